Source: an optimization exercise on an open RTL-to-GDS flow (aim: small area, a short achievable clock period and few clock cycles). Production flows keep margins and buffers that such runs may drop.
At most, simulation tests tie the RTL to the original design; equivalence was not proved.
The runs stand in the order in which they began. Some may have run side by side, so a run need not build on the results above it, and the first need not be the original design.
The series may have gaps, and a smaller design here may also do less where the tests do not look.
For run 2, only the layout was checked, not whether the RTL still works.
Power figures rest on the tool's default switching activity, not on a simulated workload.

File: design/flow/run.sh
#!/bin/bash
# synth_recipe.tcl (not shown) runs the flow's synth.tcl, then flattens the netlist and writes it again
# the make line also repeats each setting of config.mk as NAME=value (left out here)
make -C /OpenROAD-flow-scripts/flow DESIGN_CONFIG=/design/flow/config.mk WORK_HOME=/design/flow/orfs CLKGATE_MAP_FILE= SYNTH_SCRIPT=/design/flow/synth_recipe.tcl finish
File: design/flow/constraint.sdc
create_clock -name core_clock -period 10.0 [get_ports {i_CLK}]
set_input_delay 2.0000 -clock core_clock [delete_from_list [all_inputs] [get_ports {i_CLK}]]
set_output_delay 2.0000 -clock core_clock [all_outputs]
set_load 0.01 [all_outputs]
File: design/flow/config.mk
export PLATFORM = sky130hd
export DESIGN_NAME = SM_TOP
export DESIGN_NICKNAME = SM_TOP
export VERILOG_FILES = /design/flow/design.v
export SDC_FILE = /design/flow/constraint.sdc
export NUM_CORES = 4
export LEC_CHECK = 0
export CAP_MARGIN = 20
export CORE_MARGIN = 2
export CORE_UTILIZATION = 40
export SLEW_MARGIN = 20
File: design/flow/design.v
module SM_CODE_RAM (i_RSTn, i_CLK, i_WE, i_WADDR, i_WDATA, i_RADDR, o_RDATA, o_WORD0);
  parameter DATA_WIDTH = 20;
  input                   i_RSTn, i_CLK, i_WE;
  input  [5:0]            i_WADDR, i_RADDR;
  input  [DATA_WIDTH-1:0] i_WDATA;
  output [DATA_WIDTH-1:0] o_RDATA;
  output [DATA_WIDTH-1:0] o_WORD0;
  reg [DATA_WIDTH-1:0] ram [0:62];
  reg [62:0]           vld;
  always @(posedge i_CLK)
    if (i_WE && i_WADDR != 6'd63)
      ram[i_WADDR] <= i_WDATA;
  always @(posedge i_CLK, negedge i_RSTn)
    if (!i_RSTn)
      vld <= 63'd0;
    else if (i_WE && i_WADDR != 6'd63)
      vld[i_WADDR] <= 1'b1;
  assign o_RDATA = (i_RADDR != 6'd63 && vld[i_RADDR]) ? ram[i_RADDR] : {DATA_WIDTH{1'b0}};
  assign o_WORD0 = vld[0] ? ram[0] : {DATA_WIDTH{1'b0}};
endmodule
module SM_DATA_RAM (i_RSTn, i_CLK, i_WE, i_WADDR, i_WDATA, i_RADDR0, o_RDATA0, i_RADDR1, o_RDATA1);
  input         i_RSTn, i_CLK, i_WE;
  input  [5:0]  i_WADDR, i_RADDR0, i_RADDR1;
  input  [15:0] i_WDATA;
  output [15:0] o_RDATA0, o_RDATA1;
  reg [15:0] ram [1:63];
  reg [63:1] vld;
  always @(posedge i_CLK)
    if (i_WE && i_WADDR != 6'd0)
      ram[i_WADDR] <= i_WDATA;
  always @(posedge i_CLK, negedge i_RSTn)
    if (!i_RSTn)
      vld <= 63'd0;
    else if (i_WE && i_WADDR != 6'd0)
      vld[i_WADDR] <= 1'b1;
  assign o_RDATA0 = (i_RADDR0 != 6'd0 && vld[i_RADDR0]) ? ram[i_RADDR0] : 16'd0;
  assign o_RDATA1 = (i_RADDR1 != 6'd0 && vld[i_RADDR1]) ? ram[i_RADDR1] : 16'd0;
endmodule
module SM_ALU (
    input  signed [15:0] i_X,
    input  signed [15:0] i_Y,
    input                i_ADD, i_SUB,
    output        [15:0] o_RES,
    output               o_OVF
);
  wire signed [16:0] sum  = i_X + i_Y;
  wire signed [16:0] diff = i_X - i_Y;
  wire signed [31:0] prod = i_X * i_Y;
  assign o_RES = i_ADD ? sum[15:0] : i_SUB ? diff[15:0] : prod[15:0];
  assign o_OVF = (sum[16] != sum[15]) | (diff[16] != diff[15]) |
                 ~((&prod[31:15]) | ~(|prod[31:15]));
endmodule
module SM_CORE (
    input             i_RSTn, i_CLK, i_WE,
    input      [6:0]  i_ADDRESS,
    input      [20:0] i_DATA,
    output            o_RDY, o_ERROR,
    output     [15:0] o_RESULT,
    output            o_CODE_WE,
    output     [5:0]  o_CODE_WADDR,
    output     [19:0] o_CODE_WDATA,
    output     [5:0]  o_CODE_RADDR,
    input      [19:0] i_CODE_RDATA,
    input      [19:0] i_CODE_WORD0,
    output            o_DATA_WE,
    output     [5:0]  o_DATA_WADDR,
    output     [15:0] o_DATA_WDATA,
    output     [5:0]  o_DATA_RADDR0,
    output     [5:0]  o_DATA_RADDR1,
    input      [15:0] i_DATA_RDATA0,
    input      [15:0] i_DATA_RDATA1
);
  wire [2:0]  iop  = i_DATA[20:18];
  wire [1:0]  icls = (iop == 3'd1) ? 2'b01 : (iop == 3'd2) ? 2'b10 :
                     (iop == 3'd3) ? 2'b11 : 2'b00;
  wire [19:0] enc  = {icls, (icls == 2'b00) ? {5'd0, iop == 3'd7} : i_DATA[17:12], i_DATA[11:0]};
  assign o_CODE_WE    = i_WE & ~i_ADDRESS[6];
  assign o_CODE_WADDR = i_ADDRESS[5:0];
  assign o_CODE_WDATA = enc;
  reg         run_r;           
  reg  [5:0]  pc;
  reg  [19:0] ir;
  reg         rdy;
  reg  [15:0] acc;
  reg         ovf;
  reg         xv, xadd, xsub, xacc_a, xacc_b, xwen;
  reg  [15:0] xa, xb;
  reg  [5:0]  xc;
  reg         wv;
  reg  [5:0]  wc;
  wire        r_act = run_r & ~i_WE;
  wire [1:0]  rcls  = ir[19:18];
  wire [5:0]  ra    = ir[17:12];
  wire [5:0]  rb    = ir[11:6];
  wire [5:0]  rc    = ir[5:0];
  wire        r_end = (rcls == 2'b00) & ra[0];
  wire        r_go  = r_act & ~r_end;
  assign o_CODE_RADDR  = pc;
  assign o_DATA_RADDR0 = ra;
  assign o_DATA_RADDR1 = rb;
  wire [15:0] op_a = (wv && wc == ra) ? acc : i_DATA_RDATA0;
  wire [15:0] op_b = (wv && wc == rb) ? acc : i_DATA_RDATA1;
  wire [19:0] fetched = {i_CODE_RDATA[19:13], i_CODE_RDATA[12] | (pc == 6'd63), i_CODE_RDATA[11:0]};
  always @(posedge i_CLK) begin
    if (i_WE) begin
      pc <= 6'd1;
      ir <= (o_CODE_WE && i_ADDRESS[5:0] == 6'd0) ? enc : i_CODE_WORD0;
    end else if (r_go) begin
      pc <= pc + 6'd1;
      ir <= fetched;
    end
  end
  always @(posedge i_CLK, negedge i_RSTn) begin
    if (!i_RSTn) begin
      run_r <= 1'b0;
      rdy   <= 1'b0;
      xv    <= 1'b0;
      xwen  <= 1'b0;
    end else begin
      if (i_WE)
        run_r <= 1'b1;
      else if (r_act && r_end)
        run_r <= 1'b0;
      rdy  <= r_act & r_end;
      xv   <= r_go & (rcls != 2'b00);
      xwen <= r_go & (rc != 6'd0);
    end
  end
  always @(posedge i_CLK) begin
    if (r_go) begin
      xadd   <= rcls == 2'b01;
      xsub   <= rcls == 2'b10;
      xacc_a <= ra == 6'd0;
      xacc_b <= rb == 6'd0;
      xa     <= op_a;
      xb     <= op_b;
      xc     <= rc;
    end
  end
  wire [15:0] x = xacc_a ? acc : xa;
  wire [15:0] y = xacc_b ? acc : xb;
  wire [15:0] res;
  wire        ovf_now;
  SM_ALU ALU (.i_X(x), .i_Y(y), .i_ADD(xadd), .i_SUB(xsub), .o_RES(res), .o_OVF(ovf_now));
  always @(posedge i_CLK, negedge i_RSTn) begin
    if (!i_RSTn) begin
      acc <= 16'd0;
      ovf <= 1'b0;
    end else begin
      if (xv)
        acc <= res;
      if (i_WE)
        ovf <= 1'b0;
      else if (xv)
        ovf <= ovf | ovf_now;
    end
  end
  wire ldw = i_WE & i_ADDRESS[6];
  assign o_DATA_WE    = ldw | wv;
  assign o_DATA_WADDR = ldw ? i_ADDRESS[5:0] : wc;
  assign o_DATA_WDATA = ldw ? i_DATA[15:0] : acc;
  always @(posedge i_CLK, negedge i_RSTn) begin
    if (!i_RSTn)
      wv <= 1'b0;
    else if (xwen)
      wv <= 1'b1;
    else if (!(ldw && i_ADDRESS[5:0] != wc))
      wv <= 1'b0;
  end
  always @(posedge i_CLK)
    if (xwen)
      wc <= xc;
  assign o_RDY    = rdy;
  assign o_ERROR  = ovf;
  assign o_RESULT = acc;
endmodule
module SM_TOP (
    input         i_CLK,
    input         i_RSTn,
    input         i_WE,
    input  [6:0]  i_ADDRESS,
    input  [20:0] i_DATA,
    output        o_RDY,
    output        o_ERROR,
    output [15:0] o_RESULT
);
  wire        code_we;
  wire [5:0]  code_waddr, code_raddr;
  wire [19:0] code_wdata, code_rdata, code_word0;
  wire        data_we;
  wire [5:0]  data_waddr, data_raddr0, data_raddr1;
  wire [15:0] data_wdata, data_rdata0, data_rdata1;
  SM_CORE CORE (
    .i_RSTn(i_RSTn), .i_CLK(i_CLK), .i_WE(i_WE), .i_ADDRESS(i_ADDRESS), .i_DATA(i_DATA),
    .o_RDY(o_RDY), .o_ERROR(o_ERROR), .o_RESULT(o_RESULT),
    .o_CODE_WE(code_we), .o_CODE_WADDR(code_waddr), .o_CODE_WDATA(code_wdata),
    .o_CODE_RADDR(code_raddr), .i_CODE_RDATA(code_rdata), .i_CODE_WORD0(code_word0),
    .o_DATA_WE(data_we), .o_DATA_WADDR(data_waddr), .o_DATA_WDATA(data_wdata),
    .o_DATA_RADDR0(data_raddr0), .o_DATA_RADDR1(data_raddr1),
    .i_DATA_RDATA0(data_rdata0), .i_DATA_RDATA1(data_rdata1)
  );
  SM_CODE_RAM CODE_RAM (
    .i_RSTn(i_RSTn), .i_CLK(i_CLK), .i_WE(code_we), .i_WADDR(code_waddr), .i_WDATA(code_wdata),
    .i_RADDR(code_raddr), .o_RDATA(code_rdata), .o_WORD0(code_word0)
  );
  SM_DATA_RAM DATA_RAM (
    .i_RSTn(i_RSTn), .i_CLK(i_CLK), .i_WE(data_we), .i_WADDR(data_waddr), .i_WDATA(data_wdata),
    .i_RADDR0(data_raddr0), .o_RDATA0(data_rdata0), .i_RADDR1(data_raddr1), .o_RDATA1(data_rdata1)
  );
endmodule
==> results.cfg, run 1 <==
[logic_synthesis]
synth_ff_type = edfxtp_1
synth_top_area_share_pct = 59.4
yosysTopAreaCell = edfxtp_1
synthTopCellsByCount = 2336 x edfxtp_1, 1086 x mux4_2, 423 x nor2_1
async_reset_ff_share_pct = 5.90
synth_most_common_cell = edfxtp_1
synth_cell_types = 79
synth_edf_count = 2336
synth_area_sq_mm = 0.118
synth_warnings = 3
ys_ff_latch = 2508
avgSynthCellArea_sq_um = 18.5
syn-instance-count = 6379
yosys-top-cells-area = edfxtp_1 59%, mux4_2 21%, fa_1 4.5%, dfrtp_1 3.1%, ha_1 1.4%
ys_seq_area_share_pct = 63.0

[drt]
vias = 63300
routed_wl_um = 332000
routed_via_density = 5.92
drt_iter0_drc = 7298
wl_per_cell_um = 31.1
drc = 0
firstDrtPassIters = 16
ant_nets = 0

[layout]
drive_above_1_share_pct = 28.6
nets = 6993
area_growth_pct = 13.1
fillCellCount = 24900
final_util_pct = 45.4

[worst_setup_path]
r2r_cells = 22
cp-start-kind = register
reg2reg_slack_ns = 1.57
cp.required_ns = 10.75
crit_type = reg2reg
worstPathMaxFanout = 9
cp-end-kind = register
arrival_ns = 9.18

[die]
die_h_um = 547
coreArea_sq_mm = 0.294
die_w_um = 547
start_util_pct = 40.2
io_pins = 49
die_area_sq_mm = 0.299
rows = 199

[timing]
fin_skew_ns = 0.0945
max_clock_freq_mhz = 119
hold-worst-slack_ns = 0.417
hold_viol = 0
drv_slew = 0
tns_ns = 0
rsz0062_at_grt = no
fin_crit_sh_pct = 84.3
worst_slew_pin_slew_ns = 1.19
slew-limit-headroom_pct = 20.3
finalCriticalPeriod_ns = 8.43
setup_viol = 0
layout_setup_ws_ns = 1.57

[clocking]
cts_resized = 0
cts_tree = done
cts.clk_slew.worst_paths_ns = 0.07
hold_buffers = 0
ctsRootBufferMaster = clkbuf_16
clock_latency_ns = 0.93
cts_setup_buffers = 0
htree_num_levels = 5
cts.sinks = 2508
clk_path_buf_depth = 4
cts_inserted_buffers = 277

[grt]
grt_pass1_vias = 65600
grt_first_pass_wirelength_um = 477000
grt_util_all_layers_pct = 22.1
grt_overflow = 0
grt_max_degree = 142
antenna_found_initial = 18

[placed_design]
dp_slack_ns = 1.73
dp_hpwl_um = 207000
port_buffers = 48
gp_congestion = 0.895

[worst_hold_path]
whs_path_depth = 0
worstHoldPathType = reg2reg

[flow_run]
drv_cap = 0

[outcome]
status = finished clean
[worst max-delay path: stages, from the launching register on]
cell       delay, ns
dfrtp_1         0.40
mux2i_1         0.81
clkinv_1        0.56
ha_1            0.44
fa_1            0.52
fa_1            0.46
fa_1            0.51
fa_1            0.55
inv_1           0.05
fa_1            0.47
inv_1           0.05
fa_1            0.43
ha_1            0.34
a21oi_1         0.28
o211ai_1        0.29
o21ai_0         0.48
a2111oi_0       0.20
a311oi_1        0.45
nand4b_1        0.16
nor4b_1         0.29
and4_1          0.25
o2111a_1        0.20
nor3_1          0.05
[layer usage]
metal	global-route usage, %	wire length [um]	vias to the layer above
met1	30.0	132000	34100
met2	36.7	165000	2639
met5	0	26	-
li1	-	-	25900
met4	7.09	11600	4
met3	3.43	24500	559
[path summary, 6_finish.rpt]
check,start,endpoint
hold reg to reg,CORE.xc[2]$_DFFE_PP_,CORE.wc[2]$_DFFE_PP_
hold / removal,CORE.xc[2]$_DFFE_PP_,CORE.wc[2]$_DFFE_PP_
max in group asynchronous,i_RSTn,DATA_RAM.vld[62]$_DFFE_PN0P_
min in group asynchronous,i_RSTn,CORE.ovf$_DFFE_PN0P_
setup reg to reg,CORE.acc[6]$_DFFE_PN0P_,CORE.ovf$_DFFE_PN0P_
setup / recovery,CORE.acc[6]$_DFFE_PN0P_,CORE.ovf$_DFFE_PN0P_
[sequential cells by signal, summed over array words and instances, names as in the netlist, 6 cells and up, named ones only]
| name | flops |
|---|---|
| CORE.xc | 6 |
| CORE.xa | 16 |
| CODE_RAM.ram | 1260 |
| CORE.acc | 16 |
| CORE.ir | 20 |
| CORE.wc | 6 |
| DATA_RAM.ram | 1008 |
| CODE_RAM.vld | 63 |
| CORE.pc | 6 |
| DATA_RAM.vld | 63 |
| CORE.xb | 16 |
[cell type report]
| class | instances | area (sq um) | share of cell area, % |
|---|---|---|---|
| antenna | 5 | 12.5 | 0.00937 |
| clock buffer | 336 | 7280 | 5.45 |
| clock inverter | 145 | 1690 | 1.26 |
| inverter | 392 | 1470 | 1.10 |
| multi-input combinational | 3108 | 41500 | 31.1 |
| sequential | 2508 | 74400 | 55.7 |
| tap | 3919 | 4900 | 3.67 |
| timing repair buffer | 277 | 2250 | 1.69 |
[logic make-up (layout without fill, tap and decap cells)]
| group | after synthesis | count (layout) | synth area share, % |
|---|---|---|---|
| AOI/OAI and AO/OA | 508 | 508 | 2.77 |
| xor gates and xnor gates | 94 | 94 | 0.704 |
| DFF | 2508 | 2508 | 63.0 |
| other | 0 | 5 | 0 |
| and+or+nand+nor | 894 | 894 | 3.34 |
| adders and majority gates | 398 | 398 | 5.90 |
| buffers and inverters | 763 | 1150 | 2.46 |
| muxes | 1214 | 1214 | 21.8 |
[cell usage in the layout, fill, tap and decap left out, drive strengths merged, types with 9 or more instances in the layout]
master,n
o21bai,78
bufinv,25
and3,16
dfxtp,24
a31oi,10
nor3,27
nand2b,15
a221oi,10
ha,134
or2,12
or3,13
o211ai,9
nand4,47
a21o,59
o21a,9
nand3,49
inv,396
nor2b,14
a21oi,115
clkinv,110
mux2i,110
a211oi,18
nor2,425
buf,242
o21ai,139
xor2,33
xnor2,61
a31o,9
fa,264
mux4,1086
nor4,13
clkdlybuf4s50,35
edfxtp,2336
mux2,18
and2,17
clkbuf,336
dfrtp,148
nand2,222
[stage by stage]
step	cell area, sq um	std cells
2_1_floorplan	118000	6379
3_3_place_gp	124000	10200
3_5_place_dp	124000	10200
4_1_cts	133000	10700
5_1_grt	133000	10700
6_report	133000	10700
Testbench counts, summed over its fixed seeds: cycles 24,872.
Power of run 1 is not shown: the default activity estimate is doubtful for this run.
==> run 2: changes to the inputs <==
--- a/design/flow/design.v
+++ b/design/flow/design.v
@@ -38,2 +38,265 @@
 endmodule
+module SM_MUL (input [15:0] i_X, input [15:0] i_Y, output [31:0] o_P0, output [31:0] o_P1);
+  wire [16:0] yy = {i_Y, 1'b0};
+  wire [16:0] x1 = {i_X[15], i_X};
+  wire [16:0] x2 = {i_X, 1'b0};
+  wire b2_0 = yy[2], b1_0 = yy[1], b0_0 = yy[0];
+  wire one_0 = b1_0 ^ b0_0;
+  wire two_0 = (b2_0 & ~b1_0 & ~b0_0) | (~b2_0 & b1_0 & b0_0);
+  wire [16:0] r_0 = (({17{one_0}} & x1) | ({17{two_0}} & x2)) ^ {17{b2_0}};
+  wire b2_1 = yy[4], b1_1 = yy[3], b0_1 = yy[2];
+  wire one_1 = b1_1 ^ b0_1;
+  wire two_1 = (b2_1 & ~b1_1 & ~b0_1) | (~b2_1 & b1_1 & b0_1);
+  wire [16:0] r_1 = (({17{one_1}} & x1) | ({17{two_1}} & x2)) ^ {17{b2_1}};
+  wire b2_2 = yy[6], b1_2 = yy[5], b0_2 = yy[4];
+  wire one_2 = b1_2 ^ b0_2;
+  wire two_2 = (b2_2 & ~b1_2 & ~b0_2) | (~b2_2 & b1_2 & b0_2);
+  wire [16:0] r_2 = (({17{one_2}} & x1) | ({17{two_2}} & x2)) ^ {17{b2_2}};
+  wire b2_3 = yy[8], b1_3 = yy[7], b0_3 = yy[6];
+  wire one_3 = b1_3 ^ b0_3;
+  wire two_3 = (b2_3 & ~b1_3 & ~b0_3) | (~b2_3 & b1_3 & b0_3);
+  wire [16:0] r_3 = (({17{one_3}} & x1) | ({17{two_3}} & x2)) ^ {17{b2_3}};
+  wire b2_4 = yy[10], b1_4 = yy[9], b0_4 = yy[8];
+  wire one_4 = b1_4 ^ b0_4;
+  wire two_4 = (b2_4 & ~b1_4 & ~b0_4) | (~b2_4 & b1_4 & b0_4);
+  wire [16:0] r_4 = (({17{one_4}} & x1) | ({17{two_4}} & x2)) ^ {17{b2_4}};
+  wire b2_5 = yy[12], b1_5 = yy[11], b0_5 = yy[10];
+  wire one_5 = b1_5 ^ b0_5;
+  wire two_5 = (b2_5 & ~b1_5 & ~b0_5) | (~b2_5 & b1_5 & b0_5);
+  wire [16:0] r_5 = (({17{one_5}} & x1) | ({17{two_5}} & x2)) ^ {17{b2_5}};
+  wire b2_6 = yy[14], b1_6 = yy[13], b0_6 = yy[12];
+  wire one_6 = b1_6 ^ b0_6;
+  wire two_6 = (b2_6 & ~b1_6 & ~b0_6) | (~b2_6 & b1_6 & b0_6);
+  wire [16:0] r_6 = (({17{one_6}} & x1) | ({17{two_6}} & x2)) ^ {17{b2_6}};
+  wire b2_7 = yy[16], b1_7 = yy[15], b0_7 = yy[14];
+  wire one_7 = b1_7 ^ b0_7;
+  wire two_7 = (b2_7 & ~b1_7 & ~b0_7) | (~b2_7 & b1_7 & b0_7);
+  wire [16:0] r_7 = (({17{one_7}} & x1) | ({17{two_7}} & x2)) ^ {17{b2_7}};
+  wire t1 = r_0[10] ^ r_1[8];
+  wire t2 = r_0[10] & r_1[8];
+  wire t3 = r_0[11] ^ r_1[9];
+  wire t4 = r_0[11] & r_1[9];
+  wire t5 = r_0[12] ^ r_1[10] ^ r_2[8];
+  wire t6 = (r_0[12] & r_1[10]) | (r_0[12] & r_2[8]) | (r_1[10] & r_2[8]);
+  wire t7 = r_3[6] ^ r_4[4];
+  wire t8 = r_3[6] & r_4[4];
+  wire t9 = r_0[13] ^ r_1[11] ^ r_2[9];
+  wire t10 = (r_0[13] & r_1[11]) | (r_0[13] & r_2[9]) | (r_1[11] & r_2[9]);
+  wire t11 = r_3[7] ^ r_4[5];
+  wire t12 = r_3[7] & r_4[5];
+  wire t13 = r_0[14] ^ r_1[12] ^ r_2[10];
+  wire t14 = (r_0[14] & r_1[12]) | (r_0[14] & r_2[10]) | (r_1[12] & r_2[10]);
+  wire t15 = r_3[8] ^ r_4[6] ^ r_5[4];
+  wire t16 = (r_3[8] & r_4[6]) | (r_3[8] & r_5[4]) | (r_4[6] & r_5[4]);
+  wire t17 = r_6[2] ^ r_7[0];
+  wire t18 = r_6[2] & r_7[0];
+  wire t19 = r_0[15] ^ r_1[13] ^ r_2[11];
+  wire t20 = (r_0[15] & r_1[13]) | (r_0[15] & r_2[11]) | (r_1[13] & r_2[11]);
+  wire t21 = r_3[9] ^ r_4[7] ^ r_5[5];
+  wire t22 = (r_3[9] & r_4[7]) | (r_3[9] & r_5[5]) | (r_4[7] & r_5[5]);
+  wire t23 = r_6[3] ^ r_7[1];
+  wire t24 = r_6[3] & r_7[1];
+  wire t25 = ~r_0[16] ^ r_1[14] ^ r_2[12];
+  wire t26 = (~r_0[16] & r_1[14]) | (~r_0[16] & r_2[12]) | (r_1[14] & r_2[12]);
+  wire t27 = r_3[10] ^ r_4[8] ^ r_5[6];
+  wire t28 = (r_3[10] & r_4[8]) | (r_3[10] & r_5[6]) | (r_4[8] & r_5[6]);
+  wire t29 = r_6[4] ^ r_7[2] ^ 1'b1;
+  wire t30 = (r_6[4] & r_7[2]) | (r_6[4] & 1'b1) | (r_7[2] & 1'b1);
+  wire t31 = r_1[15] ^ r_2[13] ^ r_3[11];
+  wire t32 = (r_1[15] & r_2[13]) | (r_1[15] & r_3[11]) | (r_2[13] & r_3[11]);
+  wire t33 = r_4[9] ^ r_5[7] ^ r_6[5];
+  wire t34 = (r_4[9] & r_5[7]) | (r_4[9] & r_6[5]) | (r_5[7] & r_6[5]);
+  wire t35 = r_7[3] ^ 1'b1;
+  wire t36 = r_7[3] & 1'b1;
+  wire t37 = ~r_1[16] ^ r_2[14] ^ r_3[12];
+  wire t38 = (~r_1[16] & r_2[14]) | (~r_1[16] & r_3[12]) | (r_2[14] & r_3[12]);
+  wire t39 = r_4[10] ^ r_5[8] ^ r_6[6];
+  wire t40 = (r_4[10] & r_5[8]) | (r_4[10] & r_6[6]) | (r_5[8] & r_6[6]);
+  wire t41 = r_2[15] ^ r_3[13] ^ r_4[11];
+  wire t42 = (r_2[15] & r_3[13]) | (r_2[15] & r_4[11]) | (r_3[13] & r_4[11]);
+  wire t43 = r_5[9] ^ r_6[7];
+  wire t44 = r_5[9] & r_6[7];
+  wire t45 = ~r_2[16] ^ r_3[14] ^ r_4[12];
+  wire t46 = (~r_2[16] & r_3[14]) | (~r_2[16] & r_4[12]) | (r_3[14] & r_4[12]);
+  wire t47 = r_3[15] ^ r_4[13];
+  wire t48 = r_3[15] & r_4[13];
+  wire t49 = r_0[6] ^ r_1[4];
+  wire t50 = r_0[6] & r_1[4];
+  wire t51 = r_0[7] ^ r_1[5];
+  wire t52 = r_0[7] & r_1[5];
+  wire t53 = r_0[8] ^ r_1[6] ^ r_2[4];
+  wire t54 = (r_0[8] & r_1[6]) | (r_0[8] & r_2[4]) | (r_1[6] & r_2[4]);
+  wire t55 = r_3[2] ^ r_4[0];
+  wire t56 = r_3[2] & r_4[0];
+  wire t57 = r_0[9] ^ r_1[7] ^ r_2[5];
+  wire t58 = (r_0[9] & r_1[7]) | (r_0[9] & r_2[5]) | (r_1[7] & r_2[5]);
+  wire t59 = r_3[3] ^ r_4[1];
+  wire t60 = r_3[3] & r_4[1];
+  wire t61 = r_2[6] ^ r_3[4] ^ r_4[2];
+  wire t62 = (r_2[6] & r_3[4]) | (r_2[6] & r_4[2]) | (r_3[4] & r_4[2]);
+  wire t63 = r_5[0] ^ b2_5 ^ t1;
+  wire t64 = (r_5[0] & b2_5) | (r_5[0] & t1) | (b2_5 & t1);
+  wire t65 = r_2[7] ^ r_3[5] ^ r_4[3];
+  wire t66 = (r_2[7] & r_3[5]) | (r_2[7] & r_4[3]) | (r_3[5] & r_4[3]);
+  wire t67 = r_5[1] ^ t3 ^ t2;
+  wire t68 = (r_5[1] & t3) | (r_5[1] & t2) | (t3 & t2);
+  wire t69 = r_5[2] ^ r_6[0] ^ b2_6;
+  wire t70 = (r_5[2] & r_6[0]) | (r_5[2] & b2_6) | (r_6[0] & b2_6);
+  wire t71 = t5 ^ t7 ^ t4;
+  wire t72 = (t5 & t7) | (t5 & t4) | (t7 & t4);
+  wire t73 = r_5[3] ^ r_6[1] ^ t9;
+  wire t74 = (r_5[3] & r_6[1]) | (r_5[3] & t9) | (r_6[1] & t9);
+  wire t75 = t11 ^ t6 ^ t8;
+  wire t76 = (t11 & t6) | (t11 & t8) | (t6 & t8);
+  wire t77 = b2_7 ^ t13 ^ t15;
+  wire t78 = (b2_7 & t13) | (b2_7 & t15) | (t13 & t15);
+  wire t79 = t17 ^ t10 ^ t12;
+  wire t80 = (t17 & t10) | (t17 & t12) | (t10 & t12);
+  wire t81 = t19 ^ t21 ^ t23;
+  wire t82 = (t19 & t21) | (t19 & t23) | (t21 & t23);
+  wire t83 = t14 ^ t16 ^ t18;
+  wire t84 = (t14 & t16) | (t14 & t18) | (t16 & t18);
+  wire t85 = t25 ^ t27 ^ t29;
+  wire t86 = (t25 & t27) | (t25 & t29) | (t27 & t29);
+  wire t87 = t20 ^ t22 ^ t24;
+  wire t88 = (t20 & t22) | (t20 & t24) | (t22 & t24);
+  wire t89 = t31 ^ t33 ^ t35;
+  wire t90 = (t31 & t33) | (t31 & t35) | (t33 & t35);
+  wire t91 = t26 ^ t28 ^ t30;
+  wire t92 = (t26 & t28) | (t26 & t30) | (t28 & t30);
+  wire t93 = r_7[4] ^ t37 ^ t39;
+  wire t94 = (r_7[4] & t37) | (r_7[4] & t39) | (t37 & t39);
+  wire t95 = t32 ^ t34 ^ t36;
+  wire t96 = (t32 & t34) | (t32 & t36) | (t34 & t36);
+  wire t97 = r_7[5] ^ 1'b1 ^ t41;
+  wire t98 = (r_7[5] & 1'b1) | (r_7[5] & t41) | (1'b1 & t41);
+  wire t99 = t43 ^ t38 ^ t40;
+  wire t100 = (t43 & t38) | (t43 & t40) | (t38 & t40);
+  wire t101 = r_5[10] ^ r_6[8] ^ r_7[6];
+  wire t102 = (r_5[10] & r_6[8]) | (r_5[10] & r_7[6]) | (r_6[8] & r_7[6]);
+  wire t103 = t45 ^ t42 ^ t44;
+  wire t104 = (t45 & t42) | (t45 & t44) | (t42 & t44);
+  wire t105 = r_5[11] ^ r_6[9] ^ r_7[7];
+  wire t106 = (r_5[11] & r_6[9]) | (r_5[11] & r_7[7]) | (r_6[9] & r_7[7]);
+  wire t107 = 1'b1 ^ t47 ^ t46;
+  wire t108 = (1'b1 & t47) | (1'b1 & t46) | (t47 & t46);
+  wire t109 = ~r_3[16] ^ r_4[14] ^ r_5[12];
+  wire t110 = (~r_3[16] & r_4[14]) | (~r_3[16] & r_5[12]) | (r_4[14] & r_5[12]);
+  wire t111 = r_6[10] ^ r_7[8] ^ t48;
+  wire t112 = (r_6[10] & r_7[8]) | (r_6[10] & t48) | (r_7[8] & t48);
+  wire t113 = r_4[15] ^ r_5[13] ^ r_6[11];
+  wire t114 = (r_4[15] & r_5[13]) | (r_4[15] & r_6[11]) | (r_5[13] & r_6[11]);
+  wire t115 = r_7[9] ^ 1'b1;
+  wire t116 = r_7[9] & 1'b1;
+  wire t117 = ~r_4[16] ^ r_5[14] ^ r_6[12];
+  wire t118 = (~r_4[16] & r_5[14]) | (~r_4[16] & r_6[12]) | (r_5[14] & r_6[12]);
+  wire t119 = r_5[15] ^ r_6[13];
+  wire t120 = r_5[15] & r_6[13];
+  wire t121 = r_0[4] ^ r_1[2];
+  wire t122 = r_0[4] & r_1[2];
+  wire t123 = r_0[5] ^ r_1[3];
+  wire t124 = r_0[5] & r_1[3];
+  wire t125 = r_2[2] ^ r_3[0] ^ b2_3;
+  wire t126 = (r_2[2] & r_3[0]) | (r_2[2] & b2_3) | (r_3[0] & b2_3);
+  wire t127 = r_2[3] ^ r_3[1] ^ t51;
+  wire t128 = (r_2[3] & r_3[1]) | (r_2[3] & t51) | (r_3[1] & t51);
+  wire t129 = b2_4 ^ t53 ^ t55;
+  wire t130 = (b2_4 & t53) | (b2_4 & t55) | (t53 & t55);
+  wire t131 = t57 ^ t59 ^ t54;
+  wire t132 = (t57 & t59) | (t57 & t54) | (t59 & t54);
+  wire t133 = t61 ^ t63 ^ t58;
+  wire t134 = (t61 & t63) | (t61 & t58) | (t63 & t58);
+  wire t135 = t65 ^ t67 ^ t62;
+  wire t136 = (t65 & t67) | (t65 & t62) | (t67 & t62);
+  wire t137 = t69 ^ t71 ^ t66;
+  wire t138 = (t69 & t71) | (t69 & t66) | (t71 & t66);
+  wire t139 = t73 ^ t75 ^ t70;
+  wire t140 = (t73 & t75) | (t73 & t70) | (t75 & t70);
+  wire t141 = t77 ^ t79 ^ t74;
+  wire t142 = (t77 & t79) | (t77 & t74) | (t79 & t74);
+  wire t143 = t81 ^ t83 ^ t78;
+  wire t144 = (t81 & t83) | (t81 & t78) | (t83 & t78);
+  wire t145 = t85 ^ t87 ^ t82;
+  wire t146 = (t85 & t87) | (t85 & t82) | (t87 & t82);
+  wire t147 = t89 ^ t91 ^ t86;
+  wire t148 = (t89 & t91) | (t89 & t86) | (t91 & t86);
+  wire t149 = t93 ^ t95 ^ t90;
+  wire t150 = (t93 & t95) | (t93 & t90) | (t95 & t90);
+  wire t151 = t97 ^ t99 ^ t94;
+  wire t152 = (t97 & t99) | (t97 & t94) | (t99 & t94);
+  wire t153 = t101 ^ t103 ^ t98;
+  wire t154 = (t101 & t103) | (t101 & t98) | (t103 & t98);
+  wire t155 = t105 ^ t107 ^ t102;
+  wire t156 = (t105 & t107) | (t105 & t102) | (t107 & t102);
+  wire t157 = t109 ^ t111 ^ t106;
+  wire t158 = (t109 & t111) | (t109 & t106) | (t111 & t106);
+  wire t159 = t113 ^ t115 ^ t110;
+  wire t160 = (t113 & t115) | (t113 & t110) | (t115 & t110);
+  wire t161 = r_7[10] ^ t117 ^ t114;
+  wire t162 = (r_7[10] & t117) | (r_7[10] & t114) | (t117 & t114);
+  wire t163 = r_7[11] ^ 1'b1 ^ t119;
+  wire t164 = (r_7[11] & 1'b1) | (r_7[11] & t119) | (1'b1 & t119);
+  wire t165 = ~r_5[16] ^ r_6[14] ^ r_7[12];
+  wire t166 = (~r_5[16] & r_6[14]) | (~r_5[16] & r_7[12]) | (r_6[14] & r_7[12]);
+  wire t167 = r_6[15] ^ r_7[13];
+  wire t168 = r_6[15] & r_7[13];
+  wire t169 = r_0[2] ^ r_1[0];
+  wire t170 = r_0[2] & r_1[0];
+  wire t171 = r_0[3] ^ r_1[1];
+  wire t172 = r_0[3] & r_1[1];
+  wire t173 = r_2[0] ^ b2_2 ^ t121;
+  wire t174 = (r_2[0] & b2_2) | (r_2[0] & t121) | (b2_2 & t121);
+  wire t175 = r_2[1] ^ t123 ^ t122;
+  wire t176 = (r_2[1] & t123) | (r_2[1] & t122) | (t123 & t122);
+  wire t177 = t49 ^ t125 ^ t124;
+  wire t178 = (t49 & t125) | (t49 & t124) | (t125 & t124);
+  wire t179 = t50 ^ t127 ^ t126;
+  wire t180 = (t50 & t127) | (t50 & t126) | (t127 & t126);
+  wire t181 = t52 ^ t129 ^ t128;
+  wire t182 = (t52 & t129) | (t52 & t128) | (t129 & t128);
+  wire t183 = t56 ^ t131 ^ t130;
+  wire t184 = (t56 & t131) | (t56 & t130) | (t131 & t130);
+  wire t185 = t60 ^ t133 ^ t132;
+  wire t186 = (t60 & t133) | (t60 & t132) | (t133 & t132);
+  wire t187 = t64 ^ t135 ^ t134;
+  wire t188 = (t64 & t135) | (t64 & t134) | (t135 & t134);
+  wire t189 = t68 ^ t137 ^ t136;
+  wire t190 = (t68 & t137) | (t68 & t136) | (t137 & t136);
+  wire t191 = t72 ^ t139 ^ t138;
+  wire t192 = (t72 & t139) | (t72 & t138) | (t139 & t138);
+  wire t193 = t76 ^ t141 ^ t140;
+  wire t194 = (t76 & t141) | (t76 & t140) | (t141 & t140);
+  wire t195 = t80 ^ t143 ^ t142;
+  wire t196 = (t80 & t143) | (t80 & t142) | (t143 & t142);
+  wire t197 = t84 ^ t145 ^ t144;
+  wire t198 = (t84 & t145) | (t84 & t144) | (t145 & t144);
+  wire t199 = t88 ^ t147 ^ t146;
+  wire t200 = (t88 & t147) | (t88 & t146) | (t147 & t146);
+  wire t201 = t92 ^ t149 ^ t148;
+  wire t202 = (t92 & t149) | (t92 & t148) | (t149 & t148);
+  wire t203 = t96 ^ t151 ^ t150;
+  wire t204 = (t96 & t151) | (t96 & t150) | (t151 & t150);
+  wire t205 = t100 ^ t153 ^ t152;
+  wire t206 = (t100 & t153) | (t100 & t152) | (t153 & t152);
+  wire t207 = t104 ^ t155 ^ t154;
+  wire t208 = (t104 & t155) | (t104 & t154) | (t155 & t154);
+  wire t209 = t108 ^ t157 ^ t156;
+  wire t210 = (t108 & t157) | (t108 & t156) | (t157 & t156);
+  wire t211 = t112 ^ t159 ^ t158;
+  wire t212 = (t112 & t159) | (t112 & t158) | (t159 & t158);
+  wire t213 = t116 ^ t161 ^ t160;
+  wire t214 = (t116 & t161) | (t116 & t160) | (t161 & t160);
+  wire t215 = t118 ^ t163 ^ t162;
+  wire t216 = (t118 & t163) | (t118 & t162) | (t163 & t162);
+  wire t217 = t120 ^ t165 ^ t164;
+  wire t218 = (t120 & t165) | (t120 & t164) | (t165 & t164);
+  wire t219 = 1'b1 ^ t167 ^ t166;
+  wire t220 = (1'b1 & t167) | (1'b1 & t166) | (t167 & t166);
+  wire t221 = ~r_6[16] ^ r_7[14] ^ t168;
+  wire t222 = (~r_6[16] & r_7[14]) | (~r_6[16] & t168) | (r_7[14] & t168);
+  wire t223 = r_7[15] ^ 1'b1;
+  wire t224 = r_7[15] & 1'b1;
+  assign o_P0 = {1'b1, ~r_7[16], t223, t221, t219, t217, t215, t213, t211, t209, t207, t205, t203, t201, t199, t197, t195, t193, t191, t189, t187, t185, t183, t181, t179, t177, t175, t173, t171, b2_1, r_0[1], r_0[0]};
+  assign o_P1 = {1'b0, t224, t222, t220, t218, t216, t214, t212, t210, t208, t206, t204, t202, t200, t198, t196, t194, t192, t190, t188, t186, t184, t182, t180, t178, t176, t174, t172, t170, t169, 1'b0, b2_0};
+endmodule
 module SM_ALU (
@@ -47,6 +310,12 @@
   wire signed [16:0] diff = i_X - i_Y;
-  wire signed [31:0] prod = i_X * i_Y;
-  assign o_RES = i_ADD ? sum[15:0] : i_SUB ? diff[15:0] : prod[15:0];
-  assign o_OVF = (sum[16] != sum[15]) | (diff[16] != diff[15]) |
-                 ~((&prod[31:15]) | ~(|prod[31:15]));
+  wire [31:0] p0, p1;
+  SM_MUL MUL (.i_X(i_X), .i_Y(i_Y), .o_P0(p0), .o_P1(p1));
+  wire [15:0] plo = p0[15:0] + p1[15:0];
+  wire        c15 = plo[15] ^ p0[15] ^ p1[15];
+  wire [16:0] a = p0[31:15], b = p1[31:15];
+  wire [16:0] zc = (a ^ b) ^ {a[15:0] | b[15:0], c15};
+  wire [16:0] oc = ~(a ^ b) ^ {a[15:0] & b[15:0], c15};
+  wire mul_ok = ~(|zc) | ~(|oc);
+  assign o_RES = i_ADD ? sum[15:0] : i_SUB ? diff[15:0] : plo;
+  assign o_OVF = (sum[16] != sum[15]) | (diff[16] != diff[15]) | ~mul_ok;
 endmodule
--- a/design/flow/config.mk
+++ b/design/flow/config.mk
@@ -9,3 +9,7 @@
 export CORE_MARGIN = 2
-export CORE_UTILIZATION = 40
+export CORE_UTILIZATION = 55
+export CTS_CLUSTER_DIAMETER = 80
+export CTS_CLUSTER_SIZE = 30
+export PLACE_DENSITY = 0.65
+export SETUP_SLACK_MARGIN = 3.0
 export SLEW_MARGIN = 20
==> run 2 against run 1 <==
  * Synthesized cell count up 2.7%
  * Via count up 3.2%
  * Utilization up 14 points
  * Sequential share of layout area up 3.4 points
  * Synthesized area down 0.94%
  * Hold slack better by 0.014 ns
  * Highest routed layer unchanged
==> results.cfg, run 2 <==
[outcome]
status = finished clean

[clocking]
clk_path_buf_depth = 3
cts.sinks = 2508
cts.clk_slew.worst_paths_ns = 0.10
cts_tree = done
cts_inserted_buffers = 120
ctsRootBufferMaster = clkbuf_16
clock_latency_ns = 0.84
htree_num_levels = 3
hold_buffers = 0

[timing]
finalCriticalPeriod_ns = 6.70
layout_setup_ws_ns = 3.30
slew-limit-headroom_pct = 27.0
max_clock_freq_mhz = 149
worst_slew_pin_slew_ns = 1.09
setup_viol = 0
fin_crit_sh_pct = 67.0
hold_viol = 0
hold-worst-slack_ns = 0.431
rsz0062_at_grt = no
tns_ns = 0
fin_skew_ns = 0.0482
drv_slew = 0

[power]
seq_power_share_pct = 35.2
p_int_w = 0.0219
cellLeakagePower_nw = 39.1
power.density_mw_per_mm2 = 284
comb_power_share_pct = 47.7
ir_drop_mv = 1.17
switchingPower_w = 0.0140
swShare_pct = 39.0
clock_power_share_pct = 17.1

[worst_setup_path]
cp.required_ns = 10.76
cp-start-kind = input pin
path_cells = buf_2, buf_4, nand4bb_1, a221oi_1, nand3_1, o22ai_1, nand2_1, inv_1, ha_1, or4_1, nor4_1, o221ai_1, or4_1, a211oi_2, and2_1, and2b_1, a21o_1
r2r-start = CORE.xacc_b$_DFFE_PP_
cp_common_cell = or4_1
arrival_ns = 7.46
cp-end-kind = register
path_buf_inv = 3
reg2reg_slack_ns = 3.32
cpPeakStageDelay_ns = 0.61
crit_family = simple AND/OR/NAND/NOR gates
cp_slowest_cell = buf_4
r2r-end = CORE.ovf$_DFFE_PN0P_
worstPathMaxFanout = 45
crit_type = in2reg
r2r_cells = 21

[logic_synthesis]
muxShareOfSynthArea_pct = 22.3
synth_warnings = 3
synth_cell_types = 92
yosys-top-cells-area = edfxtp_1 60%, mux4_2 20%, dfrtp_1 3.2%, fa_1 1.4%, mux2i_1 1.3%
synthTopCellsByCount = 2336 x edfxtp_1, 1041 x mux4_2, 318 x nor2_1
synth_xor_area_share_pct = 0.944
avgSynthCellArea_sq_um = 17.9
syn-instance-count = 6549
synth_ff_type = edfxtp_1
ys_ff_latch = 2508
ys_seq_area_share_pct = 63.6
synth_top_area_share_pct = 60.0
synth_area_sq_mm = 0.117
synth_fa_ha_area_share_pct = 2.73
synth_compound_area_share_pct = 5.21
synth_most_common_cell = edfxtp_1
async_reset_ff_share_pct = 5.90
yosysTopAreaCell = edfxtp_1
synth_top_family_by_area = multiplexers
synth_edf_count = 2336
synthSimpleGateAreaFrac_pct = 2.99

[worst_hold_path]
whs_path_depth = 0
worstHoldEndpoint = CORE.wc[3]$_DFFE_PP_
holdCritStartpoint = CORE.xc[3]$_DFFE_PP_
worstHoldPathType = reg2reg

[layout]
nets = 6728
final_common_cell = edfxtp_1
drive_above_1_share_pct = 27.7
reg.largest.list = CODE_RAM.ram: 1260 flops, DATA_RAM.ram: 1008 flops
final_cells = 9422
area_growth_pct = 7.71
final_cell_mix = 2336 x edfxtp_1, 1041 x mux4_2, 255 x o21ai_0, 234 x nand2_1, 233 x buf_4
top_register = CODE_RAM.ram
largest_register_ff_count = 1260
final_util_pct = 59.5

[drt]
routed_wl_um = 321000
ant_nets = 0
wl_per_cell_um = 34.0
vias = 65300
drc = 0
firstDrtPassIters = 7
routed_via_density = 6.93
drt_iter0_drc = 10200

[die]
rows = 169
die_w_um = 465
io_pins = 49
die_area_sq_mm = 0.216
die_h_um = 465
start_util_pct = 55.2
coreArea_sq_mm = 0.212

[placed_design]
gp_congestion = 0.951
dp_slack_ns = 1.41
port_buffers = 48
placed_cells = 9184
dp_hpwl_um = 197000

[grt]
grt_max_degree = 150
grt_util_all_layers_pct = 29.7
antenna_found_initial = 26
grt_pass1_vias = 63700
grt_first_pass_wirelength_um = 461000
grt_overflow = 0

[flow_run]
drv_cap = 0
==> run 2: changes by cell type after synthesis, sizes merged, moves of 106 or more <==
cell and change:
inv -194, fa -180, o21ai +119, o22ai +115, nor2 -107, a21oi +106
==> run 2: final cells by class <==
cell class	count	area, sq um
Antenna cell	10	25.0
Clock inverter	91	1150
Clock buffer	130	3110
Sequential cell	2508	74400
Timing Repair Buffer	290	2330
Multi-Input combinational cell	3371	40600
Fill cell	15400	85700
Inverter	199	769
Tap cell	2821	3530
Timing Repair inverter	2	10.0
==> run 2: worst reg2reg max path, cell delays in order (launching register included) <==
cell	delay, ns
edfxtp_1	0.44
buf_12	0.17
buf_4	0.18
mux2i_1	0.13
buf_4	0.20
inv_1	0.56
nand2_1	0.42
o22ai_1	0.28
ha_1	0.31
xnor2_1	0.36
fa_1	0.49
inv_1	0.09
fa_1	0.42
ha_1	0.35
a21oi_1	0.20
nor2b_1	0.20
or3b_2	0.45
o32a_1	0.35
a31o_2	0.33
or3_1	0.39
o2111ai_1	0.12
a311oi_1	0.12
==> run 2: cell families after synthesis <==
group,after synthesis
AO/OA/AOI/OAI,963
flip-flops,2508
adder cells (fa/ha/maj),205
buffers and inverters,671
AND/OR/NAND/NOR,789
XOR/XNOR,126
multiplexers,1287
==> run 2: worst max path at each step <==
| stage | from | endpoint | slack (ns) | cells after the start |
|---|---|---|---|---|
| final | i_WE | DATA_RAM.vld[34]$_DFFE_PN0P_ | 3.30 | 17 |
| after global routing | CORE.xacc_b$_DFFE_PP_ | CORE.ovf$_DFFE_PN0P_ | 3.02 | 21 |
| after CTS | i_ADDRESS[6] | DATA_RAM.vld[4]$_DFFE_PN0P_ | 3.04 | 18 |
| after detailed placement | i_ADDRESS[6] | DATA_RAM.vld[4]$_DFFE_PN0P_ | 1.41 | 18 |
| after global placement | i_ADDRESS[6] | DATA_RAM.vld[3]$_DFFE_PN0P_ | 1.51 | 18 |
| after floorplan | i_WE | DATA_RAM.vld[4]$_DFFE_PN0P_ | 3.48 | 20 |
==> run 2: metrics by stage <==
step / instance area [sq um] / power, W
final: 126000 / 0.0358
after global routing: 126000 / 0.0380
after CTS: 126000 / 0.0358
after detailed placement: 121000 / 0.0297
after global placement: 121000 / 0.0296
after floorplan: 117000 / 0.0248
==> run 2: what timing repair did <==
| item | in CTS | in global routing |
|---|---|---|
| buffers inserted | 4 | 0 |
| setup endpoints to repair | 69 | 63 |
| pin swaps | 0 | 1 |
| gates cloned | 0 | 3 |
| resized for setup | 6 | 24 |
==> run 2: layer usage <==
| metal | GRT usage (%) | wire, um |
|---|---|---|
| met1 | 45.8 | 130000 |
| met2 | 43.9 | 145000 |
| met3 | 5.85 | 35800 |
| met4 | 7.97 | 9400 |
| met5 | 0 | 48 |
==> run 2: power by group through the flow <==
| stage | Combinational (W) | Clock (W) | Sequential [W] |
|---|---|---|---|
| 6_report | 0.0171 | 0.00614 | 0.0126 |
| 5_1_grt | 0.0188 | 0.00657 | 0.0126 |
| 3_5_place_dp | 0.0168 | 0 | 0.0128 |
| 2_1_floorplan | 0.0122 | 0 | 0.0126 |
| 3_3_place_gp | 0.0168 | 0 | 0.0128 |
| 4_1_cts | 0.0170 | 0.00623 | 0.0126 |
==> run 3: changes to the inputs <==
--- a/design/flow/design.v
+++ b/design/flow/design.v
@@ -1,2 +1,2 @@
-module SM_CODE_RAM (i_RSTn, i_CLK, i_WE, i_WADDR, i_WDATA, i_RADDR, o_RDATA, o_WORD0);
+module SM_CODE_RAM (i_RSTn, i_CLK, i_WE, i_WADDR, i_WDATA, i_RADDR, o_RDATA, o_WORD0, o_WORD1);
   parameter DATA_WIDTH = 20;
@@ -6,3 +6,3 @@
   output [DATA_WIDTH-1:0] o_RDATA;
-  output [DATA_WIDTH-1:0] o_WORD0;
+  output [DATA_WIDTH-1:0] o_WORD0, o_WORD1;
   reg [DATA_WIDTH-1:0] ram [0:62];
@@ -12,9 +12,15 @@
       ram[i_WADDR] <= i_WDATA;
-  always @(posedge i_CLK, negedge i_RSTn)
-    if (!i_RSTn)
-      vld <= 63'd0;
-    else if (i_WE && i_WADDR != 6'd63)
-      vld[i_WADDR] <= 1'b1;
+  genvar w;
+  generate
+    for (w = 0; w < 63; w = w + 1) begin : gv
+      always @(posedge i_CLK, negedge i_RSTn)
+        if (!i_RSTn)
+          vld[w] <= 1'b0;
+        else if (i_WE && i_WADDR == w)
+          vld[w] <= 1'b1;
+    end
+  endgenerate
   assign o_RDATA = (i_RADDR != 6'd63 && vld[i_RADDR]) ? ram[i_RADDR] : {DATA_WIDTH{1'b0}};
   assign o_WORD0 = vld[0] ? ram[0] : {DATA_WIDTH{1'b0}};
+  assign o_WORD1 = vld[1] ? ram[1] : {DATA_WIDTH{1'b0}};
 endmodule
@@ -30,7 +36,12 @@
       ram[i_WADDR] <= i_WDATA;
-  always @(posedge i_CLK, negedge i_RSTn)
-    if (!i_RSTn)
-      vld <= 63'd0;
-    else if (i_WE && i_WADDR != 6'd0)
-      vld[i_WADDR] <= 1'b1;
+  genvar w;
+  generate
+    for (w = 1; w < 64; w = w + 1) begin : gv
+      always @(posedge i_CLK, negedge i_RSTn)
+        if (!i_RSTn)
+          vld[w] <= 1'b0;
+        else if (i_WE && i_WADDR == w)
+          vld[w] <= 1'b1;
+    end
+  endgenerate
   assign o_RDATA0 = (i_RADDR0 != 6'd0 && vld[i_RADDR0]) ? ram[i_RADDR0] : 16'd0;
@@ -38,3 +49,3 @@
 endmodule
-module SM_MUL (input [15:0] i_X, input [15:0] i_Y, output [31:0] o_P0, output [31:0] o_P1);
+module SM_MUL (input [15:0] i_X, input [15:0] i_Y, output [31:0] o_P0, output [31:0] o_P1, output [31:0] o_P2);
   wire [16:0] yy = {i_Y, 1'b0};
@@ -242,80 +253,5 @@
   wire t168 = r_6[15] & r_7[13];
-  wire t169 = r_0[2] ^ r_1[0];
-  wire t170 = r_0[2] & r_1[0];
-  wire t171 = r_0[3] ^ r_1[1];
-  wire t172 = r_0[3] & r_1[1];
-  wire t173 = r_2[0] ^ b2_2 ^ t121;
-  wire t174 = (r_2[0] & b2_2) | (r_2[0] & t121) | (b2_2 & t121);
-  wire t175 = r_2[1] ^ t123 ^ t122;
-  wire t176 = (r_2[1] & t123) | (r_2[1] & t122) | (t123 & t122);
-  wire t177 = t49 ^ t125 ^ t124;
-  wire t178 = (t49 & t125) | (t49 & t124) | (t125 & t124);
-  wire t179 = t50 ^ t127 ^ t126;
-  wire t180 = (t50 & t127) | (t50 & t126) | (t127 & t126);
-  wire t181 = t52 ^ t129 ^ t128;
-  wire t182 = (t52 & t129) | (t52 & t128) | (t129 & t128);
-  wire t183 = t56 ^ t131 ^ t130;
-  wire t184 = (t56 & t131) | (t56 & t130) | (t131 & t130);
-  wire t185 = t60 ^ t133 ^ t132;
-  wire t186 = (t60 & t133) | (t60 & t132) | (t133 & t132);
-  wire t187 = t64 ^ t135 ^ t134;
-  wire t188 = (t64 & t135) | (t64 & t134) | (t135 & t134);
-  wire t189 = t68 ^ t137 ^ t136;
-  wire t190 = (t68 & t137) | (t68 & t136) | (t137 & t136);
-  wire t191 = t72 ^ t139 ^ t138;
-  wire t192 = (t72 & t139) | (t72 & t138) | (t139 & t138);
-  wire t193 = t76 ^ t141 ^ t140;
-  wire t194 = (t76 & t141) | (t76 & t140) | (t141 & t140);
-  wire t195 = t80 ^ t143 ^ t142;
-  wire t196 = (t80 & t143) | (t80 & t142) | (t143 & t142);
-  wire t197 = t84 ^ t145 ^ t144;
-  wire t198 = (t84 & t145) | (t84 & t144) | (t145 & t144);
-  wire t199 = t88 ^ t147 ^ t146;
-  wire t200 = (t88 & t147) | (t88 & t146) | (t147 & t146);
-  wire t201 = t92 ^ t149 ^ t148;
-  wire t202 = (t92 & t149) | (t92 & t148) | (t149 & t148);
-  wire t203 = t96 ^ t151 ^ t150;
-  wire t204 = (t96 & t151) | (t96 & t150) | (t151 & t150);
-  wire t205 = t100 ^ t153 ^ t152;
-  wire t206 = (t100 & t153) | (t100 & t152) | (t153 & t152);
-  wire t207 = t104 ^ t155 ^ t154;
-  wire t208 = (t104 & t155) | (t104 & t154) | (t155 & t154);
-  wire t209 = t108 ^ t157 ^ t156;
-  wire t210 = (t108 & t157) | (t108 & t156) | (t157 & t156);
-  wire t211 = t112 ^ t159 ^ t158;
-  wire t212 = (t112 & t159) | (t112 & t158) | (t159 & t158);
-  wire t213 = t116 ^ t161 ^ t160;
-  wire t214 = (t116 & t161) | (t116 & t160) | (t161 & t160);
-  wire t215 = t118 ^ t163 ^ t162;
-  wire t216 = (t118 & t163) | (t118 & t162) | (t163 & t162);
-  wire t217 = t120 ^ t165 ^ t164;
-  wire t218 = (t120 & t165) | (t120 & t164) | (t165 & t164);
-  wire t219 = 1'b1 ^ t167 ^ t166;
-  wire t220 = (1'b1 & t167) | (1'b1 & t166) | (t167 & t166);
-  wire t221 = ~r_6[16] ^ r_7[14] ^ t168;
-  wire t222 = (~r_6[16] & r_7[14]) | (~r_6[16] & t168) | (r_7[14] & t168);
-  wire t223 = r_7[15] ^ 1'b1;
-  wire t224 = r_7[15] & 1'b1;
-  assign o_P0 = {1'b1, ~r_7[16], t223, t221, t219, t217, t215, t213, t211, t209, t207, t205, t203, t201, t199, t197, t195, t193, t191, t189, t187, t185, t183, t181, t179, t177, t175, t173, t171, b2_1, r_0[1], r_0[0]};
-  assign o_P1 = {1'b0, t224, t222, t220, t218, t216, t214, t212, t210, t208, t206, t204, t202, t200, t198, t196, t194, t192, t190, t188, t186, t184, t182, t180, t178, t176, t174, t172, t170, t169, 1'b0, b2_0};
-endmodule
-module SM_ALU (
-    input  signed [15:0] i_X,
-    input  signed [15:0] i_Y,
-    input                i_ADD, i_SUB,
-    output        [15:0] o_RES,
-    output               o_OVF
-);
-  wire signed [16:0] sum  = i_X + i_Y;
-  wire signed [16:0] diff = i_X - i_Y;
-  wire [31:0] p0, p1;
-  SM_MUL MUL (.i_X(i_X), .i_Y(i_Y), .o_P0(p0), .o_P1(p1));
-  wire [15:0] plo = p0[15:0] + p1[15:0];
-  wire        c15 = plo[15] ^ p0[15] ^ p1[15];
-  wire [16:0] a = p0[31:15], b = p1[31:15];
-  wire [16:0] zc = (a ^ b) ^ {a[15:0] | b[15:0], c15};
-  wire [16:0] oc = ~(a ^ b) ^ {a[15:0] & b[15:0], c15};
-  wire mul_ok = ~(|zc) | ~(|oc);
-  assign o_RES = i_ADD ? sum[15:0] : i_SUB ? diff[15:0] : plo;
-  assign o_OVF = (sum[16] != sum[15]) | (diff[16] != diff[15]) | ~mul_ok;
+  assign o_P0 = {1'b1, ~r_7[16], r_7[15], ~r_6[16], 1'b1, t120, t118, t116, t112, t108, t104, t100, t96, t92, t88, t84, t80, t76, t72, t68, t64, t60, t56, t52, t50, t49, r_2[1], r_2[0], r_0[3], r_0[2], r_0[1], r_0[0]};
+  assign o_P1 = {1'b0, 1'b0, 1'b1, r_7[14], t167, t165, t163, t161, t159, t157, t155, t153, t151, t149, t147, t145, t143, t141, t139, t137, t135, t133, t131, t129, t127, t125, t123, b2_2, r_1[1], r_1[0], 1'b0, b2_0};
+  assign o_P2 = {1'b0, 1'b0, 1'b0, t168, t166, t164, t162, t160, t158, t156, t154, t152, t150, t148, t146, t144, t142, t140, t138, t136, t134, t132, t130, t128, t126, t124, t122, t121, 1'b0, b2_1, 1'b0, 1'b0};
 endmodule
@@ -333,2 +269,3 @@
     input      [19:0] i_CODE_WORD0,
+    input      [19:0] i_CODE_WORD1,
     output            o_DATA_WE,
@@ -341,9 +278,28 @@
 );
-  wire [2:0]  iop  = i_DATA[20:18];
-  wire [1:0]  icls = (iop == 3'd1) ? 2'b01 : (iop == 3'd2) ? 2'b10 :
-                     (iop == 3'd3) ? 2'b11 : 2'b00;
-  wire [19:0] enc  = {icls, (icls == 2'b00) ? {5'd0, iop == 3'd7} : i_DATA[17:12], i_DATA[11:0]};
-  assign o_CODE_WE    = i_WE & ~i_ADDRESS[6];
-  assign o_CODE_WADDR = i_ADDRESS[5:0];
-  assign o_CODE_WDATA = enc;
+  function [19:0] encode(input [20:0] d);
+    reg [1:0] cls;
+    begin
+      cls = (d[20:18] == 3'd1) ? 2'b01 : (d[20:18] == 3'd2) ? 2'b10 :
+            (d[20:18] == 3'd3) ? 2'b11 : 2'b00;
+      encode = {cls, (cls == 2'b00) ? {5'd0, d[20:18] == 3'd7} : d[17:12], d[11:0]};
+    end
+  endfunction
+  reg         we_r;
+  reg  [6:0]  ad_r;
+  reg  [20:0] dt_r;
+  always @(posedge i_CLK, negedge i_RSTn)
+    if (!i_RSTn)
+      we_r <= 1'b0;
+    else
+      we_r <= i_WE;
+  always @(posedge i_CLK) begin
+    ad_r <= i_ADDRESS;
+    dt_r <= i_DATA;
+  end
+  wire [19:0] enc_r = encode(dt_r);
+  wire        cw    = we_r & ~ad_r[6];
+  wire        ldw   = we_r & ad_r[6];
+  assign o_CODE_WE    = cw;
+  assign o_CODE_WADDR = ad_r[5:0];
+  assign o_CODE_WDATA = enc_r;
   reg         run_r;           
@@ -351,11 +307,17 @@
   reg  [19:0] ir;
-  reg         rdy;
+  reg         fin, rdy;
   reg  [15:0] acc;
+  wire [15:0] acc_n;           
   reg         ovf;
-  reg         xv, xadd, xsub, xacc_a, xacc_b, xwen;
+  reg         xlive, xalu, xmul, xadd, xsub, xwen;
   reg  [15:0] xa, xb;
   reg  [5:0]  xc;
+  reg         ov_v, m_v, m_wen, as_ovf;
+  reg  [31:0] m_p0, m_p1, m_p2;
+  reg  [5:0]  m_c;
   reg         wv;
   reg  [5:0]  wc;
-  wire        r_act = run_r & ~i_WE;
+  reg  [15:0] wd;
+  wire        cyc1  = we_r & ~i_WE;        
+  wire        r_act = run_r | cyc1;
   wire [1:0]  rcls  = ir[19:18];
@@ -365,3 +327,8 @@
   wire        r_end = (rcls == 2'b00) & ra[0];
-  wire        r_go  = r_act & ~r_end;
+  wire        r_free = (rcls == 2'b00) | (ra != 6'd0 && rb != 6'd0);
+  wire        r_wq   = (rc != 6'd0) & (rcls != 2'b11);
+  wire        r_rdc  = (rcls != 2'b00) & (ra == m_c || rb == m_c);
+  wire        stall  = (xlive & xmul & (~r_free | (xwen & r_wq))) | (m_v & m_wen & r_rdc);
+  wire        issue = r_act & ~stall & ~r_end;
+  wire        issue_run = run_r & ~stall & ~r_end;    
   assign o_CODE_RADDR  = pc;
@@ -369,13 +336,20 @@
   assign o_DATA_RADDR1 = rb;
-  wire [15:0] op_a = (wv && wc == ra) ? acc : i_DATA_RDATA0;
-  wire [15:0] op_b = (wv && wc == rb) ? acc : i_DATA_RDATA1;
+  wire [15:0] op_a = (ldw && ad_r[5:0] == ra) ? dt_r[15:0] : (wv && wc == ra) ? wd : i_DATA_RDATA0;
+  wire [15:0] op_b = (ldw && ad_r[5:0] == rb) ? dt_r[15:0] : (wv && wc == rb) ? wd : i_DATA_RDATA1;
   wire [19:0] fetched = {i_CODE_RDATA[19:13], i_CODE_RDATA[12] | (pc == 6'd63), i_CODE_RDATA[11:0]};
+  wire [19:0] word0_n = (cw && ad_r[5:0] == 6'd0) ? enc_r : i_CODE_WORD0;
+  wire [19:0] word1_n = (cw && ad_r[5:0] == 6'd1) ? enc_r : i_CODE_WORD1;
   always @(posedge i_CLK) begin
-    if (i_WE) begin
-      pc <= 6'd1;
-      ir <= (o_CODE_WE && i_ADDRESS[5:0] == 6'd0) ? enc : i_CODE_WORD0;
-    end else if (r_go) begin
-      pc <= pc + 6'd1;
+    if (i_WE)
+      ir <= (!i_ADDRESS[6] && i_ADDRESS[5:0] == 6'd0) ? encode(i_DATA) : word0_n;
+    else if (we_r)
+      ir <= word1_n;
+    else if (issue_run)
       ir <= fetched;
-    end
+  end
+  always @(posedge i_CLK) begin
+    if (we_r)
+      pc <= 6'd2;
+    else if (issue_run)
+      pc <= pc + 6'd1;
   end
@@ -384,13 +358,10 @@
       run_r <= 1'b0;
+      fin   <= 1'b0;
       rdy   <= 1'b0;
-      xv    <= 1'b0;
-      xwen  <= 1'b0;
+      xlive <= 1'b0;
     end else begin
-      if (i_WE)
-        run_r <= 1'b1;
-      else if (r_act && r_end)
-        run_r <= 1'b0;
-      rdy  <= r_act & r_end;
-      xv   <= r_go & (rcls != 2'b00);
-      xwen <= r_go & (rc != 6'd0);
+      run_r <= r_act & ~r_end;
+      fin   <= r_act & r_end & xlive & xalu;
+      rdy   <= fin | (r_act & r_end & ~(xlive & xalu));
+      xlive <= issue;
     end
@@ -398,34 +369,56 @@
   always @(posedge i_CLK) begin
-    if (r_go) begin
-      xadd   <= rcls == 2'b01;
-      xsub   <= rcls == 2'b10;
-      xacc_a <= ra == 6'd0;
-      xacc_b <= rb == 6'd0;
-      xa     <= op_a;
-      xb     <= op_b;
-      xc     <= rc;
-    end
+    xalu   <= rcls != 2'b00;
+    xmul   <= rcls == 2'b11;
+    xadd   <= rcls == 2'b01;
+    xsub   <= rcls == 2'b10;
+    xwen   <= rc != 6'd0;
+    xa     <= (ra == 6'd0) ? acc_n : op_a;
+    xb     <= (rb == 6'd0) ? acc_n : op_b;
+    xc     <= rc;
   end
-  wire [15:0] x = xacc_a ? acc : xa;
-  wire [15:0] y = xacc_b ? acc : xb;
-  wire [15:0] res;
-  wire        ovf_now;
-  SM_ALU ALU (.i_X(x), .i_Y(y), .i_ADD(xadd), .i_SUB(xsub), .o_RES(res), .o_OVF(ovf_now));
+  wire signed [15:0] x = xa;
+  wire signed [15:0] y = xb;
+  wire signed [16:0] sum  = x + y;
+  wire signed [16:0] diff = x - y;
+  wire [31:0] p0, p1, p2;
+  SM_MUL MUL (.i_X(x), .i_Y(y), .o_P0(p0), .o_P1(p1), .o_P2(p2));
+  wire x_as = xlive & xalu & ~xmul;
+  wire [31:0] q0  = m_p0 ^ m_p1 ^ m_p2;
+  wire [31:0] q1  = {(m_p0[30:0] & m_p1[30:0]) | (m_p0[30:0] & m_p2[30:0]) | (m_p1[30:0] & m_p2[30:0]), 1'b0};
+  wire [15:0] plo = q0[15:0] + q1[15:0];
+  wire        c15 = plo[15] ^ q0[15] ^ q1[15];
+  wire [16:0] ha = q0[31:15], hb = q1[31:15];
+  wire [16:0] zc = (ha ^ hb) ^ {ha[15:0] | hb[15:0], c15};
+  wire [16:0] oc = ~(ha ^ hb) ^ {ha[15:0] & hb[15:0], c15};
+  wire        mul_ok = ~(|zc) | ~(|oc);
+  assign acc_n = x_as ? (xadd ? sum[15:0] : diff[15:0]) : m_v ? plo : acc;
   always @(posedge i_CLK, negedge i_RSTn) begin
     if (!i_RSTn) begin
-      acc <= 16'd0;
-      ovf <= 1'b0;
+      acc  <= 16'd0;
+      ovf  <= 1'b0;
+      ov_v <= 1'b0;
+      m_v  <= 1'b0;
     end else begin
-      if (xv)
-        acc <= res;
-      if (i_WE)
+      acc <= acc_n;
+      if (we_r)
         ovf <= 1'b0;
-      else if (xv)
-        ovf <= ovf | ovf_now;
+      else if (ov_v)
+        ovf <= ovf | as_ovf | ~mul_ok;
+      ov_v <= xlive & xalu;
+      m_v  <= xlive & xmul;
     end
   end
-  wire ldw = i_WE & i_ADDRESS[6];
+  always @(posedge i_CLK) begin
+    m_p0   <= p0;
+    m_p1   <= p1;
+    m_p2   <= p2;
+    as_ovf <= (sum[16] != sum[15]) | (diff[16] != diff[15]);
+    m_wen  <= xwen;
+    m_c    <= xc;
+  end
+  wire        w_mul = m_v & m_wen;
+  wire        w_new = (xlive & ~xmul & xwen) | w_mul;
   assign o_DATA_WE    = ldw | wv;
-  assign o_DATA_WADDR = ldw ? i_ADDRESS[5:0] : wc;
-  assign o_DATA_WDATA = ldw ? i_DATA[15:0] : acc;
+  assign o_DATA_WADDR = ldw ? ad_r[5:0] : wc;
+  assign o_DATA_WDATA = ldw ? dt_r[15:0] : wd;
   always @(posedge i_CLK, negedge i_RSTn) begin
@@ -433,5 +426,5 @@
       wv <= 1'b0;
-    else if (xwen)
+    else if (w_new)
       wv <= 1'b1;
-    else if (!(ldw && i_ADDRESS[5:0] != wc))
+    else if (!(ldw && ad_r[5:0] != wc))
       wv <= 1'b0;
@@ -439,4 +432,6 @@
   always @(posedge i_CLK)
-    if (xwen)
-      wc <= xc;
+    if (w_new) begin
+      wc <= w_mul ? m_c : xc;
+      wd <= w_mul ? plo : acc_n;
+    end
   assign o_RDY    = rdy;
@@ -457,3 +452,3 @@
   wire [5:0]  code_waddr, code_raddr;
-  wire [19:0] code_wdata, code_rdata, code_word0;
+  wire [19:0] code_wdata, code_rdata, code_word0, code_word1;
   wire        data_we;
@@ -465,3 +460,3 @@
     .o_CODE_WE(code_we), .o_CODE_WADDR(code_waddr), .o_CODE_WDATA(code_wdata),
-    .o_CODE_RADDR(code_raddr), .i_CODE_RDATA(code_rdata), .i_CODE_WORD0(code_word0),
+    .o_CODE_RADDR(code_raddr), .i_CODE_RDATA(code_rdata), .i_CODE_WORD0(code_word0), .i_CODE_WORD1(code_word1),
     .o_DATA_WE(data_we), .o_DATA_WADDR(data_waddr), .o_DATA_WDATA(data_wdata),
@@ -472,3 +467,3 @@
     .i_RSTn(i_RSTn), .i_CLK(i_CLK), .i_WE(code_we), .i_WADDR(code_waddr), .i_WDATA(code_wdata),
-    .i_RADDR(code_raddr), .o_RDATA(code_rdata), .o_WORD0(code_word0)
+    .i_RADDR(code_raddr), .o_RDATA(code_rdata), .o_WORD0(code_word0), .o_WORD1(code_word1)
   );
==> design/flow/flow/run.sh (new file) <==
#!/bin/bash
export SETUP_SLACK_MARGIN=6.5
bash standard.sh > standard.log 2>&1
==> design/flow/standard.sh (new file) <==
#!/bin/bash
# synth_recipe.tcl (not shown) runs the flow's synth.tcl, then flattens the netlist and writes it again
# the make line also repeats each setting of config.mk as NAME=value (left out here)
make -C /OpenROAD-flow-scripts/flow DESIGN_CONFIG=/design/flow/config.mk WORK_HOME=/design/flow/orfs CLKGATE_MAP_FILE= SYNTH_SCRIPT=/design/flow/synth_recipe.tcl "${@:-finish}"
--- a/design/flow/config.mk
+++ b/design/flow/config.mk
@@ -13,3 +13,2 @@
 export PLACE_DENSITY = 0.65
-export SETUP_SLACK_MARGIN = 3.0
 export SLEW_MARGIN = 20
removed: design/flow/run.sh
==> run 3 against run 2 <==
  * Cell count rose by 6.3%
  * Highest routed layer unchanged
  * Synthesized cell count rose by 7.1%
  * Largest cell class unchanged
  * Sequential share of layout area fell by 0.61 points
  * Setup slack improved by 3.1 ns
  * Still clean on timing, DRC and antenna
  * Sequential power rose by 13%
  * Critical endpoint is now DATA_RAM.ram[63][4]$_DFFE_PP_
==> results.cfg, run 3 <==
[power]
cellLeakagePower_nw = 41.8
total_power_w = 0.0359
power.density_mw_per_mm2 = 271
ir_drop_mv = 0.220

[clocking]
cts.clk_slew.worst_paths_ns = 0.11
cts.sinks = 2667
clock_latency_ns = 0.88
clk_path_buf_depth = 3
ctsRootBufferMaster = clkbuf_16
cts_inserted_buffers = 130
cts_tree = done
htree_num_levels = 4

[logic_synthesis]
synthTopCellsByCount = 2330 x edfxtp_1, 1031 x mux4_2, 396 x nand2_1
syn-instance-count = 7015
ys_seq_area_share_pct = 63.9
synth_warnings = 3
synth_ff_type = edfxtp_1
synth_area_sq_mm = 0.121
ys_ff_latch = 2667
synth_edf_count = 2330
async_reset_ff_share_pct = 5.66
yosys-top-cells-area = edfxtp_1 58%, mux4_2 19%, dfrtp_1 3.1%, dfxtp_1 3.1%, fa_1 1.4%
synth_most_common_cell = edfxtp_1
yosysTopAreaCell = edfxtp_1
synth_top_area_share_pct = 57.8
synth_cell_types = 89
avgSynthCellArea_sq_um = 17.3

[die]
die_area_sq_mm = 0.224
coreArea_sq_mm = 0.219
io_pins = 49
start_util_pct = 55.2
die_h_um = 473
rows = 172
die_w_um = 473

[layout]
top_register = CODE_RAM.ram
final_common_cell = edfxtp_1
fillCellCount = 15700
final_cell_mix = 2330 x edfxtp_1, 1031 x mux4_2, 377 x nand2_1, 269 x a21oi_1, 239 x buf_4
nets = 7258
reg.largest.list = CODE_RAM.ram: 1280 flops, DATA_RAM.ram: 1008 flops
drive_above_1_share_pct = 28.8
area_growth_pct = 9.52
final_util_pct = 60.5
multiInputGateArea_sq_mm = 0.0420
largest_register_ff_count = 1280
seq_area_sq_mm = 0.0776
final_cells = 10000

[worst_setup_path]
arrival_ns = 4.08
r2r_cells = 6
cp-end-kind = register
cp-start-kind = register
r2r-end = DATA_RAM.ram[63][4]$_DFFE_PP_
crit_type = reg2reg
cp_slowest_cell = nor2_4
worstPathMaxFanout = 49
path_cells = buf_6, nand2_1, buf_4, o21ai_0, nand2_1, nor2_4
cpPeakStageDelay_ns = 0.88
reg2reg_slack_ns = 6.40
cp.required_ns = 10.48
r2r-start = CORE.we_r$_DFF_PN0_
startpoint = CORE.we_r$_DFF_PN0_
cp_common_cell = nand2_1

[drt]
routed_via_density = 6.95
ant_nets = 0
drt_iter0_drc = 9504
vias = 69600
firstDrtPassIters = 8
routed_wl_um = 356000
wl_per_cell_um = 35.6
drc = 0

[outcome]
status = finished clean

[grt]
grt_max_degree = 103
antenna_found_initial = 20
grt_first_pass_wirelength_um = 505000
grt_overflow = 0
grt_util_all_layers_pct = 31.9
grt_pass1_vias = 68100

[timing]
fin_skew_ns = 0.0564
rsz0062_at_grt = yes
hold-worst-slack_ns = 0.360
hold_viol = 0
worst_slew_pin_slew_ns = 1.18
drv_slew = 0
slew-limit-headroom_pct = 21.0
fin_crit_sh_pct = 36.0
finalCriticalPeriod_ns = 3.60
tns_ns = 0
setup_viol = 0
max_clock_freq_mhz = 278

[placed_design]
placed_cells = 9639
dp_hpwl_um = 208000
gp_congestion = 0.907
port_buffers = 48

[worst_hold_path]
worstHoldEndpoint = CORE.m_c[0]$_DFF_P_
holdCritStartpoint = CORE.xc[0]$_DFF_P_
worstHoldPathType = reg2reg
whs_path_depth = 0

[flow_run]
drv_cap = 0
-- run 3: cell count changes in the layout (fill, tap and decap cells not counted), moves of 43 or more --
cell	change
a21oi_1	+50
o21bai_1	-91
dfxtp_1	+141
a22oi_1	+53
nor2_4	+47
o22ai_1	-76
buf_12	+43
o221ai_1	-62
mux2_2	-68
nand2_1	+143
inv_1	-48
o21ai_0	-60
a221oi_1	+44
or2_2	+122
-- run 3: cells by family after synthesis --
| logic type | after synthesis | synth area share, % |
|---|---|---|
| adders and majority gates | 218 | 2.73 |
| muxes | 1195 | 20.5 |
| other | 1 | 0.00310 |
| and+or+nand+nor | 1229 | 4.71 |
| DFF | 2667 | 63.9 |
| AOI/OAI and AO/OA | 904 | 4.76 |
| xor gates and xnor gates | 122 | 0.904 |
| buffers and inverters | 679 | 2.41 |
-- run 3: through the flow --
stage	area, sq um	setup slack (ns)
final	133000	6.40
after global routing	133000	6.40
after detailed placement	125000	5.41
after CTS	132000	6.43
after global placement	125000	5.46
after floorplan	121000	5.84
-- run 3: area by class of cell --
| type | count | share of cell area [%] |
|---|---|---|
| Antenna cell | 8 | 0.0151 |
| Clock buffer | 153 | 2.66 |
| Clock inverter | 78 | 0.713 |
| Inverter | 162 | 0.502 |
| Multi-Input combinational cell | 3690 | 31.7 |
| Sequential cell | 2667 | 58.5 |
| Tap cell | 2871 | 2.71 |
| Timing Repair Buffer | 384 | 3.24 |
| Timing Repair inverter | 1 | 0.00566 |
-- run 3: worst max-delay path by stage --
| stage | end | slack [ns] | cells after the start |
|---|---|---|---|
| after floorplan | DATA_RAM.ram[10][12]$_DFFE_PP_ | 5.84 | 4 |
| after global placement | register | 5.46 | 8 |
| after detailed placement | register | 5.41 | 6 |
| after CTS | o_RESULT[0] | 6.43 | 1 |
| after global routing | CORE.wd[13]$_DFFE_PP_ | 6.40 | 11 |
| final | DATA_RAM.ram[63][4]$_DFFE_PP_ | 6.40 | 6 |
-- run 3: critical path: cells and delay by family, from the launching register on --
family	cells	cell delay (ns)
flip-flops	1	0.40
AND/OR/NAND/NOR	3	1.39
buffers and inverters	2	0.75
AO/OA/AOI/OAI	1	0.60
-- run 3: report_power, final --
| part | leakage, nW | switching, W | internal (W) |
|---|---|---|---|
| clock | 2.15 | 0.00378 | 0.00282 |
| sequential | 23.9 | 0.000695 | 0.0135 |
| combinational | 15.7 | 0.00889 | 0.00629 |
-- run 3: what timing repair did --
item / 4_1_cts / 5_1_grt
hold buffers: 0 / 0
setup buffers: 72 / 50
pin swaps: 12 / 25
endpoints found under the setup margin: 327 / 553
gates resized for setup: 222 / 78
cloned: 11 / 2
-- run 3: routing by layer --
| metal | up-vias | wire [um] | GRT usage [%] |
|---|---|---|---|
| met3 | 789 | 34800 | 5.52 |
| met4 | 6 | 20000 | 14.8 |
| met2 | 3908 | 170000 | 50.4 |
| met1 | 36700 | 131000 | 43.8 |
| met5 | - | 40 | 0 |
| li1 | 28200 | - | - |
Testbench counts for the RTL of run 3, summed over its fixed seeds: cycles 27,024.
==> run 4: changes to the inputs <==
--- a/design/flow/design.v
+++ b/design/flow/design.v
@@ -1,49 +1,91 @@
-module SM_CODE_RAM (i_RSTn, i_CLK, i_WE, i_WADDR, i_WDATA, i_RADDR, o_RDATA, o_WORD0, o_WORD1);
+module SM_MUX64 (i_D, i_A, o_Q);
+  parameter W = 16;
+  input  [64*W-1:0] i_D;
+  input  [5:0]      i_A;
+  output [W-1:0]    o_Q;
+  wire [W-1:0] t [0:126];      
+  genvar n;
+  generate
+    for (n = 0; n < 64; n = n + 1) begin : leaf
+      assign t[63 + n] = i_D[W*n +: W];
+    end
+    for (n = 0; n < 63; n = n + 1) begin : node
+      localparam integer D = (n < 1) ? 0 : (n < 3) ? 1 : (n < 7) ? 2 : (n < 15) ? 3 : (n < 31) ? 4 : 5;
+      assign t[n] = i_A[5 - D] ? t[2 * n + 2] : t[2 * n + 1];
+    end
+  endgenerate
+  assign o_Q = t[0];
+endmodule
+module SM_CODE_RAM (i_RSTn, i_CLK, i_WSEL, i_WDATA, i_RADDR, o_RDATA, o_WORD0, o_WORD1);
   parameter DATA_WIDTH = 20;
-  input                   i_RSTn, i_CLK, i_WE;
-  input  [5:0]            i_WADDR, i_RADDR;
+  input                   i_RSTn, i_CLK;
+  input  [62:0]           i_WSEL;
   input  [DATA_WIDTH-1:0] i_WDATA;
+  input  [5:0]            i_RADDR;
   output [DATA_WIDTH-1:0] o_RDATA;
   output [DATA_WIDTH-1:0] o_WORD0, o_WORD1;
-  reg [DATA_WIDTH-1:0] ram [0:62];
-  reg [62:0]           vld;
-  always @(posedge i_CLK)
-    if (i_WE && i_WADDR != 6'd63)
-      ram[i_WADDR] <= i_WDATA;
+  wire [64*DATA_WIDTH-1:0] words;
+  wire [63:0]              vld;
   genvar w;
   generate
-    for (w = 0; w < 63; w = w + 1) begin : gv
+    for (w = 0; w < 63; w = w + 1) begin : g
+      reg [DATA_WIDTH-1:0] q;
+      reg                  v;
+      always @(posedge i_CLK)
+        if (i_WSEL[w])
+          q <= i_WDATA;
       always @(posedge i_CLK, negedge i_RSTn)
         if (!i_RSTn)
-          vld[w] <= 1'b0;
-        else if (i_WE && i_WADDR == w)
-          vld[w] <= 1'b1;
+          v <= 1'b0;
+        else if (i_WSEL[w])
+          v <= 1'b1;
+      assign words[DATA_WIDTH*w +: DATA_WIDTH] = q;
+      assign vld[w] = v;
     end
   endgenerate
-  assign o_RDATA = (i_RADDR != 6'd63 && vld[i_RADDR]) ? ram[i_RADDR] : {DATA_WIDTH{1'b0}};
-  assign o_WORD0 = vld[0] ? ram[0] : {DATA_WIDTH{1'b0}};
-  assign o_WORD1 = vld[1] ? ram[1] : {DATA_WIDTH{1'b0}};
+  assign words[DATA_WIDTH*63 +: DATA_WIDTH] = {DATA_WIDTH{1'b0}};
+  assign vld[63] = 1'b0;
+  wire [DATA_WIDTH-1:0] rd;
+  wire                  rv;
+  SM_MUX64 #(.W(DATA_WIDTH)) RD (.i_D(words), .i_A(i_RADDR), .o_Q(rd));
+  SM_MUX64 #(.W(1))          RV (.i_D(vld),   .i_A(i_RADDR), .o_Q(rv));
+  assign o_RDATA = rd & {DATA_WIDTH{rv}};
+  assign o_WORD0 = vld[0] ? words[0 +: DATA_WIDTH] : {DATA_WIDTH{1'b0}};
+  assign o_WORD1 = vld[1] ? words[DATA_WIDTH +: DATA_WIDTH] : {DATA_WIDTH{1'b0}};
 endmodule
-module SM_DATA_RAM (i_RSTn, i_CLK, i_WE, i_WADDR, i_WDATA, i_RADDR0, o_RDATA0, i_RADDR1, o_RDATA1);
-  input         i_RSTn, i_CLK, i_WE;
-  input  [5:0]  i_WADDR, i_RADDR0, i_RADDR1;
+module SM_DATA_RAM (i_RSTn, i_CLK, i_WSEL, i_WDATA, i_RADDR0, o_RDATA0, i_RADDR1, o_RDATA1);
+  input         i_RSTn, i_CLK;
+  input  [63:1] i_WSEL;
   input  [15:0] i_WDATA;
+  input  [5:0]  i_RADDR0, i_RADDR1;
   output [15:0] o_RDATA0, o_RDATA1;
-  reg [15:0] ram [1:63];
-  reg [63:1] vld;
-  always @(posedge i_CLK)
-    if (i_WE && i_WADDR != 6'd0)
-      ram[i_WADDR] <= i_WDATA;
+  wire [64*16-1:0] words;
+  wire [63:0]      vld;
   genvar w;
   generate
-    for (w = 1; w < 64; w = w + 1) begin : gv
+    for (w = 1; w < 64; w = w + 1) begin : g
+      reg [15:0] q;
+      reg        v;
+      always @(posedge i_CLK)
+        if (i_WSEL[w])
+          q <= i_WDATA;
       always @(posedge i_CLK, negedge i_RSTn)
         if (!i_RSTn)
-          vld[w] <= 1'b0;
-        else if (i_WE && i_WADDR == w)
-          vld[w] <= 1'b1;
+          v <= 1'b0;
+        else if (i_WSEL[w])
+          v <= 1'b1;
+      assign words[16*w +: 16] = q;
+      assign vld[w] = v;
     end
   endgenerate
-  assign o_RDATA0 = (i_RADDR0 != 6'd0 && vld[i_RADDR0]) ? ram[i_RADDR0] : 16'd0;
-  assign o_RDATA1 = (i_RADDR1 != 6'd0 && vld[i_RADDR1]) ? ram[i_RADDR1] : 16'd0;
+  assign words[15:0] = 16'd0;
+  assign vld[0] = 1'b0;
+  wire [15:0] rd0, rd1;
+  wire        rv0, rv1;
+  SM_MUX64 #(.W(16)) RD0 (.i_D(words), .i_A(i_RADDR0), .o_Q(rd0));
+  SM_MUX64 #(.W(16)) RD1 (.i_D(words), .i_A(i_RADDR1), .o_Q(rd1));
+  SM_MUX64 #(.W(1))  RV0 (.i_D(vld),   .i_A(i_RADDR0), .o_Q(rv0));
+  SM_MUX64 #(.W(1))  RV1 (.i_D(vld),   .i_A(i_RADDR1), .o_Q(rv1));
+  assign o_RDATA0 = rd0 & {16{rv0}};
+  assign o_RDATA1 = rd1 & {16{rv1}};
 endmodule
@@ -263,4 +305,3 @@
     output     [15:0] o_RESULT,
-    output            o_CODE_WE,
-    output     [5:0]  o_CODE_WADDR,
+    output     [62:0] o_CODE_WSEL,
     output     [19:0] o_CODE_WDATA,
@@ -270,4 +311,3 @@
     input      [19:0] i_CODE_WORD1,
-    output            o_DATA_WE,
-    output     [5:0]  o_DATA_WADDR,
+    output     [63:1] o_DATA_WSEL,
     output     [15:0] o_DATA_WDATA,
@@ -298,2 +338,13 @@
   end
+  reg  [7:0]  pd_lo, pd_hc, pd_hd;
+  always @(posedge i_CLK)
+    pd_lo <= 8'd1 << i_ADDRESS[2:0];
+  always @(posedge i_CLK, negedge i_RSTn)
+    if (!i_RSTn) begin
+      pd_hc <= 8'd0;
+      pd_hd <= 8'd0;
+    end else begin
+      pd_hc <= (i_WE && !i_ADDRESS[6]) ? 8'd1 << i_ADDRESS[5:3] : 8'd0;
+      pd_hd <= (i_WE &&  i_ADDRESS[6]) ? 8'd1 << i_ADDRESS[5:3] : 8'd0;
+    end
   wire [19:0] enc_r = encode(dt_r);
@@ -301,4 +352,8 @@
   wire        ldw   = we_r & ad_r[6];
-  assign o_CODE_WE    = cw;
-  assign o_CODE_WADDR = ad_r[5:0];
+  genvar gw;
+  generate
+    for (gw = 0; gw < 63; gw = gw + 1) begin : gcw
+      assign o_CODE_WSEL[gw] = pd_hc[gw / 8] & pd_lo[gw % 8];
+    end
+  endgenerate
   assign o_CODE_WDATA = enc_r;
@@ -320,2 +375,3 @@
   reg  [15:0] wd;
+  reg  [7:0]  w_hi, w_lo;      
   wire        cyc1  = we_r & ~i_WE;        
@@ -420,4 +476,9 @@
   wire        w_new = (xlive & ~xmul & xwen) | w_mul;
-  assign o_DATA_WE    = ldw | wv;
-  assign o_DATA_WADDR = ldw ? ad_r[5:0] : wc;
+  wire        w_com = wv & ~ldw;
+  wire [7:0]  w_hc  = w_hi & {8{w_com}};
+  generate
+    for (gw = 1; gw < 64; gw = gw + 1) begin : gdw
+      assign o_DATA_WSEL[gw] = (pd_hd[gw / 8] & pd_lo[gw % 8]) | (w_hc[gw / 8] & w_lo[gw % 8]);
+    end
+  endgenerate
   assign o_DATA_WDATA = ldw ? dt_r[15:0] : wd;
@@ -433,4 +494,6 @@
     if (w_new) begin
-      wc <= w_mul ? m_c : xc;
-      wd <= w_mul ? plo : acc_n;
+      wc   <= w_mul ? m_c : xc;
+      w_hi <= 8'd1 << (w_mul ? m_c[5:3] : xc[5:3]);
+      w_lo <= 8'd1 << (w_mul ? m_c[2:0] : xc[2:0]);
+      wd   <= w_mul ? plo : acc_n;
     end
@@ -450,7 +513,7 @@
 );
-  wire        code_we;
-  wire [5:0]  code_waddr, code_raddr;
+  wire [62:0] code_wsel;
+  wire [5:0]  code_raddr;
   wire [19:0] code_wdata, code_rdata, code_word0, code_word1;
-  wire        data_we;
-  wire [5:0]  data_waddr, data_raddr0, data_raddr1;
+  wire [63:1] data_wsel;
+  wire [5:0]  data_raddr0, data_raddr1;
   wire [15:0] data_wdata, data_rdata0, data_rdata1;
@@ -459,5 +522,5 @@
     .o_RDY(o_RDY), .o_ERROR(o_ERROR), .o_RESULT(o_RESULT),
-    .o_CODE_WE(code_we), .o_CODE_WADDR(code_waddr), .o_CODE_WDATA(code_wdata),
+    .o_CODE_WSEL(code_wsel), .o_CODE_WDATA(code_wdata),
     .o_CODE_RADDR(code_raddr), .i_CODE_RDATA(code_rdata), .i_CODE_WORD0(code_word0), .i_CODE_WORD1(code_word1),
-    .o_DATA_WE(data_we), .o_DATA_WADDR(data_waddr), .o_DATA_WDATA(data_wdata),
+    .o_DATA_WSEL(data_wsel), .o_DATA_WDATA(data_wdata),
     .o_DATA_RADDR0(data_raddr0), .o_DATA_RADDR1(data_raddr1),
@@ -466,3 +529,3 @@
   SM_CODE_RAM CODE_RAM (
-    .i_RSTn(i_RSTn), .i_CLK(i_CLK), .i_WE(code_we), .i_WADDR(code_waddr), .i_WDATA(code_wdata),
+    .i_RSTn(i_RSTn), .i_CLK(i_CLK), .i_WSEL(code_wsel), .i_WDATA(code_wdata),
     .i_RADDR(code_raddr), .o_RDATA(code_rdata), .o_WORD0(code_word0), .o_WORD1(code_word1)
@@ -470,3 +533,3 @@
   SM_DATA_RAM DATA_RAM (
-    .i_RSTn(i_RSTn), .i_CLK(i_CLK), .i_WE(data_we), .i_WADDR(data_waddr), .i_WDATA(data_wdata),
+    .i_RSTn(i_RSTn), .i_CLK(i_CLK), .i_WSEL(data_wsel), .i_WDATA(data_wdata),
     .i_RADDR0(data_raddr0), .o_RDATA0(data_rdata0), .i_RADDR1(data_raddr1), .o_RDATA1(data_rdata1)
==> run 4 against run 3 <==
  * Critical path type unchanged
  * Final area down 0.38%
  * Critical endpoint is now CORE.xa[2]$_DFF_P_
  * Sequential share of layout area up 0.26 points
  * Hold slack is essentially flat
  * Synthesized area is 0.30% higher
  * Maximum frequency fell by 1.0%
==> results.cfg, run 4 <==
[worst_setup_path]
cp_slowest_cell = a222oi_1
r2r_cells = 9
cp.required_ns = 10.74
r2r-end = CORE.xa[2]$_DFF_P_
r2r-start = CORE.ir[14]$_DFFE_PP_
cp.depth = 9
cp-start-kind = register
reg2reg_slack_ns = 6.36
path_cells = buf_8, buf_16, and2_2, a221oi_1, a21o_1, a222oi_1, o21ai_2, o211ai_1, o21ai_0
crit_family = compound AO/OA/AOI/OAI gates
crit_type = reg2reg
worstPathMaxFanout = 31
cpPeakStageDelay_ns = 0.84
path_buf_inv = 2
arrival_ns = 4.37
cp-end-kind = register

[layout]
fillCellCount = 15900
final_cells = 10100
final_common_cell = edfxtp_1
area_growth_pct = 8.77
final_util_pct = 60.2
final_cell_mix = 2326 x edfxtp_1, 932 x mux4_2, 362 x nand2_1, 233 x buf_4, 230 x o21ai_0
top_register = CODE_RAM.g.q
largest_register_ff_count = 1260
nets = 7227
drive_above_1_share_pct = 26.8
reg.largest.list = CODE_RAM.g.q: 1260 flops, DATA_RAM.g.q: 1008 flops

[logic_synthesis]
async_reset_ff_share_pct = 6.26
synth_area_sq_mm = 0.122
yosys-top-cells-area = edfxtp_1 57%, mux4_2 17%, dfrtp_1 3.4%, dfxtp_1 2.9%, fa_1 1.4%
synth_cell_types = 87
ys_ff_latch = 2669
synthTopCellsByCount = 2326 x edfxtp_1, 932 x mux4_2, 364 x nand2_1
syn-instance-count = 7041
synth_top_area_share_pct = 57.5
avgSynthCellArea_sq_um = 17.3
yosysTopAreaCell = edfxtp_1
synth_most_common_cell = edfxtp_1
synth_edf_count = 2326
ys_seq_area_share_pct = 63.8
synth_ff_type = edfxtp_1
synth_warnings = 6

[worst_hold_path]
whs_path_depth = 0
worstHoldPathType = reg2reg
worstHoldEndpoint = CORE.m_c[2]$_DFF_P_
holdCritStartpoint = CORE.xc[2]$_DFF_P_

[die]
coreArea_sq_mm = 0.220
rows = 172
io_pins = 49
die_w_um = 474
die_h_um = 474
die_area_sq_mm = 0.225
start_util_pct = 55.3

[timing]
drv_slew = 0
rsz0062_at_grt = yes
setup_viol = 0
hold_viol = 0
fin_crit_sh_pct = 36.4
fin_skew_ns = 0.0597
tns_ns = 0
worst_slew_pin_slew_ns = 1.10
max_clock_freq_mhz = 275
finalCriticalPeriod_ns = 3.64
slew-limit-headroom_pct = 26.8
layout_setup_ws_ns = 6.36

[power]
power.density_mw_per_mm2 = 276
cellLeakagePower_nw = 42.1
total_power_w = 0.0364
ir_drop_mv = 0.204

[grt]
grt_pass1_vias = 68200
antenna_found_initial = 28
grt_util_all_layers_pct = 32.2
grt_overflow = 0
grt_max_degree = 104
grt_first_pass_wirelength_um = 510000

[drt]
routed_via_density = 7.03
drc = 0
routed_wl_um = 365000
firstDrtPassIters = 6
wl_per_cell_um = 36.2
drt_iter0_drc = 10700
vias = 70900
ant_nets = 0

[clocking]
clk_path_buf_depth = 3
cts.sinks = 2669
htree_num_levels = 4
cts.clk_slew.worst_paths_ns = 0.11
cts_inserted_buffers = 130
ctsRootBufferMaster = clkbuf_16
clock_latency_ns = 0.88
cts_tree = done

[outcome]
status = finished clean

[placed_design]
gp_congestion = 0.917
dp_slack_ns = 5.33
dp_hpwl_um = 212000
placed_cells = 9738
port_buffers = 48

[flow_run]
drv_cap = 0
run 4: cell count changes in the layout (fill, tap and decap cells not counted), sizes merged, moves of 38 or more:
cell   previous run  this run
a21oi           272       226
a22o              8        94
and2             22        84
mux2             19        82
mux4           1032       955
nor2            344       201
o21ai           206       244
run 4: worst max path at each step:
stage	startpoint	slack (ns)	end
6_report	CORE.ir[14]$_DFFE_PP_	6.36	CORE.xa[2]$_DFF_P_
5_1_grt	CORE.xb[11]$_DFF_P_	6.48	CORE.wd[15]$_DFFE_PP_
4_1_cts	CORE.pc[0]$_SDFFE_PP0P_	6.42	CORE.ir[12]$_DFFE_PP_
3_5_place_dp	CORE.pc[0]$_SDFFE_PP0P_	5.33	CORE.ir[12]$_DFFE_PP_
3_3_place_gp	CORE.pc[0]$_SDFFE_PP0P_	5.25	CORE.ir[12]$_DFFE_PP_
2_1_floorplan	i_ADDRESS[3]	6.59	CORE.ir[13]$_DFFE_PP_
run 4: worst reg2reg max path, stage by stage, from the launching register on:
cell      delay, ns
edfxtp_1       0.44
buf_8          0.32
buf_16         0.32
and2_2         0.62
a221oi_1       0.20
a21o_1         0.19
a222oi_1       0.84
o21ai_2        0.21
o211ai_1       0.25
o21ai_0        0.13
run 4: final cells by class:
cell class	instances	area [sq um]	share of cell area [%]
multi-input cells	3686	41300	31.3
clock inverters	79	1120	0.848
flip-flops and latches	2669	77600	58.7
diodes	20	50.0	0.0379
inverters	153	621	0.470
repair buffers	368	4320	3.27
well taps	2958	3700	2.80
clock buffers	151	3420	2.58
run 4: timing repair:
action / in CTS / in global routing
hold buffers: 0 / 0
pin swaps: 4 / 13
gates resized for setup: 246 / 79
cloned: 15 / 15
endpoints found under the setup margin: 137 / 103
buffers inserted: 35 / 28
run 4: metal layers:
layer | global-route usage (%) | vias to the layer above | part of all wire [%]
met1 | 45.0 | 37300 | 37
met5 | 0 | - | 0.015
met3 | 6.06 | 818 | 11
met2 | 49.9 | 4423 | 47
met4 | 14.4 | 10 | 5.4
li1 | - | 28300 | -
run 4: cells by family after synthesis:
| family | after synthesis | share of synthesized area, % |
|---|---|---|
| adders and majority gates | 215 | 2.69 |
| DFF | 2669 | 63.8 |
| AOI/OAI and AO/OA | 1027 | 5.58 |
| muxes | 1196 | 19.8 |
| xor gates and xnor gates | 120 | 0.865 |
| and+or+nand+nor | 1127 | 4.52 |
| buffers and inverters | 687 | 2.69 |
run 4: power by group:
part	switching, W	total (W)	leakage, nW	internal [W]
Combinational	0.00903	0.0151	16.1	0.00605
Sequential	0.000704	0.0146	23.9	0.0139
Clock	0.00378	0.00672	2.18	0.00294
run 4: stage by stage:
stage | cell area [sq um] | hold slack (ns)
3_3_place_gp | 125000 | 0.339
2_1_floorplan | 122000 | 0.330
3_5_place_dp | 125000 | 0.342
5_1_grt | 132000 | 0.373
6_report | 132000 | 0.359
4_1_cts | 131000 | 0.360
Testbench counts for the RTL of run 4, summed over its fixed seeds: cycles 27,024.
==> run 5: changes to the inputs <==
--- a/design/flow/design.v
+++ b/design/flow/design.v
@@ -329,7 +329,12 @@
   reg  [20:0] dt_r;
+  reg         ldw;             
   always @(posedge i_CLK, negedge i_RSTn)
-    if (!i_RSTn)
+    if (!i_RSTn) begin
       we_r <= 1'b0;
-    else
+      ldw  <= 1'b0;
+    end else begin
       we_r <= i_WE;
+      ldw  <= i_WE & i_ADDRESS[6];
+    end
+  reg  [7:0]  eh_r;            
   always @(posedge i_CLK) begin
@@ -337,2 +342,3 @@
     dt_r <= i_DATA;
+    eh_r <= encode(i_DATA) >> 12;
   end
@@ -349,5 +355,4 @@
     end
-  wire [19:0] enc_r = encode(dt_r);
+  wire [19:0] enc_r = {eh_r, dt_r[11:0]};
   wire        cw    = we_r & ~ad_r[6];
-  wire        ldw   = we_r & ad_r[6];
   genvar gw;
--- a/design/flow/config.mk
+++ b/design/flow/config.mk
@@ -9,6 +9,6 @@
 export CORE_MARGIN = 2
-export CORE_UTILIZATION = 55
+export CORE_UTILIZATION = 60
 export CTS_CLUSTER_DIAMETER = 80
 export CTS_CLUSTER_SIZE = 30
-export PLACE_DENSITY = 0.65
+export PLACE_DENSITY = 0.68
 export SLEW_MARGIN = 20
==> run 5 against run 4 <==
  * Still clean
  * First-iteration DRC count hardly changed
  * Clock power is 1% higher
  * Synthesized cell count is 0.45% lower
  * Synthesized area is 0.47% lower
  * Flip-flop and latch count is 4 higher
  * Non-clock buffer count is 6 higher
  * Setup slack better by 0.084 ns
  * Maximum frequency is 2.4% higher
  * Critical path depth is 2 lower
  * Critical path type is now in2reg
==> results.cfg, run 5 <==
[worst_hold_path]
worstHoldPathType = reg2reg

[placed_design]
dp_slack_ns = 5.09
gp_congestion = 0.943
dp_hpwl_um = 210000
port_buffers = 48

[worst_setup_path]
reg2reg_slack_ns = 6.49
cpPeakStageDelay_ns = 0.60
path_buf_inv = 2
cp_slowest_cell = clkdlybuf4s50_1
crit_type = in2reg
cp.required_ns = 10.56
worstPathMaxFanout = 40
path_cells = clkdlybuf4s50_1, nor4_1, and2_1, clkbuf_8, a21oi_1, a21oi_1, mux2i_1
cp-start-kind = input pin
crit_family = buffers and inverters
arrival_ns = 4.11
cp_common_cell = a21oi_1
cp-end-kind = register

[layout]
largest_register_ff_count = 1260
final_util_pct = 65.9
reg.largest.list = CODE_RAM.g.q: 1260 flops, DATA_RAM.g.q: 1008 flops
final_common_cell = edfxtp_1
final_cell_mix = 2326 x edfxtp_1, 968 x mux4_2, 402 x nand2_1, 249 x a21oi_1, 229 x buf_4
fillCellCount = 13400
area_growth_pct = 8.99
drive_above_1_share_pct = 27.3
multiInputGateArea_sq_mm = 0.0411
nets = 7208
top_register = CODE_RAM.g.q
seq_area_sq_mm = 0.0777

[grt]
grt_max_degree = 122
grt_pass1_vias = 68200
top_usage_layer = met2
met2_usage_pct = 55.4
antenna_found_initial = 24
met3_usage_pct = 6.29
gr-usage-met1_pct = 48.0
grt_first_pass_wirelength_um = 508000
grt_util_all_layers_pct = 35.1
grt_overflow = 0

[timing]
max_clock_freq_mhz = 282
fin_crit_sh_pct = 35.5
hold_viol = 0
finalCriticalPeriod_ns = 3.55
rsz0062_at_grt = yes
tns_ns = 0
fin_skew_ns = 0.0474
layout_setup_ws_ns = 6.45
setup_viol = 0
worst_slew_pin_slew_ns = 1.27
slew-limit-headroom_pct = 14.9
drv_slew = 0

[logic_synthesis]
synth_xor_area_share_pct = 0.854
synthTopCellsByCount = 2326 x edfxtp_1, 968 x mux4_2, 404 x nand2_1
avgSynthCellArea_sq_um = 17.3
synth_compound_area_share_pct = 5.34
synth_area_sq_mm = 0.121
synthSimpleGateAreaFrac_pct = 4.60
muxShareOfSynthArea_pct = 19.9
synth_warnings = 6
async_reset_ff_share_pct = 6.29
synth_fa_ha_area_share_pct = 2.71
synth_edf_count = 2326
synth_cell_types = 76
ys_ff_latch = 2673
synth_most_common_cell = edfxtp_1
synth_top_area_share_pct = 57.7
synth_top_family_by_area = multiplexers
synth_ff_type = edfxtp_1
ys_seq_area_share_pct = 64.2
yosys-top-cells-area = edfxtp_1 58%, mux4_2 18%, dfrtp_1 3.5%, dfxtp_1 3.0%, fa_1 1.4%
yosysTopAreaCell = edfxtp_1
syn-instance-count = 7009

[clocking]
htree_num_levels = 4
cts.clk_slew.worst_paths_ns = 0.10
hold_buffers = 0
ctsRootBufferMaster = clkbuf_16
cts_inserted_buffers = 135
cts.sinks = 2673
cts_tree = done
clock_latency_ns = 0.84
clk_path_buf_depth = 3

[outcome]
status = finished clean

[die]
rows = 164
start_util_pct = 60.5
die_area_sq_mm = 0.205
die_w_um = 453
io_pins = 49
coreArea_sq_mm = 0.200
die_h_um = 453

[drt]
vias = 70600
firstDrtPassIters = 7
ant_nets = 0
wl_per_cell_um = 37.0
routed_via_density = 7.24
routed_wl_um = 361000
drt_iter0_drc = 10700
drc = 0

[power]
ir_drop_mv = 0.230
cellLeakagePower_nw = 42.0
power.density_mw_per_mm2 = 286

[flow_run]
drv_cap = 0
-- run 5: per-layer routing --
metal  wire length, um  vias up
li1                  -    28100
met1            128000    36800
met2            170000     4793
met3             39600      879
met4             23100       16
met5               115        -
-- run 5: cell type report --
cell class              count  area share (%)
diodes                      8          0.0152
clock buffers             160            2.78
clock inverters            81           0.805
inverters                 138           0.439
multi-input cells        3667            31.2
flip-flops and latches   2673            59.0
well taps                2656            2.52
repair buffers            374            3.27
-- run 5: cells by family after synthesis --
family | after synthesis
XOR/XNOR | 118
AO/OA/AOI/OAI | 995
adder cells (fa/ha/maj) | 216
AND/OR/NAND/NOR | 1153
buffers and inverters | 670
multiplexers | 1184
flip-flops | 2673
-- run 5: worst register-to-register path, stage by stage, from the launching register on --
cell and delay (ns):
edfxtp_1 0.41, buf_12 0.38, nor2b_2 0.97, a22oi_1 0.18, a41o_1 0.27, a21oi_1 0.16
buf_4 0.26, and2_4 0.20, and3_1 0.31, a221o_1 0.15, mux2_2 0.14
-- run 5: through the flow --
stage | power, W | area, sq um | instances | hold WS (ns)
finish | 0.0377 | 132000 | 9757 | 0.361
global route | 0.0392 | 132000 | 9752 | 0.363
CTS | 0.0371 | 131000 | 9705 | 0.358
detailed placement | 0.0298 | 124000 | 9424 | 0.341
global placement | 0.0295 | 124000 | 9422 | 0.332
floorplan | 0.0248 | 121000 | 7009 | 0.330
-- run 5: where the power goes --
part	internal (W)	switching [W]	leakage, nW
sequential	0.0141	0.000877	24.0
combinational	0.00652	0.00946	15.7
clock	0.00296	0.00383	2.28
total	0.0236	0.0142	42.0
-- run 5: worst paths after layout --
path                                       start                      endpoint  depth (start not counted)
max                                 i_ADDRESS[3]         CORE.ir[12]$_DFFE_PP_                          7
min                           CORE.xc[2]$_DFF_P_           CORE.m_c[2]$_DFF_P_                          0
max reg2reg                CORE.ir[15]$_DFFE_PP_           CORE.xa[14]$_DFF_P_                         10
min reg2reg                   CORE.xc[2]$_DFF_P_           CORE.m_c[2]$_DFF_P_                          0
max in group asynchronous                 i_RSTn   DATA_RAM.g[1].v$_DFFE_PN0P_                          3
min in group asynchronous                 i_RSTn  CODE_RAM.g[30].v$_DFFE_PN0P_                          1
-- run 5: what timing repair did --
action                                  4_1_cts  5_1_grt
endpoints found under the setup margin      147       87
pin swaps                                     2       20
cloned                                       15       16
endpoints found under the hold margin         0        0
gates resized for setup                     297       99
setup buffers                                25       28
Testbench counts for the RTL of run 5, summed over its fixed seeds: cycles 27,024.
==> run 6: changes to the inputs <==
--- a/design/flow/design.v
+++ b/design/flow/design.v
@@ -455,2 +455,9 @@
   assign acc_n = x_as ? (xadd ? sum[15:0] : diff[15:0]) : m_v ? plo : acc;
+  wire ovf_n = we_r ? 1'b0 : ov_v ? (ovf | as_ovf | ~mul_ok) : ovf;
+  reg  [15:0] res_q;
+  reg         err_q;
+  always @(posedge i_CLK) begin
+    res_q <= acc_n;
+    err_q <= ovf_n;
+  end
   always @(posedge i_CLK, negedge i_RSTn) begin
@@ -463,6 +470,3 @@
       acc <= acc_n;
-      if (we_r)
-        ovf <= 1'b0;
-      else if (ov_v)
-        ovf <= ovf | as_ovf | ~mul_ok;
+      ovf <= ovf_n;
       ov_v <= xlive & xalu;
@@ -505,4 +509,4 @@
   assign o_RDY    = rdy;
-  assign o_ERROR  = ovf;
-  assign o_RESULT = acc;
+  assign o_ERROR  = err_q;
+  assign o_RESULT = res_q;
 endmodule
==> run 6 against run 5 <==
  * Still clean
  * Total power about the same
  * Sequential share of layout area is 0.38 points higher
  * Final area decreased by 0.20%
  * Setup slack lost 0.065 ns
  * Non-clock buffer count rose by 5
  * Synthesized area up 0.36%
  * Global-route usage down 0.46 points
  * Combinational power hardly changed
  * Largest cell class unchanged
==> results.cfg, run 6 <==
[outcome]
status = finished clean

[grt]
grt_util_all_layers_pct = 34.7
grt_max_degree = 99
antenna_found_initial = 31
grt_overflow = 0
grt_pass1_vias = 67000
grt_first_pass_wirelength_um = 501000

[logic_synthesis]
synth_warnings = 6
synthTopCellsByCount = 2326 x edfxtp_1, 974 x mux4_2, 356 x nand2_1
synth_top_area_share_pct = 57.5
synth_area_sq_mm = 0.121
avgSynthCellArea_sq_um = 17.4
syn-instance-count = 6973
ys_seq_area_share_pct = 64.2
synth_ff_type = edfxtp_1
synth_edf_count = 2326
yosysTopAreaCell = edfxtp_1
synth_most_common_cell = edfxtp_1
synth_cell_types = 84
ys_ff_latch = 2690
async_reset_ff_share_pct = 6.25
yosys-top-cells-area = edfxtp_1 58%, mux4_2 18%, dfrtp_1 3.5%, dfxtp_1 3.2%, fa_1 1.4%

[layout]
final_cells = 9744
nets = 7177
area_growth_pct = 8.38
largest_register_ff_count = 1260
drive_above_1_share_pct = 26.9
top_register = CODE_RAM.g.q
final_common_cell = edfxtp_1
fin_area_sq_mm = 0.132
final_cell_mix = 2326 x edfxtp_1, 974 x mux4_2, 353 x nand2_1, 269 x a21oi_1, 248 x buf_4
reg.largest.list = CODE_RAM.g.q: 1260 flops, DATA_RAM.g.q: 1008 flops
final_util_pct = 65.2

[worst_setup_path]
path_buf_inv = 3
crit_family = compound AO/OA/AOI/OAI gates
cp.required_ns = 10.79
cp-start-kind = register
cp-end-kind = register
cp_slowest_cell = nor2b_2
arrival_ns = 4.40
crit_type = reg2reg
cpPeakStageDelay_ns = 0.70
path_cells = buf_4, buf_6, nor2b_2, a22oi_1, a21oi_1, a21o_1, a22oi_1, buf_4, a211o_1, a311oi_1, a21o_1
worstPathMaxFanout = 48

[timing]
hold_viol = 0
slew-limit-headroom_pct = 14.5
finalCriticalPeriod_ns = 3.62
tns_ns = 0
fin_crit_sh_pct = 36.2
setup_viol = 0
max_clock_freq_mhz = 276
drv_slew = 0
layout_setup_ws_ns = 6.38
worst_slew_pin_slew_ns = 1.28
fin_skew_ns = 0.0402
rsz0062_at_grt = yes

[power]
p_int_w = 0.0234
power.density_mw_per_mm2 = 287
ir_drop_mv = 0.198
swShare_pct = 38.0
cellLeakagePower_nw = 42.1
switchingPower_w = 0.0143
comb_power_share_pct = 43.2
clock_power_share_pct = 17.1
seq_power_share_pct = 39.7

[flow_run]
drv_cap = 0

[worst_hold_path]
worstHoldPathType = reg2reg

[clocking]
ctsRootBufferMaster = clkbuf_16
cts_tree = done
cts_inserted_buffers = 130
cts.sinks = 2690
htree_num_levels = 4
cts.clk_slew.worst_paths_ns = 0.10
clock_latency_ns = 0.85
clk_path_buf_depth = 3

[placed_design]
dp_hpwl_um = 220000
dpl_cell_area_sq_mm = 0.125
dp_slack_ns = 5.19
placed_cells = 9425
port_buffers = 48
gp_congestion = 0.975

[drt]
drt_iter0_drc = 11200
routed_via_density = 7.23
drc = 0
routed_wl_um = 359000
ant_nets = 0
firstDrtPassIters = 7
vias = 70500
wl_per_cell_um = 36.8

[die]
die_area_sq_mm = 0.206
rows = 165
coreArea_sq_mm = 0.202
die_w_um = 454
io_pins = 49
die_h_um = 454
start_util_pct = 60.2
## run 6: final timing paths
path	from	end	slack [ns]	cells past startpoint
setup / recovery	CORE.ir[8]$_DFFE_PP_	CORE.xb[6]$_DFF_P_	6.38	11
hold / removal	CORE.xc[3]$_DFF_P_	CORE.m_c[3]$_DFF_P_	0.35	0
setup reg to reg	CORE.ir[8]$_DFFE_PP_	CORE.xb[6]$_DFF_P_	6.38	11
hold reg to reg	CORE.xc[3]$_DFF_P_	CORE.m_c[3]$_DFF_P_	0.35	0
max in group asynchronous	i_RSTn	CODE_RAM.g[3].v$_DFFE_PN0P_	7.38	2
min in group asynchronous	i_RSTn	DATA_RAM.g[55].v$_DFFE_PN0P_	1.24	1
## run 6: per-stage QoR
step | hold slack (ns) | total power [W]
2_1_floorplan | 0.330 | 0.0249
3_3_place_gp | 0.343 | 0.0300
3_5_place_dp | 0.343 | 0.0302
4_1_cts | 0.361 | 0.0371
5_1_grt | 0.362 | 0.0392
6_report | 0.351 | 0.0377
## run 6: area by class of cell
class                      count  area, sq um
antenna                       20         50.0
clock buffer                 156         3460
timing repair buffer         379         4180
clock inverter                70          838
fill                       13600        70100
tap                         2672         3340
inverter                     142          571
multi-input combinational   3615        41000
sequential                  2690        78100
## run 6: worst register-to-register path: stages, from the launching register on
cell and delay, ns:
edfxtp_1 0.35, buf_4 0.24, buf_6 0.61, nor2b_2 0.73
a22oi_1 0.22, a21oi_1 0.37, a21o_1 0.13, a22oi_1 0.07
buf_4 0.23, a211o_1 0.25, a311oi_1 0.28, a21o_1 0.11
## run 6: logic make-up after synthesis
family	share of synthesized area (%)
xor gates and xnor gates	0.851
DFF	64.2
AOI/OAI and AO/OA	5.47
muxes	20.2
adders and majority gates	2.69
and+or+nand+nor	4.21
buffers and inverters	2.38
## run 6: repair_timing
action | 4_1_cts | 5_1_grt
hold buffers | 0 | 0
setup buffers | 28 | 18
gates cloned | 12 | 15
pin swaps | 4 | 7
endpoints found under the setup margin | 157 | 106
resized for setup | 210 | 82
## run 6: power groups by stage
| stage | clock network [W] | logic [W] | registers [W] |
|---|---|---|---|
| 2_1_floorplan | 0 | 0.0101 | 0.0148 |
| 3_3_place_gp | 0 | 0.0149 | 0.0151 |
| 3_5_place_dp | 0 | 0.0150 | 0.0152 |
| 4_1_cts | 0.00649 | 0.0157 | 0.0149 |
| 5_1_grt | 0.00685 | 0.0173 | 0.0151 |
| 6_report | 0.00645 | 0.0163 | 0.0150 |
## run 6: layer usage
layer	GRT usage, %	vias to the layer above	wire length, um
met2	50.4	4654	160000
met4	14.5	6	17800
met1	51.4	37000	136000
li1	-	28100	-
met5	0	-	32
met3	7.84	802	44900
Testbench counts for the RTL of run 6, summed over its fixed seeds: cycles 27,024.
==> run 7: changes to the inputs <==
==> design/flow/flow/run.sh (replaced) <==
#!/bin/bash
export SETUP_SLACK_MARGIN=6.8
bash standard.sh > standard.log 2>&1
==> run 7 against run 6 <==
  * Critical path type is now reg2out
  * Largest cell class unchanged
  * Register-to-register slack improved by 0.34 ns
  * Setup slack gained 0.20 ns
  * Clock power increased by 4.8%
  * Non-clock buffer count increased by 169
  * Sequential power about the same
  * Total power up 5.6%
  * Still clean on timing, DRC and antenna
  * Highest routed layer unchanged
==> results.cfg, run 7 <==
[outcome]
status = finished clean

[clocking]
clk_path_buf_depth = 3
clock_latency_ns = 0.86
cts_inserted_buffers = 134
cts.clk_slew.worst_paths_ns = 0.10
ctsRootBufferMaster = clkbuf_16
cts.sinks = 2690
htree_num_levels = 4
cts_tree = done

[logic_synthesis]
synth_xor_area_share_pct = 0.851
synthTopCellsByCount = 2326 x edfxtp_1, 974 x mux4_2, 356 x nand2_1
ys_ff_latch = 2690
avgSynthCellArea_sq_um = 17.4
syn-instance-count = 6973
synth_ff_type = edfxtp_1
synthSimpleGateAreaFrac_pct = 4.21
synth_warnings = 6
synth_edf_count = 2326
synth_compound_area_share_pct = 5.47
async_reset_ff_share_pct = 6.25
synth_most_common_cell = edfxtp_1
yosysTopAreaCell = edfxtp_1
synth_top_family_by_area = multiplexers
ys_seq_area_share_pct = 64.2
muxShareOfSynthArea_pct = 20.2
synth_top_area_share_pct = 57.5
synth_fa_ha_area_share_pct = 2.69
synth_area_sq_mm = 0.121
yosys-top-cells-area = edfxtp_1 58%, mux4_2 18%, dfrtp_1 3.5%, dfxtp_1 3.2%, fa_1 1.4%
synth_cell_types = 84

[worst_setup_path]
worstPathMaxFanout = 1
r2r-end = CORE.xa[10]$_DFF_P_
path_cells = buf_2
cp-end-kind = output port
r2r_cells = 7
cpPeakStageDelay_ns = 0.42
arrival_ns = 1.42
cp.required_ns = 8.00
cp_slowest_cell = dfrtp_1
crit_family = flip-flops
r2r-start = CORE.ir[16]$_DFFE_PP_
reg2reg_slack_ns = 6.72
crit_type = reg2out
cp-start-kind = register
path_buf_inv = 1

[worst_hold_path]
worstHoldPathType = reg2reg
whs_path_depth = 0
worstHoldEndpoint = CORE.m_c[5]$_DFF_P_
holdCritStartpoint = CORE.xc[5]$_DFF_P_

[die]
io_pins = 49
rows = 165
die_h_um = 454
start_util_pct = 60.2
die_w_um = 454
die_area_sq_mm = 0.206
coreArea_sq_mm = 0.202

[layout]
nets = 7356
multiInputGateArea_sq_mm = 0.0421
top_register = CODE_RAM.g.q
fin_area_sq_mm = 0.136
seq_area_sq_mm = 0.0781
largest_register_ff_count = 1260
final_common_cell = edfxtp_1
reg.largest.list = CODE_RAM.g.q: 1260 flops, DATA_RAM.g.q: 1008 flops
final_cell_mix = 2326 x edfxtp_1, 976 x mux4_2, 349 x nand2_1, 327 x buf_4, 253 x a21oi_1
fillCellCount = 13100
drive_above_1_share_pct = 31.2
area_growth_pct = 11.9
final_util_pct = 67.3

[drt]
wl_met1_um = 141000
ant_nets = 0
drt_iter0_drc = 12600
routed_wl_um = 380000
firstDrtPassIters = 8
dr.max_layer_used = met5
wl_met2_um = 165000
wl_per_cell_um = 38.3
drc = 0
routed_via_density = 7.32
wl_met3_um = 54200
vias = 72700

[grt]
grt_pass1_vias = 68600
grt_util_all_layers_pct = 36.8
antenna_found_initial = 34
grt_overflow = 0
grt_max_degree = 96
grt_first_pass_wirelength_um = 528000

[timing]
tns_ns = 0
hold_viol = 0
max_clock_freq_mhz = 293
worst_slew_pin_slew_ns = 1.21
slew-limit-headroom_pct = 19.3
fin_crit_sh_pct = 34.2
finalCriticalPeriod_ns = 3.42
setup_viol = 0
rsz0062_at_grt = yes
drv_slew = 0
fin_skew_ns = 0.0432

[placed_design]
dpl_cell_area_sq_mm = 0.125
gp_congestion = 0.978
port_buffers = 48
dp_hpwl_um = 219000

[power]
ir_drop_mv = 0.246
cellLeakagePower_nw = 43.9
power.density_mw_per_mm2 = 293

[flow_run]
drv_cap = 0
## run 7: cell counts after synthesis
No cell type changed its count.
## run 7: repair_timing
item / CTS / global route
hold buffers: 0 / 0
buffers inserted: 94 / 79
gates cloned: 54 / 21
hold endpoints to repair: 0 / 0
resized for setup: 500 / 176
pin swaps: 49 / 81
endpoints found under the setup margin: 188 / 138
## run 7: worst max-delay path by stage
stage | slack (ns) | cells past startpoint | to | start
2_1_floorplan | 6.81 | 8 | CORE.ir[0]$_DFFE_PP_ | i_ADDRESS[3]
3_3_place_gp | 5.15 | 11 | CORE.ir[7]$_DFFE_PP_ | CORE.pc[0]$_SDFFE_PP0P_
3_5_place_dp | 5.17 | 11 | CORE.ir[7]$_DFFE_PP_ | CORE.pc[0]$_SDFFE_PP0P_
4_1_cts | 6.53 | 1 | o_RDY | CORE.rdy$_DFF_PN0_
5_1_grt | 6.55 | 1 | o_RDY | CORE.rdy$_DFF_PN0_
6_report | 6.58 | 1 | o_RDY | CORE.rdy$_DFF_PN0_
## run 7: kinds of logic after synthesis
kind of cell | count (synthesis)
flip-flops | 2690
multiplexers | 1209
AND/OR/NAND/NOR | 1058
AO/OA/AOI/OAI | 1015
buffers and inverters | 668
adder cells (fa/ha/maj) | 215
XOR/XNOR | 118
## run 7: cell type report
class                      instances  area share (%)
inverter                         142           0.427
antenna                           12          0.0221
timing repair buffer             548            5.15
sequential                      2690            57.5
clock buffer                     160            2.70
multi-input combinational       3621            31.0
tap                             2672            2.46
clock inverter                    82           0.730
## run 7: where the power goes
part	internal (W)	switching, W	total, W
Clock	0.00298	0.00378	0.00676
Sequential	0.0142	0.000805	0.0150
Combinational	0.00771	0.0104	0.0181
## run 7: stage by stage
step	total power (W)	setup WS (ns)	std cells	hold slack, ns
after floorplan	0.0249	6.81	6973	0.330
after global placement	0.0299	5.15	9424	0.338
after detailed placement	0.0302	5.17	9424	0.339
after CTS	0.0387	6.53	9814	0.358
after global routing	0.0413	6.55	9922	0.371
final	0.0399	6.58	9927	0.358
## run 7: metal layers
| layer | global-route usage, % | vias up |
|---|---|---|
| li1 | - | 28500 |
| met1 | 54.3 | 37900 |
| met2 | 52.2 | 5364 |
| met3 | 10.6 | 965 |
| met4 | 15.0 | 16 |
| met5 | 0 | - |
==> run 8: changes to the inputs <==
==> design/flow/flow/run.sh (replaced) <==
#!/bin/bash
export SETUP_SLACK_MARGIN=6.8
export CTS_ARGS="-sink_clustering_enable -repair_clock_nets -sink_clustering_size 30 -sink_clustering_max_diameter 80 -dont_use_dummy_load"
bash standard.sh > standard.log 2>&1
==> run 8 against run 7 <==
  * Still clean
  * Synthesized cell count is the same
  * Global-route usage decreased by 0.15 points
  * Via count fell by 0.40%
  * Setup slack improved by 0.028 ns
  * Cell count decreased by 0.83%
  * Sequential share of layout area up 0.43 points
  * Sequential power about the same
  * Largest power group unchanged
  * Highest routed layer unchanged
==> results.cfg, run 8 <==
[outcome]
status = finished clean

[placed_design]
gp_congestion = 0.978
dp_slack_ns = 5.17
port_buffers = 48
dpl_cell_area_sq_mm = 0.125
dp_hpwl_um = 219000

[logic_synthesis]
async_reset_ff_share_pct = 6.25
avgSynthCellArea_sq_um = 17.4
synth_ff_type = edfxtp_1
synth_warnings = 6
synth_area_sq_mm = 0.121
syn-instance-count = 6973
synth_edf_count = 2326
yosysTopAreaCell = edfxtp_1
synth_most_common_cell = edfxtp_1
synth_top_area_share_pct = 57.5
yosys-top-cells-area = edfxtp_1 58%, mux4_2 18%, dfrtp_1 3.5%, dfxtp_1 3.2%, fa_1 1.4%
synth_cell_types = 84
ys_seq_area_share_pct = 64.2
ys_ff_latch = 2690
synthTopCellsByCount = 2326 x edfxtp_1, 974 x mux4_2, 356 x nand2_1

[worst_setup_path]
path_buf_inv = 1
cpPeakStageDelay_ns = 0.41
worstPathMaxFanout = 1
crit_family = flip-flops
reg2reg_slack_ns = 6.65
cp-end-kind = output port
path_cells = buf_2
cp_slowest_cell = dfrtp_1
arrival_ns = 1.39
cp.required_ns = 8.00
cp-start-kind = register
crit_type = reg2out

[drt]
drt_iter0_drc = 11800
firstDrtPassIters = 9
routed_wl_um = 379000
routed_via_density = 7.35
vias = 72400
wl_per_cell_um = 38.5
ant_nets = 0
drc = 0

[clocking]
htree_num_levels = 4
cts.clk_slew.worst_paths_ns = 0.10
cts_inserted_buffers = 134
cts_tree = done
clock_latency_ns = 0.87
cts.sinks = 2690
clk_path_buf_depth = 3
ctsRootBufferMaster = clkbuf_16

[layout]
drive_above_1_share_pct = 30.8
top_register = CODE_RAM.g.q
nets = 7374
largest_register_ff_count = 1260
fillCellCount = 13200
area_growth_pct = 11.1
final_cell_mix = 2326 x edfxtp_1, 974 x mux4_2, 348 x nand2_1, 342 x buf_4, 250 x a21oi_1
multiInputGateArea_sq_mm = 0.0423
fin_area_sq_mm = 0.135
seq_area_sq_mm = 0.0781
final_common_cell = edfxtp_1
reg.largest.list = CODE_RAM.g.q: 1260 flops, DATA_RAM.g.q: 1008 flops

[timing]
rsz0062_at_grt = yes
slew-limit-headroom_pct = 17.1
hold-worst-slack_ns = 0.356
tns_ns = 0
max_clock_freq_mhz = 295
setup_viol = 0
worst_slew_pin_slew_ns = 1.24
drv_slew = 0
fin_crit_sh_pct = 33.9
hold_viol = 0
finalCriticalPeriod_ns = 3.39
layout_setup_ws_ns = 6.61
fin_skew_ns = 0.0969

[grt]
grt_pass1_vias = 68400
antenna_found_initial = 31
grt_overflow = 0
grt_first_pass_wirelength_um = 525000
grt_util_all_layers_pct = 36.7
grt_max_degree = 96

[die]
coreArea_sq_mm = 0.202
start_util_pct = 60.2
die_h_um = 454
die_w_um = 454
die_area_sq_mm = 0.206
rows = 165
io_pins = 49

[flow_run]
drv_cap = 0

[power]
total_power_w = 0.0390
cellLeakagePower_nw = 43.5
ir_drop_mv = 0.246
power.density_mw_per_mm2 = 289

[worst_hold_path]
worstHoldPathType = reg2reg
==> run 8: cell counts after synthesis <==
Identical to the previous run, type by type.
==> run 8: layer usage <==
metal	GRT usage (%)	part of all wire (%)	up-vias
li1	-	-	28400
met1	53.9	37	37800
met2	52.2	44	5309
met3	10.6	14	924
met4	15.0	5.0	10
met5	0	0.042	-
==> run 8: kinds of logic (layout without fill, tap and decap cells) <==
kind of cell,Yosys count,count (layout),share of synthesized area [%]
DFF,2690,2690,64.2
muxes,1209,1209,20.2
and+or+nand+nor,1058,1064,4.21
AOI/OAI and AO/OA,1015,1015,5.47
buffers and inverters,668,842,2.38
adders and majority gates,215,215,2.69
xor gates and xnor gates,118,118,0.851
other,0,20,0
==> run 8: path summary, 6_finish.rpt <==
path | end | cells past startpoint | startpoint
max | o_RDY | 1 | CORE.rdy$_DFF_PN0_
min | CORE.m_c[5]$_DFF_P_ | 0 | CORE.xc[5]$_DFF_P_
max reg2reg | CORE.xb[6]$_DFF_P_ | 16 | CORE.ir[6]$_DFFE_PP_
min reg2reg | CORE.m_c[5]$_DFF_P_ | 0 | CORE.xc[5]$_DFF_P_
max in group asynchronous | CODE_RAM.g[51].v$_DFFE_PN0P_ | 2 | i_RSTn
min in group asynchronous | DATA_RAM.g[54].v$_DFFE_PN0P_ | 1 | i_RSTn
==> run 8: what timing repair did <==
item                       CTS  global route
pin swaps                   40            89
hold endpoints to repair     0             0
setup endpoints to repair  188           126
resized for setup          511           202
buffers inserted            99            96
gates cloned                56            16
hold buffers                 0             0
==> run 8: metrics by stage <==
stage	utilization, %	cells
finish	66.8	9845
CTS	65.8	9713
detailed placement	62.0	9424
global route	66.8	9833
floorplan	-	6973
global placement	62.0	9424
==> run 8: cell type report <==
class                   instances  area share (%)
multi-input cells            3621            31.4
flip-flops and latches       2690            57.9
inverters                     142           0.435
well taps                    2672            2.48
repair buffers                566            5.27
diodes                         20          0.0371
clock buffers                 134            2.49
==> run 8: report_power, final <==
group	leakage (nW)	switching [W]	internal [W]
Combinational	17.7	0.0105	0.00783
Sequential	24.1	0.000792	0.0142
Clock	1.65	0.00337	0.00240
Total	43.5	0.0146	0.0244
==> run 9: changes to the inputs <==
--- a/design/flow/design.v
+++ b/design/flow/design.v
@@ -381,2 +381,4 @@
   reg  [7:0]  w_hi, w_lo;      
+  reg         x2w;
+  reg  [15:0] x2d;             
   wire        cyc1  = we_r & ~i_WE;        
@@ -389,5 +391,4 @@
   wire        r_free = (rcls == 2'b00) | (ra != 6'd0 && rb != 6'd0);
-  wire        r_wq   = (rc != 6'd0) & (rcls != 2'b11);
   wire        r_rdc  = (rcls != 2'b00) & (ra == m_c || rb == m_c);
-  wire        stall  = (xlive & xmul & (~r_free | (xwen & r_wq))) | (m_v & m_wen & r_rdc);
+  wire        stall  = (xlive & xmul & ~r_free) | (m_v & m_wen & r_rdc);
   wire        issue = r_act & ~stall & ~r_end;
@@ -397,4 +398,6 @@
   assign o_DATA_RADDR1 = rb;
-  wire [15:0] op_a = (ldw && ad_r[5:0] == ra) ? dt_r[15:0] : (wv && wc == ra) ? wd : i_DATA_RDATA0;
-  wire [15:0] op_b = (ldw && ad_r[5:0] == rb) ? dt_r[15:0] : (wv && wc == rb) ? wd : i_DATA_RDATA1;
+  wire [15:0] op_a = (ldw && ad_r[5:0] == ra) ? dt_r[15:0] : (x2w && !m_v && m_c == ra) ? x2d :
+                     (wv && wc == ra) ? wd : i_DATA_RDATA0;
+  wire [15:0] op_b = (ldw && ad_r[5:0] == rb) ? dt_r[15:0] : (x2w && !m_v && m_c == rb) ? x2d :
+                     (wv && wc == rb) ? wd : i_DATA_RDATA1;
   wire [19:0] fetched = {i_CODE_RDATA[19:13], i_CODE_RDATA[12] | (pc == 6'd63), i_CODE_RDATA[11:0]};
@@ -422,3 +425,5 @@
       xlive <= 1'b0;
+      x2w   <= 1'b0;
     end else begin
+      x2w   <= xlive & xwen;
       run_r <= r_act & ~r_end;
@@ -482,5 +487,5 @@
     m_c    <= xc;
+    x2d    <= acc_n;
   end
-  wire        w_mul = m_v & m_wen;
-  wire        w_new = (xlive & ~xmul & xwen) | w_mul;
+  wire        w_new = x2w;
   wire        w_com = wv & ~ldw;
@@ -503,6 +508,6 @@
     if (w_new) begin
-      wc   <= w_mul ? m_c : xc;
-      w_hi <= 8'd1 << (w_mul ? m_c[5:3] : xc[5:3]);
-      w_lo <= 8'd1 << (w_mul ? m_c[2:0] : xc[2:0]);
-      wd   <= w_mul ? plo : acc_n;
+      wc   <= m_c;
+      w_hi <= 8'd1 << m_c[5:3];
+      w_lo <= 8'd1 << m_c[2:0];
+      wd   <= m_v ? plo : x2d;
     end
==> run 9 against run 8 <==
  * Critical path type unchanged
  * Critical endpoint unchanged
  * Cell count is essentially flat
  * Clock power shrank 0.7%
  * Still clean
  * Largest cell class unchanged
  * Wire length shrank 3.3%
  * Final area shrank 0.53%
  * Critical path depth is the same
==> results.cfg, run 9 <==
[clocking]
htree_num_levels = 4
cts.clk_slew.worst_paths_ns = 0.11
cts.sinks = 2691
clk_path_buf_depth = 3
ctsRootBufferMaster = clkbuf_16
clock_latency_ns = 0.85
cts_inserted_buffers = 133
cts_tree = done

[worst_setup_path]
crit_family = flip-flops
cp-end-kind = output port
arrival_ns = 1.43
cp-start-kind = register
path_buf_inv = 1
path_cells = buf_2
crit_type = reg2out
cp_slowest_cell = dfrtp_1
cp.required_ns = 8.00
worstPathMaxFanout = 1
cpPeakStageDelay_ns = 0.44

[logic_synthesis]
synth_top_family_by_area = multiplexers
syn-instance-count = 7023
synth_area_sq_mm = 0.122
synth_cell_types = 80
synthSimpleGateAreaFrac_pct = 4.45
yosys-top-cells-area = edfxtp_1 57%, mux4_2 18%, dfrtp_1 3.5%, dfxtp_1 3.2%, fa_1 1.4%
synth_fa_ha_area_share_pct = 2.68
avgSynthCellArea_sq_um = 17.3
synth_top_area_share_pct = 57.4
muxShareOfSynthArea_pct = 20.0
ys_seq_area_share_pct = 64.1
synth_ff_type = edfxtp_1
synth_edf_count = 2326
synthTopCellsByCount = 2326 x edfxtp_1, 997 x mux4_2, 383 x nand2_1
synth_xor_area_share_pct = 0.835
ys_ff_latch = 2691
yosysTopAreaCell = edfxtp_1
synth_most_common_cell = edfxtp_1
synth_warnings = 6
async_reset_ff_share_pct = 6.28
synth_compound_area_share_pct = 5.57

[layout]
fin_area_sq_mm = 0.134
top_register = CODE_RAM.g.q
final_util_pct = 66.4
reg.largest.list = CODE_RAM.g.q: 1260 flops, DATA_RAM.g.q: 1008 flops
drive_above_1_share_pct = 29.9
final_cell_mix = 2326 x edfxtp_1, 997 x mux4_2, 375 x nand2_1, 334 x buf_4, 293 x a21oi_1
final_common_cell = edfxtp_1
nets = 7385
largest_register_ff_count = 1260
area_growth_pct = 10.2

[timing]
fin_crit_sh_pct = 34.3
drv_slew = 0
rsz0062_at_grt = yes
hold_viol = 0
fin_skew_ns = 0.0702
tns_ns = 0
setup_viol = 0
finalCriticalPeriod_ns = 3.43
max_clock_freq_mhz = 292
slew-limit-headroom_pct = 19.7
worst_slew_pin_slew_ns = 1.21

[drt]
routed_wl_um = 366000
drc = 0
vias = 71600
ant_nets = 0
wl_per_cell_um = 37.2
firstDrtPassIters = 8
drt_iter0_drc = 11000
routed_via_density = 7.27

[die]
die_h_um = 454
die_area_sq_mm = 0.207
coreArea_sq_mm = 0.202
rows = 165
die_w_um = 454
io_pins = 49
start_util_pct = 60.3

[power]
switchingPower_w = 0.0127
seq_power_share_pct = 41.4
cellLeakagePower_nw = 43.1
comb_power_share_pct = 42.4
total_power_w = 0.0353
swShare_pct = 36.0
clock_power_share_pct = 16.2
power.density_mw_per_mm2 = 263
ir_drop_mv = 0.212
p_int_w = 0.0226

[worst_hold_path]
worstHoldPathType = reg2reg

[placed_design]
dp_hpwl_um = 212000
dpl_cell_area_sq_mm = 0.125
gp_congestion = 0.979
port_buffers = 48

[grt]
grt_overflow = 0
grt_util_all_layers_pct = 35.4
met3_usage_pct = 6.84
gr-usage-met1_pct = 49.4
antenna_found_initial = 28
grt_first_pass_wirelength_um = 512000
grt_max_degree = 70
met2_usage_pct = 54.2
top_usage_layer = met2
grt_pass1_vias = 69100

[flow_run]
drv_cap = 0

[outcome]
status = finished clean
[run 9: changes by cell type after synthesis, sizes merged, moves of 10 or more]
cell	before	now
mux2i	142	104
a21oi	273	303
nand3	79	107
nand2	356	383
nor3	60	33
mux4	978	997
a22oi	104	90
o2111ai	4	18
a211oi	48	35
o211ai	40	53
a211o	16	4
o21ai	202	190
clkbuf	307	317
[run 9: routing by layer]
| layer | up-vias | wire, um |
|---|---|---|
| met4 | 16 | 22300 |
| met3 | 903 | 40800 |
| met5 | - | 99 |
| li1 | 28500 | - |
| met1 | 37500 | 133000 |
| met2 | 4786 | 170000 |
[run 9: worst paths after layout]
| path | start | end | cells past startpoint | slack (ns) |
|---|---|---|---|---|
| max in group asynchronous | i_RSTn | DATA_RAM.g[57].v$_DFFE_PN0P_ | 3 | 7.15 |
| hold reg to reg | CORE.xc[4]$_DFF_P_ | CORE.m_c[4]$_DFF_P_ | 0 | 0.33 |
| hold / removal | CORE.xc[4]$_DFF_P_ | CORE.m_c[4]$_DFF_P_ | 0 | 0.33 |
| setup reg to reg | CORE.ir[6]$_DFFE_PP_ | CORE.xb[7]$_DFF_P_ | 10 | 6.66 |
| setup / recovery | CORE.rdy$_DFF_PN0_ | o_RDY | 1 | 6.57 |
| min in group asynchronous | i_RSTn | CORE.acc[6]$_DFF_PN0_ | 1 | 1.13 |
[run 9: final cells by class]
type,instances,area [sq um]
repair buffers,544,6650
multi-input cells,3660,42100
diodes,10,25.0
inverters,136,553
fillers,13500,67800
well taps,2672,3340
clock buffers,133,3330
flip-flops and latches,2691,78200
[run 9: through the flow]
stage          instances  hold WS, ns  worst slack (ns)
2_1_floorplan       7023        0.310              6.81
3_3_place_gp        9468        0.315              5.17
3_5_place_dp        9469        0.316              5.18
4_1_cts             9738        0.334              6.53
5_1_grt             9839        0.345              6.55
6_report            9846        0.332              6.57
[run 9: power by group through the flow]
stage                     combinational, W  sequential, W  clock [W]
after floorplan                    0.00880         0.0145          0
after global placement              0.0126         0.0149          0
after detailed placement            0.0128         0.0149          0
after CTS                           0.0142         0.0146    0.00578
after global routing                0.0159         0.0147    0.00613
final                               0.0149         0.0146    0.00573
[run 9: repair_timing]
action	in CTS	in global routing
gates resized for setup	456	173
hold buffers	0	0
pin swaps	22	59
buffers inserted	90	79
setup endpoints to repair	220	176
cloned	46	19
[run 9: kinds of logic after synthesis]
family	count (synthesis)
and+or+nand+nor	1111
DFF	2691
xor gates and xnor gates	116
buffers and inverters	675
AOI/OAI and AO/OA	1033
adders and majority gates	215
muxes	1182
Testbench counts for the RTL of run 9, summed over its fixed seeds: cycles 26,698.
==> run 10: changes to the inputs <==
==> design/flow/flow/run.sh (replaced) <==
#!/bin/bash
export SETUP_SLACK_MARGIN=6.8
export CTS_ARGS="-sink_clustering_enable -repair_clock_nets -sink_clustering_size 30 -sink_clustering_max_diameter 80 -dont_use_dummy_load"
bash standard.sh MATCH_CELL_FOOTPRINT=0 finish > standard.log 2>&1
==> run 10 against run 9 <==
  * Still clean on timing, DRC and antenna
  * Via count increased by 0.50%
  * First-iteration DRC count is 6.9% higher
  * Hold slack better by 0.00068 ns
  * Sequential power about the same
  * Synthesized cell count unchanged
  * Critical path depth did not move
  * Flip-flop and latch count unchanged
  * Die area unchanged
  * Utilization up 0.13 points
  * Count of clock-buffer cells in the layout is 3 higher
  * Largest cell class unchanged
==> results.cfg, run 10 <==
[worst_setup_path]
cp-end-kind = output port
reg2reg_slack_ns = 6.68
cp_slowest_cell = dfxtp_4
arrival_ns = 1.39
cpPeakStageDelay_ns = 0.43
cp-start-kind = register
crit_family = flip-flops
path_buf_inv = 1
r2r_cells = 13
r2r-end = CORE.xb[0]$_DFF_P_
cp.required_ns = 8.00
worstPathMaxFanout = 2
crit_type = reg2out
r2r-start = CORE.ir[6]$_DFFE_PP_
path_cells = buf_6

[logic_synthesis]
synth_area_sq_mm = 0.122
ys_ff_latch = 2691
ys_seq_area_share_pct = 64.1
yosys-top-cells-area = edfxtp_1 57%, mux4_2 18%, dfrtp_1 3.5%, dfxtp_1 3.2%, fa_1 1.4%
synthTopCellsByCount = 2326 x edfxtp_1, 997 x mux4_2, 383 x nand2_1
synth_edf_count = 2326
async_reset_ff_share_pct = 6.28
avgSynthCellArea_sq_um = 17.3
synth_cell_types = 80
yosysTopAreaCell = edfxtp_1
synth_most_common_cell = edfxtp_1
synth_ff_type = edfxtp_1
syn-instance-count = 7023
synth_top_area_share_pct = 57.4
synth_warnings = 6

[worst_hold_path]
whs_path_depth = 0
worstHoldEndpoint = CORE.m_c[4]$_DFF_P_
worstHoldPathType = reg2reg
holdCritStartpoint = CORE.xc[4]$_DFF_P_

[clocking]
ctsRootBufferMaster = clkbuf_16
cts_tree = done
clk_path_buf_depth = 3
cts.sinks = 2691
hold_buffers = 0
htree_num_levels = 4
cts.clk_slew.worst_paths_ns = 0.09
cts_inserted_buffers = 136
clock_latency_ns = 0.84

[power]
p_int_w = 0.0226
ir_drop_mv = 0.232
comb_power_share_pct = 42.6
seq_power_share_pct = 41.0
switchingPower_w = 0.0129
cellLeakagePower_nw = 43.2
swShare_pct = 36.3
clock_power_share_pct = 16.4
power.density_mw_per_mm2 = 264

[layout]
area_growth_pct = 10.4
largest_register_ff_count = 1260
seq_area_sq_mm = 0.0782
final_cell_mix = 2326 x edfxtp_1, 997 x mux4_2, 373 x nand2_1, 368 x buf_4, 291 x a21oi_1
reg.largest.list = CODE_RAM.g.q: 1260 flops, DATA_RAM.g.q: 1008 flops
final_common_cell = edfxtp_1
drive_above_1_share_pct = 30.3
fin_area_sq_mm = 0.134
nets = 7435
fillCellCount = 13500
multiInputGateArea_sq_mm = 0.0421
top_register = CODE_RAM.g.q

[placed_design]
gp_congestion = 0.976
dp_hpwl_um = 216000
dpl_cell_area_sq_mm = 0.125
port_buffers = 48

[die]
die_h_um = 454
die_w_um = 454
coreArea_sq_mm = 0.202
die_area_sq_mm = 0.207
io_pins = 49
start_util_pct = 60.3
rows = 165

[drt]
vias = 72000
wl_per_cell_um = 37.9
routed_wl_um = 375000
drt_iter0_drc = 11800
ant_nets = 0
firstDrtPassIters = 9
drc = 0
routed_via_density = 7.27

[timing]
fin_crit_sh_pct = 33.9
worst_slew_pin_slew_ns = 1.13
tns_ns = 0
fin_skew_ns = 0.0678
hold_viol = 0
rsz0062_at_grt = yes
finalCriticalPeriod_ns = 3.39
max_clock_freq_mhz = 295
setup_viol = 0
slew-limit-headroom_pct = 24.0
hold-worst-slack_ns = 0.333
drv_slew = 0

[grt]
grt_pass1_vias = 69000
grt_max_degree = 69
antenna_found_initial = 24
grt_util_all_layers_pct = 36.1
grt_overflow = 0
grt_first_pass_wirelength_um = 519000

[outcome]
status = finished clean

[flow_run]
drv_cap = 0
==> run 10: cell counts after synthesis <==
Identical to the previous run, type by type.
==> run 10: through the flow <==
stage	util (%)	instances	power (W)	worst slack [ns]
after floorplan	-	7023	0.0233	6.84
after global placement	62.1	9459	0.0275	5.01
after detailed placement	62.1	9460	0.0277	5.26
after CTS	65.6	9780	0.0345	6.57
after global routing	66.6	9890	0.0370	6.59
final	66.6	9893	0.0355	6.61
==> run 10: cells by family after synthesis <==
group / share of synthesized area [%]
AO/OA/AOI/OAI: 5.57
XOR/XNOR: 0.835
adder cells (fa/ha/maj): 2.68
buffers and inverters: 2.34
flip-flops: 64.1
multiplexers: 20.0
AND/OR/NAND/NOR: 4.45
==> run 10: area by class of cell <==
| type | count | area share (%) |
|---|---|---|
| sequential | 2691 | 58.2 |
| tap | 2672 | 2.49 |
| inverter | 136 | 0.422 |
| multi-input combinational | 3661 | 31.3 |
| antenna | 7 | 0.0130 |
| timing repair buffer | 590 | 5.05 |
| clock buffer | 136 | 2.53 |
==> run 10: worst max path at each step <==
stage                             to                  from  cells past startpoint
2_1_floorplan  CORE.ir[10]$_DFFE_PP_          i_ADDRESS[3]                      8
3_5_place_dp      CORE.xb[8]$_DFF_P_  CORE.ir[6]$_DFFE_PP_                     10
5_1_grt                 o_RESULT[15]  CORE.x2d[15]$_DFF_P_                      1
3_3_place_gp     CORE.xb[15]$_DFF_P_  CORE.ir[6]$_DFFE_PP_                      9
6_report                o_RESULT[15]  CORE.x2d[15]$_DFF_P_                      1
4_1_cts                 o_RESULT[15]  CORE.x2d[15]$_DFF_P_                      1
==> run 10: routing by layer <==
| metal | up-vias | share of wire, % | track usage [%] |
|---|---|---|---|
| li1 | 28600 | - | - |
| met1 | 37600 | 36 | 49.7 |
| met2 | 4801 | 46 | 55.2 |
| met3 | 1004 | 12 | 7.58 |
| met4 | 10 | 6.6 | 18.7 |
| met5 | - | 0.016 | 0 |
==> run 10: what timing repair did <==
action,CTS,global route
gates resized for setup,447,185
pin swaps,28,59
setup buffers,142,82
endpoints found under the setup margin,158,103
gates cloned,42,24
==> run 10: worst register-to-register path: cells and delay by family (launching register included) <==
family / cells / cell delay [ns]
flops: 1 / 0.49
mux: 1 / 0.50
buf+inv: 5 / 0.90
simple gates: 2 / 0.24
compound gates: 5 / 1.03
==> run 10: power by group through the flow <==
| stage | logic (W) | registers (W) | clock network, W |
|---|---|---|---|
| after floorplan | 0.00880 | 0.0145 | 0 |
| after global placement | 0.0127 | 0.0148 | 0 |
| after detailed placement | 0.0129 | 0.0149 | 0 |
| after CTS | 0.0141 | 0.0146 | 0.00585 |
| after global routing | 0.0161 | 0.0147 | 0.00620 |
| final | 0.0151 | 0.0146 | 0.00582 |
==> run 11: changes to the inputs <==
==> design/flow/flow/run.sh (replaced) <==
#!/bin/bash
export SETUP_SLACK_MARGIN=6.62
export CTS_ARGS="-sink_clustering_enable -repair_clock_nets -sink_clustering_size 30 -sink_clustering_max_diameter 80 -dont_use_dummy_load"
bash standard.sh MATCH_CELL_FOOTPRINT=0 finish > standard.log 2>&1
==> run 11 against run 10 <==
  * First-iteration DRC count fell by 4.0%
  * Clock power fell by 1%
  * Non-clock buffer count fell by 183
  * Hold slack got worse by 0.014 ns
  * Flip-flop and latch count did not move
  * Synthesized cell count did not move
==> results.cfg, run 11 <==
[logic_synthesis]
avgSynthCellArea_sq_um = 17.3
async_reset_ff_share_pct = 6.28
syn-instance-count = 7023
synth_most_common_cell = edfxtp_1
ys_seq_area_share_pct = 64.1
synthTopCellsByCount = 2326 x edfxtp_1, 997 x mux4_2, 383 x nand2_1
synth_cell_types = 80
synth_top_area_share_pct = 57.4
yosys-top-cells-area = edfxtp_1 57%, mux4_2 18%, dfrtp_1 3.5%, dfxtp_1 3.2%, fa_1 1.4%
synth_area_sq_mm = 0.122
synth_warnings = 6
ys_ff_latch = 2691
synth_edf_count = 2326
yosysTopAreaCell = edfxtp_1
synth_ff_type = edfxtp_1

[worst_setup_path]
cp_slowest_cell = clkdlybuf4s50_1
cp-end-kind = register
path_cells = clkdlybuf4s50_1, nor4_1, and2_1, buf_6, a21oi_1, a21oi_2, a21oi_1
cpPeakStageDelay_ns = 0.62
cp.required_ns = 10.51
arrival_ns = 3.98
crit_type = in2reg
worstPathMaxFanout = 40
path_buf_inv = 2
startpoint = i_ADDRESS[4]
cp-start-kind = input pin
crit_family = buffers and inverters
r2r-start = CORE.ir[11]$_DFFE_PP_
cp_common_cell = a21oi_1

[timing]
layout_setup_ws_ns = 6.53
hold_viol = 0
tns_ns = 0
finalCriticalPeriod_ns = 3.47
worst_slew_pin_slew_ns = 1.15
slew-limit-headroom_pct = 23.1
rsz0062_at_grt = yes
fin_crit_sh_pct = 34.7
setup_viol = 0
max_clock_freq_mhz = 288
fin_skew_ns = 0.0849
drv_slew = 0

[layout]
top_register = CODE_RAM.g.q
area_growth_pct = 8.04
final_cell_mix = 2326 x edfxtp_1, 997 x mux4_2, 378 x nand2_1, 297 x a21oi_1, 248 x buf_4
final_cells = 9706
drive_above_1_share_pct = 27.6
final_common_cell = edfxtp_1
reg.largest.list = CODE_RAM.g.q: 1260 flops, DATA_RAM.g.q: 1008 flops
largest_register_ff_count = 1260
nets = 7246

[grt]
grt_first_pass_wirelength_um = 510000
grt_overflow = 0
grt_pass1_vias = 68700
antenna_found_initial = 21
grt_util_all_layers_pct = 35.2
grt_max_degree = 84

[flow_run]
drv_cap = 0

[drt]
routed_via_density = 7.28
firstDrtPassIters = 8
drt_iter0_drc = 11300
vias = 70600
wl_per_cell_um = 37.3
routed_wl_um = 362000
ant_nets = 0
drc = 0

[die]
rows = 165
die_h_um = 454
io_pins = 49
start_util_pct = 60.3
coreArea_sq_mm = 0.202
die_w_um = 454
die_area_sq_mm = 0.207

[power]
cellLeakagePower_nw = 41.8
ir_drop_mv = 0.226
power.density_mw_per_mm2 = 262

[placed_design]
dp_slack_ns = 5.19
placed_cells = 9433
port_buffers = 48
gp_congestion = 0.960
dp_hpwl_um = 210000

[clocking]
cts_tree = done
cts_inserted_buffers = 132
cts.clk_slew.worst_paths_ns = 0.09
cts.sinks = 2691
clock_latency_ns = 0.85
clk_path_buf_depth = 3
ctsRootBufferMaster = clkbuf_16
htree_num_levels = 4

[worst_hold_path]
holdCritStartpoint = CORE.xc[1]$_DFF_P_
worstHoldPathType = reg2reg

[outcome]
status = finished clean
## run 11: area by class of cell
cell class / instances / area (sq um)
Fill cell: 13600 / 70400
Inverter: 136 / 564
Timing Repair Buffer: 407 / 4670
Clock buffer: 132 / 3300
Sequential cell: 2691 / 78200
Multi-Input combinational cell: 3659 / 41500
Antenna cell: 9 / 22.5
Tap cell: 2672 / 3340
## run 11: power breakdown
group	switching, W	leakage (nW)	internal (W)
clock network	0.00337	1.63	0.00237
logic	0.00835	16.1	0.00581
registers	0.000743	24.1	0.0139
## run 11: timing repair
action | CTS | global route
pin swaps | 9 | 14
setup endpoints to repair | 195 | 104
setup buffers | 63 | 24
hold buffers | 0 | 0
resized for setup | 340 | 85
cloned | 30 | 15
## run 11: final timing paths
check	end	slack, ns	depth (start not counted)
max	CORE.ir[12]$_DFFE_PP_	6.53	7
min reg2reg	CORE.m_c[1]$_DFF_P_	0.32	0
max in group asynchronous	DATA_RAM.g[20].v$_DFFE_PN0P_	6.85	3
max reg2reg	CORE.xb[9]$_DFF_P_	6.54	9
min	CORE.m_c[1]$_DFF_P_	0.32	0
min in group asynchronous	CORE.ovf$_DFF_PN0_	1.04	1
## run 11: metrics by stage
stage          util [%]  hold WS [ns]  total power, W  area, sq um
6_report           65.1         0.319          0.0345       132000
5_1_grt            65.1         0.320          0.0360       132000
4_1_cts            64.7         0.316          0.0340       131000
3_5_place_dp       62.0         0.313          0.0277       125000
3_3_place_gp       62.0         0.311          0.0274       125000
2_1_floorplan         -         0.310          0.0233       122000
## run 11: cells by family (layout without fill, tap and decap cells)
family / after synthesis / after routing / share of synthesized area [%]
flip-flops: 2691 / 2691 / 64.1
multiplexers: 1182 / 1182 / 20.0
AND/OR/NAND/NOR: 1111 / 1112 / 4.45
AO/OA/AOI/OAI: 1033 / 1034 / 5.57
buffers and inverters: 675 / 675 / 2.34
adder cells (fa/ha/maj): 215 / 215 / 2.68
XOR/XNOR: 116 / 116 / 0.835
other: 0 / 9 / 0
## run 11: layer usage
layer  wire length, um  global-route usage (%)  up-vias
met1            133000                    49.7    37000
met2            169000                    54.0     4628
met3             38600                    6.06      882
li1                  -                       -    28100
met4             21800                    17.2        6
met5                39                       0        -
==> run 12: changes to the inputs <==
==> design/flow/flow/run.sh (replaced) <==
#!/bin/bash
export SETUP_SLACK_MARGIN=6.8
export CTS_ARGS="-sink_clustering_enable -repair_clock_nets -sink_clustering_size 30 -sink_clustering_max_diameter 80 -dont_use_dummy_load"
bash standard.sh MATCH_CELL_FOOTPRINT=0 finish > standard.log 2>&1
--- a/design/flow/config.mk
+++ b/design/flow/config.mk
@@ -7,2 +7,3 @@
 export LEC_CHECK = 0
+export ABC_AREA = 1
 export CAP_MARGIN = 20
==> run 12 against run 11 <==
  * Flip-flop and latch count did not move
  * Wire length rose by 23%
  * Cell count rose by 52%
  * Clock skew rose by 0.0055 ns
  * Total power rose by 23%
  * Via count rose by 40%
  * Combinational power rose by 52%
  * Synthesized cell count rose by 73%
  * First-iteration DRC count rose by 48%
  * Utilization rose by 0.74 points
  * Maximum frequency rose by 3.4%
  * Setup slack improved by 0.12 ns
  * Critical path type is now reg2out
  * Critical endpoint is now o_RESULT[13]
  * Largest power group is now combinational cells
==> results.cfg, run 12 <==
[logic_synthesis]
avgSynthCellArea_sq_um = 10.2
synthTopCellsByCount = 3046 x nand2_1, 2326 x edfxtp_1, 1098 x nand3_1
async_reset_ff_share_pct = 6.28
synth_edf_count = 2326
ys_ff_latch = 2691
synth_most_common_cell = nand2_1
synth_cell_types = 54
ys_seq_area_share_pct = 62.6
synth_top_area_share_pct = 56.0
synth_warnings = 6
synth_area_sq_mm = 0.125
syn-instance-count = 12200
synth_ff_type = edfxtp_1
yosysTopAreaCell = edfxtp_1
yosys-top-cells-area = edfxtp_1 56%, nand2_1 9.2%, nand3_1 4.4%, dfrtp_1 3.4%, dfxtp_1 3.1%

[drt]
drt_iter0_drc = 16800
vias = 99200
routed_wl_um = 447000
drc = 0
routed_via_density = 6.71
firstDrtPassIters = 7
ant_nets = 0
wl_per_cell_um = 30.2

[worst_hold_path]
worstHoldPathType = reg2reg

[worst_setup_path]
crit_family = flip-flops
path_buf_inv = 1
cp-start-kind = register
worstPathMaxFanout = 2
path_cells = buf_6
arrival_ns = 1.36
cpPeakStageDelay_ns = 0.41
cp_slowest_cell = dfxtp_4
crit_type = reg2out
cp-end-kind = output port
cp.required_ns = 8.00

[timing]
fin_skew_ns = 0.0904
drv_slew = 0
hold_viol = 0
layout_setup_ws_ns = 6.64
setup_viol = 0
worst_slew_pin_slew_ns = 1.17
fin_crit_sh_pct = 33.6
finalCriticalPeriod_ns = 3.36
slew-limit-headroom_pct = 21.8
rsz0062_at_grt = yes
tns_ns = 0
max_clock_freq_mhz = 298

[die]
io_pins = 49
coreArea_sq_mm = 0.207
start_util_pct = 60.3
die_w_um = 460
die_area_sq_mm = 0.211
rows = 167
die_h_um = 460

[placed_design]
gp_congestion = 0.962
port_buffers = 48
dp_hpwl_um = 242000
dpl_cell_area_sq_mm = 0.128
dp_slack_ns = 4.91

[grt]
grt_util_all_layers_pct = 40.4
grt_overflow = 0
grt_max_degree = 139
grt_first_pass_wirelength_um = 622000
antenna_found_initial = 14
grt_pass1_vias = 92300

[clocking]
ctsRootBufferMaster = clkbuf_16
clock_latency_ns = 0.87
hold_buffers = 0
clk_path_buf_depth = 3
cts_inserted_buffers = 134
cts_tree = done
cts.clk_slew.worst_paths_ns = 0.12
cts.sinks = 2691
htree_num_levels = 4

[power]
total_power_w = 0.0424
power.density_mw_per_mm2 = 311
ir_drop_mv = 0.223
cellLeakagePower_nw = 50.5

[layout]
reg.largest.list = CODE_RAM.g.q: 1260 flops, DATA_RAM.g.q: 1008 flops
seq_area_sq_mm = 0.0781
top_register = CODE_RAM.g.q
final_cell_mix = 3003 x nand2_1, 2326 x edfxtp_1, 1088 x nand3_1, 926 x inv_1, 754 x nor2_1
drive_above_1_share_pct = 8.56
multiInputGateArea_sq_mm = 0.0405
final_common_cell = nand2_1
fillCellCount = 15600
fin_area_sq_mm = 0.136
nets = 12300
area_growth_pct = 9.33
largest_register_ff_count = 1260

[outcome]
status = finished clean

[flow_run]
drv_cap = 0
-- run 12: worst paths after layout --
| kind | from | to | slack (ns) | cells past startpoint |
|---|---|---|---|---|
| max | CORE.x2d[13]$_DFF_P_ | o_RESULT[13] | 6.64 | 1 |
| min | CORE.xc[5]$_DFF_P_ | CORE.m_c[5]$_DFF_P_ | 0.34 | 0 |
| max reg2reg | CORE.ir[12]$_DFFE_PP_ | CORE.xa[13]$_DFF_P_ | 6.68 | 20 |
| min reg2reg | CORE.xc[5]$_DFF_P_ | CORE.m_c[5]$_DFF_P_ | 0.34 | 0 |
| max in group asynchronous | i_RSTn | DATA_RAM.g[29].v$_DFFE_PN0P_ | 7.28 | 3 |
| min in group asynchronous | i_RSTn | CORE.acc[2]$_DFF_PN0_ | 1.05 | 1 |
-- run 12: cell families after synthesis --
family                   share of synthesized area [%]
AND/OR/NAND/NOR                                   17.6
flip-flops                                        62.6
AO/OA/AOI/OAI                                     10.4
buffers and inverters                             5.93
adder cells (fa/ha/maj)                           2.40
XOR/XNOR                                          1.09
-- run 12: area by class of cell --
type	instances	share of cell area, %
timing repair buffer	516	5.05
timing repair inverter	6	0.0431
tap	2704	2.48
sequential	2691	57.3
inverter	1004	2.95
multi-input combinational	7712	29.7
clock buffer	134	2.46
antenna	11	0.0202
-- run 12: stage by stage --
| step | utilization (%) | hold WS, ns | cells |
|---|---|---|---|
| 3_5_place_dp | 61.8 | 0.313 | 14400 |
| 3_3_place_gp | 61.7 | 0.315 | 14400 |
| 6_report | 65.9 | 0.337 | 14800 |
| 4_1_cts | 64.8 | 0.336 | 14700 |
| 2_1_floorplan | - | 0.310 | 12200 |
| 5_1_grt | 65.9 | 0.342 | 14800 |
-- run 12: power by group --
part	internal (W)	switching, W
Sequential	0.0141	0.000747
Combinational	0.00652	0.0151
Clock	0.00240	0.00345
Total	0.0231	0.0193
-- run 12: per-layer routing --
layer  wire length (um)  track usage, %  vias up
li1                   -               -    41900
met1             153000            52.2    47600
met2             197000            61.2     7916
met3              61500            10.0     1746
met4              34700            26.2       10
met5                161          0.0689        -
-- run 12: timing repair --
action,4_1_cts,5_1_grt
gates resized for setup,437,191
pin swaps,25,13
endpoints found under the setup margin,489,139
cloned,33,41
buffers inserted,90,59

## separate check: timing with driven ports
No port has a modelled driver above. Below, the same layouts with a new extraction and two added sets of constraints.
Step 1: set_driving_cell puts a clkbuf_16 on i_CLK and a buf_2 on each other input, an assumption about the parent block.
Step 2 times the ports against the registers' clock, not the clock port: input delays grow and output delays shrink by t, the midpoint of the rising clock arrivals with the driver on.
a / b / c = ideal / step 1 / step 2; a / b = the first two.
run | t, ns | setup slack, ns | worst hold slack (ns)
run 1 | 0.977 | 1.573 / 1.573 / 1.573 | 0.417 / 0.417 / 0.417
run 2 | 0.905 | 3.299 / 3.266 / 2.361 | 0.431 / 0.431 / 0.431
run 3 | 0.944 | 6.402 / 6.398 / 5.712 | 0.360 / 0.360 / 0.360
run 4 | 0.942 | 6.365 / 6.365 / 5.610 | 0.359 / 0.359 / 0.359
run 5 | 0.917 | 6.449 / 6.420 / 5.530 | 0.361 / 0.361 / 0.361
run 6 | 0.930 | 6.383 / 6.383 / 5.613 | 0.351 / 0.351 / 0.351
run 7 | 0.931 | 6.584 / 6.493 / 5.781 | 0.358 / 0.358 / 0.358
run 8 | 0.922 | 6.612 / 6.508 / 5.854 | 0.356 / 0.356 / 0.356
run 9 | 0.903 | 6.573 / 6.480 / 5.874 | 0.332 / 0.332 / 0.332
run 10 | 0.907 | 6.609 / 6.513 / 5.989 | 0.333 / 0.333 / 0.333
run 11 | 0.901 | 6.525 / 6.498 / 5.597 | 0.319 / 0.319 / 0.319
run 12 | 0.921 | 6.641 / 6.542 / 6.036 | 0.337 / 0.337 / 0.337
After both steps every run listed still meets setup and hold. For run 2, which loses most, drivers alone change the setup slack by -0.033 ns; drivers and shift together by -0.938 ns.
